What follows belongs to an exercise in optimizing a design on an open flow for small area; a production flow would make more cautious choices.
At most, simulation tests tie the RTL to the original design; equivalence was not proved.
Runs are listed by start time; runs that overlapped did not see each other's results, and the first one shown may already differ from the original design.
Some runs may be left out. An edit can pass the tests and still lose a function that they never use.
For run 1, only the layout was checked, not whether the RTL still works.
No driver is modelled on the clock port, so clocking that relies on it looks cheaper here than on a real chip.

===== run.sh =====
#!/bin/bash
# synth_recipe.tcl (not shown) runs the flow's synth.tcl, then flattens the netlist and writes it again
# the make line also repeats each setting of config.mk as NAME=value (left out here)
make -C /OpenROAD-flow-scripts/flow DESIGN_CONFIG=/design/flow/config.mk WORK_HOME=/design/flow/orfs CLKGATE_MAP_FILE= SYNTH_SCRIPT=/design/flow/synth_recipe.tcl finish

===== config.mk =====
export PLATFORM = sky130hd
export DESIGN_NAME = sqrt
export DESIGN_NICKNAME = sqrt
export VERILOG_FILES = /design/flow/design.v
export SDC_FILE = /design/flow/constraint.sdc
export NUM_CORES = 4
export LEC_CHECK = 0
export CAP_MARGIN = 20
export CORE_MARGIN = 2
export CORE_UTILIZATION = 50
export CTS_CLUSTER_DIAMETER = 50
export CTS_CLUSTER_SIZE = 10
export SLEW_MARGIN = 20

===== constraint.sdc =====
create_clock -name core_clock -period 15.0 [get_ports {CLK}]
set_input_delay 3.0000 -clock core_clock [delete_from_list [all_inputs] [get_ports {CLK}]]
set_output_delay 3.0000 -clock core_clock [all_outputs]
set_load 0.01 [all_outputs]

===== design.v =====
module sqrt(input RESET, PREVIOUS, NEXT,CLK, input [31:0] N , input [31:0] DELTA , output reg [63:0] m);
    reg done;    
    reg [31:0] sqrt;
    reg [31:0] h;
    reg [31:0] l;
    reg [31:0] n;
    reg [31:0] delta;
    reg [4:0]  iterations;
    reg [63:0] current_sqrt;
    always @(posedge CLK) begin
        if(PREVIOUS && NEXT) begin
            n = N;
            delta = DELTA;    
            iterations = 0;
            done = 0;
            sqrt = n;
        end
        if(~done) begin
        current_sqrt = (h + l)/2;
        if(delta >= 0) begin
            if(current_sqrt * current_sqrt > n) begin
                    h = current_sqrt;
                    n = N; 
                    delta = delta / 2;
            end else begin
                    l = current_sqrt;
                    n = N; 
                    delta = delta / 2;    
            end
        end
        if(iterations == 17) begin
            done = 1;
            iterations = 0;
        end
        if(RESET) begin
            sqrt = 1;
            done = 1;
            delta = 1;
            current_sqrt = 1;
        end
             if(NEXT) begin
             h = sqrt + delta;
             l = sqrt;
             n = n+1;
             delta = delta;
             sqrt = (n+1);
        end
        if(PREVIOUS) begin
            h = sqrt;
            l = sqrt - delta;
            n = n - 1;
            delta = delta;
            sqrt = (n-1);
        end
         m = current_sqrt; 
         iterations = iterations +1; 
       end
    end
endmodule

==> results by group, run 1 <==
Final layout
  – Most common cell after layout, fill and taps aside: inv_1
  – Layout Nets: about 6.9k
  – Ratio of cells with drive above 1 in the final layout: ~5.2%
  – Most frequent cells in the layout: inv_1, fa_1, nand2_1, nor2_1, ha_1
  – Ant diodes: 0
  – Layout area overhead: 6.060%

Clock tree
  – Clock slew at the register clock pins of the worst setup and hold paths: 0.09 ns
  – CTS tree: done
  – Post-CTS Hold Fix Bufs: 0
  – CTS Buf Count: 17
  – Worst skew pair latency: between 0.5 and 0.6 ns
  – CTS Buffer Depth: 2
  – Postcts setup bufs: 0
  – Number of gates resized after cts: 0
  – H-Tree Depth: 4
  – Clock Sinks: 197
  – CTS root buf: clkbuf_16

STA
  – Tmin final: ~14 ns
  – TNS Setup: 0 ns
  – Fin. max-slew vios: 0
  – Clock Skew: ~0.023 ns
  – Max Freq: 0.07072 GHz
  – Worst Tran Pin Value: 1.161 ns
  – RSZ-0062 raised after global routing: false
  – Final setup fails: 0
  – Final period util: between 90% and 100%
  – Final Hold Vio Count: 0
  – Rel. slew slack: between 20% and 30%
  – WHS: between 0.4 and 0.5 ns

Floorplan
  – IO Pins: around 130
  – # rows: 113
  – Initial Utilization: between 50% and 60%
  – Core area: around 95000 um^2
  – Die height: roughly 310 um
  – DIE AREA: between 90000 and 100000 um^2
  – Die W: approximately 310 um

Synthesis
  – Number of flops mapped to enable cells by yosys: 96
  – Largest family of logic cells by synthesized area: adder cells
  – Simple-gate portion of the synthesized area: 15.47%
  – Post-Synthesis Cells: about 5.7k
  – Mapped cell area: slightly below 50000 um^2
  – Sequential share of the synthesized area: approximately a tenth
  – Synth Area in Compound Gates: 12.35%
  – Synth Register Bits: roughly 200
  – Xor and xnor area share after synthesis: about 5.4%
  – Main synth FF type: dfxtp_1
  – Asr flop ratio synth: 0%
  – Avg Cell Area, Syn: approximately 8.5 um^2
  – Adder-cell share of the synthesized area: ~44%
  – Synth cell types: ~110
  – Post-synthesis mux area share: under 10%
  – Synth warn: 1

Global route
  – Vias in the first global route: 39.91k
  – Grt total ovfl: 0
  – Largest net degree at the start of global routing: 84
  – First-pass GRT wire length: ~240000 um
  – Antenna violations before repair: 3
  – GRT Util Overall: roughly a third

Worst setup path
  – Reg2reg setup slack: 0.86 ns
  – Critical path arrival: around 14 ns
  – Slowest stage delay, CP: 0.62 ns
  – Critical Path Start Type: register
  – Slowest cell on the critical path: inv_1
  – WP data required: between 15 and 20 ns
  – Crit. End Element: register
  – Setup Crit Path Kind: register to register
  – Most frequent CP cell: fa_1
  – Crit-path max FO: 32

Drt
  – Routed WL: approximately 150000 um
  – DR WL/cell: about 22 um
  – Detailed-route via count: approximately 39k
  – DRC errors left: 0
  – DRT iter0 DRCs: between 3k and 4k
  – Vias per std cell: 5.709
  – Post-DRT Antenna Nets: 0
  – Pre-Repair DR Iteration Count: 5

Place
  – DP HPWL: ~120000 um
  – Gpl congestion: 0.9373
  – I/O Buffers: 98

Job
  – Number of max-cap violations: 0

Status
  – Status: complete, no violations

Worst hold path
  – Hold Path Class: register to register
==> final cells by class <==
class                      count  area [um^2]
fill                        9164        44180
multi-input combinational   4137        38290
sequential                   197         4905
inverter                    1081         4060
timing repair buffer         188         1669
tap                         1265         1583
clock buffer                  21        481.7
clock inverter                11        125.1
==> cells in the mapped netlist (all sizes together), types with 11 or more instances <==
library cell	instances	area, um^2
inv	1073	4028
fa	807	16160
nand2	571	2146
nor2	502	1887
ha	397	4967
a21oi	342	1715
clkbuf	214	803.3
xnor2	200	1759
o21ai	194	970.9
dfxtp	101	2022
edfxtp	96	2883
xor2	92	820.8
a21o	87	653.1
buf	86	505.5
nand3	83	432.9
nand4	68	483.0
nor3	67	391.6
a211oi	65	510.5
and3	50	312.8
mux2i	46	460.4
or2	45	281.5
nor4	38	292.8
a31oi	32	200.2
nor2b	29	181.4
a21boi	28	210.2
or3	27	173.9
mux2	23	259.0
nand2b	23	143.9
and4	22	195.2
o21bai	22	165.2
and2	21	131.4
o211ai	21	157.7
o21a	19	142.6
o31ai	19	142.6
o22ai	12	87.58
o31a	11	96.34
==> worst max-delay path, delay by kind of cell (launching register included) <==
| kind | cells | cell delay, ns |
|---|---|---|
| xor+xnor | 2 | 0.57 |
| compound gates | 11 | 3.08 |
| simple gates | 12 | 2.84 |
| fa+ha+maj | 11 | 5.26 |
| buf+inv | 6 | 1.59 |
| flops | 1 | 0.40 |
==> flip-flops by register name (all words and copies together) (netlist names) <==
name / cells
done: 1
h: 32
iterations: 5
m: 32
sqrt: 32
l: 32
n: 32
delta: 31
==> path summary, 6_finish.rpt <==
kind	end	from	cells after the start
worst max-delay path	l[6]	h[0]	42
worst min-delay path	sqrt[24]	sqrt[24]	2
worst max register to register	l[6]	h[0]	42
worst min register to register	sqrt[24]	sqrt[24]	2
==> kinds of logic (layout without fill, tap and decap cells) <==
kind of cell    count (synthesis)  count (layout)
buf+inv                      1381            1301
fa+ha+maj                    1204            1204
mux                            72              72
simple gates                 1591            1591
compound gates                945             945
flops                         197             197
other cells                     1              32
xor+xnor                      293             293
==> layer usage <==
metal	GRT usage, %	vias to the layer above	wire length [um]
li1	-	18080	-
met1	43.57	19640	64990
met2	50.52	1427	69540
met3	4.835	244	11120
met4	11.17	2	5967
met5	0	-	13
==> through the flow <==
stage                     std cells  cell area, um^2  setup slack (ns)  util (%)
final                          6900            51110            0.8590     53.63
after global routing           6900            51110            0.1536     53.63
after CTS                      6900            51110            0.8863     53.63
after detailed placement       6868            50500            0.9640     53.00
after global placement         6868            50500            0.9318     53.00
after floorplan                5715            48310             1.015         -
Power of run 1 is not shown: default switching activity piles up to over one toggle a cycle in this logic, so the estimate is an artifact.
==> run 2, diff against run 1 <==
==> design.v (replaced) <==
module sqrt(input RESET, PREVIOUS, NEXT,CLK, input [31:0] N , input [31:0] DELTA , output [63:0] m);
    function automatic [32:0] radd;
        input [31:0] a;
        input [31:0] b;
        input        ci;
        integer i;
        reg k;
        begin
            k = ci;
            for (i = 0; i < 32; i = i + 1) begin
                radd[i] = a[i] ^ b[i] ^ k;
                k = (a[i] & b[i]) | (a[i] & k) | (b[i] & k);
            end
            radd[32] = k;
        end
    endfunction
    reg        done;
    reg [31:0] s;        
    reg [1:0]  ks;       
    reg [31:0] h;
    reg [31:0] l;
    reg [31:0] nn;       
    reg [30:0] dh;       
    reg [4:0]  it;
    reg [31:0] mr;
    assign m = {32'd0, mr};
    wire load   = PREVIOUS & NEXT;
    wire nxt    = NEXT & ~PREVIOUS;
    wire prv    = PREVIOUS & ~NEXT;
    wire active = load | ~done;
    reg  [32:0] sum;
    reg         cy17;
    reg         k;
    integer g;
    always @* begin
        k = 1'b0;
        cy17 = 1'b0;
        for (g = 0; g < 32; g = g + 1) begin
            sum[g] = h[g] ^ l[g] ^ k;
            k = (h[g] & l[g]) | (h[g] & k) | (l[g] & k);
            if (g == 16) cy17 = k;
        end
        sum[32] = k;
    end
    wire [31:0] c   = sum[32:1];
    wire [15:0] x   = c[15:0];
    wire pp1;
    wire pp2;
    wire pp3;
    wire pp4;
    wire pp5;
    wire pp6;
    wire pp7;
    wire pp8;
    wire pp9;
    wire pp10;
    wire pp11;
    wire pp12;
    wire pp13;
    wire pp14;
    wire pp15;
    wire pp16;
    wire pp17;
    wire pp18;
    wire pp19;
    wire pp20;
    wire pp21;
    wire pp22;
    wire pp23;
    wire pp24;
    wire pp25;
    wire pp26;
    wire pp27;
    wire pp28;
    wire pp29;
    wire pp30;
    wire pp31;
    wire pp32;
    wire pp33;
    wire pp34;
    wire pp35;
    wire pp36;
    wire pp37;
    wire pp38;
    wire pp39;
    wire pp40;
    wire pp41;
    wire pp42;
    wire pp43;
    wire pp44;
    wire pp45;
    wire pp46;
    wire pp47;
    wire pp48;
    wire pp49;
    wire pp50;
    wire pp51;
    wire pp52;
    wire pp53;
    wire pp54;
    wire pp55;
    wire pp56;
    wire pp57;
    wire pp58;
    wire pp59;
    wire pp60;
    wire pp61;
    wire pp62;
    wire pp63;
    wire pp64;
    wire pp65;
    wire pp66;
    wire pp67;
    wire pp68;
    wire pp69;
    wire pp70;
    wire pp71;
    wire pp72;
    wire pp73;
    wire pp74;
    wire pp75;
    wire pp76;
    wire pp77;
    wire pp78;
    wire pp79;
    wire pp80;
    wire pp81;
    wire pp82;
    wire pp83;
    wire pp84;
    wire pp85;
    wire pp86;
    wire pp87;
    wire pp88;
    wire pp89;
    wire pp90;
    wire pp91;
    wire pp92;
    wire pp93;
    wire pp94;
    wire pp95;
    wire pp96;
    wire pp97;
    wire pp98;
    wire pp99;
    wire pp100;
    wire pp101;
    wire pp102;
    wire pp103;
    wire pp104;
    wire pp105;
    wire pp106;
    wire pp107;
    wire pp108;
    wire pp109;
    wire pp110;
    wire pp111;
    wire pp112;
    wire pp113;
    wire pp114;
    wire pp115;
    wire pp116;
    wire pp117;
    wire pp118;
    wire pp119;
    wire pp120;
    wire hs121;
    wire hc122;
    wire hs123;
    wire hc124;
    wire hs125;
    wire hc126;
    wire fs127;
    wire fc128;
    wire hs129;
    wire hc130;
    wire fs131;
    wire fc132;
    wire hs133;
    wire hc134;
    wire fs135;
    wire fc136;
    wire fs137;
    wire fc138;
    wire hs139;
    wire hc140;
    wire fs141;
    wire fc142;
    wire fs143;
    wire fc144;
    wire hs145;
    wire hc146;
    wire fs147;
    wire fc148;
    wire fs149;
    wire fc150;
    wire fs151;
    wire fc152;
    wire fs153;
    wire fc154;
    wire fs155;
    wire fc156;
    wire fs157;
    wire fc158;
    wire fs159;
    wire fc160;
    wire fs161;
    wire fc162;
    wire fs163;
    wire fc164;
    wire fs165;
    wire fc166;
    wire fs167;
    wire fc168;
    wire fs169;
    wire fc170;
    wire fs171;
    wire fc172;
    wire fs173;
    wire fc174;
    wire fs175;
    wire fc176;
    wire hs177;
    wire hc178;
    wire hs179;
    wire hc180;
    wire fs181;
    wire fc182;
    wire hs183;
    wire hc184;
    wire fs185;
    wire fc186;
    wire hs187;
    wire hc188;
    wire fs189;
    wire fc190;
    wire fs191;
    wire fc192;
    wire fs193;
    wire fc194;
    wire fs195;
    wire fc196;
    wire fs197;
    wire fc198;
    wire fs199;
    wire fc200;
    wire fs201;
    wire fc202;
    wire fs203;
    wire fc204;
    wire fs205;
    wire fc206;
    wire fs207;
    wire fc208;
    wire fs209;
    wire fc210;
    wire fs211;
    wire fc212;
    wire fs213;
    wire fc214;
    wire fs215;
    wire fc216;
    wire fs217;
    wire fc218;
    wire fs219;
    wire fc220;
    wire fs221;
    wire fc222;
    wire fs223;
    wire fc224;
    wire fs225;
    wire fc226;
    wire fs227;
    wire fc228;
    wire fs229;
    wire fc230;
    wire fs231;
    wire fc232;
    wire fs233;
    wire fc234;
    wire fs235;
    wire fc236;
    wire fs237;
    wire fc238;
    wire fs239;
    wire fc240;
    wire fs241;
    wire fc242;
    wire fs243;
    wire fc244;
    wire fs245;
    wire fc246;
    wire fs247;
    wire fc248;
    wire fs249;
    wire fc250;
    wire fs251;
    wire fc252;
    wire hs253;
    wire hc254;
    wire hs255;
    wire hc256;
    wire fs257;
    wire fc258;
    wire fs259;
    wire fc260;
    wire fs261;
    wire fc262;
    wire fs263;
    wire fc264;
    wire fs265;
    wire fc266;
    wire fs267;
    wire fc268;
    wire fs269;
    wire fc270;
    wire fs271;
    wire fc272;
    wire fs273;
    wire fc274;
    wire fs275;
    wire fc276;
    wire fs277;
    wire fc278;
    wire fs279;
    wire fc280;
    wire fs281;
    wire fc282;
    wire fs283;
    wire fc284;
    wire fs285;
    wire fc286;
    wire fs287;
    wire fc288;
    wire fs289;
    wire fc290;
    wire fs291;
    wire fc292;
    wire fs293;
    wire fc294;
    wire fs295;
    wire fc296;
    wire fs297;
    wire fc298;
    wire fs299;
    wire fc300;
    wire fs301;
    wire fc302;
    wire hs303;
    wire hc304;
    wire hs305;
    wire hc306;
    wire fs307;
    wire fc308;
    wire fs309;
    wire fc310;
    wire fs311;
    wire fc312;
    wire fs313;
    wire fc314;
    wire fs315;
    wire fc316;
    wire fs317;
    wire fc318;
    wire fs319;
    wire fc320;
    wire fs321;
    wire fc322;
    wire fs323;
    wire fc324;
    wire fs325;
    wire fc326;
    wire fs327;
    wire fc328;
    wire fs329;
    wire fc330;
    wire fs331;
    wire fc332;
    wire fs333;
    wire fc334;
    wire fs335;
    wire fc336;
    wire fs337;
    wire fc338;
    wire fs339;
    wire fc340;
    wire fs341;
    wire fc342;
    wire fs343;
    wire fc344;
    wire fs345;
    wire fc346;
    wire fs347;
    wire fc348;
    wire fs349;
    wire fc350;
    wire fs351;
    wire fc352;
    wire fs353;
    wire fc354;
    wire fs355;
    wire fc356;
    wire fs357;
    wire fc358;
    wire fs359;
    wire fc360;
    wire cc361;
    wire cc362;
    wire cc363;
    wire cc364;
    wire cc365;
    wire cc366;
    wire cc367;
    wire cc368;
    wire cc369;
    wire cc370;
    wire cc371;
    wire cc372;
    wire cc373;
    wire cc374;
    wire cc375;
    wire cc376;
    wire cc377;
    wire cc378;
    wire cc379;
    wire cc380;
    wire cc381;
    wire cc382;
    wire cc383;
    wire cc384;
    wire cc385;
    wire cc386;
    wire cc387;
    wire cc388;
    wire cc389;
    wire cc390;
    wire cc391;
    wire cc392;
    assign pp1 = x[0] & x[1];
    assign pp2 = x[0] & x[2];
    assign pp3 = x[0] & x[3];
    assign pp4 = x[0] & x[4];
    assign pp5 = x[0] & x[5];
    assign pp6 = x[0] & x[6];
    assign pp7 = x[0] & x[7];
    assign pp8 = x[0] & x[8];
    assign pp9 = x[0] & x[9];
    assign pp10 = x[0] & x[10];
    assign pp11 = x[0] & x[11];
    assign pp12 = x[0] & x[12];
    assign pp13 = x[0] & x[13];
    assign pp14 = x[0] & x[14];
    assign pp15 = x[0] & x[15];
    assign pp16 = x[1] & x[2];
    assign pp17 = x[1] & x[3];
    assign pp18 = x[1] & x[4];
    assign pp19 = x[1] & x[5];
    assign pp20 = x[1] & x[6];
    assign pp21 = x[1] & x[7];
    assign pp22 = x[1] & x[8];
    assign pp23 = x[1] & x[9];
    assign pp24 = x[1] & x[10];
    assign pp25 = x[1] & x[11];
    assign pp26 = x[1] & x[12];
    assign pp27 = x[1] & x[13];
    assign pp28 = x[1] & x[14];
    assign pp29 = x[1] & x[15];
    assign pp30 = x[2] & x[3];
    assign pp31 = x[2] & x[4];
    assign pp32 = x[2] & x[5];
    assign pp33 = x[2] & x[6];
    assign pp34 = x[2] & x[7];
    assign pp35 = x[2] & x[8];
    assign pp36 = x[2] & x[9];
    assign pp37 = x[2] & x[10];
    assign pp38 = x[2] & x[11];
    assign pp39 = x[2] & x[12];
    assign pp40 = x[2] & x[13];
    assign pp41 = x[2] & x[14];
    assign pp42 = x[2] & x[15];
    assign pp43 = x[3] & x[4];
    assign pp44 = x[3] & x[5];
    assign pp45 = x[3] & x[6];
    assign pp46 = x[3] & x[7];
    assign pp47 = x[3] & x[8];
    assign pp48 = x[3] & x[9];
    assign pp49 = x[3] & x[10];
    assign pp50 = x[3] & x[11];
    assign pp51 = x[3] & x[12];
    assign pp52 = x[3] & x[13];
    assign pp53 = x[3] & x[14];
    assign pp54 = x[3] & x[15];
    assign pp55 = x[4] & x[5];
    assign pp56 = x[4] & x[6];
    assign pp57 = x[4] & x[7];
    assign pp58 = x[4] & x[8];
    assign pp59 = x[4] & x[9];
    assign pp60 = x[4] & x[10];
    assign pp61 = x[4] & x[11];
    assign pp62 = x[4] & x[12];
    assign pp63 = x[4] & x[13];
    assign pp64 = x[4] & x[14];
    assign pp65 = x[4] & x[15];
    assign pp66 = x[5] & x[6];
    assign pp67 = x[5] & x[7];
    assign pp68 = x[5] & x[8];
    assign pp69 = x[5] & x[9];
    assign pp70 = x[5] & x[10];
    assign pp71 = x[5] & x[11];
    assign pp72 = x[5] & x[12];
    assign pp73 = x[5] & x[13];
    assign pp74 = x[5] & x[14];
    assign pp75 = x[5] & x[15];
    assign pp76 = x[6] & x[7];
    assign pp77 = x[6] & x[8];
    assign pp78 = x[6] & x[9];
    assign pp79 = x[6] & x[10];
    assign pp80 = x[6] & x[11];
    assign pp81 = x[6] & x[12];
    assign pp82 = x[6] & x[13];
    assign pp83 = x[6] & x[14];
    assign pp84 = x[6] & x[15];
    assign pp85 = x[7] & x[8];
    assign pp86 = x[7] & x[9];
    assign pp87 = x[7] & x[10];
    assign pp88 = x[7] & x[11];
    assign pp89 = x[7] & x[12];
    assign pp90 = x[7] & x[13];
    assign pp91 = x[7] & x[14];
    assign pp92 = x[7] & x[15];
    assign pp93 = x[8] & x[9];
    assign pp94 = x[8] & x[10];
    assign pp95 = x[8] & x[11];
    assign pp96 = x[8] & x[12];
    assign pp97 = x[8] & x[13];
    assign pp98 = x[8] & x[14];
    assign pp99 = x[8] & x[15];
    assign pp100 = x[9] & x[10];
    assign pp101 = x[9] & x[11];
    assign pp102 = x[9] & x[12];
    assign pp103 = x[9] & x[13];
    assign pp104 = x[9] & x[14];
    assign pp105 = x[9] & x[15];
    assign pp106 = x[10] & x[11];
    assign pp107 = x[10] & x[12];
    assign pp108 = x[10] & x[13];
    assign pp109 = x[10] & x[14];
    assign pp110 = x[10] & x[15];
    assign pp111 = x[11] & x[12];
    assign pp112 = x[11] & x[13];
    assign pp113 = x[11] & x[14];
    assign pp114 = x[11] & x[15];
    assign pp115 = x[12] & x[13];
    assign pp116 = x[12] & x[14];
    assign pp117 = x[12] & x[15];
    assign pp118 = x[13] & x[14];
    assign pp119 = x[13] & x[15];
    assign pp120 = x[14] & x[15];
    assign hs121 = pp15 ^ pp28;
    assign hc122 = pp15 & pp28;
    assign hs123 = pp9 ^ pp22;
    assign hc124 = pp9 & pp22;
    assign hs125 = pp10 ^ pp23;
    assign hc126 = pp10 & pp23;
    assign fs127 = pp11 ^ pp24 ^ pp36;
    assign fc128 = (pp11 & pp24) | (pp11 & pp36) | (pp24 & pp36);
    assign hs129 = pp47 ^ pp57;
    assign hc130 = pp47 & pp57;
    assign fs131 = pp12 ^ pp25 ^ pp37;
    assign fc132 = (pp12 & pp25) | (pp12 & pp37) | (pp25 & pp37);
    assign hs133 = pp48 ^ pp58;
    assign hc134 = pp48 & pp58;
    assign fs135 = pp13 ^ pp26 ^ pp38;
    assign fc136 = (pp13 & pp26) | (pp13 & pp38) | (pp26 & pp38);
    assign fs137 = pp49 ^ pp59 ^ pp68;
    assign fc138 = (pp49 & pp59) | (pp49 & pp68) | (pp59 & pp68);
    assign hs139 = pp76 ^ x[7];
    assign hc140 = pp76 & x[7];
    assign fs141 = pp14 ^ pp27 ^ pp39;
    assign fc142 = (pp14 & pp27) | (pp14 & pp39) | (pp27 & pp39);
    assign fs143 = pp50 ^ pp60 ^ pp69;
    assign fc144 = (pp50 & pp60) | (pp50 & pp69) | (pp60 & pp69);
    assign hs145 = pp77 ^ nn[15];
    assign hc146 = pp77 & nn[15];
    assign fs147 = pp40 ^ pp51 ^ pp61;
    assign fc148 = (pp40 & pp51) | (pp40 & pp61) | (pp51 & pp61);
    assign fs149 = pp70 ^ pp78 ^ pp85;
    assign fc150 = (pp70 & pp78) | (pp70 & pp85) | (pp78 & pp85);
    assign fs151 = x[8] ^ nn[16] ^ hs121;
    assign fc152 = (x[8] & nn[16]) | (x[8] & hs121) | (nn[16] & hs121);
    assign fs153 = pp29 ^ pp41 ^ pp52;
    assign fc154 = (pp29 & pp41) | (pp29 & pp52) | (pp41 & pp52);
    assign fs155 = pp62 ^ pp71 ^ pp79;
    assign fc156 = (pp62 & pp71) | (pp62 & pp79) | (pp71 & pp79);
    assign fs157 = pp86 ^ nn[17] ^ hc122;
    assign fc158 = (pp86 & nn[17]) | (pp86 & hc122) | (nn[17] & hc122);
    assign fs159 = pp42 ^ pp53 ^ pp63;
    assign fc160 = (pp42 & pp53) | (pp42 & pp63) | (pp53 & pp63);
    assign fs161 = pp72 ^ pp80 ^ pp87;
    assign fc162 = (pp72 & pp80) | (pp72 & pp87) | (pp80 & pp87);
    assign fs163 = pp93 ^ x[9] ^ nn[18];
    assign fc164 = (pp93 & x[9]) | (pp93 & nn[18]) | (x[9] & nn[18]);
    assign fs165 = pp54 ^ pp64 ^ pp73;
    assign fc166 = (pp54 & pp64) | (pp54 & pp73) | (pp64 & pp73);
    assign fs167 = pp81 ^ pp88 ^ pp94;
    assign fc168 = (pp81 & pp88) | (pp81 & pp94) | (pp88 & pp94);
    assign fs169 = pp65 ^ pp74 ^ pp82;
    assign fc170 = (pp65 & pp74) | (pp65 & pp82) | (pp74 & pp82);
    assign fs171 = pp89 ^ pp95 ^ pp100;
    assign fc172 = (pp89 & pp95) | (pp89 & pp100) | (pp95 & pp100);
    assign fs173 = pp75 ^ pp83 ^ pp90;
    assign fc174 = (pp75 & pp83) | (pp75 & pp90) | (pp83 & pp90);
    assign fs175 = pp84 ^ pp91 ^ pp97;
    assign fc176 = (pp84 & pp91) | (pp84 & pp97) | (pp91 & pp97);
    assign hs177 = pp5 ^ pp18;
    assign hc178 = pp5 & pp18;
    assign hs179 = pp6 ^ pp19;
    assign hc180 = pp6 & pp19;
    assign fs181 = pp7 ^ pp20 ^ pp32;
    assign fc182 = (pp7 & pp20) | (pp7 & pp32) | (pp20 & pp32);
    assign hs183 = pp43 ^ x[4];
    assign hc184 = pp43 & x[4];
    assign fs185 = pp8 ^ pp21 ^ pp33;
    assign fc186 = (pp8 & pp21) | (pp8 & pp33) | (pp21 & pp33);
    assign hs187 = pp44 ^ nn[9];
    assign hc188 = pp44 & nn[9];
    assign fs189 = pp34 ^ pp45 ^ pp55;
    assign fc190 = (pp34 & pp45) | (pp34 & pp55) | (pp45 & pp55);
    assign fs191 = x[5] ^ nn[10] ^ hs123;
    assign fc192 = (x[5] & nn[10]) | (x[5] & hs123) | (nn[10] & hs123);
    assign fs193 = pp35 ^ pp46 ^ pp56;
    assign fc194 = (pp35 & pp46) | (pp35 & pp56) | (pp46 & pp56);
    assign fs195 = nn[11] ^ hc124 ^ hs125;
    assign fc196 = (nn[11] & hc124) | (nn[11] & hs125) | (hc124 & hs125);
    assign fs197 = pp66 ^ x[6] ^ nn[12];
    assign fc198 = (pp66 & x[6]) | (pp66 & nn[12]) | (x[6] & nn[12]);
    assign fs199 = hc126 ^ fs127 ^ hs129;
    assign fc200 = (hc126 & fs127) | (hc126 & hs129) | (fs127 & hs129);
    assign fs201 = pp67 ^ nn[13] ^ fc128;
    assign fc202 = (pp67 & nn[13]) | (pp67 & fc128) | (nn[13] & fc128);
    assign fs203 = hc130 ^ fs131 ^ hs133;
    assign fc204 = (hc130 & fs131) | (hc130 & hs133) | (fs131 & hs133);
    assign fs205 = nn[14] ^ fc132 ^ hc134;
    assign fc206 = (nn[14] & fc132) | (nn[14] & hc134) | (fc132 & hc134);
    assign fs207 = fs135 ^ fs137 ^ hs139;
    assign fc208 = (fs135 & fs137) | (fs135 & hs139) | (fs137 & hs139);
    assign fs209 = fc136 ^ fc138 ^ hc140;
    assign fc210 = (fc136 & fc138) | (fc136 & hc140) | (fc138 & hc140);
    assign fs211 = fs141 ^ fs143 ^ hs145;
    assign fc212 = (fs141 & fs143) | (fs141 & hs145) | (fs143 & hs145);
    assign fs213 = fc142 ^ fc144 ^ hc146;
    assign fc214 = (fc142 & fc144) | (fc142 & hc146) | (fc144 & hc146);
    assign fs215 = fs147 ^ fs149 ^ fs151;
    assign fc216 = (fs147 & fs149) | (fs147 & fs151) | (fs149 & fs151);
    assign fs217 = fc148 ^ fc150 ^ fc152;
    assign fc218 = (fc148 & fc150) | (fc148 & fc152) | (fc150 & fc152);
    assign fs219 = fs153 ^ fs155 ^ fs157;
    assign fc220 = (fs153 & fs155) | (fs153 & fs157) | (fs155 & fs157);
    assign fs221 = fc154 ^ fc156 ^ fc158;
    assign fc222 = (fc154 & fc156) | (fc154 & fc158) | (fc156 & fc158);
    assign fs223 = fs159 ^ fs161 ^ fs163;
    assign fc224 = (fs159 & fs161) | (fs159 & fs163) | (fs161 & fs163);
    assign fs225 = nn[19] ^ fc160 ^ fc162;
    assign fc226 = (nn[19] & fc160) | (nn[19] & fc162) | (fc160 & fc162);
    assign fs227 = fc164 ^ fs165 ^ fs167;
    assign fc228 = (fc164 & fs165) | (fc164 & fs167) | (fs165 & fs167);
    assign fs229 = x[10] ^ nn[20] ^ fc166;
    assign fc230 = (x[10] & nn[20]) | (x[10] & fc166) | (nn[20] & fc166);
    assign fs231 = fc168 ^ fs169 ^ fs171;
    assign fc232 = (fc168 & fs169) | (fc168 & fs171) | (fs169 & fs171);
    assign fs233 = pp96 ^ pp101 ^ nn[21];
    assign fc234 = (pp96 & pp101) | (pp96 & nn[21]) | (pp101 & nn[21]);
    assign fs235 = fc170 ^ fc172 ^ fs173;
    assign fc236 = (fc170 & fc172) | (fc170 & fs173) | (fc172 & fs173);
    assign fs237 = pp102 ^ pp106 ^ x[11];
    assign fc238 = (pp102 & pp106) | (pp102 & x[11]) | (pp106 & x[11]);
    assign fs239 = nn[22] ^ fc174 ^ fs175;
    assign fc240 = (nn[22] & fc174) | (nn[22] & fs175) | (fc174 & fs175);
    assign fs241 = pp92 ^ pp98 ^ pp103;
    assign fc242 = (pp92 & pp98) | (pp92 & pp103) | (pp98 & pp103);
    assign fs243 = pp107 ^ nn[23] ^ fc176;
    assign fc244 = (pp107 & nn[23]) | (pp107 & fc176) | (nn[23] & fc176);
    assign fs245 = pp99 ^ pp104 ^ pp108;
    assign fc246 = (pp99 & pp104) | (pp99 & pp108) | (pp104 & pp108);
    assign fs247 = pp111 ^ x[12] ^ nn[24];
    assign fc248 = (pp111 & x[12]) | (pp111 & nn[24]) | (x[12] & nn[24]);
    assign fs249 = pp105 ^ pp109 ^ pp112;
    assign fc250 = (pp105 & pp109) | (pp105 & pp112) | (pp109 & pp112);
    assign fs251 = pp110 ^ pp113 ^ pp115;
    assign fc252 = (pp110 & pp113) | (pp110 & pp115) | (pp113 & pp115);
    assign hs253 = pp3 ^ pp16;
    assign hc254 = pp3 & pp16;
    assign hs255 = pp4 ^ pp17;
    assign hc256 = pp4 & pp17;
    assign fs257 = pp30 ^ x[3] ^ nn[6];
    assign fc258 = (pp30 & x[3]) | (pp30 & nn[6]) | (x[3] & nn[6]);
    assign fs259 = pp31 ^ nn[7] ^ hc178;
    assign fc260 = (pp31 & nn[7]) | (pp31 & hc178) | (nn[7] & hc178);
    assign fs261 = nn[8] ^ hc180 ^ fs181;
    assign fc262 = (nn[8] & hc180) | (nn[8] & fs181) | (hc180 & fs181);
    assign fs263 = fc182 ^ hc184 ^ fs185;
    assign fc264 = (fc182 & hc184) | (fc182 & fs185) | (hc184 & fs185);
    assign fs265 = fc186 ^ hc188 ^ fs189;
    assign fc266 = (fc186 & hc188) | (fc186 & fs189) | (hc188 & fs189);
    assign fs267 = fc190 ^ fc192 ^ fs193;
    assign fc268 = (fc190 & fc192) | (fc190 & fs193) | (fc192 & fs193);
    assign fs269 = fc194 ^ fc196 ^ fs197;
    assign fc270 = (fc194 & fc196) | (fc194 & fs197) | (fc196 & fs197);
    assign fs271 = fc198 ^ fc200 ^ fs201;
    assign fc272 = (fc198 & fc200) | (fc198 & fs201) | (fc200 & fs201);
    assign fs273 = fc202 ^ fc204 ^ fs205;
    assign fc274 = (fc202 & fc204) | (fc202 & fs205) | (fc204 & fs205);
    assign fs275 = fc206 ^ fc208 ^ fs209;
    assign fc276 = (fc206 & fc208) | (fc206 & fs209) | (fc208 & fs209);
    assign fs277 = fc210 ^ fc212 ^ fs213;
    assign fc278 = (fc210 & fc212) | (fc210 & fs213) | (fc212 & fs213);
    assign fs279 = fc214 ^ fc216 ^ fs217;
    assign fc280 = (fc214 & fc216) | (fc214 & fs217) | (fc216 & fs217);
    assign fs281 = fc218 ^ fc220 ^ fs221;
    assign fc282 = (fc218 & fc220) | (fc218 & fs221) | (fc220 & fs221);
    assign fs283 = fc222 ^ fc224 ^ fs225;
    assign fc284 = (fc222 & fc224) | (fc222 & fs225) | (fc224 & fs225);
    assign fs285 = fc226 ^ fc228 ^ fs229;
    assign fc286 = (fc226 & fc228) | (fc226 & fs229) | (fc228 & fs229);
    assign fs287 = fc230 ^ fc232 ^ fs233;
    assign fc288 = (fc230 & fc232) | (fc230 & fs233) | (fc232 & fs233);
    assign fs289 = fc234 ^ fc236 ^ fs237;
    assign fc290 = (fc234 & fc236) | (fc234 & fs237) | (fc236 & fs237);
    assign fs291 = fc238 ^ fc240 ^ fs241;
    assign fc292 = (fc238 & fc240) | (fc238 & fs241) | (fc240 & fs241);
    assign fs293 = fc242 ^ fc244 ^ fs245;
    assign fc294 = (fc242 & fc244) | (fc242 & fs245) | (fc244 & fs245);
    assign fs295 = nn[25] ^ fc246 ^ fc248;
    assign fc296 = (nn[25] & fc246) | (nn[25] & fc248) | (fc246 & fc248);
    assign fs297 = x[13] ^ nn[26] ^ fc250;
    assign fc298 = (x[13] & nn[26]) | (x[13] & fc250) | (nn[26] & fc250);
    assign fs299 = pp114 ^ pp116 ^ nn[27];
    assign fc300 = (pp114 & pp116) | (pp114 & nn[27]) | (pp116 & nn[27]);
    assign fs301 = pp117 ^ pp118 ^ x[14];
    assign fc302 = (pp117 & pp118) | (pp117 & x[14]) | (pp118 & x[14]);
    assign hs303 = pp1 ^ x[1];
    assign hc304 = pp1 & x[1];
    assign hs305 = pp2 ^ nn[3];
    assign hc306 = pp2 & nn[3];
    assign fs307 = x[2] ^ nn[4] ^ hs253;
    assign fc308 = (x[2] & nn[4]) | (x[2] & hs253) | (nn[4] & hs253);
    assign fs309 = nn[5] ^ hc254 ^ hs255;
    assign fc310 = (nn[5] & hc254) | (nn[5] & hs255) | (hc254 & hs255);
    assign fs311 = hs177 ^ hc256 ^ fs257;
    assign fc312 = (hs177 & hc256) | (hs177 & fs257) | (hc256 & fs257);
    assign fs313 = hs179 ^ fc258 ^ fs259;
    assign fc314 = (hs179 & fc258) | (hs179 & fs259) | (fc258 & fs259);
    assign fs315 = hs183 ^ fc260 ^ fs261;
    assign fc316 = (hs183 & fc260) | (hs183 & fs261) | (fc260 & fs261);
    assign fs317 = hs187 ^ fc262 ^ fs263;
    assign fc318 = (hs187 & fc262) | (hs187 & fs263) | (fc262 & fs263);
    assign fs319 = fs191 ^ fc264 ^ fs265;
    assign fc320 = (fs191 & fc264) | (fs191 & fs265) | (fc264 & fs265);
    assign fs321 = fs195 ^ fc266 ^ fs267;
    assign fc322 = (fs195 & fc266) | (fs195 & fs267) | (fc266 & fs267);
    assign fs323 = fs199 ^ fc268 ^ fs269;
    assign fc324 = (fs199 & fc268) | (fs199 & fs269) | (fc268 & fs269);
    assign fs325 = fs203 ^ fc270 ^ fs271;
    assign fc326 = (fs203 & fc270) | (fs203 & fs271) | (fc270 & fs271);
    assign fs327 = fs207 ^ fc272 ^ fs273;
    assign fc328 = (fs207 & fc272) | (fs207 & fs273) | (fc272 & fs273);
    assign fs329 = fs211 ^ fc274 ^ fs275;
    assign fc330 = (fs211 & fc274) | (fs211 & fs275) | (fc274 & fs275);
    assign fs331 = fs215 ^ fc276 ^ fs277;
    assign fc332 = (fs215 & fc276) | (fs215 & fs277) | (fc276 & fs277);
    assign fs333 = fs219 ^ fc278 ^ fs279;
    assign fc334 = (fs219 & fc278) | (fs219 & fs279) | (fc278 & fs279);
    assign fs335 = fs223 ^ fc280 ^ fs281;
    assign fc336 = (fs223 & fc280) | (fs223 & fs281) | (fc280 & fs281);
    assign fs337 = fs227 ^ fc282 ^ fs283;
    assign fc338 = (fs227 & fc282) | (fs227 & fs283) | (fc282 & fs283);
    assign fs339 = fs231 ^ fc284 ^ fs285;
    assign fc340 = (fs231 & fc284) | (fs231 & fs285) | (fc284 & fs285);
    assign fs341 = fs235 ^ fc286 ^ fs287;
    assign fc342 = (fs235 & fc286) | (fs235 & fs287) | (fc286 & fs287);
    assign fs343 = fs239 ^ fc288 ^ fs289;
    assign fc344 = (fs239 & fc288) | (fs239 & fs289) | (fc288 & fs289);
    assign fs345 = fs243 ^ fc290 ^ fs291;
    assign fc346 = (fs243 & fc290) | (fs243 & fs291) | (fc290 & fs291);
    assign fs347 = fs247 ^ fc292 ^ fs293;
    assign fc348 = (fs247 & fc292) | (fs247 & fs293) | (fc292 & fs293);
    assign fs349 = fs249 ^ fc294 ^ fs295;
    assign fc350 = (fs249 & fc294) | (fs249 & fs295) | (fc294 & fs295);
    assign fs351 = fs251 ^ fc296 ^ fs297;
    assign fc352 = (fs251 & fc296) | (fs251 & fs297) | (fc296 & fs297);
    assign fs353 = fc252 ^ fc298 ^ fs299;
    assign fc354 = (fc252 & fc298) | (fc252 & fs299) | (fc298 & fs299);
    assign fs355 = nn[28] ^ fc300 ^ fs301;
    assign fc356 = (nn[28] & fc300) | (nn[28] & fs301) | (fc300 & fs301);
    assign fs357 = pp119 ^ nn[29] ^ fc302;
    assign fc358 = (pp119 & nn[29]) | (pp119 & fc302) | (nn[29] & fc302);
    assign fs359 = pp120 ^ x[15] ^ nn[30];
    assign fc360 = (pp120 & x[15]) | (pp120 & nn[30]) | (x[15] & nn[30]);
    assign cc361 = x[0] & nn[0];
    assign cc362 = nn[1] & cc361;
    assign cc363 = (nn[2] & hs303) | (nn[2] & cc362) | (hs303 & cc362);
    assign cc364 = (hc304 & hs305) | (hc304 & cc363) | (hs305 & cc363);
    assign cc365 = (hc306 & fs307) | (hc306 & cc364) | (fs307 & cc364);
    assign cc366 = (fc308 & fs309) | (fc308 & cc365) | (fs309 & cc365);
    assign cc367 = (fc310 & fs311) | (fc310 & cc366) | (fs311 & cc366);
    assign cc368 = (fc312 & fs313) | (fc312 & cc367) | (fs313 & cc367);
    assign cc369 = (fc314 & fs315) | (fc314 & cc368) | (fs315 & cc368);
    assign cc370 = (fc316 & fs317) | (fc316 & cc369) | (fs317 & cc369);
    assign cc371 = (fc318 & fs319) | (fc318 & cc370) | (fs319 & cc370);
    assign cc372 = (fc320 & fs321) | (fc320 & cc371) | (fs321 & cc371);
    assign cc373 = (fc322 & fs323) | (fc322 & cc372) | (fs323 & cc372);
    assign cc374 = (fc324 & fs325) | (fc324 & cc373) | (fs325 & cc373);
    assign cc375 = (fc326 & fs327) | (fc326 & cc374) | (fs327 & cc374);
    assign cc376 = (fc328 & fs329) | (fc328 & cc375) | (fs329 & cc375);
    assign cc377 = (fc330 & fs331) | (fc330 & cc376) | (fs331 & cc376);
    assign cc378 = (fc332 & fs333) | (fc332 & cc377) | (fs333 & cc377);
    assign cc379 = (fc334 & fs335) | (fc334 & cc378) | (fs335 & cc378);
    assign cc380 = (fc336 & fs337) | (fc336 & cc379) | (fs337 & cc379);
    assign cc381 = (fc338 & fs339) | (fc338 & cc380) | (fs339 & cc380);
    assign cc382 = (fc340 & fs341) | (fc340 & cc381) | (fs341 & cc381);
    assign cc383 = (fc342 & fs343) | (fc342 & cc382) | (fs343 & cc382);
    assign cc384 = (fc344 & fs345) | (fc344 & cc383) | (fs345 & cc383);
    assign cc385 = (fc346 & fs347) | (fc346 & cc384) | (fs347 & cc384);
    assign cc386 = (fc348 & fs349) | (fc348 & cc385) | (fs349 & cc385);
    assign cc387 = (fc350 & fs351) | (fc350 & cc386) | (fs351 & cc386);
    assign cc388 = (fc352 & fs353) | (fc352 & cc387) | (fs353 & cc387);
    assign cc389 = (fc354 & fs355) | (fc354 & cc388) | (fs355 & cc388);
    assign cc390 = (fc356 & fs357) | (fc356 & cc389) | (fs357 & cc389);
    assign cc391 = (fc358 & fs359) | (fc358 & cc390) | (fs359 & cc390);
    assign cc392 = (nn[31] & fc360) | (nn[31] & cc391) | (fc360 & cc391);
    wire big = (|h[31:17]) | (|l[31:17]) | cy17;
    wire gt  = big | cc392;
    wire [31:0] dpre  = load ? DELTA : {1'b0, dh};
    wire [31:0] duse  = RESET ? 32'd1 : {1'b0, dpre[31:1]};
    wire [4:0] itpre = load ? 5'd0 : it;
    wire [31:0] xb   = load ? N : s;
    wire        kinc = load | (ks == 2'd0);
    wire        kd2  = ~load & (ks == 2'd1);
    wire        kd1  = ~load & ks[1];
    reg  [31:0] bk;
    reg         p1, z1;
    integer i;
    always @* begin
        bk[0] = xb[0] ^ kd1;
        p1 = 1'b1;
        z1 = 1'b1;
        for (i = 1; i < 32; i = i + 1) begin
            bk[i] = xb[i] ^ ((kinc & p1) | ((kd2 | (kd1 & ~xb[0])) & z1));
            p1 = p1 & xb[i];
            z1 = z1 & ~xb[i];
        end
    end
    wire [31:0] b = (RESET & ~load) ? 32'd1 : bk;
    wire [32:0] asum = radd(b, duse ^ {32{~nxt}}, ~nxt);
    wire [31:0] a    = asum[31:0];
    reg [31:0] nnx;
    reg        q1, q0;
    integer j;
    always @* begin
        q1 = 1'b1;
        q0 = 1'b1;
        for (j = 0; j < 32; j = j + 1) begin
            nnx[j] = ~N[j] ^ ((nxt & q0) | (prv & q1));
            q1 = q1 & ~N[j];
            q0 = q0 & N[j];
        end
    end
    always @(posedge CLK) begin
        nn <= nnx;
        dh <= dpre[31:1];
        it <= itpre + 5'd1;
        if (NEXT | PREVIOUS) begin
            s  <= N;
            ks <= {load, prv};
        end
        if (active) begin
            done <= RESET | (itpre == 5'd17);
            mr   <= RESET ? 32'd1 : c;
            if (nxt) begin
                h <= a;
                l <= b;
            end else if (PREVIOUS) begin
                h <= b;
                l <= a;
            end else if (gt) begin
                h <= c;
            end else begin
                l <= c;
            end
        end
    end
endmodule
==> results by group, run 2 <==
Synthesis
  – Most common library cells after synthesis: nor2_1, fa_1, inv_1
  – Sequential share of the synthesized area: 33.31% (+23 points)
  – Main synth FF type: edfxtp_1
  – Avg Cell Area, Syn: 10.04 um^2 (+18%)
  – Synth area leaders: edfxtp_1, fa_1, dfxtp_1
  – Post-Synthesis Cells: 1577 (-72%)
  – Synth cell types: 79 (-25%)
  – Synth Register Bits: 198 (+0.51%)
  – Top-area cell type share of the netlist area: 24.84% (-8.7 points)
  – Synth warn: 1 (unchanged)
  – Top-count cell post-synth: nor2_1
  – Asr flop ratio synth: 0% (unchanged)
  – Mapped cell area: 15840 um^2 (-67%)
  – Number of flops mapped to enable cells by yosys: 131 (+36%)
  – Leading area contributor after synthesis: edfxtp_1

Drt
  – Pre-Repair DR Iteration Count: 6 (+1)
  – Routed WL: 39250 um (-74%)
  – DR WL/cell: 19.03 um (-13%)
  – Detailed-route via count: 11.30k (-71%)
  – DRC errors left: 0 (unchanged)
  – Vias per std cell: 5.482 (-4.0%)
  – Post-DRT Antenna Nets: 0 (unchanged)
  – DRT iter0 DRCs: 833 (-73%)

Place
  – DP HPWL: 30020 um (-75%)
  – Worst slack at placement: -0.7927 ns (-1.757 ns)
  – Cells after DPL: 2027 (-70%)
  – I/O Buffers: 98 (unchanged)
  – Gpl congestion: 0.8325 (-11%)

STA
  – Worst Tran Pin Value: 0.9900 ns (-0.1713 ns)
  – Clock Skew: 0.01405 ns (-0.009389 ns)
  – Min setup slack post-route: 0.1279 ns (-0.7311 ns)
  – Rel. slew slack: 33.92% (+12 points)
  – Max Freq: 0.06724 GHz (-4.9%)
  – RSZ-0062 raised after global routing: true
  – Final Hold Vio Count: 0 (unchanged)
  – Final period util: 99.15% (+4.9 points)
  – Final setup fails: 0 (unchanged)
  – WHS: 0.4295 ns (-0.02045 ns)
  – Fin. max-slew vios: 0 (unchanged)
  – Tmin final: 14.87 ns (+0.7311 ns)

Floorplan
  – Initial Utilization: 50.45% (-0.12 points)
  – Core area: 31390 um^2 (-67%)
  – Die W: 182.0 um (-42%)
  – Die height: 182.0 um (-42%)
  – IO Pins: 132 (unchanged)
  – DIE AREA: 33110 um^2 (-67%)
  – # rows: 65 (-42%)

Clock tree
  – Clock Sinks: 198 (+0.51%)
  – H-Tree Depth: 4 (unchanged)
  – CTS tree: done
  – Post-CTS Hold Fix Bufs: 0 (unchanged)
  – CTS root buf: clkbuf_16
  – Worst skew pair latency: 0.45 ns (-0.08 ns)
  – Clock slew at the register clock pins of the worst setup and hold paths: 0.08 ns (about the same)
  – CTS Buf Count: 17 (unchanged)
  – CTS Buffer Depth: 2 (unchanged)

Worst setup path
  – Critical path arrival: 15.05 ns (+0.70 ns)
  – Crit path from: PREVIOUS
  – Crit path buffers/inverters: 1 (-5)
  – WP data required: 15.18 ns (-0.02 ns)
  – Crit. End Element: register
  – Slowest cell on the critical path: fa_2
  – Crit-path leading delay family: adder cells
  – Critical Path Start Type: input pin
  – Setup Crit Path Kind: input pin to register
  – RR Startpoint: h[1]
  – Most frequent CP cell: fa_2
  – Crit-path max FO: 4 (-88%)
  – Slowest stage delay, CP: 0.54 ns (-0.08 ns)
  – Reg2reg setup slack: 1.80 ns (+0.94 ns)

Global route
  – GRT Util Overall: 24.64% (-6.9 points)
  – First-pass GRT wire length: 62450 um (-74%)
  – Antenna violations before repair: 1 (-2)
  – Grt total ovfl: 0 (unchanged)
  – Vias in the first global route: 11.05k (-72%)
  – Largest net degree at the start of global routing: 76 (-9.5%)

Final layout
  – Non-filler cells, final: 2062 (-70%)
  – Ant diodes: 0 (unchanged)
  – Layout area overhead: 13.17%
  – Layout Nets: 1896 (-72%)
  – Register Area: 5275 um^2 (+7.6%)
  – Most frequent cells in the layout: nor2_1, inv_1, edfxtp_1, fa_1, clkdlybuf4s50_1
  – Ratio of cells with drive above 1 in the final layout: 13.07% (+7.9 points)
  – FILL cells: 2799 (-69%)
  – Most common cell after layout, fill and taps aside: nor2_1
  – Multi-input gate area: 9612 um^2 (-75%)

Job
  – Number of max-cap violations: 0 (unchanged)

Status
  – Status: complete, no violations

Worst hold path
  – Hold Path Class: register to register
  – Hold Startpoint: it[0]
-- run 2: cell types whose count changed in the layout (fill, tap and decap cells not counted), sizes merged, moves of 59 or more --
cell    delta
nor2     -329
a21o      -83
xor2      -60
ha       -375
a21oi    -267
inv      -937
nand4     -59
nand2    -490
fa       -648
xnor2    -127
nand3     -61
o21ai    -145
a211oi    -59
-- run 2: worst register-to-register path, delay by kind of cell, from the launching register on --
| family | cells | cell delay, ns |
|---|---|---|
| buffers and inverters | 4 | 0.98 |
| AND/OR/NAND/NOR | 3 | 0.45 |
| flip-flops | 1 | 0.32 |
| AO/OA/AOI/OAI | 5 | 2.42 |
| adder cells (fa/ha/maj) | 21 | 8.70 |
-- run 2: what timing repair did --
action	in CTS	in global routing
setup endpoints to repair	5	5
pin swaps	3	5
setup buffers	1	2
gates resized for setup	7	12
-- run 2: metrics by stage --
step                utilization (%)  setup TNS (ns)  area [um^2]
finish                        57.09               0        17920
global route                  57.09         -0.5858        17920
CTS                           56.90               0        17860
detailed placement            54.99          -3.678        17260
global placement              54.99          -3.469        17260
floorplan                         -          -3.307        16080
-- run 2: kinds of logic (layout without fill, tap and decap cells) --
kind of cell / after synthesis / after routing / share of synthesized area [%]
XOR/XNOR: 105 / 105 / 5.807
multiplexers: 86 / 86 / 5.728
AND/OR/NAND/NOR: 496 / 496 / 16.03
buffers and inverters: 276 / 328 / 7.608
flip-flops: 198 / 198 / 33.31
adder cells (fa/ha/maj): 183 / 183 / 21.96
other: 1 / 32 / 0.02368
AO/OA/AOI/OAI: 232 / 232 / 9.529
-- run 2: worst paths after layout --
check / cells past startpoint / to
max reg2reg: 33 / l[16]
max: 41 / l[30]
min: 1 / it[0]
min reg2reg: 1 / it[0]
-- run 2: metal layers --
metal,routed length [um],share of wire [%],vias to the layer above,track usage (%)
met5,0,0,-,0
met4,485,1.2,0,5.839
met3,2114,5.4,28,3.871
met2,16770,43,331,35.71
met1,19880,51,5599,38.64
li1,-,-,5346,-
-- run 2: cell type report --
class                   count  area share (%)
inverters                 143           2.995
flip-flops and latches    198           29.43
clock inverters            10          0.5096
multi-input cells        1134           53.63
well taps                 402           2.806
clock buffers              22           2.827
repair buffers            153           7.798
Power of run 2 is left out for the same reason.
==> run 3, diff against run 2 <==
--- a/design.v
+++ b/design.v
@@ -17,8 +17,9 @@
     reg        done;
     reg [31:0] s;        
     reg [1:0]  ks;       
-    reg [31:0] h;
-    reg [31:0] l;
+    reg [31:0] A;
+    reg [31:0] B;
+    reg        o;
     reg [31:0] nn;       
     reg [30:0] dh;       
     reg [4:0]  it;
@@ -36,8 +37,8 @@
         k = 1'b0;
         cy17 = 1'b0;
         for (g = 0; g < 32; g = g + 1) begin
-            sum[g] = h[g] ^ l[g] ^ k;
-            k = (h[g] & l[g]) | (h[g] & k) | (l[g] & k);
+            sum[g] = A[g] ^ B[g] ^ k;
+            k = (A[g] & B[g]) | (A[g] & k) | (B[g] & k);
             if (g == 16) cy17 = k;
         end
         sum[32] = k;
@@ -828,29 +829,33 @@
     assign cc390 = (fc356 & fs357) | (fc356 & cc389) | (fs357 & cc389);
     assign cc391 = (fc358 & fs359) | (fc358 & cc390) | (fs359 & cc390);
     assign cc392 = (nn[31] & fc360) | (nn[31] & cc391) | (fc360 & cc391);
-    wire big = (|h[31:17]) | (|l[31:17]) | cy17;
+    wire big = (|A[31:17]) | (|B[31:17]) | cy17;
     wire gt  = big | cc392;
     wire [31:0] dpre  = load ? DELTA : {1'b0, dh};
     wire [31:0] duse  = RESET ? 32'd1 : {1'b0, dpre[31:1]};
     wire [4:0] itpre = load ? 5'd0 : it;
-    wire [31:0] xb   = load ? N : s;
-    wire        kinc = load | (ks == 2'd0);
-    wire        kd2  = ~load & (ks == 2'd1);
-    wire        kd1  = ~load & ks[1];
-    reg  [31:0] bk;
-    reg         p1, z1;
+    wire        kinc = (ks == 2'd0);
+    wire        kd2  = (ks == 2'd1);
+    wire        kd1  = ks[1];
+    reg  [31:0] sk;
+    reg  [31:0] n2;
+    reg         p1, z1, p2;
     integer i;
     always @* begin
-        bk[0] = xb[0] ^ kd1;
+        sk[0] = s[0] ^ kd1;
+        n2[0] = N[0];
         p1 = 1'b1;
         z1 = 1'b1;
+        p2 = 1'b1;
         for (i = 1; i < 32; i = i + 1) begin
-            bk[i] = xb[i] ^ ((kinc & p1) | ((kd2 | (kd1 & ~xb[0])) & z1));
-            p1 = p1 & xb[i];
-            z1 = z1 & ~xb[i];
+            sk[i] = s[i] ^ ((kinc & p1) | ((kd2 | (kd1 & ~s[0])) & z1));
+            n2[i] = N[i] ^ p2;
+            p1 = p1 & s[i];
+            z1 = z1 & ~s[i];
+            p2 = p2 & N[i];
         end
     end
-    wire [31:0] b = (RESET & ~load) ? 32'd1 : bk;
+    wire [31:0] b = load ? n2 : RESET ? 32'd1 : sk;
     wire [32:0] asum = radd(b, duse ^ {32{~nxt}}, ~nxt);
     wire [31:0] a    = asum[31:0];
     reg [31:0] nnx;
@@ -876,16 +881,14 @@
         if (active) begin
             done <= RESET | (itpre == 5'd17);
             mr   <= RESET ? 32'd1 : c;
-            if (nxt) begin
-                h <= a;
-                l <= b;
-            end else if (PREVIOUS) begin
-                h <= b;
-                l <= a;
-            end else if (gt) begin
-                h <= c;
+            if (NEXT | PREVIOUS) begin
+                A <= a;
+                B <= b;
+                o <= nxt;
+            end else if (gt == o) begin
+                A <= c;
             end else begin
-                l <= c;
+                B <= c;
             end
         end
     end
--- a/config.mk
+++ b/config.mk
@@ -8,6 +8,8 @@
 export CAP_MARGIN = 20
 export CORE_MARGIN = 2
 export CORE_UTILIZATION = 50
-export CTS_CLUSTER_DIAMETER = 50
-export CTS_CLUSTER_SIZE = 10
+export CTS_BUF_LIST = sky130_fd_sc_hd__clkbuf_8
+export CTS_CLUSTER_DIAMETER = 60
+export CTS_CLUSTER_SIZE = 16
+export SETUP_SLACK_MARGIN = 0.1
 export SLEW_MARGIN = 20
==> results by group, run 3 <==
Drt
  – Pre-Repair DR Iteration Count: 6 (unchanged)
  – DRT iter0 DRCs: 729 (-12%)
  – DRC errors left: 0 (unchanged)
  – Post-DRT Antenna Nets: 0 (unchanged)
  – Routed WL: 37050 um (-5.6%)
  – DR WL/cell: 19.13 um (+0.54%)
  – Detailed-route via count: 10.58k (-6.4%)
  – Vias per std cell: 5.465 (-0.31%)

Synthesis
  – Leading area contributor after synthesis: edfxtp_1
  – Number of flops mapped to enable cells by yosys: 132 (+0.76%)
  – Top-area cell type share of the netlist area: 26.08% (+1.2 points)
  – Top-count cell post-synth: fa_1
  – Synth Register Bits: 199 (+0.51%)
  – Asr flop ratio synth: 0% (unchanged)
  – Mapped cell area: 15200 um^2 (-4.0%)
  – Synth area leaders: edfxtp_1, fa_1, dfxtp_1
  – Avg Cell Area, Syn: 10.51 um^2 (+4.7%)
  – Synth warn: 1 (unchanged)
  – Post-Synthesis Cells: 1446 (-8.3%)
  – Most common library cells after synthesis: fa_1, inv_1, edfxtp_1, nor2_1, nand2_1
  – Main synth FF type: edfxtp_1
  – Sequential share of the synthesized area: 34.90% (+1.6 points)
  – Synth cell types: 70 (-11%)

Worst setup path
  – Critical Path Start Type: input pin
  – Most frequent CP cell: fa_2
  – Crit-path max FO: 4 (unchanged)
  – Setup Crit Path Kind: input pin to register
  – Slowest cell on the critical path: fa_2
  – WP data required: 15.25 ns (+0.07 ns)
  – Critical path arrival: 15.66 ns (+0.61 ns)
  – Crit. End Element: register
  – Slowest stage delay, CP: 0.39 ns (-0.15 ns)

STA
  – Max Freq: 0.06489 GHz (-3.5%)
  – Min setup slack post-route: -0.4111 ns (-0.5390 ns)
  – RSZ-0062 raised after global routing: true
  – Worst Tran Pin Value: 0.9667 ns (-0.02334 ns)
  – Final Hold Vio Count: 0 (unchanged)
  – Final setup fails: 2 (+2)
  – Tmin final: 15.41 ns (+0.5390 ns)
  – Final period util: 102.7% (+3.6 points)
  – Fin. max-slew vios: 0 (unchanged)
  – Rel. slew slack: 35.55% (+1.6 points)
  – Clock Skew: 0.01949 ns (+0.005440 ns)

Clock tree
  – H-Tree Depth: 4 (unchanged)
  – CTS Buffer Depth: 2 (unchanged)
  – Clock Sinks: 199 (+0.51%)
  – Post-CTS Hold Fix Bufs: 0 (unchanged)
  – Clock slew at the register clock pins of the worst setup and hold paths: 0.11 ns (+0.03 ns)
  – Worst skew pair latency: 0.48 ns (+0.03 ns)
  – CTS Buf Count: 17 (unchanged)
  – CTS tree: done
  – CTS root buf: clkbuf_8

Global route
  – Vias in the first global route: 10.64k (-3.7%)
  – Grt total ovfl: 0 (unchanged)
  – First-pass GRT wire length: 59000 um (-5.5%)
  – GRT Util Overall: 24.60% (-0.042 points)
  – Largest net degree at the start of global routing: 70 (-7.9%)
  – Antenna violations before repair: 0 (-1)

Place
  – Worst slack at placement: -1.322 ns (-0.5291 ns)
  – Cells after DPL: 1899 (-6.3%)
  – DP HPWL: 28080 um (-6.5%)
  – Post-Place Cell Area: 16670 um^2 (-3.4%)
  – I/O Buffers: 98 (unchanged)
  – Gpl congestion: 0.8494 (+2.0%)

Final layout
  – Design Area, Final: 17090 um^2 (-4.7%)
  – Most frequent cells in the layout: inv_1, edfxtp_1, nor2_1, fa_1, clkdlybuf4s50_1
  – Most common cell after layout, fill and taps aside: inv_1
  – Ant diodes: 0 (unchanged)
  – Non-filler cells, final: 1936 (-6.1%)
  – Layout area overhead: 12.40%
  – Ratio of cells with drive above 1 in the final layout: 13.58% (+0.51 points)
  – Layout Nets: 1809 (-4.6%)

Floorplan
  – Core area: 29800 um^2 (-5.1%)
  – Die height: 178.4 um (-2.0%)
  – Die W: 178.4 um (-2.0%)
  – # rows: 63 (-3.1%)
  – DIE AREA: 31810 um^2 (-3.9%)
  – Initial Utilization: 51.02% (+0.57 points)
  – IO Pins: 132 (unchanged)

Job
  – Number of max-cap violations: 0 (unchanged)

Worst hold path
  – Hold Path Class: register to register

Status
  – Status: complete, but fails checks
  – SO Faults: negative setup slack
## run 3: what timing repair did
| action | 4_1_cts | 5_1_grt |
|---|---|---|
| resized for setup | 11 | 2 |
| setup endpoints to repair | 3 | 3 |
| pin swaps | 4 | 4 |
| buffers inserted | 3 | 2 |
| cloned | 0 | 0 |
## run 3: per-layer routing
metal / vias to the layer above / routed length, um / share of wire, % / global-route usage [%]
li1: 4932 / - / - / -
met1: 5274 / 17160 / 46 / 35.72
met2: 329 / 16960 / 46 / 38.58
met3: 45 / 2182 / 5.9 / 3.751
met4: 0 / 748 / 2.0 / 6.572
met5: - / 0 / 0 / 0
## run 3: metrics by stage
stage	TNS, ns	hold WS, ns	util, %
floorplan	-0.7655	0.3860	-
global placement	-2.980	0.3970	55.95
detailed placement	-3.125	0.4159	55.95
CTS	-0.7030	0.4418	57.27
global route	-1.124	0.4714	57.34
finish	-0.4207	0.4398	57.34
## run 3: cells by family after synthesis
logic type	synth area share, %
flops	34.90
other cells	0.02467
xor+xnor	5.984
compound gates	7.416
fa+ha+maj	25.10
buf+inv	7.120
simple gates	15.00
mux	4.453
## run 3: critical path: cells and delay by family
kind	cells	cell delay [ns]
AO/OA/AOI/OAI	3	0.59
adder cells (fa/ha/maj)	31	11.23
buffers and inverters	1	0.10
XOR/XNOR	1	0.19
AND/OR/NAND/NOR	5	0.55
## run 3: cell type report
class / instances / area, um^2
Multi-Input combinational cell: 1028 / 9049
Clock inverter: 14 / 121.4
Fill cell: 2610 / 12710
Sequential cell: 199 / 5305
Timing Repair Buffer: 147 / 1350
Inverter: 140 / 525.5
Clock buffer: 18 / 247.7
Tap cell: 390 / 488.0
## run 3: path summary, 6_finish.rpt
path / start / to / slack [ns] / cells past startpoint
setup / recovery: PREVIOUS / A[31] / -0.41 / 41
hold / removal: it[0] / it[0] / 0.44 / 1
setup reg to reg: ks[1] / A[31] / 1.86 / 39
hold reg to reg: it[0] / it[0] / 0.44 / 1
Power of run 3 is left out for the same reason.
==> run 4, diff against run 3 <==
==> flow/run.sh (new file) <==
#!/bin/bash
# Standard ORFS layout with two changes: ports are buffered with the smallest
# buffer, and clock tree synthesis inserts no dummy loads.
set -euo pipefail
bash standard.sh \
  BUFFER_PORTS_ARGS="-buffer_cell sky130_fd_sc_hd__buf_1" \
  CTS_ARGS="-sink_clustering_enable -repair_clock_nets -sink_clustering_size 16 -sink_clustering_max_diameter 60 -buf_list {sky130_fd_sc_hd__clkbuf_8} -dont_use_dummy_load" \
  finish > flow_make.log 2>&1
==> standard.sh (new file) <==
#!/bin/bash
# synth_recipe.tcl (not shown) runs the flow's synth.tcl, then flattens the netlist and writes it again
# the make line also repeats each setting of config.mk as NAME=value (left out here)
make -C /OpenROAD-flow-scripts/flow DESIGN_CONFIG=/design/flow/config.mk WORK_HOME=/design/flow/orfs CLKGATE_MAP_FILE= SYNTH_SCRIPT=/design/flow/synth_recipe.tcl "${@:-finish}"
removed: run.sh
==> results by group, run 4 <==
Status
  – Status: complete, but fails checks
  – SO Faults: negative setup slack

Worst setup path
  – Most frequent CP cell: fa_2
  – Slowest stage delay, CP: 0.40 ns (about the same)
  – Critical path arrival: 15.72 ns (+0.06 ns)
  – Crit. End Element: register
  – Setup Crit Path Kind: input pin to register
  – Crit-path max FO: 5 (+1)
  – WP data required: 15.22 ns (-0.03 ns)
  – Slowest cell on the critical path: fa_2
  – Critical Path Start Type: input pin

STA
  – Fin. max-slew vios: 0 (unchanged)
  – Tmin final: 15.50 ns (+0.08432 ns)
  – Max Freq: 0.06454 GHz (-0.54%)
  – Clock Skew: 0.03720 ns (+0.01770 ns)
  – Final period util: 103.3% (+0.56 points)
  – RSZ-0062 raised after global routing: true
  – Final setup fails: 2 (unchanged)
  – Min setup slack post-route: -0.4954 ns (-0.08432 ns)
  – Final Hold Vio Count: 0 (unchanged)
  – Worst Tran Pin Value: 0.9946 ns (+0.02794 ns)
  – Rel. slew slack: 33.46% (-2.1 points)
  – TNS Setup: -0.5773 ns (-0.1566 ns)

Synthesis
  – Asr flop ratio synth: 0% (unchanged)
  – Most common library cells after synthesis: fa_1, inv_1, edfxtp_1, nor2_1, nand2_1
  – Main synth FF type: edfxtp_1
  – Top-area cell type share of the netlist area: 26.08% (unchanged)
  – Synth warn: 1 (unchanged)
  – Mapped cell area: 15200 um^2 (unchanged)
  – Synth Register Bits: 199 (unchanged)
  – Post-Synthesis Cells: 1446 (unchanged)
  – Leading area contributor after synthesis: edfxtp_1
  – Top-count cell post-synth: fa_1
  – Sequential share of the synthesized area: 34.90% (unchanged)
  – Synth area leaders: edfxtp_1, fa_1, dfxtp_1
  – Number of flops mapped to enable cells by yosys: 132 (unchanged)
  – Synth cell types: 70 (unchanged)
  – Avg Cell Area, Syn: 10.51 um^2 (unchanged)

Worst hold path
  – Hold Path Class: register to register

Job
  – Number of max-cap violations: 0 (unchanged)

Final layout
  – Core Util, Final: 54.90% (-2.4 points)
  – Most common cell after layout, fill and taps aside: inv_1
  – Most frequent cells in the layout: inv_1, edfxtp_1, nor2_1, fa_1, buf_1
  – Ratio of cells with drive above 1 in the final layout: 12.74% (-0.85 points)
  – FILL cells: 2683 (+2.8%)
  – Layout area overhead: 7.614%
  – Layout Nets: 1809 (unchanged)
  – Ant diodes: 0 (unchanged)

Global route
  – Largest net degree at the start of global routing: 71 (+1.4%)
  – Antenna violations before repair: 0 (unchanged)
  – First-pass GRT wire length: 58100 um (-1.5%)
  – GRT Util Overall: 24.29% (-0.30 points)
  – Grt total ovfl: 0 (unchanged)
  – Vias in the first global route: 10.60k (-0.39%)

Drt
  – Pre-Repair DR Iteration Count: 7 (+1)
  – Vias per std cell: 5.501 (+0.67%)
  – DRC errors left: 0 (unchanged)
  – Detailed-route via count: 10.57k (-0.11%)
  – Routed WL: 36800 um (-0.67%)
  – DRT iter0 DRCs: 852 (+17%)
  – DR WL/cell: 19.15 um (+0.10%)
  – Post-DRT Antenna Nets: 0 (unchanged)
  – WL met2: 16780 um (-1.0%)
  – DR WL met3: 1914 um (-12%)
  – Highest routed layer: met4
  – Met1 wire length: 17280 um (+0.71%)

Floorplan
  – # rows: 63 (unchanged)
  – Die W: 178.4 um (unchanged)
  – Initial Utilization: 51.02% (unchanged)
  – DIE AREA: 31810 um^2 (unchanged)
  – Core area: 29800 um^2 (unchanged)
  – IO Pins: 132 (unchanged)
  – Die height: 178.4 um (unchanged)

Clock tree
  – CTS root buf: clkbuf_8
  – CTS Buf Count: 17 (unchanged)
  – CTS Buffer Depth: 2 (unchanged)
  – Clock slew at the register clock pins of the worst setup and hold paths: 0.10 ns (about the same)
  – Clock Sinks: 199 (unchanged)
  – H-Tree Depth: 4 (unchanged)
  – Post-CTS Hold Fix Bufs: 0 (unchanged)
  – CTS tree: done
  – Worst skew pair latency: 0.49 ns (about the same)

Place
  – Gpl congestion: 0.8522 (+0.33%)
  – I/O Buffers: 98 (unchanged)
  – DP HPWL: 27840 um (-0.85%)
run 4: changes by cell type in the layout (fill, tap and decap cells not counted), moves of 2 or more:
cell / before / now
inv_6: 5 / 0
clkdlybuf4s50_1: 95 / 0
clkinv_2: 3 / 0
inv_4: 2 / 0
buf_1: 0 / 95
run 4: layout make-up:
| class | instances | area, um^2 | share of cell area (%) |
|---|---|---|---|
| Clock buffer | 17 | 234.0 | 1.430 |
| Multi-Input combinational cell | 1028 | 9046 | 55.30 |
| Tap cell | 390 | 488.0 | 2.983 |
| Inverter | 140 | 525.5 | 3.212 |
| Timing Repair Buffer | 147 | 759.5 | 4.643 |
| Sequential cell | 199 | 5305 | 32.43 |
run 4: routing by layer:
metal	GRT usage [%]	vias to the layer above
li1	-	4915
met1	35.15	5260
met2	37.73	344
met3	3.815	49
met4	7.486	0
met5	0	-
run 4: path summary, 6_finish.rpt:
| kind | startpoint | end | slack, ns | cells after the start |
|---|---|---|---|---|
| max | PREVIOUS | A[31] | -0.50 | 41 |
| min | it[0] | it[0] | 0.43 | 1 |
| max reg2reg | ks[1] | A[31] | 1.82 | 39 |
| min reg2reg | it[0] | it[0] | 0.43 | 1 |
run 4: cells by family (layout without fill, tap and decap cells):
group           Yosys count  in the layout  synth area share [%]
compound gates          171            171                 7.416
fa+ha+maj               210            210                 25.10
xor+xnor                103            103                 5.984
flops                   199            199                 34.90
buf+inv                 250            304                 7.120
simple gates            451            451                 15.00
mux                      61             61                 4.453
other cells               1             32               0.02467
run 4: per-stage QoR:
step           instances  hold WS (ns)  setup slack [ns]  cell area [um^2]
2_1_floorplan       1477        0.3860           -0.5730             15440
3_3_place_gp        1900        0.3989           -0.9410             16070
3_5_place_dp        1900        0.4046           -0.9714             16070
4_1_cts             1919        0.4296           -0.4499             16340
5_1_grt             1921        0.4570           -0.7205             16360
6_report            1921        0.4277           -0.4954             16360
run 4: what timing repair did:
item	CTS	global route
gates resized for setup	6	2
pin swaps	0	0
buffers inserted	2	2
cloned	0	0
endpoints found under the setup margin	2	3
run 4: critical path: cells and delay by family:
| family | cells | cell delay, ns |
|---|---|---|
| buffers and inverters | 1 | 0.10 |
| AO/OA/AOI/OAI | 3 | 0.58 |
| AND/OR/NAND/NOR | 5 | 0.58 |
| adder cells (fa/ha/maj) | 31 | 11.24 |
| XOR/XNOR | 1 | 0.18 |
Power of run 4 is left out for the same reason.
==> run 5, diff against run 4 <==
==> design.v (replaced) <==
module sqrt(input RESET, PREVIOUS, NEXT,CLK, input [31:0] N , input [31:0] DELTA , output [63:0] m);
    reg        done;
    reg [31:0] s;        
    reg [1:0]  ks;       
    reg [31:0] A;
    reg [31:0] B;
    reg        o;
    reg [31:0] nq;       
    reg        pcn;      
    reg        nz;       
    reg [30:0] dh;       
    reg [4:0]  it;
    reg [31:0] mr;
    assign m = {32'd0, mr};
    wire load   = PREVIOUS & NEXT;
    wire nxt    = NEXT & ~PREVIOUS;
    wire prv    = PREVIOUS & ~NEXT;
    wire active = load | ~done;
    wire [32:0] sum;
    wire [32:0] sk_c;
    assign sk_c[0] = 1'b0;
    genvar g;
    generate
        for (g = 0; g < 32; g = g + 1) begin : add_hl
            sqrt_fa u_fa (.a(A[g]), .b(B[g]), .c(sk_c[g]), .s(sum[g]), .co(sk_c[g+1]));
        end
    endgenerate
    assign sum[32] = sk_c[32];
    wire cy17 = sk_c[17];
    wire [31:0] c   = sum[32:1];
    wire [15:0] x   = c[15:0];
    wire [15:0] xn  = ~x;
    wire pp1;
    wire pp2;
    wire pp3;
    wire pp4;
    wire pp5;
    wire pp6;
    wire pp7;
    wire pp8;
    wire pp9;
    wire pp10;
    wire pp11;
    wire pp12;
    wire pp13;
    wire pp14;
    wire pp15;
    wire pp16;
    wire pp17;
    wire pp18;
    wire pp19;
    wire pp20;
    wire pp21;
    wire pp22;
    wire pp23;
    wire pp24;
    wire pp25;
    wire pp26;
    wire pp27;
    wire pp28;
    wire pp29;
    wire pp30;
    wire pp31;
    wire pp32;
    wire pp33;
    wire pp34;
    wire pp35;
    wire pp36;
    wire pp37;
    wire pp38;
    wire pp39;
    wire pp40;
    wire pp41;
    wire pp42;
    wire pp43;
    wire pp44;
    wire pp45;
    wire pp46;
    wire pp47;
    wire pp48;
    wire pp49;
    wire pp50;
    wire pp51;
    wire pp52;
    wire pp53;
    wire pp54;
    wire pp55;
    wire pp56;
    wire pp57;
    wire pp58;
    wire pp59;
    wire pp60;
    wire pp61;
    wire pp62;
    wire pp63;
    wire pp64;
    wire pp65;
    wire pp66;
    wire pp67;
    wire pp68;
    wire pp69;
    wire pp70;
    wire pp71;
    wire pp72;
    wire pp73;
    wire pp74;
    wire pp75;
    wire pp76;
    wire pp77;
    wire pp78;
    wire pp79;
    wire pp80;
    wire pp81;
    wire pp82;
    wire pp83;
    wire pp84;
    wire pp85;
    wire pp86;
    wire pp87;
    wire pp88;
    wire pp89;
    wire pp90;
    wire pp91;
    wire pp92;
    wire pp93;
    wire pp94;
    wire pp95;
    wire pp96;
    wire pp97;
    wire pp98;
    wire pp99;
    wire pp100;
    wire pp101;
    wire pp102;
    wire pp103;
    wire pp104;
    wire pp105;
    wire pp106;
    wire pp107;
    wire pp108;
    wire pp109;
    wire pp110;
    wire pp111;
    wire pp112;
    wire pp113;
    wire pp114;
    wire pp115;
    wire pp116;
    wire pp117;
    wire pp118;
    wire pp119;
    wire pp120;
    wire hs121;
    wire hc122;
    wire hs123;
    wire hc124;
    wire hs125;
    wire hc126;
    wire fs127;
    wire fc128;
    wire hs129;
    wire hc130;
    wire fs131;
    wire fc132;
    wire hs133;
    wire hc134;
    wire fs135;
    wire fc136;
    wire fs137;
    wire fc138;
    wire hs139;
    wire hc140;
    wire fs141;
    wire fc142;
    wire fs143;
    wire fc144;
    wire hs145;
    wire hc146;
    wire fs147;
    wire fc148;
    wire fs149;
    wire fc150;
    wire fs151;
    wire fc152;
    wire fs153;
    wire fc154;
    wire fs155;
    wire fc156;
    wire fs157;
    wire fc158;
    wire fs159;
    wire fc160;
    wire fs161;
    wire fc162;
    wire fs163;
    wire fc164;
    wire fs165;
    wire fc166;
    wire fs167;
    wire fc168;
    wire fs169;
    wire fc170;
    wire fs171;
    wire fc172;
    wire fs173;
    wire fc174;
    wire fs175;
    wire fc176;
    wire hs177;
    wire hc178;
    wire hs179;
    wire hc180;
    wire fs181;
    wire fc182;
    wire hs183;
    wire hc184;
    wire fs185;
    wire fc186;
    wire hs187;
    wire hc188;
    wire fs189;
    wire fc190;
    wire fs191;
    wire fc192;
    wire fs193;
    wire fc194;
    wire fs195;
    wire fc196;
    wire fs197;
    wire fc198;
    wire fs199;
    wire fc200;
    wire fs201;
    wire fc202;
    wire fs203;
    wire fc204;
    wire fs205;
    wire fc206;
    wire fs207;
    wire fc208;
    wire fs209;
    wire fc210;
    wire fs211;
    wire fc212;
    wire fs213;
    wire fc214;
    wire fs215;
    wire fc216;
    wire fs217;
    wire fc218;
    wire fs219;
    wire fc220;
    wire fs221;
    wire fc222;
    wire fs223;
    wire fc224;
    wire fs225;
    wire fc226;
    wire fs227;
    wire fc228;
    wire fs229;
    wire fc230;
    wire fs231;
    wire fc232;
    wire fs233;
    wire fc234;
    wire fs235;
    wire fc236;
    wire fs237;
    wire fc238;
    wire fs239;
    wire fc240;
    wire fs241;
    wire fc242;
    wire fs243;
    wire fc244;
    wire fs245;
    wire fc246;
    wire fs247;
    wire fc248;
    wire fs249;
    wire fc250;
    wire fs251;
    wire fc252;
    wire hs253;
    wire hc254;
    wire hs255;
    wire hc256;
    wire fs257;
    wire fc258;
    wire fs259;
    wire fc260;
    wire fs261;
    wire fc262;
    wire fs263;
    wire fc264;
    wire fs265;
    wire fc266;
    wire fs267;
    wire fc268;
    wire fs269;
    wire fc270;
    wire fs271;
    wire fc272;
    wire fs273;
    wire fc274;
    wire fs275;
    wire fc276;
    wire fs277;
    wire fc278;
    wire fs279;
    wire fc280;
    wire fs281;
    wire fc282;
    wire fs283;
    wire fc284;
    wire fs285;
    wire fc286;
    wire fs287;
    wire fc288;
    wire fs289;
    wire fc290;
    wire fs291;
    wire fc292;
    wire fs293;
    wire fc294;
    wire fs295;
    wire fc296;
    wire fs297;
    wire fc298;
    wire fs299;
    wire fc300;
    wire fs301;
    wire fc302;
    wire hs303;
    wire hc304;
    wire hs305;
    wire hc306;
    wire hs307;
    wire hc308;
    wire fs309;
    wire fc310;
    wire fs311;
    wire fc312;
    wire fs313;
    wire fc314;
    wire fs315;
    wire fc316;
    wire fs317;
    wire fc318;
    wire fs319;
    wire fc320;
    wire fs321;
    wire fc322;
    wire fs323;
    wire fc324;
    wire fs325;
    wire fc326;
    wire fs327;
    wire fc328;
    wire fs329;
    wire fc330;
    wire fs331;
    wire fc332;
    wire fs333;
    wire fc334;
    wire fs335;
    wire fc336;
    wire fs337;
    wire fc338;
    wire fs339;
    wire fc340;
    wire fs341;
    wire fc342;
    wire fs343;
    wire fc344;
    wire fs345;
    wire fc346;
    wire fs347;
    wire fc348;
    wire fs349;
    wire fc350;
    wire fs351;
    wire fc352;
    wire fs353;
    wire fc354;
    wire fs355;
    wire fc356;
    wire fs357;
    wire fc358;
    wire fs359;
    wire fc360;
    wire fs361;
    wire fc362;
    wire cc363;
    wire cc364;
    wire cc365;
    wire cc366;
    wire cc367;
    wire cc368;
    wire cc369;
    wire cc370;
    wire cc371;
    wire cc372;
    wire cc373;
    wire cc374;
    wire cc375;
    wire cc376;
    wire cc377;
    wire cc378;
    wire cc379;
    wire cc380;
    wire cc381;
    wire cc382;
    wire cc383;
    wire cc384;
    wire cc385;
    wire cc386;
    wire cc387;
    wire cc388;
    wire cc389;
    wire cc390;
    wire cc391;
    wire cc392;
    wire cc393;
    wire cc394;
    assign pp1 = ~(x[0] & x[1]);
    assign pp2 = ~(x[0] & x[2]);
    assign pp3 = ~(x[0] & x[3]);
    assign pp4 = ~(x[0] & x[4]);
    assign pp5 = ~(x[0] & x[5]);
    assign pp6 = ~(x[0] & x[6]);
    assign pp7 = ~(x[0] & x[7]);
    assign pp8 = ~(x[0] & x[8]);
    assign pp9 = ~(x[0] & x[9]);
    assign pp10 = ~(x[0] & x[10]);
    assign pp11 = ~(x[0] & x[11]);
    assign pp12 = ~(x[0] & x[12]);
    assign pp13 = ~(x[0] & x[13]);
    assign pp14 = ~(x[0] & x[14]);
    assign pp15 = ~(x[0] & x[15]);
    assign pp16 = ~(x[1] & x[2]);
    assign pp17 = ~(x[1] & x[3]);
    assign pp18 = ~(x[1] & x[4]);
    assign pp19 = ~(x[1] & x[5]);
    assign pp20 = ~(x[1] & x[6]);
    assign pp21 = ~(x[1] & x[7]);
    assign pp22 = ~(x[1] & x[8]);
    assign pp23 = ~(x[1] & x[9]);
    assign pp24 = ~(x[1] & x[10]);
    assign pp25 = ~(x[1] & x[11]);
    assign pp26 = ~(x[1] & x[12]);
    assign pp27 = ~(x[1] & x[13]);
    assign pp28 = ~(x[1] & x[14]);
    assign pp29 = ~(x[1] & x[15]);
    assign pp30 = ~(x[2] & x[3]);
    assign pp31 = ~(x[2] & x[4]);
    assign pp32 = ~(x[2] & x[5]);
    assign pp33 = ~(x[2] & x[6]);
    assign pp34 = ~(x[2] & x[7]);
    assign pp35 = ~(x[2] & x[8]);
    assign pp36 = ~(x[2] & x[9]);
    assign pp37 = ~(x[2] & x[10]);
    assign pp38 = ~(x[2] & x[11]);
    assign pp39 = ~(x[2] & x[12]);
    assign pp40 = ~(x[2] & x[13]);
    assign pp41 = ~(x[2] & x[14]);
    assign pp42 = ~(x[2] & x[15]);
    assign pp43 = ~(x[3] & x[4]);
    assign pp44 = ~(x[3] & x[5]);
    assign pp45 = ~(x[3] & x[6]);
    assign pp46 = ~(x[3] & x[7]);
    assign pp47 = ~(x[3] & x[8]);
    assign pp48 = ~(x[3] & x[9]);
    assign pp49 = ~(x[3] & x[10]);
    assign pp50 = ~(x[3] & x[11]);
    assign pp51 = ~(x[3] & x[12]);
    assign pp52 = ~(x[3] & x[13]);
    assign pp53 = ~(x[3] & x[14]);
    assign pp54 = ~(x[3] & x[15]);
    assign pp55 = ~(x[4] & x[5]);
    assign pp56 = ~(x[4] & x[6]);
    assign pp57 = ~(x[4] & x[7]);
    assign pp58 = ~(x[4] & x[8]);
    assign pp59 = ~(x[4] & x[9]);
    assign pp60 = ~(x[4] & x[10]);
    assign pp61 = ~(x[4] & x[11]);
    assign pp62 = ~(x[4] & x[12]);
    assign pp63 = ~(x[4] & x[13]);
    assign pp64 = ~(x[4] & x[14]);
    assign pp65 = ~(x[4] & x[15]);
    assign pp66 = ~(x[5] & x[6]);
    assign pp67 = ~(x[5] & x[7]);
    assign pp68 = ~(x[5] & x[8]);
    assign pp69 = ~(x[5] & x[9]);
    assign pp70 = ~(x[5] & x[10]);
    assign pp71 = ~(x[5] & x[11]);
    assign pp72 = ~(x[5] & x[12]);
    assign pp73 = ~(x[5] & x[13]);
    assign pp74 = ~(x[5] & x[14]);
    assign pp75 = ~(x[5] & x[15]);
    assign pp76 = ~(x[6] & x[7]);
    assign pp77 = ~(x[6] & x[8]);
    assign pp78 = ~(x[6] & x[9]);
    assign pp79 = ~(x[6] & x[10]);
    assign pp80 = ~(x[6] & x[11]);
    assign pp81 = ~(x[6] & x[12]);
    assign pp82 = ~(x[6] & x[13]);
    assign pp83 = ~(x[6] & x[14]);
    assign pp84 = ~(x[6] & x[15]);
    assign pp85 = ~(x[7] & x[8]);
    assign pp86 = ~(x[7] & x[9]);
    assign pp87 = ~(x[7] & x[10]);
    assign pp88 = ~(x[7] & x[11]);
    assign pp89 = ~(x[7] & x[12]);
    assign pp90 = ~(x[7] & x[13]);
    assign pp91 = ~(x[7] & x[14]);
    assign pp92 = ~(x[7] & x[15]);
    assign pp93 = ~(x[8] & x[9]);
    assign pp94 = ~(x[8] & x[10]);
    assign pp95 = ~(x[8] & x[11]);
    assign pp96 = ~(x[8] & x[12]);
    assign pp97 = ~(x[8] & x[13]);
    assign pp98 = ~(x[8] & x[14]);
    assign pp99 = ~(x[8] & x[15]);
    assign pp100 = ~(x[9] & x[10]);
    assign pp101 = ~(x[9] & x[11]);
    assign pp102 = ~(x[9] & x[12]);
    assign pp103 = ~(x[9] & x[13]);
    assign pp104 = ~(x[9] & x[14]);
    assign pp105 = ~(x[9] & x[15]);
    assign pp106 = ~(x[10] & x[11]);
    assign pp107 = ~(x[10] & x[12]);
    assign pp108 = ~(x[10] & x[13]);
    assign pp109 = ~(x[10] & x[14]);
    assign pp110 = ~(x[10] & x[15]);
    assign pp111 = ~(x[11] & x[12]);
    assign pp112 = ~(x[11] & x[13]);
    assign pp113 = ~(x[11] & x[14]);
    assign pp114 = ~(x[11] & x[15]);
    assign pp115 = ~(x[12] & x[13]);
    assign pp116 = ~(x[12] & x[14]);
    assign pp117 = ~(x[12] & x[15]);
    assign pp118 = ~(x[13] & x[14]);
    assign pp119 = ~(x[13] & x[15]);
    assign pp120 = ~(x[14] & x[15]);
    assign hs121 = ~(pp15 ^ pp28);
    assign hc122 = pp15 | pp28;
    assign hs123 = ~(pp9 ^ pp22);
    assign hc124 = pp9 | pp22;
    assign hs125 = ~(pp10 ^ pp23);
    assign hc126 = pp10 | pp23;
    sqrt_fa u_fs127 (.a(pp11), .b(pp24), .c(pp36), .s(fs127), .co(fc128));
    assign hs129 = ~(pp47 ^ pp57);
    assign hc130 = pp47 | pp57;
    sqrt_fa u_fs131 (.a(pp12), .b(pp25), .c(pp37), .s(fs131), .co(fc132));
    assign hs133 = ~(pp48 ^ pp58);
    assign hc134 = pp48 | pp58;
    sqrt_fa u_fs135 (.a(pp13), .b(pp26), .c(pp38), .s(fs135), .co(fc136));
    sqrt_fa u_fs137 (.a(pp49), .b(pp59), .c(pp68), .s(fs137), .co(fc138));
    assign hs139 = ~(pp76 ^ xn[7]);
    assign hc140 = pp76 | xn[7];
    sqrt_fa u_fs141 (.a(pp14), .b(pp27), .c(pp39), .s(fs141), .co(fc142));
    sqrt_fa u_fs143 (.a(pp50), .b(pp60), .c(pp69), .s(fs143), .co(fc144));
    assign hs145 = ~(pp77 ^ nq[15]);
    assign hc146 = pp77 | nq[15];
    sqrt_fa u_fs147 (.a(pp40), .b(pp51), .c(pp61), .s(fs147), .co(fc148));
    sqrt_fa u_fs149 (.a(pp70), .b(pp78), .c(pp85), .s(fs149), .co(fc150));
    sqrt_fa u_fs151 (.a(xn[8]), .b(nq[16]), .c(hs121), .s(fs151), .co(fc152));
    sqrt_fa u_fs153 (.a(pp29), .b(pp41), .c(pp52), .s(fs153), .co(fc154));
    sqrt_fa u_fs155 (.a(pp62), .b(pp71), .c(pp79), .s(fs155), .co(fc156));
    sqrt_fa u_fs157 (.a(pp86), .b(nq[17]), .c(hc122), .s(fs157), .co(fc158));
    sqrt_fa u_fs159 (.a(pp42), .b(pp53), .c(pp63), .s(fs159), .co(fc160));
    sqrt_fa u_fs161 (.a(pp72), .b(pp80), .c(pp87), .s(fs161), .co(fc162));
    sqrt_fa u_fs163 (.a(pp93), .b(xn[9]), .c(nq[18]), .s(fs163), .co(fc164));
    sqrt_fa u_fs165 (.a(pp54), .b(pp64), .c(pp73), .s(fs165), .co(fc166));
    sqrt_fa u_fs167 (.a(pp81), .b(pp88), .c(pp94), .s(fs167), .co(fc168));
    sqrt_fa u_fs169 (.a(pp65), .b(pp74), .c(pp82), .s(fs169), .co(fc170));
    sqrt_fa u_fs171 (.a(pp89), .b(pp95), .c(pp100), .s(fs171), .co(fc172));
    sqrt_fa u_fs173 (.a(pp75), .b(pp83), .c(pp90), .s(fs173), .co(fc174));
    sqrt_fa u_fs175 (.a(pp84), .b(pp91), .c(pp97), .s(fs175), .co(fc176));
    assign hs177 = ~(pp5 ^ pp18);
    assign hc178 = pp5 | pp18;
    assign hs179 = ~(pp6 ^ pp19);
    assign hc180 = pp6 | pp19;
    sqrt_fa u_fs181 (.a(pp7), .b(pp20), .c(pp32), .s(fs181), .co(fc182));
    assign hs183 = ~(pp43 ^ xn[4]);
    assign hc184 = pp43 | xn[4];
    sqrt_fa u_fs185 (.a(pp8), .b(pp21), .c(pp33), .s(fs185), .co(fc186));
    assign hs187 = ~(pp44 ^ nq[9]);
    assign hc188 = pp44 | nq[9];
    sqrt_fa u_fs189 (.a(pp34), .b(pp45), .c(pp55), .s(fs189), .co(fc190));
    sqrt_fa u_fs191 (.a(xn[5]), .b(nq[10]), .c(hs123), .s(fs191), .co(fc192));
    sqrt_fa u_fs193 (.a(pp35), .b(pp46), .c(pp56), .s(fs193), .co(fc194));
    sqrt_fa u_fs195 (.a(nq[11]), .b(hc124), .c(hs125), .s(fs195), .co(fc196));
    sqrt_fa u_fs197 (.a(pp66), .b(xn[6]), .c(nq[12]), .s(fs197), .co(fc198));
    sqrt_fa u_fs199 (.a(hc126), .b(fs127), .c(hs129), .s(fs199), .co(fc200));
    sqrt_fa u_fs201 (.a(pp67), .b(nq[13]), .c(fc128), .s(fs201), .co(fc202));
    sqrt_fa u_fs203 (.a(hc130), .b(fs131), .c(hs133), .s(fs203), .co(fc204));
    sqrt_fa u_fs205 (.a(nq[14]), .b(fc132), .c(hc134), .s(fs205), .co(fc206));
    sqrt_fa u_fs207 (.a(fs135), .b(fs137), .c(hs139), .s(fs207), .co(fc208));
    sqrt_fa u_fs209 (.a(fc136), .b(fc138), .c(hc140), .s(fs209), .co(fc210));
    sqrt_fa u_fs211 (.a(fs141), .b(fs143), .c(hs145), .s(fs211), .co(fc212));
    sqrt_fa u_fs213 (.a(fc142), .b(fc144), .c(hc146), .s(fs213), .co(fc214));
    sqrt_fa u_fs215 (.a(fs147), .b(fs149), .c(fs151), .s(fs215), .co(fc216));
    sqrt_fa u_fs217 (.a(fc148), .b(fc150), .c(fc152), .s(fs217), .co(fc218));
    sqrt_fa u_fs219 (.a(fs153), .b(fs155), .c(fs157), .s(fs219), .co(fc220));
    sqrt_fa u_fs221 (.a(fc154), .b(fc156), .c(fc158), .s(fs221), .co(fc222));
    sqrt_fa u_fs223 (.a(fs159), .b(fs161), .c(fs163), .s(fs223), .co(fc224));
    sqrt_fa u_fs225 (.a(nq[19]), .b(fc160), .c(fc162), .s(fs225), .co(fc226));
    sqrt_fa u_fs227 (.a(fc164), .b(fs165), .c(fs167), .s(fs227), .co(fc228));
    sqrt_fa u_fs229 (.a(xn[10]), .b(nq[20]), .c(fc166), .s(fs229), .co(fc230));
    sqrt_fa u_fs231 (.a(fc168), .b(fs169), .c(fs171), .s(fs231), .co(fc232));
    sqrt_fa u_fs233 (.a(pp96), .b(pp101), .c(nq[21]), .s(fs233), .co(fc234));
    sqrt_fa u_fs235 (.a(fc170), .b(fc172), .c(fs173), .s(fs235), .co(fc236));
    sqrt_fa u_fs237 (.a(pp102), .b(pp106), .c(xn[11]), .s(fs237), .co(fc238));
    sqrt_fa u_fs239 (.a(nq[22]), .b(fc174), .c(fs175), .s(fs239), .co(fc240));
    sqrt_fa u_fs241 (.a(pp92), .b(pp98), .c(pp103), .s(fs241), .co(fc242));
    sqrt_fa u_fs243 (.a(pp107), .b(nq[23]), .c(fc176), .s(fs243), .co(fc244));
    sqrt_fa u_fs245 (.a(pp99), .b(pp104), .c(pp108), .s(fs245), .co(fc246));
    sqrt_fa u_fs247 (.a(pp111), .b(xn[12]), .c(nq[24]), .s(fs247), .co(fc248));
    sqrt_fa u_fs249 (.a(pp105), .b(pp109), .c(pp112), .s(fs249), .co(fc250));
    sqrt_fa u_fs251 (.a(pp110), .b(pp113), .c(pp115), .s(fs251), .co(fc252));
    assign hs253 = ~(pp3 ^ pp16);
    assign hc254 = pp3 | pp16;
    assign hs255 = ~(pp4 ^ pp17);
    assign hc256 = pp4 | pp17;
    sqrt_fa u_fs257 (.a(pp30), .b(xn[3]), .c(nq[6]), .s(fs257), .co(fc258));
    sqrt_fa u_fs259 (.a(pp31), .b(nq[7]), .c(hc178), .s(fs259), .co(fc260));
    sqrt_fa u_fs261 (.a(nq[8]), .b(hc180), .c(fs181), .s(fs261), .co(fc262));
    sqrt_fa u_fs263 (.a(fc182), .b(hc184), .c(fs185), .s(fs263), .co(fc264));
    sqrt_fa u_fs265 (.a(fc186), .b(hc188), .c(fs189), .s(fs265), .co(fc266));
    sqrt_fa u_fs267 (.a(fc190), .b(fc192), .c(fs193), .s(fs267), .co(fc268));
    sqrt_fa u_fs269 (.a(fc194), .b(fc196), .c(fs197), .s(fs269), .co(fc270));
    sqrt_fa u_fs271 (.a(fc198), .b(fc200), .c(fs201), .s(fs271), .co(fc272));
    sqrt_fa u_fs273 (.a(fc202), .b(fc204), .c(fs205), .s(fs273), .co(fc274));
    sqrt_fa u_fs275 (.a(fc206), .b(fc208), .c(fs209), .s(fs275), .co(fc276));
    sqrt_fa u_fs277 (.a(fc210), .b(fc212), .c(fs213), .s(fs277), .co(fc278));
    sqrt_fa u_fs279 (.a(fc214), .b(fc216), .c(fs217), .s(fs279), .co(fc280));
    sqrt_fa u_fs281 (.a(fc218), .b(fc220), .c(fs221), .s(fs281), .co(fc282));
    sqrt_fa u_fs283 (.a(fc222), .b(fc224), .c(fs225), .s(fs283), .co(fc284));
    sqrt_fa u_fs285 (.a(fc226), .b(fc228), .c(fs229), .s(fs285), .co(fc286));
    sqrt_fa u_fs287 (.a(fc230), .b(fc232), .c(fs233), .s(fs287), .co(fc288));
    sqrt_fa u_fs289 (.a(fc234), .b(fc236), .c(fs237), .s(fs289), .co(fc290));
    sqrt_fa u_fs291 (.a(fc238), .b(fc240), .c(fs241), .s(fs291), .co(fc292));
    sqrt_fa u_fs293 (.a(fc242), .b(fc244), .c(fs245), .s(fs293), .co(fc294));
    sqrt_fa u_fs295 (.a(nq[25]), .b(fc246), .c(fc248), .s(fs295), .co(fc296));
    sqrt_fa u_fs297 (.a(xn[13]), .b(nq[26]), .c(fc250), .s(fs297), .co(fc298));
    sqrt_fa u_fs299 (.a(pp114), .b(pp116), .c(nq[27]), .s(fs299), .co(fc300));
    sqrt_fa u_fs301 (.a(pp117), .b(pp118), .c(xn[14]), .s(fs301), .co(fc302));
    assign hs303 = ~(xn[0] ^ nq[0]);
    assign hc304 = xn[0] | nq[0];
    assign hs305 = ~(pp1 ^ xn[1]);
    assign hc306 = pp1 | xn[1];
    assign hs307 = ~(pp2 ^ nq[3]);
    assign hc308 = pp2 | nq[3];
    sqrt_fa u_fs309 (.a(xn[2]), .b(nq[4]), .c(hs253), .s(fs309), .co(fc310));
    sqrt_fa u_fs311 (.a(nq[5]), .b(hc254), .c(hs255), .s(fs311), .co(fc312));
    sqrt_fa u_fs313 (.a(hs177), .b(hc256), .c(fs257), .s(fs313), .co(fc314));
    sqrt_fa u_fs315 (.a(hs179), .b(fc258), .c(fs259), .s(fs315), .co(fc316));
    sqrt_fa u_fs317 (.a(hs183), .b(fc260), .c(fs261), .s(fs317), .co(fc318));
    sqrt_fa u_fs319 (.a(hs187), .b(fc262), .c(fs263), .s(fs319), .co(fc320));
    sqrt_fa u_fs321 (.a(fs191), .b(fc264), .c(fs265), .s(fs321), .co(fc322));
    sqrt_fa u_fs323 (.a(fs195), .b(fc266), .c(fs267), .s(fs323), .co(fc324));
    sqrt_fa u_fs325 (.a(fs199), .b(fc268), .c(fs269), .s(fs325), .co(fc326));
    sqrt_fa u_fs327 (.a(fs203), .b(fc270), .c(fs271), .s(fs327), .co(fc328));
    sqrt_fa u_fs329 (.a(fs207), .b(fc272), .c(fs273), .s(fs329), .co(fc330));
    sqrt_fa u_fs331 (.a(fs211), .b(fc274), .c(fs275), .s(fs331), .co(fc332));
    sqrt_fa u_fs333 (.a(fs215), .b(fc276), .c(fs277), .s(fs333), .co(fc334));
    sqrt_fa u_fs335 (.a(fs219), .b(fc278), .c(fs279), .s(fs335), .co(fc336));
    sqrt_fa u_fs337 (.a(fs223), .b(fc280), .c(fs281), .s(fs337), .co(fc338));
    sqrt_fa u_fs339 (.a(fs227), .b(fc282), .c(fs283), .s(fs339), .co(fc340));
    sqrt_fa u_fs341 (.a(fs231), .b(fc284), .c(fs285), .s(fs341), .co(fc342));
    sqrt_fa u_fs343 (.a(fs235), .b(fc286), .c(fs287), .s(fs343), .co(fc344));
    sqrt_fa u_fs345 (.a(fs239), .b(fc288), .c(fs289), .s(fs345), .co(fc346));
    sqrt_fa u_fs347 (.a(fs243), .b(fc290), .c(fs291), .s(fs347), .co(fc348));
    sqrt_fa u_fs349 (.a(fs247), .b(fc292), .c(fs293), .s(fs349), .co(fc350));
    sqrt_fa u_fs351 (.a(fs249), .b(fc294), .c(fs295), .s(fs351), .co(fc352));
    sqrt_fa u_fs353 (.a(fs251), .b(fc296), .c(fs297), .s(fs353), .co(fc354));
    sqrt_fa u_fs355 (.a(fc252), .b(fc298), .c(fs299), .s(fs355), .co(fc356));
    sqrt_fa u_fs357 (.a(nq[28]), .b(fc300), .c(fs301), .s(fs357), .co(fc358));
    sqrt_fa u_fs359 (.a(pp119), .b(nq[29]), .c(fc302), .s(fs359), .co(fc360));
    sqrt_fa u_fs361 (.a(pp120), .b(xn[15]), .c(nq[30]), .s(fs361), .co(fc362));
    assign cc363 = pcn | hs303;
    assign cc364 = (nq[1] & hc304) | (nq[1] & cc363) | (hc304 & cc363);
    assign cc365 = (nq[2] & hs305) | (nq[2] & cc364) | (hs305 & cc364);
    assign cc366 = (hc306 & hs307) | (hc306 & cc365) | (hs307 & cc365);
    assign cc367 = (hc308 & fs309) | (hc308 & cc366) | (fs309 & cc366);
    assign cc368 = (fc310 & fs311) | (fc310 & cc367) | (fs311 & cc367);
    assign cc369 = (fc312 & fs313) | (fc312 & cc368) | (fs313 & cc368);
    assign cc370 = (fc314 & fs315) | (fc314 & cc369) | (fs315 & cc369);
    assign cc371 = (fc316 & fs317) | (fc316 & cc370) | (fs317 & cc370);
    assign cc372 = (fc318 & fs319) | (fc318 & cc371) | (fs319 & cc371);
    assign cc373 = (fc320 & fs321) | (fc320 & cc372) | (fs321 & cc372);
    assign cc374 = (fc322 & fs323) | (fc322 & cc373) | (fs323 & cc373);
    assign cc375 = (fc324 & fs325) | (fc324 & cc374) | (fs325 & cc374);
    assign cc376 = (fc326 & fs327) | (fc326 & cc375) | (fs327 & cc375);
    assign cc377 = (fc328 & fs329) | (fc328 & cc376) | (fs329 & cc376);
    assign cc378 = (fc330 & fs331) | (fc330 & cc377) | (fs331 & cc377);
    assign cc379 = (fc332 & fs333) | (fc332 & cc378) | (fs333 & cc378);
    assign cc380 = (fc334 & fs335) | (fc334 & cc379) | (fs335 & cc379);
    assign cc381 = (fc336 & fs337) | (fc336 & cc380) | (fs337 & cc380);
    assign cc382 = (fc338 & fs339) | (fc338 & cc381) | (fs339 & cc381);
    assign cc383 = (fc340 & fs341) | (fc340 & cc382) | (fs341 & cc382);
    assign cc384 = (fc342 & fs343) | (fc342 & cc383) | (fs343 & cc383);
    assign cc385 = (fc344 & fs345) | (fc344 & cc384) | (fs345 & cc384);
    assign cc386 = (fc346 & fs347) | (fc346 & cc385) | (fs347 & cc385);
    assign cc387 = (fc348 & fs349) | (fc348 & cc386) | (fs349 & cc386);
    assign cc388 = (fc350 & fs351) | (fc350 & cc387) | (fs351 & cc387);
    assign cc389 = (fc352 & fs353) | (fc352 & cc388) | (fs353 & cc388);
    assign cc390 = (fc354 & fs355) | (fc354 & cc389) | (fs355 & cc389);
    assign cc391 = (fc356 & fs357) | (fc356 & cc390) | (fs357 & cc390);
    assign cc392 = (fc358 & fs359) | (fc358 & cc391) | (fs359 & cc391);
    assign cc393 = (fc360 & fs361) | (fc360 & cc392) | (fs361 & cc392);
    assign cc394 = (nq[31] & fc362) | (nq[31] & cc393) | (fc362 & cc393);
    wire big = (|A[31:17]) | (|B[31:17]) | cy17;
    wire gt  = big | ((~(cc394)) & ~nz);
    wire [31:0] dpre  = load ? DELTA : {1'b0, dh};
    wire [31:0] duse  = RESET ? 32'd1 : {1'b0, dpre[31:1]};
    wire [4:0] itpre = load ? 5'd0 : it;
    wire        kinc = (ks == 2'd0);
    wire        kd2  = (ks == 2'd1);
    wire        kd1  = ks[1];
    reg  [31:0] sk;
    reg  [31:0] n2;
    reg         p1, z1, p2;
    integer i;
    always @* begin
        sk[0] = s[0] ^ kd1;
        n2[0] = N[0];
        p1 = 1'b1;
        z1 = 1'b1;
        p2 = 1'b1;
        for (i = 1; i < 32; i = i + 1) begin
            sk[i] = s[i] ^ ((kinc & p1) | ((kd2 | (kd1 & ~s[0])) & z1));
            n2[i] = N[i] ^ p2;
            p1 = p1 & s[i];
            z1 = z1 & ~s[i];
            p2 = p2 & N[i];
        end
    end
    wire [31:0] b = load ? n2 : RESET ? 32'd1 : sk;
    localparam K = 22;
    wire [31:0] a;
    wire [32:0] a_c;
    wire [31:0] dx = duse ^ {32{~nxt}};
    wire [31:K] t;
    wire [32:K] t_c;
    wire [32:K] t_p;
    assign a_c[0] = ~nxt;
    generate
        for (g = 0; g < K; g = g + 1) begin : add_a
            sqrt_fa u_fa (.a(b[g]), .b(dx[g]), .c(a_c[g]), .s(a[g]), .co(a_c[g+1]));
        end
        sqrt_ha u_ha (.a(b[K]), .b(dx[K]), .s(t[K]), .co(t_c[K+1]));
        for (g = K + 1; g < 32; g = g + 1) begin : add_t
            sqrt_fa u_fa (.a(b[g]), .b(dx[g]), .c(t_c[g]), .s(t[g]), .co(t_c[g+1]));
        end
        assign t_p[K] = a_c[K];
        for (g = K; g < 32; g = g + 1) begin : inc_t
            assign a[g]     = t[g] ^ t_p[g];
            assign t_p[g+1] = t_p[g] & t[g];
        end
    endgenerate
    reg [31:0] nnx;
    reg        q0;
    integer j;
    always @* begin
        q0 = nxt;
        for (j = 0; j < 32; j = j + 1) begin
            nnx[j] = N[j] ^ q0;
            q0 = q0 & N[j];
        end
    end
    always @(posedge CLK) begin
        nq <= nnx;
        pcn <= ~prv;
        nz <= prv & ~|N;
        dh <= dpre[31:1];
        it <= itpre + 5'd1;
        if (NEXT | PREVIOUS) begin
            s  <= N;
            ks <= {load, prv};
        end
        if (active) begin
            done <= RESET | (itpre == 5'd17);
            mr   <= RESET ? 32'd1 : c;
            if (NEXT | PREVIOUS) begin
                A <= a;
                B <= b;
                o <= nxt;
            end else if (gt == o) begin
                A <= c;
            end else begin
                B <= c;
            end
        end
    end
endmodule
module sqrt_fa(input a, b, c, output s, co);
    assign s  = a ^ b ^ c;
    assign co = (a & b) | (a & c) | (b & c);
endmodule
module sqrt_ha(input a, b, output s, co);
    assign s  = a ^ b;
    assign co = a & b;
endmodule
==> run.sh (new file) <==
#!/bin/bash
# synth_recipe.tcl (not shown) runs the flow's synth.tcl, then flattens the netlist and writes it again
# the make line also repeats each setting of config.mk as NAME=value (left out here)
make -C /OpenROAD-flow-scripts/flow DESIGN_CONFIG=/design/flow/config.mk WORK_HOME=/design/flow/orfs CLKGATE_MAP_FILE= SYNTH_SCRIPT=/design/flow/synth_recipe.tcl finish
--- a/config.mk
+++ b/config.mk
@@ -13,3 +13,5 @@
 export CTS_CLUSTER_SIZE = 16
 export SETUP_SLACK_MARGIN = 0.1
 export SLEW_MARGIN = 20
+export SYNTH_HIERARCHICAL = 1
+export SYNTH_MINIMUM_KEEP_SIZE = 0
removed: flow/run.sh
removed: standard.sh
==> results by group, run 5 <==
Status
  – Status: complete, no violations

Final layout
  – Most frequent cells in the layout: nand2_1, fa_1, edfxtp_1, clkdlybuf4s50_1, ha_1
  – Design Area, Final: 16460 um^2 (+0.63%)
  – Most common cell after layout, fill and taps aside: nand2_1
  – Ant diodes: 0 (unchanged)
  – Register Area: 5345 um^2 (+0.75%)
  – Multi-input gate area: 8742 um^2 (-3.4%)
  – FILL cells: 2488 (-7.3%)
  – Ratio of cells with drive above 1 in the final layout: 9.154% (-3.6 points)
  – Layout area overhead: 12.12%
  – Layout Nets: 1744 (-3.6%)

Synthesis
  – Synth area leaders: edfxtp_1, fa_1, dfxtp_1
  – Top-count cell post-synth: nand2_1
  – Main synth FF type: edfxtp_1
  – Sequential share of the synthesized area: 36.41% (+1.5 points)
  – Post-Synthesis Cells: 1341 (-7.3%)
  – Asr flop ratio synth: 0% (unchanged)
  – Leading area contributor after synthesis: edfxtp_1
  – Most common library cells after synthesis: nand2_1, fa_1, edfxtp_1
  – Synth Register Bits: 201 (+1.0%)
  – Number of flops mapped to enable cells by yosys: 132 (unchanged)
  – Synth warn: 7 (+6)
  – Top-area cell type share of the netlist area: 27.00% (+0.92 points)
  – Avg Cell Area, Syn: 10.95 um^2 (+4.1%)
  – Mapped cell area: 14680 um^2 (-3.4%)
  – Synth cell types: 78 (+11%)

Worst setup path
  – Crit. End Element: register
  – Critical path arrival: 14.73 ns (-0.99 ns)
  – Slowest cell on the critical path: clkdlybuf4s50_1
  – Crit path buffers/inverters: 1 (unchanged)
  – Most frequent CP cell: fa_1
  – Crit-path leading delay family: adder cells
  – Setup Crit Path Kind: input pin to register
  – WP data required: 15.34 ns (+0.12 ns)
  – Critical Path Start Type: input pin
  – Slowest stage delay, CP: 0.50 ns (+0.10 ns)
  – Crit-path max FO: 5 (unchanged)

Floorplan
  – Die W: 175.4 um (-1.7%)
  – Initial Utilization: 51.01% (about the same)
  – IO Pins: 132 (unchanged)
  – Core area: 28780 um^2 (-3.4%)
  – Die height: 175.4 um (-1.7%)
  – DIE AREA: 30750 um^2 (-3.3%)
  – # rows: 62 (-1.6%)

Clock tree
  – Postcts setup bufs: 0 (-2)
  – Clock Sinks: 201 (+1.0%)
  – CTS root buf: clkbuf_8
  – Clock slew at the register clock pins of the worst setup and hold paths: 0.10 ns (about the same)
  – Worst skew pair latency: 0.59 ns (+0.10 ns)
  – H-Tree Depth: 1 (-3)
  – Number of gates resized after cts: 0 (-6)
  – Post-CTS Hold Fix Bufs: 0 (unchanged)
  – CTS Buffer Depth: 3 (+1)
  – CTS tree: done
  – CTS Buf Count: 25 (+8)

Place
  – Post-Place Cell Area: 15960 um^2 (-0.71%)
  – DP HPWL: 27510 um (-1.2%)
  – Gpl congestion: 0.9204 (+8.0%)
  – I/O Buffers: 98 (unchanged)

STA
  – Final setup fails: 0 (-2)
  – Final period util: 95.96% (-7.3 points)
  – Clock Skew: 0.03806 ns (+0.0008669 ns)
  – RSZ-0062 raised after global routing: false
  – Worst Tran Pin Value: 1.083 ns (+0.08844 ns)
  – Rel. slew slack: 26.78% (-6.7 points)
  – Max Freq: 0.06947 GHz (+7.6%)
  – Fin. max-slew vios: 0 (unchanged)
  – Final Hold Vio Count: 0 (unchanged)
  – Tmin final: 14.39 ns (-1.101 ns)

Drt
  – DRC errors left: 0 (unchanged)
  – Vias per std cell: 5.474 (-0.50%)
  – Post-DRT Antenna Nets: 0 (unchanged)
  – DRT iter0 DRCs: 705 (-17%)
  – Pre-Repair DR Iteration Count: 6 (-1)
  – Detailed-route via count: 9995 (-5.4%)
  – Routed WL: 36210 um (-1.6%)
  – DR WL/cell: 19.83 um (+3.5%)

Global route
  – Largest net degree at the start of global routing: 58 (-18%)
  – GRT Util Overall: 24.36% (+0.070 points)
  – Grt total ovfl: 0 (unchanged)
  – First-pass GRT wire length: 57330 um (-1.3%)
  – Vias in the first global route: 10.21k (-3.7%)
  – Antenna violations before repair: 1 (+1)

Worst hold path
  – Hold Path Class: register to register

Job
  – Number of max-cap violations: 0 (unchanged)
run 5: cell types whose count changed after synthesis, sizes merged, moves of 12 or more:
cell / previous run / this run
nand2: 89 / 329
nor2: 132 / 42
inv: 139 / 53
nand2b: 52 / 3
xor2: 61 / 16
ha: 49 / 85
mux2: 53 / 29
or2: 29 / 5
a21oi: 27 / 12
and2: 9 / 22
nor2b: 35 / 22
nand3: 24 / 12
o21ai: 53 / 41
run 5: stage by stage:
stage               std cells  setup slack (ns)  hold slack, ns  setup TNS [ns]  utilization [%]
floorplan                1373            0.4781          0.3778               0                -
global placement         1780           0.03634          0.3901               0            55.45
detailed placement       1780          -0.03566          0.3941        -0.03566            55.45
CTS                      1826            0.6006          0.4197               0            57.19
global route             1826            0.2240          0.4444               0            57.19
finish                   1826            0.6053          0.4175               0            57.19
run 5: cell type report:
cell class | instances | share of cell area (%)
flip-flops and latches | 201 | 32.47
multi-input cells | 1015 | 53.11
clock inverters | 21 | 0.9653
repair buffers | 126 | 7.206
clock buffers | 25 | 2.090
inverters | 54 | 1.239
well taps | 384 | 2.919
run 5: metal layers:
layer	share of wire (%)	GRT usage (%)	wire length, um
met1	42	33.06	15150
met2	49	40.26	17650
met3	6.7	4.329	2410
met4	2.7	7.187	988
met5	0.030	0	11
run 5: worst paths after layout:
path                              end  cells past startpoint  slack [ns]     start
worst min register to register  it[0]                      1        0.42     it[0]
worst max-delay path            A[31]                     36        0.61  PREVIOUS
worst min-delay path            it[0]                      1        0.42     it[0]
worst max register to register  B[30]                     33        1.09      A[0]
run 5: per-module statistics from Yosys (local to each module, per instance):
module   copies in the design  cells
sqrt                        1   1172
sqrt_fa                   168      1
sqrt_ha                     1      1
run 5: cells by family (layout without fill, tap and decap cells):
| logic type | after synthesis | count (layout) | synth area share (%) |
|---|---|---|---|
| compound gates | 125 | 125 | 6.093 |
| xor+xnor | 66 | 66 | 3.937 |
| fa+ha+maj | 259 | 259 | 30.56 |
| buf+inv | 157 | 226 | 4.977 |
| flops | 201 | 201 | 36.41 |
| mux | 30 | 30 | 2.318 |
| other cells | 1 | 33 | 0.02554 |
| simple gates | 502 | 502 | 15.68 |
run 5: worst reg2reg max path: cells and delay by family, from the launching register on:
family	cells	cell delay, ns
adders and majority gates	32	12.99
DFF	1	0.41
muxes	1	0.28
Power of run 5 is left out for the same reason.
==> run 6, diff against run 5 <==
==> flow/run.sh (new file) <==
#!/bin/bash
# Standard ORFS layout with two changes: ports are buffered with the smallest
# buffer, and clock tree synthesis inserts no dummy loads.
set -euo pipefail
bash standard.sh \
  BUFFER_PORTS_ARGS="-buffer_cell sky130_fd_sc_hd__buf_1" \
  CTS_ARGS="-sink_clustering_enable -repair_clock_nets -sink_clustering_size 16 -sink_clustering_max_diameter 60 -buf_list {sky130_fd_sc_hd__clkbuf_8} -dont_use_dummy_load" \
  finish > flow_make.log 2>&1
==> standard.sh (new file) <==
#!/bin/bash
# synth_recipe.tcl (not shown) runs the flow's synth.tcl, then flattens the netlist and writes it again
# the make line also repeats each setting of config.mk as NAME=value (left out here)
make -C /OpenROAD-flow-scripts/flow DESIGN_CONFIG=/design/flow/config.mk WORK_HOME=/design/flow/orfs CLKGATE_MAP_FILE= SYNTH_SCRIPT=/design/flow/synth_recipe.tcl "${@:-finish}"
removed: run.sh
==> results by group, run 6 <==
Status
  – Status: complete, no violations

Synthesis
  – Sequential share of the synthesized area: 36.41% (unchanged)
  – Leading area contributor after synthesis: edfxtp_1
  – Most common library cells after synthesis: nand2_1, fa_1, edfxtp_1
  – Post-Synthesis Cells: 1341 (unchanged)
  – Synth cell types: 78 (unchanged)
  – Synth Register Bits: 201 (unchanged)
  – Synth area leaders: edfxtp_1, fa_1, dfxtp_1
  – Main synth FF type: edfxtp_1
  – Top-area cell type share of the netlist area: 27.00% (unchanged)
  – Avg Cell Area, Syn: 10.95 um^2 (unchanged)
  – Mapped cell area: 14680 um^2 (unchanged)
  – Top-count cell post-synth: nand2_1
  – Synth warn: 7 (unchanged)
  – Number of flops mapped to enable cells by yosys: 132 (unchanged)
  – Asr flop ratio synth: 0% (unchanged)

Clock tree
  – Number of gates resized after cts: 0 (unchanged)
  – H-Tree Depth: 1 (unchanged)
  – Clock Sinks: 201 (unchanged)
  – Worst skew pair latency: 0.58 ns (about the same)
  – CTS Buffer Depth: 3 (unchanged)
  – Postcts setup bufs: 0 (unchanged)
  – CTS Buf Count: 26 (+4.0%)
  – CTS tree: done
  – Clock slew at the register clock pins of the worst setup and hold paths: 0.10 ns (about the same)
  – CTS root buf: clkbuf_8
  – Post-CTS Hold Fix Bufs: 0 (unchanged)

STA
  – Final Hold Vio Count: 0 (unchanged)
  – Clock Skew: 0.04228 ns (+0.004212 ns)
  – TNS Setup: 0 ns (unchanged)
  – Fin. max-slew vios: 0 (unchanged)
  – Final setup fails: 0 (unchanged)
  – Rel. slew slack: 36.52% (+9.7 points)
  – RSZ-0062 raised after global routing: false
  – Max Freq: 0.07110 GHz (+2.4%)
  – Final period util: 93.76% (-2.2 points)
  – Tmin final: 14.06 ns (-0.3307 ns)
  – Worst Tran Pin Value: 0.9511 ns (-0.1320 ns)

Worst setup path
  – Crit-path max FO: 4 (-1)
  – WP depth: 36 (unchanged)
  – Crit. End Element: register
  – Most frequent CP cell: fa_1
  – RR Endpoint: B[30]
  – WP data required: 15.33 ns (about the same)
  – Setup Crit Path Kind: input pin to register
  – Critical path arrival: 14.39 ns (-0.34 ns)
  – Slowest cell on the critical path: fa_1
  – Crit-path leading delay family: adder cells
  – Critical Path Start Type: input pin
  – Crit path buffers/inverters: 1 (unchanged)
  – Slowest stage delay, CP: 0.44 ns (-0.06 ns)
  – RR Startpoint: A[0]
  – FF-to-FF path depth: 33 (unchanged)
  – Reg2reg setup slack: 1.14 ns (+0.05 ns)

Final layout
  – Most frequent cells in the layout: nand2_1, fa_1, edfxtp_1, buf_1, ha_1
  – FILL cells: 2559 (+2.9%)
  – Layout area overhead: 6.800%
  – Ant diodes: 0 (unchanged)
  – Most common cell after layout, fill and taps aside: nand2_1
  – Ratio of cells with drive above 1 in the final layout: 7.963% (-1.2 points)
  – Layout Nets: 1742 (-0.11%)

Worst hold path
  – Hold Startpoint: it[0]
  – WHS Path Cells: 1 (unchanged)
  – WHS Endpoint: it[0]
  – Hold Path Class: register to register

Drt
  – DR WL/cell: 20.29 um (+2.3%)
  – Detailed-route via count: 9949 (-0.46%)
  – Routed WL: 36580 um (+1.0%)
  – DRC errors left: 0 (unchanged)
  – DRT iter0 DRCs: 633 (-10%)
  – Post-DRT Antenna Nets: 0 (unchanged)
  – Vias per std cell: 5.518 (+0.81%)
  – Pre-Repair DR Iteration Count: 5 (-1)

Place
  – DP HPWL: 27770 um (+0.93%)
  – Gpl congestion: 0.9128 (-0.83%)
  – I/O Buffers: 98 (unchanged)

Global route
  – Largest net degree at the start of global routing: 79 (+36%)
  – Grt total ovfl: 0 (unchanged)
  – Antenna violations before repair: 0 (-1)
  – First-pass GRT wire length: 58280 um (+1.6%)
  – Vias in the first global route: 10.37k (+1.6%)
  – GRT Util Overall: 24.84% (+0.48 points)

Floorplan
  – # rows: 62 (unchanged)
  – DIE AREA: 30750 um^2 (unchanged)
  – Die height: 175.4 um (unchanged)
  – IO Pins: 132 (unchanged)
  – Initial Utilization: 51.01% (unchanged)
  – Die W: 175.4 um (unchanged)
  – Core area: 28780 um^2 (unchanged)

Job
  – Number of max-cap violations: 0 (unchanged)
-- run 6: changes by cell type in the layout (fill, tap and decap cells not counted), moves of 2 or more --
cell / delta
clkdlybuf4s50_1: -97
clkinv_4: -2
buf_1: +97
inv_6: -6
inv_1: -3
inv_8: -3
clkinv_2: -2
clkinvlp_4: -4
buf_4: -3
-- run 6: final cells by class --
type | count | area, um^2 | area share [%]
Multi-Input combinational cell | 1015 | 8736 | 55.71
Sequential cell | 201 | 5345 | 34.09
Timing Repair Buffer | 123 | 556.8 | 3.551
Tap cell | 384 | 480.5 | 3.064
Clock buffer | 26 | 357.8 | 2.282
Inverter | 54 | 203.9 | 1.301
-- run 6: logic make-up after synthesis --
group | share of synthesized area [%]
adder cells (fa/ha/maj) | 30.56
XOR/XNOR | 3.937
AND/OR/NAND/NOR | 15.68
other | 0.02554
AO/OA/AOI/OAI | 6.093
multiplexers | 2.318
flip-flops | 36.41
buffers and inverters | 4.977
-- run 6: per-module statistics from Yosys, one instance, submodules excluded --
module / area [um^2] / times used
sqrt: 11310 / 1
sqrt_fa: 20.02 / 168
sqrt_ha: 12.51 / 1
-- run 6: layer usage --
| layer | global-route usage [%] | part of all wire, % |
|---|---|---|
| met1 | 34.16 | 42 |
| met2 | 40.93 | 49 |
| met3 | 2.900 | 5.7 |
| met4 | 8.924 | 3.7 |
| met5 | 0 | 0 |
-- run 6: worst max-delay path by stage --
stage,slack (ns),from,endpoint
2_1_floorplan,0.48,NEXT,A[31]
6_report,0.94,PREVIOUS,A[31]
3_5_place_dp,0.32,RESET,A[31]
3_3_place_gp,0.36,PREVIOUS,A[31]
5_1_grt,0.49,PREVIOUS,A[31]
4_1_cts,0.90,RESET,A[31]
-- run 6: worst reg2reg max path, delay by kind of cell (launching register included) --
| family | cells | cell delay [ns] |
|---|---|---|
| adders and majority gates | 32 | 12.91 |
| DFF | 1 | 0.41 |
| muxes | 1 | 0.28 |
-- run 6: per-stage QoR --
step	instance area [um^2]	setup slack (ns)	utilization [%]	instances	hold slack (ns)
floorplan	14800	0.4781	-	1373	0.3778
global placement	15320	0.3616	53.24	1777	0.3895
detailed placement	15320	0.3235	53.24	1777	0.3946
CTS	15680	0.9039	54.48	1803	0.4176
global route	15680	0.4913	54.48	1803	0.4469
finish	15680	0.9359	54.48	1803	0.4153
Power of run 6 is left out for the same reason.
==> run 7, diff against run 6 <==
--- a/design.v
+++ b/design.v
@@ -1,12 +1,12 @@
 module sqrt(input RESET, PREVIOUS, NEXT,CLK, input [31:0] N , input [31:0] DELTA , output [63:0] m);
     reg        done;
-    reg [31:0] s;        
-    reg [1:0]  ks;       
+    reg [31:0] s;
     reg [31:0] A;
     reg [31:0] B;
     reg        o;
     reg [31:0] nq;       
-    reg        pcn;      
+    reg        pcn;
+    reg        p2n;
     reg        nz;       
     reg [30:0] dh;       
     reg [4:0]  it;
@@ -336,10 +336,10 @@
     wire hc304;
     wire hs305;
     wire hc306;
-    wire hs307;
-    wire hc308;
-    wire fs309;
-    wire fc310;
+    wire fs307;
+    wire fc308;
+    wire hs309;
+    wire hc310;
     wire fs311;
     wire fc312;
     wire fs313;
@@ -392,8 +392,8 @@
     wire fc360;
     wire fs361;
     wire fc362;
-    wire cc363;
-    wire cc364;
+    wire fs363;
+    wire fc364;
     wire cc365;
     wire cc366;
     wire cc367;
@@ -424,6 +424,8 @@
     wire cc392;
     wire cc393;
     wire cc394;
+    wire cc395;
+    wire cc396;
     assign pp1 = ~(x[0] & x[1]);
     assign pp2 = ~(x[0] & x[2]);
     assign pp3 = ~(x[0] & x[3]);
@@ -650,96 +652,89 @@
     sqrt_fa u_fs301 (.a(pp117), .b(pp118), .c(xn[14]), .s(fs301), .co(fc302));
     assign hs303 = ~(xn[0] ^ nq[0]);
     assign hc304 = xn[0] | nq[0];
-    assign hs305 = ~(pp1 ^ xn[1]);
-    assign hc306 = pp1 | xn[1];
-    assign hs307 = ~(pp2 ^ nq[3]);
-    assign hc308 = pp2 | nq[3];
-    sqrt_fa u_fs309 (.a(xn[2]), .b(nq[4]), .c(hs253), .s(fs309), .co(fc310));
-    sqrt_fa u_fs311 (.a(nq[5]), .b(hc254), .c(hs255), .s(fs311), .co(fc312));
-    sqrt_fa u_fs313 (.a(hs177), .b(hc256), .c(fs257), .s(fs313), .co(fc314));
-    sqrt_fa u_fs315 (.a(hs179), .b(fc258), .c(fs259), .s(fs315), .co(fc316));
-    sqrt_fa u_fs317 (.a(hs183), .b(fc260), .c(fs261), .s(fs317), .co(fc318));
-    sqrt_fa u_fs319 (.a(hs187), .b(fc262), .c(fs263), .s(fs319), .co(fc320));
-    sqrt_fa u_fs321 (.a(fs191), .b(fc264), .c(fs265), .s(fs321), .co(fc322));
-    sqrt_fa u_fs323 (.a(fs195), .b(fc266), .c(fs267), .s(fs323), .co(fc324));
-    sqrt_fa u_fs325 (.a(fs199), .b(fc268), .c(fs269), .s(fs325), .co(fc326));
-    sqrt_fa u_fs327 (.a(fs203), .b(fc270), .c(fs271), .s(fs327), .co(fc328));
-    sqrt_fa u_fs329 (.a(fs207), .b(fc272), .c(fs273), .s(fs329), .co(fc330));
-    sqrt_fa u_fs331 (.a(fs211), .b(fc274), .c(fs275), .s(fs331), .co(fc332));
-    sqrt_fa u_fs333 (.a(fs215), .b(fc276), .c(fs277), .s(fs333), .co(fc334));
-    sqrt_fa u_fs335 (.a(fs219), .b(fc278), .c(fs279), .s(fs335), .co(fc336));
-    sqrt_fa u_fs337 (.a(fs223), .b(fc280), .c(fs281), .s(fs337), .co(fc338));
-    sqrt_fa u_fs339 (.a(fs227), .b(fc282), .c(fs283), .s(fs339), .co(fc340));
-    sqrt_fa u_fs341 (.a(fs231), .b(fc284), .c(fs285), .s(fs341), .co(fc342));
-    sqrt_fa u_fs343 (.a(fs235), .b(fc286), .c(fs287), .s(fs343), .co(fc344));
-    sqrt_fa u_fs345 (.a(fs239), .b(fc288), .c(fs289), .s(fs345), .co(fc346));
-    sqrt_fa u_fs347 (.a(fs243), .b(fc290), .c(fs291), .s(fs347), .co(fc348));
-    sqrt_fa u_fs349 (.a(fs247), .b(fc292), .c(fs293), .s(fs349), .co(fc350));
-    sqrt_fa u_fs351 (.a(fs249), .b(fc294), .c(fs295), .s(fs351), .co(fc352));
-    sqrt_fa u_fs353 (.a(fs251), .b(fc296), .c(fs297), .s(fs353), .co(fc354));
-    sqrt_fa u_fs355 (.a(fc252), .b(fc298), .c(fs299), .s(fs355), .co(fc356));
-    sqrt_fa u_fs357 (.a(nq[28]), .b(fc300), .c(fs301), .s(fs357), .co(fc358));
-    sqrt_fa u_fs359 (.a(pp119), .b(nq[29]), .c(fc302), .s(fs359), .co(fc360));
-    sqrt_fa u_fs361 (.a(pp120), .b(xn[15]), .c(nq[30]), .s(fs361), .co(fc362));
-    assign cc363 = pcn | hs303;
-    assign cc364 = (nq[1] & hc304) | (nq[1] & cc363) | (hc304 & cc363);
-    assign cc365 = (nq[2] & hs305) | (nq[2] & cc364) | (hs305 & cc364);
-    assign cc366 = (hc306 & hs307) | (hc306 & cc365) | (hs307 & cc365);
-    assign cc367 = (hc308 & fs309) | (hc308 & cc366) | (fs309 & cc366);
-    assign cc368 = (fc310 & fs311) | (fc310 & cc367) | (fs311 & cc367);
-    assign cc369 = (fc312 & fs313) | (fc312 & cc368) | (fs313 & cc368);
-    assign cc370 = (fc314 & fs315) | (fc314 & cc369) | (fs315 & cc369);
-    assign cc371 = (fc316 & fs317) | (fc316 & cc370) | (fs317 & cc370);
-    assign cc372 = (fc318 & fs319) | (fc318 & cc371) | (fs319 & cc371);
-    assign cc373 = (fc320 & fs321) | (fc320 & cc372) | (fs321 & cc372);
-    assign cc374 = (fc322 & fs323) | (fc322 & cc373) | (fs323 & cc373);
-    assign cc375 = (fc324 & fs325) | (fc324 & cc374) | (fs325 & cc374);
-    assign cc376 = (fc326 & fs327) | (fc326 & cc375) | (fs327 & cc375);
-    assign cc377 = (fc328 & fs329) | (fc328 & cc376) | (fs329 & cc376);
-    assign cc378 = (fc330 & fs331) | (fc330 & cc377) | (fs331 & cc377);
-    assign cc379 = (fc332 & fs333) | (fc332 & cc378) | (fs333 & cc378);
-    assign cc380 = (fc334 & fs335) | (fc334 & cc379) | (fs335 & cc379);
-    assign cc381 = (fc336 & fs337) | (fc336 & cc380) | (fs337 & cc380);
-    assign cc382 = (fc338 & fs339) | (fc338 & cc381) | (fs339 & cc381);
-    assign cc383 = (fc340 & fs341) | (fc340 & cc382) | (fs341 & cc382);
-    assign cc384 = (fc342 & fs343) | (fc342 & cc383) | (fs343 & cc383);
-    assign cc385 = (fc344 & fs345) | (fc344 & cc384) | (fs345 & cc384);
-    assign cc386 = (fc346 & fs347) | (fc346 & cc385) | (fs347 & cc385);
-    assign cc387 = (fc348 & fs349) | (fc348 & cc386) | (fs349 & cc386);
-    assign cc388 = (fc350 & fs351) | (fc350 & cc387) | (fs351 & cc387);
-    assign cc389 = (fc352 & fs353) | (fc352 & cc388) | (fs353 & cc388);
-    assign cc390 = (fc354 & fs355) | (fc354 & cc389) | (fs355 & cc389);
-    assign cc391 = (fc356 & fs357) | (fc356 & cc390) | (fs357 & cc390);
-    assign cc392 = (fc358 & fs359) | (fc358 & cc391) | (fs359 & cc391);
-    assign cc393 = (fc360 & fs361) | (fc360 & cc392) | (fs361 & cc392);
-    assign cc394 = (nq[31] & fc362) | (nq[31] & cc393) | (fc362 & cc393);
+    assign hs305 = ~(nq[1] ^ p2n);
+    assign hc306 = nq[1] | p2n;
+    sqrt_fa u_fs307 (.a(pp1), .b(xn[1]), .c(nq[2]), .s(fs307), .co(fc308));
+    assign hs309 = ~(pp2 ^ nq[3]);
+    assign hc310 = pp2 | nq[3];
+    sqrt_fa u_fs311 (.a(xn[2]), .b(nq[4]), .c(hs253), .s(fs311), .co(fc312));
+    sqrt_fa u_fs313 (.a(nq[5]), .b(hc254), .c(hs255), .s(fs313), .co(fc314));
+    sqrt_fa u_fs315 (.a(hs177), .b(hc256), .c(fs257), .s(fs315), .co(fc316));
+    sqrt_fa u_fs317 (.a(hs179), .b(fc258), .c(fs259), .s(fs317), .co(fc318));
+    sqrt_fa u_fs319 (.a(hs183), .b(fc260), .c(fs261), .s(fs319), .co(fc320));
+    sqrt_fa u_fs321 (.a(hs187), .b(fc262), .c(fs263), .s(fs321), .co(fc322));
+    sqrt_fa u_fs323 (.a(fs191), .b(fc264), .c(fs265), .s(fs323), .co(fc324));
+    sqrt_fa u_fs325 (.a(fs195), .b(fc266), .c(fs267), .s(fs325), .co(fc326));
+    sqrt_fa u_fs327 (.a(fs199), .b(fc268), .c(fs269), .s(fs327), .co(fc328));
+    sqrt_fa u_fs329 (.a(fs203), .b(fc270), .c(fs271), .s(fs329), .co(fc330));
+    sqrt_fa u_fs331 (.a(fs207), .b(fc272), .c(fs273), .s(fs331), .co(fc332));
+    sqrt_fa u_fs333 (.a(fs211), .b(fc274), .c(fs275), .s(fs333), .co(fc334));
+    sqrt_fa u_fs335 (.a(fs215), .b(fc276), .c(fs277), .s(fs335), .co(fc336));
+    sqrt_fa u_fs337 (.a(fs219), .b(fc278), .c(fs279), .s(fs337), .co(fc338));
+    sqrt_fa u_fs339 (.a(fs223), .b(fc280), .c(fs281), .s(fs339), .co(fc340));
+    sqrt_fa u_fs341 (.a(fs227), .b(fc282), .c(fs283), .s(fs341), .co(fc342));
+    sqrt_fa u_fs343 (.a(fs231), .b(fc284), .c(fs285), .s(fs343), .co(fc344));
+    sqrt_fa u_fs345 (.a(fs235), .b(fc286), .c(fs287), .s(fs345), .co(fc346));
+    sqrt_fa u_fs347 (.a(fs239), .b(fc288), .c(fs289), .s(fs347), .co(fc348));
+    sqrt_fa u_fs349 (.a(fs243), .b(fc290), .c(fs291), .s(fs349), .co(fc350));
+    sqrt_fa u_fs351 (.a(fs247), .b(fc292), .c(fs293), .s(fs351), .co(fc352));
+    sqrt_fa u_fs353 (.a(fs249), .b(fc294), .c(fs295), .s(fs353), .co(fc354));
+    sqrt_fa u_fs355 (.a(fs251), .b(fc296), .c(fs297), .s(fs355), .co(fc356));
+    sqrt_fa u_fs357 (.a(fc252), .b(fc298), .c(fs299), .s(fs357), .co(fc358));
+    sqrt_fa u_fs359 (.a(nq[28]), .b(fc300), .c(fs301), .s(fs359), .co(fc360));
+    sqrt_fa u_fs361 (.a(pp119), .b(nq[29]), .c(fc302), .s(fs361), .co(fc362));
+    sqrt_fa u_fs363 (.a(pp120), .b(xn[15]), .c(nq[30]), .s(fs363), .co(fc364));
+    assign cc365 = pcn | hs303;
+    assign cc366 = (hc304 & hs305) | (hc304 & cc365) | (hs305 & cc365);
+    assign cc367 = (hc306 & fs307) | (hc306 & cc366) | (fs307 & cc366);
+    assign cc368 = (fc308 & hs309) | (fc308 & cc367) | (hs309 & cc367);
+    assign cc369 = (hc310 & fs311) | (hc310 & cc368) | (fs311 & cc368);
+    assign cc370 = (fc312 & fs313) | (fc312 & cc369) | (fs313 & cc369);
+    assign cc371 = (fc314 & fs315) | (fc314 & cc370) | (fs315 & cc370);
+    assign cc372 = (fc316 & fs317) | (fc316 & cc371) | (fs317 & cc371);
+    assign cc373 = (fc318 & fs319) | (fc318 & cc372) | (fs319 & cc372);
+    assign cc374 = (fc320 & fs321) | (fc320 & cc373) | (fs321 & cc373);
+    assign cc375 = (fc322 & fs323) | (fc322 & cc374) | (fs323 & cc374);
+    assign cc376 = (fc324 & fs325) | (fc324 & cc375) | (fs325 & cc375);
+    assign cc377 = (fc326 & fs327) | (fc326 & cc376) | (fs327 & cc376);
+    assign cc378 = (fc328 & fs329) | (fc328 & cc377) | (fs329 & cc377);
+    assign cc379 = (fc330 & fs331) | (fc330 & cc378) | (fs331 & cc378);
+    assign cc380 = (fc332 & fs333) | (fc332 & cc379) | (fs333 & cc379);
+    assign cc381 = (fc334 & fs335) | (fc334 & cc380) | (fs335 & cc380);
+    assign cc382 = (fc336 & fs337) | (fc336 & cc381) | (fs337 & cc381);
+    assign cc383 = (fc338 & fs339) | (fc338 & cc382) | (fs339 & cc382);
+    assign cc384 = (fc340 & fs341) | (fc340 & cc383) | (fs341 & cc383);
+    assign cc385 = (fc342 & fs343) | (fc342 & cc384) | (fs343 & cc384);
+    assign cc386 = (fc344 & fs345) | (fc344 & cc385) | (fs345 & cc385);
+    assign cc387 = (fc346 & fs347) | (fc346 & cc386) | (fs347 & cc386);
+    assign cc388 = (fc348 & fs349) | (fc348 & cc387) | (fs349 & cc387);
+    assign cc389 = (fc350 & fs351) | (fc350 & cc388) | (fs351 & cc388);
+    assign cc390 = (fc352 & fs353) | (fc352 & cc389) | (fs353 & cc389);
+    assign cc391 = (fc354 & fs355) | (fc354 & cc390) | (fs355 & cc390);
+    assign cc392 = (fc356 & fs357) | (fc356 & cc391) | (fs357 & cc391);
+    assign cc393 = (fc358 & fs359) | (fc358 & cc392) | (fs359 & cc392);
+    assign cc394 = (fc360 & fs361) | (fc360 & cc393) | (fs361 & cc393);
+    assign cc395 = (fc362 & fs363) | (fc362 & cc394) | (fs363 & cc394);
+    assign cc396 = (nq[31] & fc364) | (nq[31] & cc395) | (fc364 & cc395);
     wire big = (|A[31:17]) | (|B[31:17]) | cy17;
-    wire gt  = big | ((~(cc394)) & ~nz);
+    wire gt  = big | ((~(cc396)) & ~nz);
     wire [31:0] dpre  = load ? DELTA : {1'b0, dh};
     wire [31:0] duse  = RESET ? 32'd1 : {1'b0, dpre[31:1]};
     wire [4:0] itpre = load ? 5'd0 : it;
-    wire        kinc = (ks == 2'd0);
-    wire        kd2  = (ks == 2'd1);
-    wire        kd1  = ks[1];
-    reg  [31:0] sk;
-    reg  [31:0] n2;
-    reg         p1, z1, p2;
+    reg  [31:0] sw;
+    reg         p1, z1;
     integer i;
     always @* begin
-        sk[0] = s[0] ^ kd1;
-        n2[0] = N[0];
+        sw[0] = N[0] ^ load;
         p1 = 1'b1;
         z1 = 1'b1;
-        p2 = 1'b1;
         for (i = 1; i < 32; i = i + 1) begin
-            sk[i] = s[i] ^ ((kinc & p1) | ((kd2 | (kd1 & ~s[0])) & z1));
-            n2[i] = N[i] ^ p2;
-            p1 = p1 & s[i];
-            z1 = z1 & ~s[i];
-            p2 = p2 & N[i];
+            sw[i] = N[i] ^ ((nxt & p1) | ((prv | (load & ~N[0])) & z1));
+            p1 = p1 & N[i];
+            z1 = z1 & ~N[i];
         end
     end
-    wire [31:0] b = load ? n2 : RESET ? 32'd1 : sk;
+    wire [31:0] b = load ? u : RESET ? 32'd1 : s;
     localparam K = 22;
     wire [31:0] a;
     wire [32:0] a_c;
@@ -762,25 +757,26 @@
             assign t_p[g+1] = t_p[g] & t[g];
         end
     endgenerate
-    reg [31:0] nnx;
+    reg [31:0] u;
     reg        q0;
     integer j;
     always @* begin
-        q0 = nxt;
-        for (j = 0; j < 32; j = j + 1) begin
-            nnx[j] = N[j] ^ q0;
+        u[0] = N[0] ^ nxt;
+        q0 = (nxt & N[0]) | load;
+        for (j = 1; j < 32; j = j + 1) begin
+            u[j] = N[j] ^ q0;
             q0 = q0 & N[j];
         end
     end
     always @(posedge CLK) begin
-        nq <= nnx;
+        nq <= u;
         pcn <= ~prv;
-        nz <= prv & ~|N;
+        p2n <= ~load;
+        nz <= (prv & ~|N) | (load & q0);
         dh <= dpre[31:1];
         it <= itpre + 5'd1;
         if (NEXT | PREVIOUS) begin
-            s  <= N;
-            ks <= {load, prv};
+            s  <= sw;
         end
         if (active) begin
             done <= RESET | (itpre == 5'd17);
==> flow/run.sh (replaced) <==
#!/bin/bash
# Standard ORFS layout with three changes: ports are buffered with the smallest
# buffer, clock tree synthesis inserts no dummy loads, and after clock tree
# synthesis the clock buffers whose flip-flop clock pins see a slow slew are
# upsized (flow/post_cts.tcl).
set -euo pipefail
here=$(pwd)
bash standard.sh \
  BUFFER_PORTS_ARGS="-buffer_cell sky130_fd_sc_hd__buf_1" \
  CTS_ARGS="-sink_clustering_enable -repair_clock_nets -sink_clustering_size 16 -sink_clustering_max_diameter 60 -buf_list {sky130_fd_sc_hd__clkbuf_8} -dont_use_dummy_load" \
  POST_CTS_TCL="$here/flow/post_cts.tcl" \
  finish > flow_make.log 2>&1
==> flow/post_cts.tcl (new file) <==
# Upsize the clock buffers that drive flip-flop clock pins with a slow slew.
estimate_parasitics -placement
foreach pass {1 2 3} {
  set todo {}
  foreach p [get_pins -hierarchical */CLK] {
    if {[get_property $p slew_max] > 0.100} {
      set net [get_nets -of_objects $p]
      foreach d [get_pins -of_objects $net -filter "direction == output"] {
        lappend todo [get_full_name [get_cells -of_objects $d]]
      }
    }
  }
  set n 0
  foreach i [lsort -unique $todo] {
    set ref [get_property [get_cells $i] ref_name]
    set to ""
    if {$ref eq "sky130_fd_sc_hd__clkbuf_4"} { set to sky130_fd_sc_hd__clkbuf_8 }
    if {$ref eq "sky130_fd_sc_hd__clkbuf_8"} { set to sky130_fd_sc_hd__clkbuf_16 }
    if {$to ne ""} { replace_cell [get_cells $i] $to; incr n }
  }
  puts "post_cts pass $pass: upsized $n clock buffers"
  if {$n == 0} { break }
  estimate_parasitics -placement
}
detailed_placement
==> results by group, run 7 <==
Status
  – Status: complete, no violations

STA
  – WHS: 0.4160 ns (+0.0007770 ns)
  – Final Hold Vio Count: 0 (unchanged)
  – RSZ-0062 raised after global routing: false
  – Tmin final: 14.41 ns (+0.3450 ns)
  – Rel. slew slack: 21.66% (-15 points)
  – Worst Tran Pin Value: 1.160 ns (+0.2093 ns)
  – Final period util: 96.06% (+2.3 points)
  – Min setup slack post-route: 0.5910 ns (-0.3450 ns)
  – Fin. max-slew vios: 0 (unchanged)
  – Clock Skew: 0.03605 ns (-0.006228 ns)
  – Max Freq: 0.06940 GHz (-2.4%)
  – Final setup fails: 0 (unchanged)
  – TNS Setup: 0 ns (unchanged)

Place
  – I/O Buffers: 98 (unchanged)
  – Gpl congestion: 0.8437 (-7.6%)
  – Worst slack at placement: 0.2116 ns (-0.1119 ns)
  – Post-Place Cell Area: 14800 um^2 (-3.4%)
  – DP HPWL: 27040 um (-2.6%)

Worst setup path
  – WP depth: 38 (+5.6%)
  – Setup Crit Path Kind: input pin to register
  – Slowest stage delay, CP: 0.45 ns (about the same)
  – Reg2reg setup slack: 0.93 ns (-0.21 ns)
  – Crit path from: NEXT
  – Crit. End Element: register
  – WP data required: 15.20 ns (-0.13 ns)
  – Worst Setup EP: A[31]
  – FF-to-FF path depth: 33 (unchanged)
  – Crit-path max FO: 2 (-2)
  – RR Startpoint: A[0]
  – Critical Path Start Type: input pin
  – Most frequent CP cell: fa_1
  – Slowest cell on the critical path: fa_1
  – Critical path arrival: 14.61 ns (+0.22 ns)
  – Crit path buffers/inverters: 1 (unchanged)
  – Crit-path leading delay family: adder cells
  – RR Endpoint: mr[30]

Floorplan
  – Initial Utilization: 50.89% (-0.12 points)
  – Core area: 27860 um^2 (-3.2%)
  – IO Pins: 132 (unchanged)
  – # rows: 61 (-1.6%)
  – Die W: 172.4 um (-1.7%)
  – DIE AREA: 29720 um^2 (-3.4%)
  – Die height: 172.4 um (-1.7%)

Drt
  – Vias per std cell: 5.414 (-1.9%)
  – Routed WL: 35900 um (-1.9%)
  – DR WL/cell: 19.68 um (-3.0%)
  – Detailed-route via count: 9875 (-0.74%)
  – Post-DRT Antenna Nets: 0 (unchanged)
  – DRC errors left: 0 (unchanged)
  – Pre-Repair DR Iteration Count: 7 (+2)
  – DRT iter0 DRCs: 792 (+25%)

Synthesis
  – Simple-gate portion of the synthesized area: 18.67% (+3.0 points)
  – Largest family of logic cells by synthesized area: adder cells
  – Avg Cell Area, Syn: 10.25 um^2 (-6.4%)
  – Main synth FF type: edfxtp_1
  – Synth Area in Compound Gates: 5.304% (-0.79 points)
  – Post-Synthesis Cells: 1383 (+3.1%)
  – Number of flops mapped to enable cells by yosys: 130 (-1.5%)
  – Synth Register Bits: 200 (-0.50%)
  – Xor and xnor area share after synthesis: 3.954% (+0.016 points)
  – Adder-cell share of the synthesized area: 29.35% (-1.2 points)
  – Asr flop ratio synth: 0% (unchanged)
  – Mapped cell area: 14180 um^2 (-3.4%)
  – Most common library cells after synthesis: nand2_1, fa_1, edfxtp_1
  – Post-synthesis mux area share: 0.1412% (-2.2 points)
  – Synth cell types: 59 (-24%)
  – Top-count cell post-synth: nand2_1
  – Synth warn: 7 (unchanged)
  – Leading area contributor after synthesis: edfxtp_1
  – Top-area cell type share of the netlist area: 27.54% (+0.54 points)
  – Sequential share of the synthesized area: 37.42% (+1.0 points)
  – Synth area leaders: edfxtp_1, fa_1, nand2_1

Final layout
  – Ratio of cells with drive above 1 in the final layout: 3.942% (-4.0 points)
  – Ant diodes: 0 (unchanged)
  – FILL cells: 2571 (+0.47%)
  – Layout Nets: 1744 (+0.11%)
  – Most common cell after layout, fill and taps aside: nand2_1
  – Design Area, Final: 15090 um^2 (-3.8%)
  – Layout area overhead: 6.407%
  – Most frequent cells in the layout: nand2_1, fa_1, edfxtp_1, buf_1, nor2_1

Worst hold path
  – Hold Path Class: register to register

Global route
  – Largest net degree at the start of global routing: 112 (+42%)
  – Antenna violations before repair: 1 (+1)
  – Grt total ovfl: 0 (unchanged)
  – First-pass GRT wire length: 55810 um (-4.2%)
  – Vias in the first global route: 9741 (-6.1%)
  – GRT Util Overall: 25.40% (+0.56 points)

Clock tree
  – Clock slew at the register clock pins of the worst setup and hold paths: 0.09 ns (about the same)
  – Worst skew pair latency: 0.49 ns (-0.09 ns)
  – CTS tree: done
  – Clock Sinks: 200 (-0.50%)

Job
  – Number of max-cap violations: 0 (unchanged)
==> run 7: worst reg2reg max path, delay by kind of cell (launching register included) <==
family        cells  cell delay [ns]
fa+ha+maj        32            13.22
flops             1             0.40
simple gates      1             0.20
==> run 7: cell families after synthesis <==
| group | after synthesis |
|---|---|
| fa+ha+maj | 232 |
| compound gates | 117 |
| simple gates | 606 |
| flops | 200 |
| other cells | 1 |
| buf+inv | 161 |
| xor+xnor | 64 |
| mux | 2 |
==> run 7: routing by layer <==
metal / vias up / global-route usage, % / part of all wire (%)
li1: 4641 / - / -
met1: 4845 / 38.65 / 47
met2: 361 / 38.21 / 44
met3: 26 / 4.738 / 7.2
met4: 2 / 5.005 / 1.2
met5: - / 0 / 0.031
==> run 7: metrics by stage <==
stage | utilization (%) | instances
2_1_floorplan | - | 1415
3_3_place_gp | 53.14 | 1807
3_5_place_dp | 53.14 | 1807
5_1_grt | 54.15 | 1824
6_report | 54.15 | 1824
==> run 7: how the worst min path moves through the flow <==
stage	start	end	slack (ns)	depth (start not counted)
6_report	it[0]	it[0]	0.42	1
5_1_grt	it[0]	it[0]	0.44	1
2_1_floorplan	it[0]	it[0]	0.38	1
3_5_place_dp	it[0]	it[0]	0.40	1
3_3_place_gp	it[0]	it[0]	0.39	1
==> run 7: final cells by class <==
| type | count | area, um^2 | share of cell area, % |
|---|---|---|---|
| inverter | 57 | 216.5 | 1.435 |
| clock buffer | 17 | 279.0 | 1.850 |
| timing repair buffer | 118 | 523.0 | 3.467 |
| multi-input combinational | 1054 | 8289 | 54.95 |
| sequential | 200 | 5305 | 35.17 |
| tap | 378 | 473.0 | 3.135 |
==> run 7: per-module statistics from Yosys, one instance, submodules excluded <==
module / cell area, um^2 / flops+latches / cells inside / times used
sqrt: 10780 / 200 / 1213 / 1
sqrt_ha: 12.51 / 0 / 1 / 1
sqrt_fa: 20.02 / 0 / 1 / 169
Power of run 7 is left out for the same reason.
==> run 8, diff against run 7 <==
==> config.mk (replaced) <==
export PLATFORM = sky130hd
export DESIGN_NAME = sqrt
export DESIGN_NICKNAME = sqrt
export VERILOG_FILES = /design/flow/design.v
export SDC_FILE = /design/flow/constraint.sdc
export NUM_CORES = 4
export LEC_CHECK = 0
export CAP_MARGIN = 5
export CORE_MARGIN = 2
export CORE_UTILIZATION = 60
export CTS_BUF_LIST = sky130_fd_sc_hd__clkbuf_8
export CTS_CLUSTER_DIAMETER = 60
export CTS_CLUSTER_SIZE = 16
export SETUP_SLACK_MARGIN = 0.1
export SLEW_MARGIN = 5
export SYNTH_HIERARCHICAL = 1
export SYNTH_MINIMUM_KEEP_SIZE = 0
==> results by group, run 8 <==
Worst setup path
  – Crit path from: NEXT
  – Critical Path Start Type: input pin
  – Worst Setup EP: A[31]
  – FF-to-FF path depth: 34 (+3.0%)
  – Crit. End Element: register
  – Setup Crit Path Kind: input pin to register
  – RR Endpoint: B[30]
  – Slowest cell on the critical path: fa_1
  – WP data required: 15.19 ns (about the same)
  – RR Startpoint: A[0]
  – Most frequent CP cell: fa_1
  – Crit-path max FO: 2 (unchanged)
  – Slowest stage delay, CP: 0.45 ns (about the same)
  – Reg2reg setup slack: 0.97 ns (+0.04 ns)
  – Critical path arrival: 14.63 ns (+0.02 ns)

Clock tree
  – Clock slew at the register clock pins of the worst setup and hold paths: 0.09 ns (about the same)
  – CTS tree: done
  – Worst skew pair latency: 0.49 ns (about the same)
  – Clock Sinks: 200 (unchanged)

Drt
  – Pre-Repair DR Iteration Count: 7 (unchanged)
  – DRT iter0 DRCs: 832 (+5.1%)
  – DR WL/cell: 19.83 um (+0.73%)
  – DRC errors left: 0 (unchanged)
  – Post-DRT Antenna Nets: 0 (unchanged)
  – Vias per std cell: 5.647 (+4.3%)
  – Routed WL: 34990 um (-2.5%)
  – Detailed-route via count: 9967 (+0.93%)

STA
  – TNS Setup: 0 ns (unchanged)
  – Tmin final: 14.44 ns (+0.03321 ns)
  – Worst Tran Pin Value: 1.180 ns (+0.02009 ns)
  – Rel. slew slack: 21.18% (-0.48 points)
  – Final Hold Vio Count: 0 (unchanged)
  – RSZ-0062 raised after global routing: false
  – Final period util: 96.28% (+0.22 points)
  – Clock Skew: 0.03425 ns (-0.001794 ns)
  – Max Freq: 0.06924 GHz (-0.23%)
  – Fin. max-slew vios: 0 (unchanged)
  – Final setup fails: 0 (unchanged)

Global route
  – Vias in the first global route: 9850 (+1.1%)
  – GRT Util Overall: 29.60% (+4.2 points)
  – First-pass GRT wire length: 54730 um (-1.9%)
  – Largest net degree at the start of global routing: 84 (-25%)
  – Antenna violations before repair: 3 (+2)
  – Grt total ovfl: 0 (unchanged)

Synthesis
  – Top-count cell post-synth: nand2_1
  – Synth cell types: 59 (unchanged)
  – Number of flops mapped to enable cells by yosys: 130 (unchanged)
  – Synth Register Bits: 200 (unchanged)
  – Synth warn: 7 (unchanged)
  – Synth area leaders: edfxtp_1, fa_1, nand2_1
  – Main synth FF type: edfxtp_1
  – Top-area cell type share of the netlist area: 27.54% (unchanged)
  – Leading area contributor after synthesis: edfxtp_1
  – Mapped cell area: 14180 um^2 (unchanged)
  – Sequential share of the synthesized area: 37.42% (unchanged)
  – Asr flop ratio synth: 0% (unchanged)
  – Most common library cells after synthesis: nand2_1, fa_1, edfxtp_1
  – Post-Synthesis Cells: 1383 (unchanged)
  – Avg Cell Area, Syn: 10.25 um^2 (unchanged)

Job
  – Number of max-cap violations: 0 (unchanged)

Floorplan
  – Initial Utilization: 60.76% (+9.9 points)
  – DIE AREA: 24870 um^2 (-16%)
  – IO Pins: 132 (unchanged)
  – Core area: 23330 um^2 (-16%)
  – # rows: 56 (-8.2%)
  – Die height: 157.7 um (-8.5%)
  – Die W: 157.7 um (-8.5%)

Final layout
  – Design Area, Final: 15030 um^2 (-0.34%)
  – FILL cells: 1968 (-23%)
  – Most common cell after layout, fill and taps aside: nand2_1
  – Layout area overhead: 6.045%
  – Register Area: 5305 um^2 (unchanged)
  – Layout Nets: 1742 (-0.11%)
  – Multi-input gate area: 8289 um^2 (unchanged)
  – Most frequent cells in the layout: nand2_1, fa_1, edfxtp_1, buf_1, nor2_1
  – Non-filler cells, final: 1765 (-3.2%)
  – Ratio of cells with drive above 1 in the final layout: 3.809% (-0.13 points)

Place
  – Cells after DPL: 1746 (-3.4%)
  – Post-Place Cell Area: 14740 um^2 (-0.43%)
  – I/O Buffers: 98 (unchanged)
  – DP HPWL: 26510 um (-2.0%)
  – Gpl congestion: 0.8956 (+6.2%)

Worst hold path
  – Hold Path Class: register to register
  – Hold Startpoint: it[0]

Status
  – Status: complete, no violations
-- run 8: worst min path at each step --
stage	cells after the start	end	slack (ns)
final	1	it[0]	0.42
after global placement	1	it[0]	0.39
after floorplan	1	it[0]	0.38
after detailed placement	1	it[0]	0.40
after global routing	1	it[0]	0.44
-- run 8: Yosys stat by module (local to each module, per instance) --
module	cells inside	flip-flops and latches	cell area (um^2)	times used
sqrt_ha	1	0	12.51	1
sqrt	1213	200	10780	1
sqrt_fa	1	0	20.02	169
-- run 8: per-stage QoR --
stage,hold slack (ns),util (%),setup slack [ns]
after floorplan,0.3778,-,0.7297
after global placement,0.3894,63.17,0.1893
after detailed placement,0.3998,63.17,0.1875
after global routing,0.4432,64.41,0.1490
final,0.4197,64.44,0.5578
-- run 8: kinds of logic after synthesis --
family | Yosys count | synth area share (%)
adder cells (fa/ha/maj) | 232 | 29.35
AND/OR/NAND/NOR | 606 | 18.67
multiplexers | 2 | 0.1412
other | 1 | 0.02645
AO/OA/AOI/OAI | 117 | 5.304
flip-flops | 200 | 37.42
XOR/XNOR | 64 | 3.954
buffers and inverters | 161 | 5.136
-- run 8: area by class of cell --
cell class                 count  area share (%)
sequential                   200           35.29
tap                          319           2.655
inverter                      57           1.440
multi-input combinational   1054           55.13
antenna                        2         0.03329
clock buffer                  17           1.931
timing repair buffer         116           3.520
-- run 8: critical path, delay by kind of cell --
kind,cells,cell delay (ns)
adders and majority gates,32,10.98
and+or+nand+nor,3,0.35
xor gates and xnor gates,1,0.15
buffers and inverters,1,0.08
AOI/OAI and AO/OA,1,0.08
-- run 8: routing by layer --
metal / share of wire, % / track usage, %
met3: 9.3 / 6.871
met4: 1.2 / 6.017
met1: 45 / 44.53
met2: 44 / 44.29
met5: 0.037 / 0
Power of run 8 is left out for the same reason.
==> run 9, diff against run 8 <==
--- a/design.v
+++ b/design.v
@@ -751,9 +751,9 @@
         for (g = K + 1; g < 32; g = g + 1) begin : add_t
             sqrt_fa u_fa (.a(b[g]), .b(dx[g]), .c(t_c[g]), .s(t[g]), .co(t_c[g+1]));
         end
-        assign t_p[K] = a_c[K];
+        assign t_p[K] = 1'b1;
         for (g = K; g < 32; g = g + 1) begin : inc_t
-            assign a[g]     = t[g] ^ t_p[g];
+            assign a[g]     = t[g] ^ (a_c[K] & t_p[g]);
             assign t_p[g+1] = t_p[g] & t[g];
         end
     endgenerate
==> config.mk (replaced) <==
export PLATFORM = sky130hd
export DESIGN_NAME = sqrt
export DESIGN_NICKNAME = sqrt
export VERILOG_FILES = /design/flow/design.v
export SDC_FILE = /design/flow/constraint.sdc
export NUM_CORES = 4
export LEC_CHECK = 0
export CAP_MARGIN = 20
export CORE_MARGIN = 2
export CORE_UTILIZATION = 50
export CTS_BUF_LIST = sky130_fd_sc_hd__clkbuf_8
export CTS_CLUSTER_DIAMETER = 60
export CTS_CLUSTER_SIZE = 16
export SETUP_SLACK_MARGIN = 0.1
export SLEW_MARGIN = 20
export SYNTH_HIERARCHICAL = 1
export SYNTH_MINIMUM_KEEP_SIZE = 0
==> results by group, run 9 <==
Synthesis
  – Number of flops mapped to enable cells by yosys: 130 (unchanged)
  – Most common library cells after synthesis: nand2_1, fa_1, edfxtp_1
  – Main synth FF type: edfxtp_1
  – Post-Synthesis Cells: 1370 (-0.94%)
  – Synth area leaders: edfxtp_1, fa_1, dfxtp_1
  – Avg Cell Area, Syn: 10.32 um^2 (+0.68%)
  – Sequential share of the synthesized area: 37.52% (+0.099 points)
  – Synth warn: 7 (unchanged)
  – Top-count cell post-synth: nand2_1
  – Top-area cell type share of the netlist area: 27.61% (+0.073 points)
  – Mapped cell area: 14140 um^2 (-0.26%)
  – Leading area contributor after synthesis: edfxtp_1
  – Synth Register Bits: 200 (unchanged)
  – Asr flop ratio synth: 0% (unchanged)
  – Synth cell types: 64 (+8.5%)

STA
  – Fin. max-slew vios: 0 (unchanged)
  – TNS Setup: 0 ns (unchanged)
  – Rel. slew slack: 30.28% (+9.1 points)
  – Max Freq: 0.07096 GHz (+2.5%)
  – Worst Tran Pin Value: 1.042 ns (-0.1384 ns)
  – Final period util: 93.95% (-2.3 points)
  – RSZ-0062 raised after global routing: false
  – Tmin final: 14.09 ns (-0.3491 ns)
  – Final setup fails: 0 (unchanged)
  – Final Hold Vio Count: 0 (unchanged)
  – Clock Skew: 0.03732 ns (+0.003072 ns)

Floorplan
  – IO Pins: 132 (unchanged)
  – # rows: 61 (+8.9%)
  – Die W: 172.2 um (+9.2%)
  – DIE AREA: 29640 um^2 (+19%)
  – Initial Utilization: 50.90% (-9.9 points)
  – Core area: 27780 um^2 (+19%)
  – Die height: 172.2 um (+9.2%)

Global route
  – Largest net degree at the start of global routing: 100 (+19%)
  – First-pass GRT wire length: 54550 um (-0.33%)
  – Vias in the first global route: 9537 (-3.2%)
  – Grt total ovfl: 0 (unchanged)
  – Antenna violations before repair: 1 (-2)
  – GRT Util Overall: 25.05% (-4.5 points)

Final layout
  – FILL cells: 2611 (+33%)
  – Most frequent cells in the layout: nand2_1, fa_1, edfxtp_1, buf_1, nor2_1
  – Ant diodes: 0 (-2)
  – Layout Nets: 1723 (-1.1%)
  – Most common cell after layout, fill and taps aside: nand2_1
  – Layout area overhead: 6.354%
  – Ratio of cells with drive above 1 in the final layout: 3.978% (+0.17 points)

Drt
  – Detailed-route via count: 9693 (-2.7%)
  – Routed WL: 35400 um (+1.2%)
  – DRT iter0 DRCs: 824 (-0.96%)
  – DRC errors left: 0 (unchanged)
  – Vias per std cell: 5.352 (-5.2%)
  – DR WL/cell: 19.55 um (-1.4%)
  – Post-DRT Antenna Nets: 0 (unchanged)
  – Pre-Repair DR Iteration Count: 5 (-2)

Worst setup path
  – RR Startpoint: A[0]
  – Most frequent CP cell: fa_1
  – Crit path from: NEXT
  – FF-to-FF path depth: 34 (unchanged)
  – Setup Crit Path Kind: input pin to register
  – Critical Path Start Type: input pin
  – Slowest cell on the critical path: nor2b_1
  – Crit-path max FO: 7 (+5)
  – Crit. End Element: register
  – WP data required: 15.23 ns (+0.04 ns)
  – Slowest stage delay, CP: 0.46 ns (about the same)
  – Critical path arrival: 14.33 ns (-0.30 ns)

Clock tree
  – Clock Sinks: 200 (unchanged)
  – Clock slew at the register clock pins of the worst setup and hold paths: 0.10 ns (about the same)
  – CTS tree: done
  – Worst skew pair latency: 0.48 ns (about the same)

Status
  – Status: complete, no violations

Worst hold path
  – Hold Path Class: register to register
  – Hold Startpoint: it[0]
  – WHS Path Cells: 1 (unchanged)

Place
  – Gpl congestion: 0.8433 (-5.8%)
  – I/O Buffers: 98 (unchanged)
  – DP HPWL: 26930 um (+1.6%)

Job
  – Number of max-cap violations: 0 (unchanged)
[run 9: path summary, 6_finish.rpt]
path	slack, ns	endpoint
max	0.91	A[30]
min	0.42	it[0]
max reg2reg	1.00	B[30]
min reg2reg	0.42	it[0]
[run 9: cells by family after synthesis]
group | count (synthesis) | synth area share [%]
compound gates | 122 | 5.469
xor+xnor | 70 | 4.336
fa+ha+maj | 224 | 28.72
buf+inv | 157 | 5.017
flops | 200 | 37.52
mux | 2 | 0.2301
other cells | 1 | 0.02652
simple gates | 594 | 18.68
[run 9: cell type report]
type,count,area [um^2],area share [%]
inverters,55,209.0,1.389
clock buffers,17,279.0,1.855
well taps,378,473.0,3.145
flip-flops and latches,200,5305,35.28
multi-input cells,1045,8255,54.90
repair buffers,116,516.7,3.436
[run 9: worst max-delay path: cells and delay by family]
| kind | cells | cell delay (ns) |
|---|---|---|
| AO/OA/AOI/OAI | 2 | 0.37 |
| adder cells (fa/ha/maj) | 23 | 9.34 |
| buffers and inverters | 1 | 0.22 |
| AND/OR/NAND/NOR | 7 | 1.39 |
[run 9: metrics by stage]
stage | worst slack, ns | instances | hold slack [ns] | util (%) | instance area, um^2
detailed placement | 0.5443 | 1794 | 0.3964 | 53.13 | 14760
global route | 0.5771 | 1811 | 0.4358 | 54.13 | 15040
global placement | 0.5867 | 1794 | 0.3917 | 53.13 | 14760
finish | 0.9069 | 1811 | 0.4180 | 54.13 | 15040
floorplan | 1.436 | 1402 | 0.3778 | - | 14260
[run 9: modules after synthesis (local to each module, per instance)]
module | cell area, um^2 | flops+latches | times used | cells
sqrt_fa | 20.02 | 0 | 169 | 1
sqrt | 10740 | 200 | 1 | 1200
sqrt_ha | 12.51 | 0 | 1 | 1
[run 9: metal layers]
layer,track usage (%),wire length [um],vias to the layer above
met5,0,0,-
met4,5.590,521,0
met3,3.571,2305,26
met2,38.05,15790,336
met1,38.33,16780,4723
li1,-,-,4608
Power of run 9 is left out for the same reason.
==> run 10, diff against run 9 <==
--- a/config.mk
+++ b/config.mk
@@ -11,6 +11,7 @@
 export CTS_BUF_LIST = sky130_fd_sc_hd__clkbuf_8
 export CTS_CLUSTER_DIAMETER = 60
 export CTS_CLUSTER_SIZE = 16
+export GPL_TIMING_DRIVEN = 0
 export SETUP_SLACK_MARGIN = 0.1
 export SLEW_MARGIN = 20
 export SYNTH_HIERARCHICAL = 1
==> results by group, run 10 <==
Status
  – Status: complete, no violations

Final layout
  – Most frequent cells in the layout: nand2_1, fa_1, edfxtp_1, buf_1, nor2_1
  – Most common cell after layout, fill and taps aside: nand2_1
  – Layout Nets: 1811 (+5.1%)
  – Ratio of cells with drive above 1 in the final layout: 5.062% (+1.1 points)
  – Layout area overhead: 9.282%
  – Ant diodes: 0 (unchanged)

Worst setup path
  – WP data required: 15.25 ns (+0.02 ns)
  – Most frequent CP cell: fa_1
  – Slowest stage delay, CP: 0.60 ns (+0.14 ns)
  – Setup Crit Path Kind: input pin to register
  – Critical path arrival: 14.80 ns (+0.47 ns)
  – Crit. End Element: register
  – Slowest cell on the critical path: clkbuf_1
  – Crit-path max FO: 10 (+3)
  – Critical Path Start Type: input pin

STA
  – Rel. slew slack: 25.46% (-4.8 points)
  – RSZ-0062 raised after global routing: false
  – Final setup fails: 0 (unchanged)
  – Final period util: 97.00% (+3.0 points)
  – Final Hold Vio Count: 0 (unchanged)
  – WHS: 0.4130 ns (-0.004978 ns)
  – Tmin final: 14.55 ns (+0.4567 ns)
  – Worst Tran Pin Value: 1.113 ns (+0.07110 ns)
  – Fin. max-slew vios: 0 (unchanged)
  – Clock Skew: 0.03874 ns (+0.001412 ns)
  – Max Freq: 0.06873 GHz (-3.1%)

Global route
  – Vias in the first global route: 10.07k (+5.6%)
  – Grt total ovfl: 0 (unchanged)
  – GRT Util Overall: 26.95% (+1.9 points)
  – Antenna violations before repair: 0 (-1)
  – First-pass GRT wire length: 58500 um (+7.2%)
  – Largest net degree at the start of global routing: 42 (-58%)

Synthesis
  – Sequential share of the synthesized area: 37.52% (unchanged)
  – Most common library cells after synthesis: nand2_1, fa_1, edfxtp_1
  – Top-count cell post-synth: nand2_1
  – Mapped cell area: 14140 um^2 (unchanged)
  – Top-area cell type share of the netlist area: 27.61% (unchanged)
  – Number of flops mapped to enable cells by yosys: 130 (unchanged)
  – Main synth FF type: edfxtp_1
  – Synth cell types: 64 (unchanged)
  – Post-Synthesis Cells: 1370 (unchanged)
  – Leading area contributor after synthesis: edfxtp_1
  – Synth Register Bits: 200 (unchanged)
  – Synth warn: 7 (unchanged)
  – Avg Cell Area, Syn: 10.32 um^2 (unchanged)
  – Asr flop ratio synth: 0% (unchanged)
  – Synth area leaders: edfxtp_1, fa_1, dfxtp_1

Floorplan
  – DIE AREA: 29640 um^2 (unchanged)
  – IO Pins: 132 (unchanged)
  – Core area: 27780 um^2 (unchanged)
  – Initial Utilization: 50.90% (unchanged)
  – Die height: 172.2 um (unchanged)
  – # rows: 61 (unchanged)
  – Die W: 172.2 um (unchanged)

Drt
  – Post-DRT Antenna Nets: 0 (unchanged)
  – Routed WL: 38060 um (+7.5%)
  – DR WL/cell: 20.04 um (+2.5%)
  – DRT iter0 DRCs: 782 (-5.1%)
  – Vias per std cell: 5.390 (+0.70%)
  – Detailed-route via count: 10.24k (+5.6%)
  – Pre-Repair DR Iteration Count: 5 (unchanged)
  – DRC errors left: 0 (unchanged)

Place
  – Gpl congestion: 0.8760 (+3.9%)
  – I/O Buffers: 97 (-1.0%)
  – DP HPWL: 30340 um (+13%)

Job
  – Number of max-cap violations: 0 (unchanged)

Worst hold path
  – Hold Path Class: register to register

Clock tree
  – Clock Sinks: 200 (unchanged)
  – CTS tree: done
  – Worst skew pair latency: 0.49 ns (about the same)
  – Clock slew at the register clock pins of the worst setup and hold paths: 0.10 ns (about the same)
==> run 10: cell types whose count changed in the layout (fill, tap and decap cells not counted), sizes merged <==
cell,previous run,this run
buf,115,139
clkbuf,18,82
==> run 10: per-layer routing <==
metal	share of wire (%)	GRT usage, %
met1	45	38.62
met2	45	42.05
met3	7.2	5.219
met4	2.3	7.709
met5	0	0
==> run 10: per-stage QoR <==
stage / utilization (%) / instance area, um^2 / worst slack [ns] / TNS [ns] / cells
final: 55.62 / 15450 / 0.4502 / 0 / 1899
after global routing: 55.62 / 15450 / 0.1656 / 0 / 1899
after detailed placement: 54.65 / 15180 / -0.03745 / -0.05174 / 1882
after global placement: 54.34 / 15100 / -1.736 / -55.61 / 1877
after floorplan: - / 14260 / 1.436 / 0 / 1402
==> run 10: cell type report <==
cell class                 instances  area, um^2
fill                            2618       12330
multi-input combinational       1045        8253
sequential                       200        5305
buffer                           102       509.2
tap                              378       473.0
timing repair buffer             102       437.9
clock buffer                      17       267.8
inverter                          55       206.4
==> run 10: cells by family after synthesis <==
logic type	after synthesis	synth area share (%)
other	1	0.02652
muxes	2	0.2301
DFF	200	37.52
xor gates and xnor gates	70	4.336
adders and majority gates	224	28.72
AOI/OAI and AO/OA	122	5.469
buffers and inverters	157	5.017
and+or+nand+nor	594	18.68
==> run 10: final timing paths <==
check | startpoint | to | slack (ns) | cells past startpoint
max | RESET | A[30] | 0.45 | 32
min | it[0] | it[0] | 0.41 | 1
max reg2reg | A[0] | B[30] | 0.84 | 34
min reg2reg | it[0] | it[0] | 0.41 | 1
==> run 10: Yosys stat by module, one instance, submodules excluded <==
| module | times used | cells | cell area, um^2 |
|---|---|---|---|
| sqrt | 1 | 1200 | 10740 |
| sqrt_ha | 1 | 1 | 12.51 |
| sqrt_fa | 169 | 1 | 20.02 |
==> run 10: worst max-delay path: cells and delay by family <==
family / cells / cell delay, ns
fa+ha+maj: 22 / 9.03
buf+inv: 3 / 1.31
simple gates: 4 / 0.75
compound gates: 3 / 0.69
Power of run 10 is left out for the same reason.
==> run 11, diff against run 10 <==
--- a/config.mk
+++ b/config.mk
@@ -7,10 +7,11 @@
 export LEC_CHECK = 0
 export CAP_MARGIN = 20
 export CORE_MARGIN = 2
-export CORE_UTILIZATION = 50
+export CORE_UTILIZATION = 65
 export CTS_BUF_LIST = sky130_fd_sc_hd__clkbuf_8
 export CTS_CLUSTER_DIAMETER = 60
 export CTS_CLUSTER_SIZE = 16
+export GPL_ROUTABILITY_DRIVEN = 0
 export GPL_TIMING_DRIVEN = 0
 export SETUP_SLACK_MARGIN = 0.1
 export SLEW_MARGIN = 20
==> results by group, run 11 <==
Synthesis
  – Leading area contributor after synthesis: edfxtp_1
  – Top-count cell post-synth: nand2_1
  – Post-Synthesis Cells: 1370 (unchanged)
  – Mapped cell area: 14140 um^2 (unchanged)
  – Top-area cell type share of the netlist area: 27.61% (unchanged)
  – Sequential share of the synthesized area: 37.52% (unchanged)
  – Avg Cell Area, Syn: 10.32 um^2 (unchanged)
  – Synth cell types: 64 (unchanged)
  – Number of flops mapped to enable cells by yosys: 130 (unchanged)
  – Main synth FF type: edfxtp_1
  – Synth warn: 7 (unchanged)
  – Asr flop ratio synth: 0% (unchanged)
  – Synth area leaders: edfxtp_1, fa_1, dfxtp_1
  – Most common library cells after synthesis: nand2_1, fa_1, edfxtp_1
  – Synth Register Bits: 200 (unchanged)

Worst hold path
  – Hold Path Class: register to register
  – WHS Path Cells: 1 (unchanged)
  – Hold Startpoint: it[0]

Worst setup path
  – Setup Crit Path Kind: input pin to register
  – Crit path from: NEXT
  – Crit. End Element: register
  – RR Startpoint: A[0]
  – Slowest cell on the critical path: fa_1
  – FF-to-FF path depth: 34 (unchanged)
  – Critical path arrival: 14.78 ns (-0.02 ns)
  – Slowest stage delay, CP: 0.54 ns (-0.06 ns)
  – Crit-path max FO: 11 (+1)
  – Most frequent CP cell: fa_1
  – Critical Path Start Type: input pin
  – WP data required: 15.22 ns (-0.03 ns)
  – Reg2reg setup slack: 0.82 ns (-0.02 ns)

Job
  – Number of max-cap violations: 0 (unchanged)

STA
  – Tmin final: 14.55 ns (+0.004535 ns)
  – Rel. slew slack: 42.62% (+17 points)
  – Max Freq: 0.06871 GHz (about the same)
  – Final Hold Vio Count: 0 (unchanged)
  – Worst Tran Pin Value: 0.8607 ns (-0.2525 ns)
  – Final setup fails: 0 (unchanged)
  – Fin. max-slew vios: 0 (unchanged)
  – RSZ-0062 raised after global routing: false
  – Clock Skew: 0.03725 ns (-0.001483 ns)
  – TNS Setup: 0 ns (unchanged)
  – Final period util: 97.03% (about the same)

Floorplan
  – Core area: 21150 um^2 (-24%)
  – Initial Utilization: 66.84% (+16 points)
  – Die W: 151.5 um (-12%)
  – # rows: 53 (-13%)
  – DIE AREA: 22950 um^2 (-23%)
  – Die height: 151.5 um (-12%)
  – IO Pins: 132 (unchanged)

Global route
  – Gr busiest metal: met2
  – M3 GR Usage: 8.144% (+2.9 points)
  – Vias in the first global route: 10.23k (+1.5%)
  – GR Util met1: 48.22% (+9.6 points)
  – Met2 Use GR: 51.40% (+9.4 points)
  – First-pass GRT wire length: 56090 um (-4.1%)
  – GRT Util Overall: 33.43% (+6.5 points)
  – Grt total ovfl: 0 (unchanged)
  – Antenna violations before repair: 0 (unchanged)
  – Largest net degree at the start of global routing: 27 (-36%)

Drt
  – Detailed-route via count: 10.49k (+2.5%)
  – DR WL/cell: 20.36 um (+1.6%)
  – Post-DRT Antenna Nets: 0 (unchanged)
  – Pre-Repair DR Iteration Count: 5 (unchanged)
  – DRT iter0 DRCs: 947 (+21%)
  – Routed WL: 36620 um (-3.8%)
  – DRC errors left: 0 (unchanged)
  – Vias per std cell: 5.833 (+8.2%)

Final layout
  – Most common cell after layout, fill and taps aside: nand2_1
  – Layout Nets: 1813 (+0.11%)
  – Most frequent cells in the layout: nand2_1, fa_1, edfxtp_1, buf_1, nor2_1
  – Ratio of cells with drive above 1 in the final layout: 5.121% (+0.059 points)
  – Layout area overhead: 8.663%

Clock tree
  – Worst skew pair latency: 0.49 ns (about the same)
  – Clock Sinks: 200 (unchanged)
  – Clock slew at the register clock pins of the worst setup and hold paths: 0.10 ns (about the same)
  – CTS tree: done

Place
  – I/O Buffers: 97 (unchanged)
  – DP HPWL: 29610 um (-2.4%)

Status
  – Status: complete, no violations
==> run 11: changes by cell type in the layout (fill, tap and decap cells not counted), sizes merged <==
cell	before	now
diode	0	1
buf	139	141
==> run 11: cell type report <==
cell class              instances  area, um^2
diodes                          1       2.502
well taps                     275       344.1
clock buffers                  17       267.8
inverters                      55       206.4
flip-flops and latches        200        5305
multi-input cells            1045        8253
repair buffers                104       480.5
fillers                      1589        5789
plain buffers                 102       505.5
==> run 11: critical path: cells and delay by family <==
family	cells	cell delay, ns
adders and majority gates	22	9.11
and+or+nand+nor	5	1.30
buffers and inverters	4	1.02
xor gates and xnor gates	1	0.23
AOI/OAI and AO/OA	1	0.10
==> run 11: modules after synthesis, one instance, submodules excluded <==
module	flip-flops and latches	cells inside	copies in the design
sqrt_fa	0	1	169
sqrt	200	1200	1
sqrt_ha	0	1	1
==> run 11: kinds of logic after synthesis <==
logic type	count (synthesis)	share of synthesized area, %
AND/OR/NAND/NOR	594	18.68
buffers and inverters	157	5.017
AO/OA/AOI/OAI	122	5.469
other	1	0.02652
adder cells (fa/ha/maj)	224	28.72
XOR/XNOR	70	4.336
multiplexers	2	0.2301
flip-flops	200	37.52
==> run 11: worst paths after layout <==
path,to
min,it[0]
min reg2reg,it[0]
max,A[31]
max reg2reg,B[31]
==> run 11: stage by stage <==
| step | std cells | area (um^2) | setup WS [ns] | utilization, % | hold slack [ns] |
|---|---|---|---|---|---|
| 3_3_place_gp | 1774 | 14970 | -1.303 | 70.76 | 0.3919 |
| 5_1_grt | 1798 | 15360 | 0.1402 | 72.62 | 0.4267 |
| 6_report | 1799 | 15360 | 0.4457 | 72.63 | 0.4115 |
| 2_1_floorplan | 1402 | 14260 | 1.436 | - | 0.3778 |
| 3_5_place_dp | 1781 | 15090 | 0.02142 | 71.35 | 0.3925 |
==> run 11: layer usage <==
| metal | share of wire (%) | wire [um] | vias up |
|---|---|---|---|
| met4 | 2.3 | 855 | 0 |
| li1 | - | - | 4789 |
| met1 | 43 | 15630 | 5085 |
| met2 | 44 | 16270 | 560 |
| met5 | 0 | 0 | - |
| met3 | 11 | 3873 | 60 |
Power of run 11 is left out for the same reason.
==> run 12, diff against run 11 <==
==> flow/run.sh (replaced) <==
#!/bin/bash
# Standard ORFS layout with four changes: ports are buffered with the smallest
# buffer, clock tree synthesis inserts no dummy loads, and after clock tree
# synthesis the clock buffers whose flip-flop clock pins see a slow slew are
# upsized (flow/post_cts.tcl); the output ports tied low share one tie cell
# (flow/post_floorplan.tcl).
set -euo pipefail
here=$(pwd)
bash standard.sh \
  BUFFER_PORTS_ARGS="-buffer_cell sky130_fd_sc_hd__buf_1" \
  CTS_ARGS="-sink_clustering_enable -repair_clock_nets -sink_clustering_size 16 -sink_clustering_max_diameter 60 -buf_list {sky130_fd_sc_hd__clkbuf_8} -dont_use_dummy_load" \
  POST_CTS_TCL="$here/flow/post_cts.tcl" \
  POST_FLOORPLAN_TCL="$here/flow/post_floorplan.tcl" \
  finish > flow_make.log 2>&1
==> flow/post_floorplan.tcl (new file) <==
# The constant outputs: drive all output ports tied low from one tie cell
# instead of one tie cell per port.
set block [ord::get_db_block]
set keep_net ""
set moved 0
foreach inst [$block getInsts] {
  if {[[$inst getMaster] getName] ne "sky130_fd_sc_hd__conb_1"} { continue }
  set lo [$inst findITerm LO]
  set hi [$inst findITerm HI]
  if {$hi ne "NULL" && [$hi getNet] ne "NULL"} { continue }
  set net [$lo getNet]
  if {$net eq "NULL"} { continue }
  set bterms [$net getBTerms]
  if {[llength $bterms] != 1 || [llength [$net getITerms]] != 1} { continue }
  if {$keep_net eq ""} { set keep_net $net; continue }
  set bt [lindex $bterms 0]
  $bt disconnect
  $bt connect $keep_net
  odb::dbInst_destroy $inst
  odb::dbNet_destroy $net
  incr moved
}
puts "post_floorplan: moved $moved tied-low output ports onto one tie cell"
--- a/config.mk
+++ b/config.mk
@@ -7,12 +7,10 @@
 export LEC_CHECK = 0
 export CAP_MARGIN = 20
 export CORE_MARGIN = 2
-export CORE_UTILIZATION = 65
+export CORE_UTILIZATION = 50
 export CTS_BUF_LIST = sky130_fd_sc_hd__clkbuf_8
 export CTS_CLUSTER_DIAMETER = 60
 export CTS_CLUSTER_SIZE = 16
-export GPL_ROUTABILITY_DRIVEN = 0
-export GPL_TIMING_DRIVEN = 0
 export SETUP_SLACK_MARGIN = 0.1
 export SLEW_MARGIN = 20
 export SYNTH_HIERARCHICAL = 1
==> results by group, run 12 <==
Drt
  – Post-DRT Antenna Nets: 0 (unchanged)
  – Pre-Repair DR Iteration Count: 5 (unchanged)
  – Routed WL: 35400 um (-3.3%)
  – DRT iter0 DRCs: 824 (-13%)
  – Vias per std cell: 5.352 (-8.2%)
  – DRC errors left: 0 (unchanged)
  – DR WL/cell: 19.55 um (-4.0%)
  – Detailed-route via count: 9693 (-7.6%)

Synthesis
  – Mapped cell area: 14140 um^2 (unchanged)
  – Avg Cell Area, Syn: 10.32 um^2 (unchanged)
  – Asr flop ratio synth: 0% (unchanged)
  – Number of flops mapped to enable cells by yosys: 130 (unchanged)
  – Synth Register Bits: 200 (unchanged)
  – Main synth FF type: edfxtp_1
  – Leading area contributor after synthesis: edfxtp_1
  – Top-area cell type share of the netlist area: 27.61% (unchanged)
  – Synth warn: 7 (unchanged)
  – Synth area leaders: edfxtp_1, fa_1, dfxtp_1
  – Post-Synthesis Cells: 1370 (unchanged)
  – Most common library cells after synthesis: nand2_1, fa_1, edfxtp_1
  – Sequential share of the synthesized area: 37.52% (unchanged)
  – Top-count cell post-synth: nand2_1
  – Synth cell types: 64 (unchanged)

Clock tree
  – Clock slew at the register clock pins of the worst setup and hold paths: 0.10 ns (about the same)
  – Worst skew pair latency: 0.48 ns (about the same)
  – CTS tree: done
  – Clock Sinks: 200 (unchanged)

Worst hold path
  – WHS Path Cells: 1 (unchanged)
  – Hold Startpoint: it[0]
  – Hold Path Class: register to register
  – WHS Endpoint: it[0]

Worst setup path
  – Slowest stage delay, CP: 0.46 ns (-0.08 ns)
  – RR Endpoint: B[30]
  – FF-to-FF path depth: 34 (unchanged)
  – Critical Path Start Type: input pin
  – RR Startpoint: A[0]
  – Crit-path max FO: 7 (-4)
  – Slowest cell on the critical path: nor2b_1
  – Most frequent CP cell: fa_1
  – Setup Crit Path Kind: input pin to register
  – WP data required: 15.23 ns (about the same)
  – Crit. End Element: register
  – Reg2reg setup slack: 1.00 ns (+0.18 ns)
  – Critical path arrival: 14.33 ns (-0.45 ns)

Global route
  – Antenna violations before repair: 1 (+1)
  – Grt total ovfl: 0 (unchanged)
  – Vias in the first global route: 9537 (-6.7%)
  – GRT Util Overall: 25.05% (-8.4 points)
  – Largest net degree at the start of global routing: 100 (+270%)
  – First-pass GRT wire length: 54550 um (-2.7%)

Floorplan
  – Die W: 172.2 um (+14%)
  – DIE AREA: 29640 um^2 (+29%)
  – Die height: 172.2 um (+14%)
  – # rows: 61 (+15%)
  – Core area: 27780 um^2 (+31%)
  – IO Pins: 132 (unchanged)
  – Initial Utilization: 50.90% (-16 points)

Job
  – Number of max-cap violations: 0 (unchanged)

Final layout
  – Ratio of cells with drive above 1 in the final layout: 3.978% (-1.1 points)
  – Non-filler cells, final: 1811 (+0.67%)
  – Core Util, Final: 54.13% (-19 points)
  – Most frequent cells in the layout: nand2_1, fa_1, edfxtp_1, buf_1, nor2_1
  – Layout Nets: 1723 (-5.0%)
  – Ant diodes: 0 (-1)
  – Most common cell after layout, fill and taps aside: nand2_1
  – Layout area overhead: 6.354%
  – FILL cells: 2611 (+64%)

STA
  – Final setup fails: 0 (unchanged)
  – Max Freq: 0.07096 GHz (+3.3%)
  – Rel. slew slack: 30.28% (-12 points)
  – Clock Skew: 0.03732 ns (+0.00007080 ns)
  – Fin. max-slew vios: 0 (unchanged)
  – Tmin final: 14.09 ns (-0.4612 ns)
  – RSZ-0062 raised after global routing: false
  – Worst Tran Pin Value: 1.042 ns (+0.1814 ns)
  – Final Hold Vio Count: 0 (unchanged)
  – TNS Setup: 0 ns (unchanged)
  – Final period util: 93.95% (-3.1 points)

Place
  – Gpl congestion: around 0.84
  – DP HPWL: 26930 um (-9.1%)
  – I/O Buffers: 98 (+1.0%)
  – Cells after DPL: 1794 (+0.73%)

Status
  – Status: complete, no violations
## run 12: cell type report
class	instances	area, um^2	area share [%]
multi-input cells	1045	8255	54.90
flip-flops and latches	200	5305	35.28
repair buffers	116	516.7	3.436
well taps	378	473.0	3.145
clock buffers	17	279.0	1.855
inverters	55	209.0	1.389
## run 12: how the worst max path moves through the flow
stage | from | to | slack [ns] | cells past startpoint
finish | NEXT | A[30] | 0.91 | 33
global route | NEXT | A[31] | 0.58 | 33
detailed placement | NEXT | A[30] | 0.54 | 33
global placement | NEXT | A[30] | 0.59 | 33
floorplan | PREVIOUS | A[31] | 1.44 | 35
## run 12: cells by family (layout without fill, tap and decap cells)
family	after synthesis	after routing	synth area share (%)
buf+inv	157	188	5.017
simple gates	594	594	18.68
flops	200	200	37.52
fa+ha+maj	224	224	28.72
compound gates	122	122	5.469
mux	2	2	0.2301
other cells	1	33	0.02652
xor+xnor	70	70	4.336
## run 12: routing by layer
metal / global-route usage (%) / vias up / routed length [um]
met5: 0 / - / 0
met4: 5.590 / 0 / 521
met3: 3.571 / 26 / 2305
met2: 38.05 / 336 / 15790
met1: 38.33 / 4723 / 16780
li1: - / 4608 / -
## run 12: worst max-delay path, delay by kind of cell
| family | cells | cell delay (ns) |
|---|---|---|
| adder cells (fa/ha/maj) | 23 | 9.34 |
| AND/OR/NAND/NOR | 7 | 1.39 |
| AO/OA/AOI/OAI | 2 | 0.37 |
| buffers and inverters | 1 | 0.22 |
## run 12: metrics by stage
step | setup slack, ns | cell area, um^2 | hold slack, ns
final | 0.9069 | 15040 | 0.4180
after global routing | 0.5771 | 15040 | 0.4358
after global placement | 0.5867 | 14760 | 0.3917
after detailed placement | 0.5443 | 14760 | 0.3964
after floorplan | 1.436 | 14260 | 0.3778
## run 12: Yosys stat by module (local to each module, per instance)
module   cell area, um^2  times used
sqrt               10740           1
sqrt_fa            20.02         169
sqrt_ha            12.51           1
Power of run 12 is left out for the same reason.
==> run 13, diff against run 12 <==
==> flow/post_floorplan.tcl (replaced) <==
# The constant outputs: drive all output ports tied low from one tie cell
# instead of one tie cell per port. Here each such port is driven by a
# buffer fed by its own tie cell; feed all those buffers from the first tie
# cell (global placement later removes the buffers).
set block [ord::get_db_block]
set keep_net ""
set moved 0
foreach inst [$block getInsts] {
  if {[[$inst getMaster] getName] ne "sky130_fd_sc_hd__conb_1"} { continue }
  set hi [$inst findITerm HI]
  if {$hi ne "NULL" && [$hi getNet] ne "NULL"} { continue }
  set lo [$inst findITerm LO]
  set net [$lo getNet]
  if {$net eq "NULL"} { continue }
  if {[llength [$net getBTerms]] != 0} { continue }
  set its [$net getITerms]
  if {[llength $its] != 2} { continue }
  set load ""
  foreach it $its { if {[$it getInst] ne $inst} { set load $it } }
  if {$load eq ""} { continue }
  set buf [$load getInst]
  if {![string match "sky130_fd_sc_hd__buf_*" [[$buf getMaster] getName]]} { continue }
  set out [$buf findITerm X]
  if {$out eq "NULL" || [$out getNet] eq "NULL"} { continue }
  set onet [$out getNet]
  if {[llength [$onet getBTerms]] != 1 || [llength [$onet getITerms]] != 1} { continue }
  if {$keep_net eq ""} { set keep_net $net; continue }
  $load disconnect
  $load connect $keep_net
  odb::dbInst_destroy $inst
  odb::dbNet_destroy $net
  incr moved
}
puts "post_floorplan: moved $moved tied-low output ports onto one tie cell"
==> results by group, run 13 <==
Status
  – Status: complete, no violations

Worst hold path
  – Hold Path Class: register to register

Floorplan
  – # rows: 61 (unchanged)
  – Die height: 172.2 um (unchanged)
  – DIE AREA: 29640 um^2 (unchanged)
  – Initial Utilization: 50.90% (unchanged)
  – Core area: 27780 um^2 (unchanged)
  – Die W: 172.2 um (unchanged)
  – IO Pins: 132 (unchanged)

Final layout
  – FILL cells: 2545 (-2.5%)
  – Most common cell after layout, fill and taps aside: nand2_1
  – Register Area: 5305 um^2 (unchanged)
  – Layout area overhead: 5.787%
  – Core Util, Final: 53.84% (-0.29 points)
  – Layout Nets: 1695 (-1.6%)
  – Non-filler cells, final: 1784 (-1.5%)
  – Multi-input gate area: 8139 um^2 (-1.4%)
  – Most frequent cells in the layout: nand2_1, fa_1, edfxtp_1, buf_1, nor2_1
  – Ratio of cells with drive above 1 in the final layout: 4.270% (+0.29 points)

Worst setup path
  – Slowest stage delay, CP: 0.45 ns (about the same)
  – Slowest cell on the critical path: fa_1
  – Crit. End Element: register
  – Critical path arrival: 14.31 ns (-0.02 ns)
  – Setup Crit Path Kind: input pin to register
  – WP data required: 15.25 ns (+0.02 ns)
  – Critical Path Start Type: input pin
  – Crit-path max FO: 7 (unchanged)
  – Most frequent CP cell: fa_1

Synthesis
  – Main synth FF type: edfxtp_1
  – Top-area cell type share of the netlist area: 27.61% (unchanged)
  – Sequential share of the synthesized area: 37.52% (unchanged)
  – Top-count cell post-synth: nand2_1
  – Avg Cell Area, Syn: 10.32 um^2 (unchanged)
  – Synth Register Bits: 200 (unchanged)
  – Leading area contributor after synthesis: edfxtp_1
  – Synth warn: 7 (unchanged)
  – Synth cell types: 64 (unchanged)
  – Most common library cells after synthesis: nand2_1, fa_1, edfxtp_1
  – Synth area leaders: edfxtp_1, fa_1, dfxtp_1
  – Asr flop ratio synth: 0% (unchanged)
  – Post-Synthesis Cells: 1370 (unchanged)
  – Number of flops mapped to enable cells by yosys: 130 (unchanged)
  – Mapped cell area: 14140 um^2 (unchanged)

Job
  – Number of max-cap violations: 0 (unchanged)

Drt
  – Pre-Repair DR Iteration Count: 5 (unchanged)
  – DR WL/cell: 19.59 um (+0.21%)
  – Detailed-route via count: 9704 (+0.11%)
  – DRC errors left: 0 (unchanged)
  – Routed WL: 34950 um (-1.3%)
  – DRT iter0 DRCs: 783 (-5.0%)
  – Vias per std cell: 5.439 (+1.6%)
  – Post-DRT Antenna Nets: 0 (unchanged)

STA
  – Fin. max-slew vios: 0 (unchanged)
  – WHS: 0.4183 ns (+0.0003400 ns)
  – Rel. slew slack: 31.37% (+1.1 points)
  – Final period util: 93.70% (-0.25 points)
  – Clock Skew: 0.02996 ns (-0.007363 ns)
  – Final setup fails: 0 (unchanged)
  – Worst Tran Pin Value: 1.026 ns (-0.01631 ns)
  – Tmin final: 14.06 ns (-0.03803 ns)
  – TNS Setup: 0 ns (unchanged)
  – Max Freq: 0.07115 GHz (+0.27%)
  – Final Hold Vio Count: 0 (unchanged)
  – RSZ-0062 raised after global routing: false

Global route
  – Grt total ovfl: 0 (unchanged)
  – First-pass GRT wire length: 54660 um (+0.20%)
  – GRT Util Overall: 24.85% (-0.20 points)
  – Largest net degree at the start of global routing: 82 (-18%)
  – Vias in the first global route: 9613 (+0.80%)
  – Antenna violations before repair: 3 (+2)

Clock tree
  – Clock slew at the register clock pins of the worst setup and hold paths: 0.09 ns (about the same)
  – Worst skew pair latency: 0.49 ns (about the same)
  – CTS tree: done
  – Clock Sinks: 200 (unchanged)

Place
  – Gpl congestion: 0.9171 (+8.8%)
  – I/O Buffers: 98 (unchanged)
  – DP HPWL: 26710 um (-0.80%)
  – Cells after DPL: 1766 (-1.6%)
==> run 13: changes by cell type in the layout (fill, tap and decap cells not counted), sizes merged <==
| cell | change |
|---|---|
| buf | +3 |
| conb | -31 |
| diode | +1 |
==> run 13: through the flow <==
stage	cell area [um^2]	setup WS, ns
6_report	14960	0.9449
5_1_grt	14960	0.6217
3_5_place_dp	14670	0.5133
3_3_place_gp	14670	0.5965
2_1_floorplan	14260	1.436
==> run 13: critical path, delay by kind of cell <==
family          cells  cell delay (ns)
simple gates        7             1.36
fa+ha+maj          23             9.31
buf+inv             1             0.23
compound gates      2             0.39
==> run 13: worst paths after layout <==
| check | to | startpoint | cells after the start | slack [ns] |
|---|---|---|---|---|
| setup / recovery | A[30] | NEXT | 33 | 0.94 |
| setup reg to reg | B[30] | A[0] | 34 | 1.09 |
| hold reg to reg | it[0] | it[0] | 1 | 0.42 |
| hold / removal | it[0] | it[0] | 1 | 0.42 |
==> run 13: per-layer routing <==
metal	vias to the layer above	GRT usage (%)	part of all wire (%)
met4	2	5.846	1.4
met1	4760	36.95	47
met2	338	38.34	44
met5	-	0	0.046
li1	4573	-	-
met3	31	4.166	7.3
==> run 13: cells by family (layout without fill, tap and decap cells) <==
kind of cell	after synthesis	count (layout)	share of synthesized area (%)
AO/OA/AOI/OAI	122	122	5.469
XOR/XNOR	70	70	4.336
adder cells (fa/ha/maj)	224	224	28.72
buffers and inverters	157	191	5.017
flip-flops	200	200	37.52
multiplexers	2	2	0.2301
other	1	3	0.02652
AND/OR/NAND/NOR	594	594	18.68
==> run 13: layout make-up <==
| class | count | area share (%) |
|---|---|---|
| Antenna cell | 1 | 0.01673 |
| Multi-Input combinational cell | 1014 | 54.41 |
| Tap cell | 378 | 3.162 |
| Clock buffer | 17 | 1.941 |
| Sequential cell | 200 | 35.47 |
| Inverter | 55 | 1.397 |
| Timing Repair Buffer | 119 | 3.605 |
==> run 13: Yosys stat by module, one instance, submodules excluded <==
module | cell area [um^2] | flip-flops and latches | cells inside
sqrt_ha | 12.51 | 0 | 1
sqrt | 10740 | 200 | 1200
sqrt_fa | 20.02 | 0 | 1
Power of run 13 is left out for the same reason.
==> run 14, diff against run 13 <==
--- a/design.v
+++ b/design.v
@@ -17,11 +17,11 @@
     wire prv    = PREVIOUS & ~NEXT;
     wire active = load | ~done;
     wire [32:0] sum;
-    wire [32:0] sk_c;
-    assign sk_c[0] = 1'b0;
+    wire [32:1] sk_c;
     genvar g;
     generate
-        for (g = 0; g < 32; g = g + 1) begin : add_hl
+        sqrt_ha u_ha0 (.a(A[0]), .b(B[0]), .s(sum[0]), .co(sk_c[1]));
+        for (g = 1; g < 32; g = g + 1) begin : add_hl
             sqrt_fa u_fa (.a(A[g]), .b(B[g]), .c(sk_c[g]), .s(sum[g]), .co(sk_c[g+1]));
         end
     endgenerate
==> flow/run.sh (replaced) <==
#!/bin/bash
# Standard ORFS layout with three changes: ports are buffered with the smallest
# buffer, clock tree synthesis inserts no dummy loads, and after clock tree
# synthesis the clock buffers whose flip-flop clock pins see a slow slew are
# upsized (flow/post_cts.tcl).
set -euo pipefail
here=$(pwd)
bash standard.sh \
  BUFFER_PORTS_ARGS="-buffer_cell sky130_fd_sc_hd__buf_1" \
  CTS_ARGS="-sink_clustering_enable -repair_clock_nets -sink_clustering_size 16 -sink_clustering_max_diameter 60 -buf_list {sky130_fd_sc_hd__clkbuf_8} -dont_use_dummy_load" \
  POST_CTS_TCL="$here/flow/post_cts.tcl" \
  finish > flow_make.log 2>&1
removed: flow/post_floorplan.tcl
==> results by group, run 14 <==
Status
  – Status: complete, no violations

Synthesis
  – Mapped cell area: 14130 um^2 (about the same)
  – Asr flop ratio synth: 0% (unchanged)
  – Most common library cells after synthesis: nand2_1, fa_1, edfxtp_1
  – Top-count cell post-synth: nand2_1
  – Number of flops mapped to enable cells by yosys: 130 (unchanged)
  – Top-area cell type share of the netlist area: 27.62% (about the same)
  – Synth cell types: 64 (unchanged)
  – Synth warn: 7 (unchanged)
  – Sequential share of the synthesized area: 37.54% (about the same)
  – Synth area leaders: edfxtp_1, fa_1, dfxtp_1
  – Main synth FF type: edfxtp_1
  – Avg Cell Area, Syn: 10.32 um^2 (about the same)
  – Post-Synthesis Cells: 1370 (unchanged)
  – Synth Register Bits: 200 (unchanged)
  – Leading area contributor after synthesis: edfxtp_1

Place
  – Post-Place Cell Area: 14720 um^2 (+0.36%)
  – Gpl congestion: 0.8734 (-4.8%)
  – Worst slack at placement: 0.4814 ns (-0.03198 ns)
  – I/O Buffers: 98 (unchanged)
  – DP HPWL: 26740 um (+0.11%)

Worst hold path
  – Hold Startpoint: it[0]
  – Hold Path Class: register to register
  – WHS Endpoint: it[0]
  – WHS Path Cells: 1 (unchanged)

Drt
  – Detailed-route via count: 9830 (+1.3%)
  – Vias per std cell: 5.443 (about the same)
  – DRC errors left: 0 (unchanged)
  – Post-DRT Antenna Nets: 0 (unchanged)
  – Pre-Repair DR Iteration Count: 5 (unchanged)
  – DR WL/cell: 19.70 um (+0.59%)
  – Routed WL: 35580 um (+1.8%)
  – DRT iter0 DRCs: 801 (+2.3%)

Floorplan
  – Initial Utilization: 50.87% (about the same)
  – # rows: 61 (unchanged)
  – Die W: 172.1 um (about the same)
  – Die height: 172.1 um (about the same)
  – IO Pins: 132 (unchanged)
  – Core area: 27780 um^2 (unchanged)
  – DIE AREA: 29630 um^2 (about the same)

Clock tree
  – Clock slew at the register clock pins of the worst setup and hold paths: 0.10 ns (about the same)
  – Clock Sinks: 200 (unchanged)
  – Worst skew pair latency: 0.50 ns (about the same)
  – CTS tree: done

Global route
  – Gr busiest metal: met2
  – Vias in the first global route: 9726 (+1.2%)
  – Antenna violations before repair: 0 (-3)
  – GR Util met1: 38.37% (+1.4 points)
  – GRT Util Overall: 25.41% (+0.56 points)
  – Largest net degree at the start of global routing: 105 (+28%)
  – First-pass GRT wire length: 55350 um (+1.3%)
  – Grt total ovfl: 0 (unchanged)
  – M3 GR Usage: 4.532% (+0.37 points)
  – Met2 Use GR: 38.68% (+0.33 points)

STA
  – Max Freq: 0.07082 GHz (-0.46%)
  – Worst Tran Pin Value: 1.077 ns (+0.05100 ns)
  – Final Hold Vio Count: 0 (unchanged)
  – RSZ-0062 raised after global routing: false
  – Clock Skew: 0.03074 ns (+0.0007775 ns)
  – Rel. slew slack: 28.21% (-3.2 points)
  – TNS Setup: 0 ns (unchanged)
  – Tmin final: 14.12 ns (+0.06479 ns)
  – Min setup slack post-route: 0.8802 ns (-0.06479 ns)
  – Final period util: 94.13% (+0.43 points)
  – Fin. max-slew vios: 0 (unchanged)
  – Final setup fails: 0 (unchanged)

Worst setup path
  – Slowest cell on the critical path: nor2b_1
  – Critical Path Start Type: input pin
  – RR Startpoint: A[0]
  – Most frequent CP cell: fa_1
  – Crit-path max FO: 7 (unchanged)
  – WP data required: 15.25 ns (about the same)
  – FF-to-FF path depth: 34 (unchanged)
  – Crit. End Element: register
  – Critical path arrival: 14.37 ns (+0.06 ns)
  – Crit-path leading delay family: adder cells
  – Crit path buffers/inverters: 1 (unchanged)
  – Reg2reg setup slack: 1.17 ns (+0.08 ns)
  – Crit path from: NEXT
  – RR Endpoint: B[30]
  – Slowest stage delay, CP: 0.47 ns (+0.02 ns)
  – Setup Crit Path Kind: input pin to register

Final layout
  – Most frequent cells in the layout: nand2_1, fa_1, edfxtp_1, buf_1, nor2_1
  – Design Area, Final: 14990 um^2 (+0.18%)
  – Layout Nets: 1718 (+1.4%)
  – Ratio of cells with drive above 1 in the final layout: 3.711% (-0.56 points)
  – Ant diodes: 0 (-1)
  – FILL cells: 2621 (+3.0%)
  – Most common cell after layout, fill and taps aside: nand2_1
  – Layout area overhead: 6.038%
  – Core Util, Final: 53.94% (+0.099 points)

Job
  – Number of max-cap violations: 0 (unchanged)
==> run 14: cell types whose count changed after synthesis <==
cell / change
fa_1: -1
ha_1: +1
==> run 14: worst max path at each step <==
stage               slack (ns)  depth (start not counted)    end
detailed placement        0.48                         33  A[30]
global placement          0.53                         33  A[30]
floorplan                 1.44                         35  A[31]
finish                    0.88                         33  A[30]
global route              0.54                         33  A[29]
==> run 14: layer usage <==
layer,part of all wire [%],wire (um)
met1,46,16510
met2,45,15840
met3,7.8,2768
met4,1.3,463
met5,0,0
==> run 14: per-module statistics from Yosys (local to each module, per instance) <==
module	flip-flops and latches	area (um^2)	times used
sqrt_fa	0	20.02	168
sqrt	200	10740	1
sqrt_ha	0	12.51	2
==> run 14: worst reg2reg max path, delay by kind of cell, from the launching register on <==
| kind | cells | cell delay (ns) |
|---|---|---|
| adders and majority gates | 32 | 12.86 |
| AOI/OAI and AO/OA | 1 | 0.06 |
| and+or+nand+nor | 1 | 0.20 |
| DFF | 1 | 0.38 |
==> run 14: area by class of cell <==
cell class,instances,area [um^2],share of cell area [%]
Clock buffer,17,267.8,1.787
Timing Repair Buffer,112,486.7,3.248
Sequential cell,200,5305,35.40
Inverter,55,209.0,1.394
Multi-Input combinational cell,1044,8244,55.01
Tap cell,378,473.0,3.156
==> run 14: kinds of logic after synthesis <==
logic type               after synthesis  share of synthesized area [%]
AO/OA/AOI/OAI                        122                          5.472
adder cells (fa/ha/maj)              224                          28.69
other                                  1                        0.02653
buffers and inverters                157                          5.020
AND/OR/NAND/NOR                      594                          18.69
flip-flops                           200                          37.54
multiplexers                           2                         0.2302
XOR/XNOR                              70                          4.338
==> run 14: through the flow <==
stage          hold slack (ns)  cells
2_1_floorplan           0.3778   1401
3_3_place_gp            0.3893   1789
3_5_place_dp            0.3929   1789
5_1_grt                 0.4362   1806
6_report                0.4144   1806
Power of run 14 is left out for the same reason.
==> run 15, diff against run 14 <==
==> flow/run.sh (replaced) <==
#!/bin/bash
# Standard ORFS layout with four changes: ports are buffered with the smallest
# buffer, clock tree synthesis inserts no dummy loads, and after clock tree
# synthesis the clock buffers whose flip-flop clock pins see a slow slew are
# upsized (flow/post_cts.tcl); the output ports tied low share one tie cell
# (flow/post_floorplan.tcl).
set -euo pipefail
here=$(pwd)
bash standard.sh \
  BUFFER_PORTS_ARGS="-buffer_cell sky130_fd_sc_hd__buf_1" \
  CTS_ARGS="-sink_clustering_enable -repair_clock_nets -sink_clustering_size 16 -sink_clustering_max_diameter 60 -buf_list {sky130_fd_sc_hd__clkbuf_8} -dont_use_dummy_load" \
  POST_CTS_TCL="$here/flow/post_cts.tcl" \
  POST_FLOORPLAN_TCL="$here/flow/post_floorplan.tcl" \
  finish > flow_make.log 2>&1
==> flow/post_floorplan.tcl (new file) <==
# The constant outputs: drive all output ports tied low from one tie cell
# instead of one tie cell per port. Here each such port is driven by a
# buffer fed by its own tie cell; feed all those buffers from the first tie
# cell (global placement later removes the buffers).
set block [ord::get_db_block]
set keep_net ""
set moved 0
foreach inst [$block getInsts] {
  if {[[$inst getMaster] getName] ne "sky130_fd_sc_hd__conb_1"} { continue }
  set hi [$inst findITerm HI]
  if {$hi ne "NULL" && [$hi getNet] ne "NULL"} { continue }
  set lo [$inst findITerm LO]
  set net [$lo getNet]
  if {$net eq "NULL"} { continue }
  if {[llength [$net getBTerms]] != 0} { continue }
  set its [$net getITerms]
  if {[llength $its] != 2} { continue }
  set load ""
  foreach it $its { if {[$it getInst] ne $inst} { set load $it } }
  if {$load eq ""} { continue }
  set buf [$load getInst]
  if {![string match "sky130_fd_sc_hd__buf_*" [[$buf getMaster] getName]]} { continue }
  set out [$buf findITerm X]
  if {$out eq "NULL" || [$out getNet] eq "NULL"} { continue }
  set onet [$out getNet]
  if {[llength [$onet getBTerms]] != 1 || [llength [$onet getITerms]] != 1} { continue }
  if {$keep_net eq ""} { set keep_net $net; continue }
  $load disconnect
  $load connect $keep_net
  odb::dbInst_destroy $inst
  odb::dbNet_destroy $net
  incr moved
}
puts "post_floorplan: moved $moved tied-low output ports onto one tie cell"
==> results by group, run 15 <==
Worst setup path
  – Slowest cell on the critical path: fa_1
  – Crit path buffers/inverters: 1 (unchanged)
  – Crit. End Element: register
  – Critical Path Start Type: input pin
  – Reg2reg setup slack: 1.19 ns (+0.02 ns)
  – Crit-path max FO: 7 (unchanged)
  – Crit-path leading delay family: adder cells
  – RR Startpoint: A[0]
  – FF-to-FF path depth: 34 (unchanged)
  – RR Endpoint: B[30]
  – Critical path arrival: 14.47 ns (+0.10 ns)
  – Slowest stage delay, CP: 0.46 ns (about the same)
  – WP data required: 15.24 ns (about the same)
  – Setup Crit Path Kind: input pin to register
  – Most frequent CP cell: fa_1

Synthesis
  – Post-synthesis mux area share: 0.2302% (unchanged)
  – Top-area cell type share of the netlist area: 27.62% (unchanged)
  – Post-Synthesis Cells: 1370 (unchanged)
  – Xor and xnor area share after synthesis: 4.338% (unchanged)
  – Leading area contributor after synthesis: edfxtp_1
  – Top-count cell post-synth: nand2_1
  – Largest family of logic cells by synthesized area: adder cells
  – Synth warn: 7 (unchanged)
  – Asr flop ratio synth: 0% (unchanged)
  – Synth Area in Compound Gates: 5.471% (unchanged)
  – Adder-cell share of the synthesized area: 28.69% (unchanged)
  – Synth Register Bits: 200 (unchanged)
  – Avg Cell Area, Syn: 10.32 um^2 (unchanged)
  – Mapped cell area: 14130 um^2 (unchanged)
  – Synth cell types: 64 (unchanged)
  – Simple-gate portion of the synthesized area: 18.69% (unchanged)
  – Most common library cells after synthesis: nand2_1, fa_1, edfxtp_1
  – Number of flops mapped to enable cells by yosys: 130 (unchanged)
  – Synth area leaders: edfxtp_1, fa_1, dfxtp_1
  – Main synth FF type: edfxtp_1
  – Sequential share of the synthesized area: 37.54% (unchanged)

Floorplan
  – IO Pins: 132 (unchanged)
  – DIE AREA: 29630 um^2 (unchanged)
  – # rows: 61 (unchanged)
  – Die W: 172.1 um (unchanged)
  – Die height: 172.1 um (unchanged)
  – Initial Utilization: 50.87% (unchanged)
  – Core area: 27780 um^2 (unchanged)

STA
  – Worst Tran Pin Value: 1.016 ns (-0.06075 ns)
  – Rel. slew slack: 32.03% (+3.8 points)
  – Fin. max-slew vios: 0 (unchanged)
  – Final period util: 94.83% (+0.69 points)
  – Final Hold Vio Count: 0 (unchanged)
  – Tmin final: 14.22 ns (+0.1039 ns)
  – RSZ-0062 raised after global routing: false
  – Clock Skew: 0.03140 ns (+0.0006573 ns)
  – Max Freq: 0.07030 GHz (-0.73%)
  – Final setup fails: 0 (unchanged)
  – TNS Setup: 0 ns (unchanged)

Place
  – DP HPWL: 27010 um (+1.0%)
  – Cells after DPL: 1763 (-1.5%)
  – I/O Buffers: 98 (unchanged)
  – Gpl congestion: 0.8610 (-1.4%)
  – Post-Place Cell Area: 14640 um^2 (-0.54%)

Worst hold path
  – Hold Path Class: register to register
  – WHS Endpoint: it[0]
  – WHS Path Cells: 1 (unchanged)
  – Hold Startpoint: it[0]

Final layout
  – Most common cell after layout, fill and taps aside: nand2_1
  – Design Area, Final: 14930 um^2 (-0.38%)
  – Core Util, Final: 53.74% (-0.20 points)
  – Ratio of cells with drive above 1 in the final layout: 4.137% (+0.43 points)
  – Layout area overhead: 5.640%
  – Ant diodes: 0 (unchanged)
  – Layout Nets: 1692 (-1.5%)
  – Most frequent cells in the layout: nand2_1, fa_1, edfxtp_1, buf_1, nor2_1
  – Non-filler cells, final: 1780 (-1.4%)
  – FILL cells: 2547 (-2.8%)

Global route
  – Vias in the first global route: 9667 (-0.61%)
  – First-pass GRT wire length: 54730 um (-1.1%)
  – Grt total ovfl: 0 (unchanged)
  – Largest net degree at the start of global routing: 82 (-22%)
  – Antenna violations before repair: 1 (+1)
  – GRT Util Overall: 25.06% (-0.35 points)

Drt
  – Pre-Repair DR Iteration Count: 5 (unchanged)
  – Post-DRT Antenna Nets: 0 (unchanged)
  – DRT iter0 DRCs: 813 (+1.5%)
  – Detailed-route via count: 9841 (+0.11%)
  – DRC errors left: 0 (unchanged)
  – DR WL/cell: 19.84 um (+0.72%)
  – Vias per std cell: 5.529 (+1.6%)
  – Routed WL: 35320 um (-0.73%)

Job
  – Number of max-cap violations: 0 (unchanged)

Clock tree
  – Worst skew pair latency: 0.49 ns (about the same)
  – Clock Sinks: 200 (unchanged)
  – Clock slew at the register clock pins of the worst setup and hold paths: 0.09 ns (about the same)
  – CTS tree: done

Status
  – Status: complete, no violations
run 15: changes by cell type in the layout (fill, tap and decap cells not counted), sizes merged:
cell	before	now
conb	32	1
buf	111	116
run 15: worst register-to-register path, delay by kind of cell, from the launching register on:
| kind | cells | cell delay [ns] |
|---|---|---|
| flops | 1 | 0.37 |
| compound gates | 1 | 0.06 |
| simple gates | 1 | 0.20 |
| fa+ha+maj | 32 | 12.87 |
run 15: cell families after synthesis:
group,after synthesis
AND/OR/NAND/NOR,594
adder cells (fa/ha/maj),224
flip-flops,200
buffers and inverters,157
AO/OA/AOI/OAI,122
XOR/XNOR,70
multiplexers,2
other,1
run 15: through the flow:
step | hold WS (ns) | worst slack (ns)
final | 0.4172 | 0.7762
after global routing | 0.4506 | 0.4348
after detailed placement | 0.3940 | 0.3936
after global placement | 0.3904 | 0.4703
after floorplan | 0.3778 | 1.436
run 15: how the worst max path moves through the flow:
stage / startpoint / to / slack, ns / cells after the start
2_1_floorplan: PREVIOUS / A[31] / 1.44 / 35
3_3_place_gp: NEXT / A[30] / 0.47 / 33
3_5_place_dp: NEXT / A[30] / 0.39 / 33
5_1_grt: NEXT / A[30] / 0.43 / 33
6_report: NEXT / A[30] / 0.78 / 33
run 15: area by class of cell:
cell class                 count  area [um^2]  area share, %
clock buffer                  17        290.3          1.944
inverter                      55        209.0          1.400
multi-input combinational   1013         8128          54.44
sequential                   200         5305          35.53
tap                          378        473.0          3.168
timing repair buffer         117        524.3          3.512
run 15: layer usage:
metal | part of all wire [%] | vias to the layer above | global-route usage [%]
li1 | - | 4570 | -
met1 | 47 | 4820 | 37.91
met2 | 44 | 410 | 38.47
met3 | 7.4 | 39 | 3.799
met4 | 1.5 | 2 | 5.444
met5 | 0.045 | - | 0
run 15: per-module statistics from Yosys, one instance, submodules excluded:
module	area [um^2]	cells	copies in the design	flip-flops and latches
sqrt	10740	1200	1	200
sqrt_fa	20.02	1	168	0
sqrt_ha	12.51	1	2	0
Power of run 15 is left out for the same reason.
==> run 16, diff against run 15 <==
--- a/design.v
+++ b/design.v
@@ -9,7 +9,7 @@
     reg        p2n;
     reg        nz;       
     reg [30:0] dh;       
-    reg [4:0]  it;
+    reg [4:0]  it;       
     reg [31:0] mr;
     assign m = {32'd0, mr};
     wire load   = PREVIOUS & NEXT;
@@ -20,7 +20,8 @@
     wire [32:1] sk_c;
     genvar g;
     generate
-        sqrt_ha u_ha0 (.a(A[0]), .b(B[0]), .s(sum[0]), .co(sk_c[1]));
+        assign sum[0]  = 1'b0;    
+        assign sk_c[1] = A[0] & B[0];
         for (g = 1; g < 32; g = g + 1) begin : add_hl
             sqrt_fa u_fa (.a(A[g]), .b(B[g]), .c(sk_c[g]), .s(sum[g]), .co(sk_c[g+1]));
         end
@@ -720,7 +721,7 @@
     wire gt  = big | ((~(cc396)) & ~nz);
     wire [31:0] dpre  = load ? DELTA : {1'b0, dh};
     wire [31:0] duse  = RESET ? 32'd1 : {1'b0, dpre[31:1]};
-    wire [4:0] itpre = load ? 5'd0 : it;
+    wire [4:0] itpre = load ? 5'd1 : it;
     reg  [31:0] sw;
     reg         p1, z1;
     integer i;
@@ -774,12 +775,12 @@
         p2n <= ~load;
         nz <= (prv & ~|N) | (load & q0);
         dh <= dpre[31:1];
-        it <= itpre + 5'd1;
+        it <= {itpre[3:0], itpre[4] ^ itpre[2]};
         if (NEXT | PREVIOUS) begin
             s  <= sw;
         end
         if (active) begin
-            done <= RESET | (itpre == 5'd17);
+            done <= RESET | (itpre == 5'b10001);    
             mr   <= RESET ? 32'd1 : c;
             if (NEXT | PREVIOUS) begin
                 A <= a;
==> results by group, run 16 <==
Place
  – Gpl congestion: 0.8620 (+0.12%)
  – I/O Buffers: 98 (unchanged)
  – DP HPWL: 26760 um (-0.92%)

STA
  – Worst Tran Pin Value: 0.9959 ns (-0.02013 ns)
  – Rel. slew slack: 32.56% (+0.53 points)
  – RSZ-0062 raised after global routing: false
  – Final period util: 93.34% (-1.5 points)
  – TNS Setup: 0 ns (unchanged)
  – Clock Skew: 0.02542 ns (-0.005978 ns)
  – Final Hold Vio Count: 0 (unchanged)
  – Final setup fails: 0 (unchanged)
  – Tmin final: 14.00 ns (-0.2227 ns)
  – Fin. max-slew vios: 0 (unchanged)
  – Max Freq: 0.07142 GHz (+1.6%)

Job
  – Number of max-cap violations: 0 (unchanged)

Synthesis
  – Main synth FF type: edfxtp_1
  – Asr flop ratio synth: 0% (unchanged)
  – Mapped cell area: 14080 um^2 (-0.40%)
  – Leading area contributor after synthesis: edfxtp_1
  – Number of flops mapped to enable cells by yosys: 130 (unchanged)
  – Post-Synthesis Cells: 1358 (-0.88%)
  – Top-count cell post-synth: nand2_1
  – Top-area cell type share of the netlist area: 27.73% (+0.11 points)
  – Synth Register Bits: 200 (unchanged)
  – Synth warn: 7 (unchanged)
  – Most common library cells after synthesis: nand2_1, fa_1, edfxtp_1
  – Avg Cell Area, Syn: 10.37 um^2 (+0.48%)
  – Synth area leaders: edfxtp_1, fa_1, dfxtp_1
  – Sequential share of the synthesized area: 37.69% (+0.15 points)
  – Synth cell types: 66 (+3.1%)

Floorplan
  – DIE AREA: 29510 um^2 (-0.39%)
  – # rows: 61 (unchanged)
  – IO Pins: 132 (unchanged)
  – Die height: 171.8 um (-0.19%)
  – Core area: 27780 um^2 (unchanged)
  – Die W: 171.8 um (-0.19%)
  – Initial Utilization: 50.67% (-0.20 points)

Worst setup path
  – Critical path arrival: 14.25 ns (-0.22 ns)
  – Crit. End Element: register
  – WP data required: 15.25 ns (about the same)
  – Slowest cell on the critical path: fa_1
  – Setup Crit Path Kind: input pin to register
  – Slowest stage delay, CP: 0.45 ns (about the same)
  – Most frequent CP cell: fa_1
  – Crit-path leading delay family: adder cells
  – Crit-path max FO: 7 (unchanged)
  – Critical Path Start Type: input pin
  – Reg2reg setup slack: 1.41 ns (+0.22 ns)
  – Crit path buffers/inverters: 1 (unchanged)

Drt
  – DRT iter0 DRCs: 840 (+3.3%)
  – Post-DRT Antenna Nets: 0 (unchanged)
  – Detailed-route via count: 9684 (-1.6%)
  – DRC errors left: 0 (unchanged)
  – Pre-Repair DR Iteration Count: 5 (unchanged)
  – Routed WL: 35190 um (-0.38%)
  – Vias per std cell: 5.465 (-1.2%)
  – DR WL/cell: 19.86 um (about the same)

Clock tree
  – Clock slew at the register clock pins of the worst setup and hold paths: 0.09 ns (about the same)
  – Clock Sinks: 200 (unchanged)
  – CTS tree: done
  – Worst skew pair latency: 0.49 ns (about the same)

Final layout
  – Core Util, Final: 53.49% (-0.24 points)
  – Most common cell after layout, fill and taps aside: nand2_1
  – Layout area overhead: 5.583% (about the same)
  – Ratio of cells with drive above 1 in the final layout: 4.098% (-0.039 points)
  – Layout Nets: 1678 (-0.83%)
  – Most frequent cells in the layout: nand2_1, fa_1, edfxtp_1, buf_1, nor2_1

Global route
  – Grt total ovfl: 0 (unchanged)
  – Antenna violations before repair: 3 (+2)
  – Vias in the first global route: 9646 (-0.22%)
  – GRT Util Overall: 25.01% (-0.048 points)
  – First-pass GRT wire length: 54560 um (-0.31%)
  – Largest net degree at the start of global routing: 114 (+39%)

Status
  – Status: complete, no violations

Worst hold path
  – Hold Path Class: register to register
[run 16: cell types whose count changed after synthesis, sizes merged, moves of 3 or more]
| cell | before | now |
|---|---|---|
| clkbuf | 65 | 51 |
| buf | 37 | 46 |
| and2 | 14 | 18 |
| ha | 52 | 49 |
| inv | 52 | 49 |
| nor2b | 23 | 20 |
| nor4b | 3 | 0 |
| xor2 | 20 | 17 |
[run 16: area by class of cell]
cell class	instances	area (um^2)
Fill cell	2621	12920
Multi-Input combinational cell	1008	8102
Sequential cell	200	5305
Timing Repair Buffer	113	505.5
Tap cell	378	473.0
Clock buffer	17	267.8
Inverter	53	201.4
Antenna cell	3	7.507
[run 16: logic make-up after synthesis]
logic type / after synthesis / share of synthesized area [%]
other cells: 1 / 0.02664
xor+xnor: 68 / 4.231
buf+inv: 150 / 4.933
fa+ha+maj: 221 / 28.53
simple gates: 594 / 18.81
flops: 200 / 37.69
compound gates: 122 / 5.636
mux: 2 / 0.1422
[run 16: tightest hold or removal path, cell delays in order (launching register included)]
cell	delay, ns
dfxtp_1	0.30
nand2_1	0.05
nand2_1	0.06
[run 16: per-layer routing]
| layer | part of all wire, % | GRT usage, % |
|---|---|---|
| met1 | 46 | 36.45 |
| met2 | 45 | 37.98 |
| met3 | 7.3 | 6.190 |
| met4 | 1.3 | 5.590 |
| met5 | 0.077 | 0 |
[run 16: per-stage QoR]
stage                     worst slack, ns  cell area [um^2]  instances  hold WS [ns]
final                              0.9990             14860       1772        0.4549
after floorplan                     1.108             14190       1389        0.4107
after detailed placement           0.5889             14560       1751        0.4312
after global placement             0.6509             14560       1751        0.4165
after global routing               0.6459             14860       1770        0.4603
[run 16: final timing paths]
kind / from / endpoint / cells past startpoint
worst max-delay path: NEXT / A[30] / 33
worst min-delay path: dh[4] / dh[3] / 2
worst max register to register: A[0] / B[30] / 34
worst min register to register: dh[4] / dh[3] / 2
[run 16: Yosys stat by module (local to each module, per instance)]
module	cells inside	times used	flip-flops and latches	cell area (um^2)
sqrt	1189	1	200	10700
sqrt_fa	1	168	0	20.02
sqrt_ha	1	1	0	12.51
Power of run 16 is left out for the same reason.
==> run 17, diff against run 16 <==
==> run.sh (new file) <==
#!/bin/bash
# synth_recipe.tcl (not shown) runs the flow's synth.tcl, then flattens the netlist and writes it again
# the make line also repeats each setting of config.mk as NAME=value (left out here)
make -C /OpenROAD-flow-scripts/flow DESIGN_CONFIG=/design/flow/config.mk WORK_HOME=/design/flow/orfs CLKGATE_MAP_FILE= SYNTH_SCRIPT=/design/flow/synth_recipe.tcl finish
--- a/config.mk
+++ b/config.mk
@@ -8,9 +8,8 @@
 export CAP_MARGIN = 20
 export CORE_MARGIN = 2
 export CORE_UTILIZATION = 50
-export CTS_BUF_LIST = sky130_fd_sc_hd__clkbuf_8
-export CTS_CLUSTER_DIAMETER = 60
-export CTS_CLUSTER_SIZE = 16
+export CTS_CLUSTER_DIAMETER = 50
+export CTS_CLUSTER_SIZE = 10
 export SETUP_SLACK_MARGIN = 0.1
 export SLEW_MARGIN = 20
 export SYNTH_HIERARCHICAL = 1
removed: flow/run.sh
removed: flow/post_cts.tcl
removed: flow/post_floorplan.tcl
removed: standard.sh
==> results by group, run 17 <==
Status
  – Status: complete, no violations

Job
  – Number of max-cap violations: 0 (unchanged)

Worst setup path
  – Crit-path max FO: 7 (unchanged)
  – Reg2reg setup slack: 1.33 ns (-0.08 ns)
  – RR Endpoint: B[30]
  – Crit. End Element: register
  – Most frequent CP cell: fa_1
  – FF-to-FF path depth: 34 (unchanged)
  – Slowest cell on the critical path: clkdlybuf4s50_1
  – RR Startpoint: A[0]
  – Critical Path Start Type: input pin
  – Critical path arrival: 14.35 ns (+0.10 ns)
  – Slowest stage delay, CP: 0.59 ns (+0.14 ns)
  – WP data required: 15.22 ns (-0.03 ns)
  – Setup Crit Path Kind: input pin to register

Clock tree
  – H-Tree Depth: 4
  – CTS root buf: clkbuf_16
  – Post-CTS Hold Fix Bufs: 0
  – Clock Sinks: 200 (unchanged)
  – CTS Buf Count: 17
  – Number of gates resized after cts: 0
  – Postcts setup bufs: 0
  – CTS tree: done
  – Worst skew pair latency: 0.45 ns (-0.04 ns)
  – Clock slew at the register clock pins of the worst setup and hold paths: 0.09 ns (about the same)
  – CTS Buffer Depth: 2

Global route
  – Largest net degree at the start of global routing: 76 (-33%)
  – GRT Util Overall: 25.76% (+0.75 points)
  – Vias in the first global route: 9834 (+1.9%)
  – First-pass GRT wire length: 56360 um (+3.3%)
  – Grt total ovfl: 0 (unchanged)
  – Antenna violations before repair: 0 (-3)

Synthesis
  – Synth Register Bits: 200 (unchanged)
  – Post-Synthesis Cells: 1358 (unchanged)
  – Synth area leaders: edfxtp_1, fa_1, dfxtp_1
  – Top-count cell post-synth: nand2_1
  – Top-area cell type share of the netlist area: 27.73% (unchanged)
  – Synth warn: 7 (unchanged)
  – Avg Cell Area, Syn: 10.37 um^2 (unchanged)
  – Leading area contributor after synthesis: edfxtp_1
  – Sequential share of the synthesized area: 37.69% (unchanged)
  – Mapped cell area: 14080 um^2 (unchanged)
  – Main synth FF type: edfxtp_1
  – Number of flops mapped to enable cells by yosys: 130 (unchanged)
  – Most common library cells after synthesis: nand2_1, fa_1, edfxtp_1
  – Asr flop ratio synth: 0% (unchanged)
  – Synth cell types: 66 (unchanged)

Worst hold path
  – Hold Path Class: register to register
  – Hold Startpoint: dh[10]
  – WHS Endpoint: dh[9]
  – WHS Path Cells: 2 (unchanged)

STA
  – Final Hold Vio Count: 0 (unchanged)
  – RSZ-0062 raised after global routing: false
  – Rel. slew slack: 36.09% (+3.5 points)
  – TNS Setup: 0 ns (unchanged)
  – Min setup slack post-route: 0.8710 ns (-0.1279 ns)
  – Final period util: 94.19% (+0.85 points)
  – Worst Tran Pin Value: 0.9576 ns (-0.03832 ns)
  – Final setup fails: 0 (unchanged)
  – Fin. max-slew vios: 0 (unchanged)
  – Clock Skew: 0.02393 ns (-0.001491 ns)
  – Max Freq: 0.07078 GHz (-0.91%)
  – Tmin final: 14.13 ns (+0.1279 ns)

Floorplan
  – # rows: 61 (unchanged)
  – Die height: 171.8 um (unchanged)
  – Initial Utilization: 50.67% (unchanged)
  – IO Pins: 132 (unchanged)
  – DIE AREA: 29510 um^2 (unchanged)
  – Die W: 171.8 um (unchanged)
  – Core area: 27780 um^2 (unchanged)

Drt
  – DR WL/cell: 19.77 um (-0.47%)
  – DRT iter0 DRCs: 781 (-7.0%)
  – DRC errors left: 0 (unchanged)
  – Pre-Repair DR Iteration Count: 5 (unchanged)
  – Vias per std cell: 5.434 (-0.57%)
  – Post-DRT Antenna Nets: 0 (unchanged)
  – Routed WL: 35900 um (+2.0%)
  – Detailed-route via count: 9868 (+1.9%)

Final layout
  – Layout Nets: 1710 (+1.9%)
  – Register Area: 5305 um^2 (unchanged)
  – Most common cell after layout, fill and taps aside: nand2_1
  – Ratio of cells with drive above 1 in the final layout: 5.076% (+0.98 points)
  – FILL cells: 2476 (-5.5%)
  – Layout area overhead: 13.03%
  – Multi-input gate area: 8223 um^2 (+1.5%)
  – Ant diodes: 0 (-3)
  – Design Area, Final: 15910 um^2 (+7.1%)
  – Core Util, Final: 57.27% (+3.8 points)
  – Most frequent cells in the layout: nand2_1, fa_1, edfxtp_1, clkdlybuf4s50_1, nor2_1

Place
  – Post-Place Cell Area: 15290 um^2 (+5.1%)
  – I/O Buffers: 98 (unchanged)
  – Gpl congestion: 0.8591 (-0.34%)
  – Worst slack at placement: 0.4831 ns (-0.1057 ns)
  – DP HPWL: 27480 um (+2.7%)
-- run 17: cell counts after synthesis --
No cell type changed its count.
-- run 17: per-module statistics from Yosys (local to each module, per instance) --
module / cells / flops+latches
sqrt: 1189 / 200
sqrt_fa: 1 / 0
sqrt_ha: 1 / 0
-- run 17: final cells by class --
cell class	count	share of cell area [%]
Timing Repair Buffer	114	6.889
Tap cell	378	2.973
Inverter	53	1.266
Clock inverter	15	1.172
Sequential cell	200	33.34
Clock buffer	17	2.674
Multi-Input combinational cell	1039	51.68
-- run 17: kinds of logic (layout without fill, tap and decap cells) --
| logic type | after synthesis | after routing | share of synthesized area, % |
|---|---|---|---|
| AND/OR/NAND/NOR | 594 | 594 | 18.81 |
| adder cells (fa/ha/maj) | 221 | 221 | 28.53 |
| flip-flops | 200 | 200 | 37.69 |
| buffers and inverters | 150 | 199 | 4.933 |
| AO/OA/AOI/OAI | 122 | 122 | 5.636 |
| XOR/XNOR | 68 | 68 | 4.231 |
| multiplexers | 2 | 2 | 0.1422 |
| other | 1 | 32 | 0.02664 |
-- run 17: through the flow --
step           cells  hold slack (ns)
2_1_floorplan   1389           0.4107
3_5_place_dp    1784           0.4324
5_1_grt         1816           0.4612
6_report        1816           0.4452
4_1_cts         1816           0.4520
3_3_place_gp    1784           0.4253
-- run 17: how the worst max path moves through the flow --
stage | startpoint | end | slack [ns] | depth (start not counted)
2_1_floorplan | A[0] | B[0] | 1.11 | 31
3_3_place_gp | NEXT | A[30] | 0.50 | 33
3_5_place_dp | NEXT | A[30] | 0.48 | 33
4_1_cts | NEXT | A[31] | 0.94 | 33
5_1_grt | NEXT | A[30] | 0.38 | 33
6_report | NEXT | A[30] | 0.87 | 33
-- run 17: per-layer routing --
layer	up-vias	wire length, um	track usage [%]
met5	-	0	0
met4	0	804	7.526
met3	45	2282	4.073
met2	352	16000	39.41
met1	4867	16810	38.11
li1	4604	-	-
-- run 17: worst max-delay path: cells and delay by family --
family                   cells  cell delay, ns
AO/OA/AOI/OAI                2            0.38
adder cells (fa/ha/maj)     23            9.24
buffers and inverters        1            0.59
AND/OR/NAND/NOR              7            1.12
Power of run 17 is left out for the same reason.
==> run 18, diff against run 17 <==
==> flow/run.sh (new file) <==
#!/bin/bash
# Standard ORFS layout with these changes:
#  - synthesis is the standard synthesis (synth_recipe.tcl), except that its
#    final ABC mapping uses flow/abc_area.script (area-oriented, no buffering);
#  - ports are buffered with the smallest buffer;
#  - clock tree synthesis inserts no dummy loads, and afterwards the clock
#    buffers whose flip-flop clock pins see a slow slew are upsized
#    (flow/post_cts.tcl);
#  - the output ports tied low share one tie cell (flow/post_floorplan.tcl).
set -euo pipefail
here=$(pwd)
cat > "$here/synth_abc.tcl" <<EOT
proc abc {args} {
  set i [lsearch -exact \$args -script]
  if {\$i >= 0} { lset args [expr {\$i + 1}] $here/flow/abc_area.script }
  yosys abc {*}\$args
}
source $here/synth_recipe.tcl
EOT
bash standard.sh \
  SYNTH_SCRIPT="$here/synth_abc.tcl" \
  BUFFER_PORTS_ARGS="-buffer_cell sky130_fd_sc_hd__buf_1" \
  CTS_ARGS="-sink_clustering_enable -repair_clock_nets -sink_clustering_size 16 -sink_clustering_max_diameter 60 -buf_list {sky130_fd_sc_hd__clkbuf_8} -dont_use_dummy_load" \
  POST_CTS_TCL="$here/flow/post_cts.tcl" \
  POST_FLOORPLAN_TCL="$here/flow/post_floorplan.tcl" \
  finish > flow_make.log 2>&1
==> flow/abc_area.script (new file) <==
&get -n
&st
&dch
&nf
&st
&syn2
&if -g -K 6
&synch2
&nf
&st
&syn2
&if -g -K 6
&synch2
&nf
&st
&dch -f
&nf -a
&put
topo
stime -c
==> flow/post_cts.tcl (new file) <==
# Upsize the clock buffers that drive flip-flop clock pins with a slow slew.
estimate_parasitics -placement
foreach pass {1 2 3} {
  set todo {}
  foreach p [get_pins -hierarchical */CLK] {
    if {[get_property $p slew_max] > 0.100} {
      set net [get_nets -of_objects $p]
      foreach d [get_pins -of_objects $net -filter "direction == output"] {
        lappend todo [get_full_name [get_cells -of_objects $d]]
      }
    }
  }
  set n 0
  foreach i [lsort -unique $todo] {
    set ref [get_property [get_cells $i] ref_name]
    set to ""
    if {$ref eq "sky130_fd_sc_hd__clkbuf_4"} { set to sky130_fd_sc_hd__clkbuf_8 }
    if {$ref eq "sky130_fd_sc_hd__clkbuf_8"} { set to sky130_fd_sc_hd__clkbuf_16 }
    if {$to ne ""} { replace_cell [get_cells $i] $to; incr n }
  }
  puts "post_cts pass $pass: upsized $n clock buffers"
  if {$n == 0} { break }
  estimate_parasitics -placement
}
detailed_placement
==> flow/post_floorplan.tcl (new file) <==
# The constant outputs: drive all output ports tied low from one tie cell
# instead of one tie cell per port. Here each such port is driven by a
# buffer fed by its own tie cell; feed all those buffers from the first tie
# cell (global placement later removes the buffers).
set block [ord::get_db_block]
set keep_net ""
set moved 0
foreach inst [$block getInsts] {
  if {[[$inst getMaster] getName] ne "sky130_fd_sc_hd__conb_1"} { continue }
  set hi [$inst findITerm HI]
  if {$hi ne "NULL" && [$hi getNet] ne "NULL"} { continue }
  set lo [$inst findITerm LO]
  set net [$lo getNet]
  if {$net eq "NULL"} { continue }
  if {[llength [$net getBTerms]] != 0} { continue }
  set its [$net getITerms]
  if {[llength $its] != 2} { continue }
  set load ""
  foreach it $its { if {[$it getInst] ne $inst} { set load $it } }
  if {$load eq ""} { continue }
  set buf [$load getInst]
  if {![string match "sky130_fd_sc_hd__buf_*" [[$buf getMaster] getName]]} { continue }
  set out [$buf findITerm X]
  if {$out eq "NULL" || [$out getNet] eq "NULL"} { continue }
  set onet [$out getNet]
  if {[llength [$onet getBTerms]] != 1 || [llength [$onet getITerms]] != 1} { continue }
  if {$keep_net eq ""} { set keep_net $net; continue }
  $load disconnect
  $load connect $keep_net
  odb::dbInst_destroy $inst
  odb::dbNet_destroy $net
  incr moved
}
puts "post_floorplan: moved $moved tied-low output ports onto one tie cell"
==> standard.sh (new file) <==
#!/bin/bash
# synth_recipe.tcl (not shown) runs the flow's synth.tcl, then flattens the netlist and writes it again
# the make line also repeats each setting of config.mk as NAME=value (left out here)
make -C /OpenROAD-flow-scripts/flow DESIGN_CONFIG=/design/flow/config.mk WORK_HOME=/design/flow/orfs CLKGATE_MAP_FILE= SYNTH_SCRIPT=/design/flow/synth_recipe.tcl "${@:-finish}"
--- a/config.mk
+++ b/config.mk
@@ -8,8 +8,9 @@
 export CAP_MARGIN = 20
 export CORE_MARGIN = 2
 export CORE_UTILIZATION = 50
-export CTS_CLUSTER_DIAMETER = 50
-export CTS_CLUSTER_SIZE = 10
+export CTS_BUF_LIST = sky130_fd_sc_hd__clkbuf_8
+export CTS_CLUSTER_DIAMETER = 60
+export CTS_CLUSTER_SIZE = 16
 export SETUP_SLACK_MARGIN = 0.1
 export SLEW_MARGIN = 20
 export SYNTH_HIERARCHICAL = 1
removed: run.sh
==> results by group, run 18 <==
Final layout
  – Register Area: 5305 um^2 (unchanged)
  – FILL cells: 2395 (-3.3%)
  – Layout Nets: 1644 (-3.9%)
  – Most common cell after layout, fill and taps aside: nor2_1
  – Multi-input gate area: 7883 um^2 (-4.1%)
  – Most frequent cells in the layout: nor2_1, fa_1, nand2_1, edfxtp_1, buf_1
  – Core Util, Final: 54.48% (-2.8 points)
  – Ratio of cells with drive above 1 in the final layout: 3.242% (-1.8 points)
  – Layout area overhead: 7.360%

Synthesis
  – Top-count cell post-synth: nor2_1
  – Xor and xnor area share after synthesis: 4.379% (+0.15 points)
  – Most common library cells after synthesis: nor2_1, fa_1, nand2_1
  – Simple-gate portion of the synthesized area: 16.39% (-2.4 points)
  – Main synth FF type: edfxtp_1
  – Asr flop ratio synth: 0% (unchanged)
  – Avg Cell Area, Syn: 10.83 um^2 (+4.5%)
  – Post-synthesis mux area share: 0.07360% (-0.069 points)
  – Synth area leaders: edfxtp_1, fa_1, dfxtp_1
  – Synth warn: 7 (unchanged)
  – Mapped cell area: 13600 um^2 (-3.4%)
  – Number of flops mapped to enable cells by yosys: 130 (unchanged)
  – Top-area cell type share of the netlist area: 28.70% (+0.97 points)
  – Synth Register Bits: 200 (unchanged)
  – Post-Synthesis Cells: 1256 (-7.5%)
  – Largest family of logic cells by synthesized area: adder cells
  – Synth cell types: 47 (-29%)
  – Sequential share of the synthesized area: 39.01% (+1.3 points)
  – Synth Area in Compound Gates: 7.654% (+2.0 points)
  – Leading area contributor after synthesis: edfxtp_1
  – Adder-cell share of the synthesized area: 29.24% (+0.70 points)

Worst setup path
  – RR Endpoint: B[30]
  – Crit-path leading delay family: adder cells
  – Critical Path Start Type: input pin
  – Slowest stage delay, CP: 0.45 ns (-0.14 ns)
  – Crit path buffers/inverters: 2 (+1)
  – Crit. End Element: register
  – FF-to-FF path depth: 34 (unchanged)
  – Slowest cell on the critical path: fa_1
  – Most frequent CP cell: fa_1
  – Setup Crit Path Kind: input pin to register
  – RR Startpoint: B[0]
  – WP data required: 15.20 ns (-0.02 ns)
  – Crit-path max FO: 7 (unchanged)
  – Crit path from: PREVIOUS
  – Reg2reg setup slack: 1.29 ns (-0.04 ns)
  – Critical path arrival: 14.05 ns (-0.30 ns)

Global route
  – Antenna violations before repair: 0 (unchanged)
  – First-pass GRT wire length: 53500 um (-5.1%)
  – Vias in the first global route: 9655 (-1.8%)
  – Largest net degree at the start of global routing: 75 (-1.3%)
  – Grt total ovfl: 0 (unchanged)
  – GRT Util Overall: 24.73% (-1.0 points)

STA
  – Tmin final: 13.85 ns (-0.2824 ns)
  – Final Hold Vio Count: 0 (unchanged)
  – Fin. max-slew vios: 0 (unchanged)
  – TNS Setup: 0 ns (unchanged)
  – Final period util: 92.31% (-1.9 points)
  – RSZ-0062 raised after global routing: false
  – Max Freq: 0.07222 GHz (+2.0%)
  – Rel. slew slack: 35.03% (-1.1 points)
  – Final setup fails: 0 (unchanged)
  – WHS: 0.4435 ns (-0.001674 ns)
  – Worst Tran Pin Value: 0.9711 ns (+0.01352 ns)
  – Clock Skew: 0.02384 ns (-0.00009020 ns)

Worst hold path
  – Hold Startpoint: it[0]
  – WHS Endpoint: it[1]
  – Hold Path Class: register to register
  – WHS Path Cells: 1 (-1)

Floorplan
  – # rows: 60 (-1.6%)
  – DIE AREA: 28540 um^2 (-3.3%)
  – IO Pins: 132 (unchanged)
  – Initial Utilization: 50.75% (+0.080 points)
  – Die height: 168.9 um (-1.7%)
  – Core area: 26800 um^2 (-3.5%)
  – Die W: 168.9 um (-1.7%)

Drt
  – Pre-Repair DR Iteration Count: 5 (unchanged)
  – DRT iter0 DRCs: 649 (-17%)
  – Routed WL: 33540 um (-6.6%)
  – Detailed-route via count: 9354 (-5.2%)
  – DR WL/cell: 19.73 um (-0.20%)
  – Post-DRT Antenna Nets: 0 (unchanged)
  – DRC errors left: 0 (unchanged)
  – Vias per std cell: 5.502 (+1.3%)

Status
  – Status: complete, no violations

Place
  – I/O Buffers: 98 (unchanged)
  – Gpl congestion: 0.8531 (-0.70%)
  – DP HPWL: 24810 um (-9.7%)

Clock tree
  – Worst skew pair latency: 0.49 ns (+0.04 ns)
  – Clock Sinks: 200 (unchanged)
  – CTS tree: done
  – Clock slew at the register clock pins of the worst setup and hold paths: 0.09 ns (about the same)

Job
  – Number of max-cap violations: 0 (unchanged)
## run 18: area by class of cell
type | instances | area share, %
well taps | 341 | 2.922
flip-flops and latches | 200 | 36.33
inverters | 53 | 1.362
diodes | 2 | 0.03428
repair buffers | 116 | 3.453
clock buffers | 17 | 1.911
multi-input cells | 971 | 53.98
## run 18: per-stage QoR
stage / instances / setup slack (ns) / area, um^2
after floorplan: 1287 / 0.2847 / 13720
after global placement: 1681 / 0.7570 / 14320
after detailed placement: 1681 / 0.6991 / 14320
after global routing: 1698 / 0.6926 / 14600
final: 1700 / 1.153 / 14600
## run 18: how the worst max path moves through the flow
stage,to,slack [ns],cells past startpoint
after floorplan,A[31],0.28,33
after global placement,A[31],0.76,35
after detailed placement,A[31],0.70,35
after global routing,A[31],0.69,35
final,A[31],1.15,35
## run 18: cell families after synthesis
group / Yosys count
buffers and inverters: 85
xor gates and xnor gates: 68
AOI/OAI and AO/OA: 149
muxes: 1
and+or+nand+nor: 535
adders and majority gates: 217
DFF: 200
other: 1
## run 18: routing by layer
metal | wire, um | up-vias | global-route usage, %
li1 | - | 4380 | -
met1 | 15320 | 4673 | 35.13
met2 | 15910 | 268 | 40.09
met3 | 1841 | 33 | 3.975
met4 | 471 | 0 | 6.109
met5 | 0 | - | 0
## run 18: modules after synthesis, one instance, submodules excluded
module	flops+latches	cells
sqrt	200	1087
sqrt_fa	0	1
sqrt_ha	0	1
Power of run 18 is left out for the same reason.
==> run 19, diff against run 18 <==
==> flow/abc_area.script (replaced) <==
&get -n
&st
&syn2
&dch -f
&nf -a -R 1000
&st
&syn2
&dch -f
&nf -a -R 1000
&put
topo
stime -c
==> results by group, run 19 <==
Worst setup path
  – Slowest stage delay, CP: 0.45 ns (about the same)
  – Setup Crit Path Kind: input pin to register
  – RR Endpoint: B[30]
  – Crit-path max FO: 6 (-1)
  – Critical Path Start Type: input pin
  – WP data required: 15.20 ns (about the same)
  – Crit. End Element: register
  – Critical path arrival: 14.09 ns (+0.04 ns)
  – Slowest cell on the critical path: fa_1
  – FF-to-FF path depth: 34 (unchanged)
  – Most frequent CP cell: fa_1
  – RR Startpoint: A[0]
  – Reg2reg setup slack: 1.43 ns (+0.14 ns)

Floorplan
  – # rows: 60 (unchanged)
  – Core area: 26800 um^2 (unchanged)
  – DIE AREA: 28420 um^2 (-0.41%)
  – Die W: 168.6 um (-0.20%)
  – Initial Utilization: 50.53% (-0.21 points)
  – IO Pins: 132 (unchanged)
  – Die height: 168.6 um (-0.20%)

STA
  – Final Hold Vio Count: 0 (unchanged)
  – Fin. max-slew vios: 0 (unchanged)
  – Max Freq: 0.07202 GHz (-0.27%)
  – Final setup fails: 0 (unchanged)
  – Final period util: 92.57% (+0.25 points)
  – TNS Setup: 0 ns (unchanged)
  – Tmin final: 13.88 ns (+0.03816 ns)
  – RSZ-0062 raised after global routing: false
  – Rel. slew slack: 30.11% (-4.9 points)
  – Clock Skew: 0.02498 ns (+0.001141 ns)
  – Worst Tran Pin Value: 1.045 ns (+0.07362 ns)

Place
  – DP HPWL: 23700 um (-4.5%)
  – I/O Buffers: 98 (unchanged)
  – Gpl congestion: 0.8528 (about the same)

Synthesis
  – Number of flops mapped to enable cells by yosys: 130 (unchanged)
  – Top-count cell post-synth: nor2_1
  – Main synth FF type: edfxtp_1
  – Leading area contributor after synthesis: edfxtp_1
  – Most common library cells after synthesis: nor2_1, fa_1, nand2_1
  – Synth warn: 7 (unchanged)
  – Post-Synthesis Cells: 1243 (-1.0%)
  – Synth cell types: 45 (-4.3%)
  – Avg Cell Area, Syn: 10.90 um^2 (+0.62%)
  – Synth area leaders: edfxtp_1, fa_1, dfxtp_1
  – Sequential share of the synthesized area: 39.17% (+0.17 points)
  – Top-area cell type share of the netlist area: 28.82% (+0.12 points)
  – Synth Register Bits: 200 (unchanged)
  – Mapped cell area: 13540 um^2 (-0.42%)
  – Asr flop ratio synth: 0% (unchanged)

Global route
  – First-pass GRT wire length: 52450 um (-2.0%)
  – Grt total ovfl: 0 (unchanged)
  – Antenna violations before repair: 3 (+3)
  – GRT Util Overall: 24.14% (-0.59 points)
  – Vias in the first global route: 9455 (-2.1%)
  – Largest net degree at the start of global routing: 75 (unchanged)

Drt
  – Pre-Repair DR Iteration Count: 5 (unchanged)
  – Vias per std cell: 5.521 (+0.33%)
  – Post-DRT Antenna Nets: 0 (unchanged)
  – Detailed-route via count: 9297 (-0.61%)
  – DRT iter0 DRCs: 725 (+12%)
  – DR WL/cell: 19.32 um (-2.1%)
  – Routed WL: 32540 um (-3.0%)
  – DRC errors left: 0 (unchanged)

Final layout
  – Most frequent cells in the layout: nor2_1, fa_1, nand2_1, edfxtp_1, buf_1
  – Most common cell after layout, fill and taps aside: nor2_1
  – Multi-input gate area: 7818 um^2 (-0.83%)
  – Core Util, Final: 54.18% (-0.30 points)
  – Layout area overhead: 7.224%
  – FILL cells: 2432 (+1.5%)
  – Register Area: 5305 um^2 (unchanged)
  – Layout Nets: 1628 (-0.97%)
  – Ratio of cells with drive above 1 in the final layout: 3.057% (-0.19 points)

Job
  – Number of max-cap violations: 0 (unchanged)

Clock tree
  – Clock slew at the register clock pins of the worst setup and hold paths: 0.09 ns (about the same)
  – CTS tree: done
  – Clock Sinks: 200 (unchanged)
  – Worst skew pair latency: 0.49 ns (about the same)

Worst hold path
  – Hold Path Class: register to register
  – WHS Endpoint: it[1]
  – Hold Startpoint: it[0]
  – WHS Path Cells: 1 (unchanged)

Status
  – Status: complete, no violations
run 19: changes by cell type after synthesis, sizes merged, moves of 4 or more:
cell    delta
nand2      -5
o21ai      +5
a21oi      +6
nor2       -7
nand3      -7
a211oi     -4
run 19: per-layer routing:
layer  global-route usage, %  routed length (um)
met1                   34.68               14930
met2                   39.58               15440
met3                   3.437                1739
met4                   5.022                 415
met5                       0                  13
run 19: final cells by class:
| class | instances | area share (%) |
|---|---|---|
| tap | 341 | 2.938 |
| sequential | 200 | 36.53 |
| inverter | 55 | 1.422 |
| multi-input combinational | 956 | 53.83 |
| clock buffer | 17 | 1.921 |
| antenna | 2 | 0.03446 |
| timing repair buffer | 113 | 3.317 |
run 19: critical path: cells and delay by family:
kind	cells	cell delay (ns)
buffers and inverters	2	0.39
AOI/OAI and AO/OA	1	0.08
and+or+nand+nor	8	1.15
adders and majority gates	23	9.31
xor gates and xnor gates	1	0.16
run 19: through the flow:
stage                     cells  cell area, um^2  hold slack [ns]  setup slack, ns
after detailed placement   1665            14240           0.4299           0.6681
final                      1684            14520           0.4618            1.115
after global routing       1682            14520           0.4831           0.5922
after floorplan            1274            13660           0.4107           0.1506
after global placement     1665            14240           0.4396           0.7510
run 19: per-module statistics from Yosys, one instance, submodules excluded:
module	copies in the design	cells
sqrt	1	1074
sqrt_fa	168	1
sqrt_ha	1	1
run 19: how the worst max path moves through the flow:
stage / start / to / slack [ns] / cells after the start
3_3_place_gp: PREVIOUS / A[31] / 0.75 / 35
3_5_place_dp: PREVIOUS / A[31] / 0.67 / 35
5_1_grt: PREVIOUS / A[31] / 0.59 / 35
6_report: PREVIOUS / A[31] / 1.12 / 35
2_1_floorplan: PREVIOUS / A[31] / 0.15 / 33
run 19: cell families (layout without fill, tap and decap cells):
family | Yosys count | in the layout | synth area share [%]
xor gates and xnor gates | 67 | 67 | 4.333
adders and majority gates | 218 | 218 | 29.43
buffers and inverters | 87 | 185 | 3.298
DFF | 200 | 200 | 39.17
and+or+nand+nor | 520 | 520 | 16.18
other | 1 | 3 | 0.02769
muxes | 2 | 2 | 0.1478
AOI/OAI and AO/OA | 148 | 148 | 7.409
Power of run 19 is left out for the same reason.
==> run 20, diff against run 19 <==
--- a/config.mk
+++ b/config.mk
@@ -7,7 +7,7 @@
 export LEC_CHECK = 0
 export CAP_MARGIN = 20
 export CORE_MARGIN = 2
-export CORE_UTILIZATION = 50
+export CORE_UTILIZATION = 70
 export CTS_BUF_LIST = sky130_fd_sc_hd__clkbuf_8
 export CTS_CLUSTER_DIAMETER = 60
 export CTS_CLUSTER_SIZE = 16
==> results by group, run 20 <==
Clock tree
  – Clock slew at the register clock pins of the worst setup and hold paths: 0.08 ns (about the same)
  – CTS tree: done
  – Clock Sinks: 200 (unchanged)
  – Worst skew pair latency: 0.49 ns (about the same)

STA
  – RSZ-0062 raised after global routing: false
  – Final period util: 92.40% (-0.16 points)
  – TNS Setup: 0 ns (unchanged)
  – Worst Tran Pin Value: 1.047 ns (+0.001844 ns)
  – Final Hold Vio Count: 0 (unchanged)
  – Max Freq: 0.07215 GHz (+0.17%)
  – Clock Skew: 0.03313 ns (+0.008154 ns)
  – Tmin final: 13.86 ns (-0.02408 ns)
  – Rel. slew slack: 30.23% (+0.12 points)
  – Fin. max-slew vios: 0 (unchanged)
  – Final setup fails: 0 (unchanged)

Global route
  – Grt total ovfl: 0 (unchanged)
  – GRT Util Overall: 33.15% (+9.0 points)
  – Antenna violations before repair: 2 (-1)
  – Vias in the first global route: 9803 (+3.7%)
  – Largest net degree at the start of global routing: 58 (-23%)
  – First-pass GRT wire length: 50810 um (-3.1%)

Synthesis
  – Mapped cell area: 13540 um^2 (unchanged)
  – Most common library cells after synthesis: nor2_1, fa_1, nand2_1
  – Leading area contributor after synthesis: edfxtp_1
  – Sequential share of the synthesized area: 39.17% (unchanged)
  – Synth warn: 7 (unchanged)
  – Post-Synthesis Cells: 1243 (unchanged)
  – Asr flop ratio synth: 0% (unchanged)
  – Synth cell types: 45 (unchanged)
  – Top-count cell post-synth: nor2_1
  – Avg Cell Area, Syn: 10.90 um^2 (unchanged)
  – Main synth FF type: edfxtp_1
  – Top-area cell type share of the netlist area: 28.82% (unchanged)
  – Synth area leaders: edfxtp_1, fa_1, dfxtp_1
  – Synth Register Bits: 200 (unchanged)
  – Number of flops mapped to enable cells by yosys: 130 (unchanged)

Worst setup path
  – Slowest stage delay, CP: 0.44 ns (about the same)
  – Slowest cell on the critical path: fa_1
  – Crit-path leading delay family: adder cells
  – Setup Crit Path Kind: input pin to register
  – Crit-path max FO: 6 (unchanged)
  – Critical Path Start Type: input pin
  – Crit. End Element: register
  – Most frequent CP cell: fa_1
  – Crit path buffers/inverters: 2 (unchanged)
  – WP data required: 15.21 ns (about the same)
  – Critical path arrival: 14.08 ns (about the same)

Drt
  – Vias per std cell: 5.951 (+7.8%)
  – DRT iter0 DRCs: 681 (-6.1%)
  – Detailed-route via count: 9522 (+2.4%)
  – Routed WL: 31640 um (-2.8%)
  – Post-DRT Antenna Nets: 0 (unchanged)
  – DRC errors left: 0 (unchanged)
  – Pre-Repair DR Iteration Count: 7 (+2)
  – DR WL/cell: 19.77 um (+2.3%)

Floorplan
  – # rows: 50 (-17%)
  – Die height: 143.1 um (-15%)
  – Die W: 143.1 um (-15%)
  – DIE AREA: 20480 um^2 (-28%)
  – Core area: 18830 um^2 (-30%)
  – Initial Utilization: 71.92% (+21 points)
  – IO Pins: 132 (unchanged)

Final layout
  – Multi-input gate area: 7818 um^2 (unchanged)
  – Register Area: 5305 um^2 (unchanged)
  – Layout Nets: 1626 (-0.12%)
  – Most common cell after layout, fill and taps aside: nor2_1
  – Ratio of cells with drive above 1 in the final layout: 2.913% (-0.14 points)
  – Layout area overhead: 6.412%
  – FILL cells: 1322 (-46%)
  – Most frequent cells in the layout: nor2_1, fa_1, nand2_1, edfxtp_1, buf_1

Place
  – Gpl congestion: 0.9107 (+6.8%)
  – DP HPWL: 23390 um (-1.3%)
  – I/O Buffers: 98 (unchanged)

Job
  – Number of max-cap violations: 0 (unchanged)

Status
  – Status: complete, no violations

Worst hold path
  – Hold Path Class: register to register
==> run 20: per-stage QoR <==
| step | std cells | cell area, um^2 | util (%) | setup slack, ns | hold WS (ns) |
|---|---|---|---|---|---|
| after floorplan | 1274 | 13660 | - | 0.1506 | 0.4107 |
| after global placement | 1581 | 14110 | 74.95 | 0.8287 | 0.4384 |
| after detailed placement | 1582 | 14140 | 75.10 | 0.7202 | 0.4468 |
| after global routing | 1599 | 14410 | 76.52 | 0.6879 | 0.4779 |
| final | 1600 | 14410 | 76.53 | 1.139 | 0.4697 |
==> run 20: path summary, 6_finish.rpt <==
kind	startpoint	to	slack (ns)	cells after the start
setup / recovery	PREVIOUS	A[31]	1.14	35
hold / removal	it[1]	it[2]	0.47	1
setup reg to reg	A[0]	B[30]	1.30	34
hold reg to reg	it[1]	it[2]	0.47	1
==> run 20: cell families after synthesis <==
| group | after synthesis | synth area share (%) |
|---|---|---|
| simple gates | 520 | 16.18 |
| fa+ha+maj | 218 | 29.43 |
| flops | 200 | 39.17 |
| compound gates | 148 | 7.409 |
| buf+inv | 87 | 3.298 |
| xor+xnor | 67 | 4.333 |
| mux | 2 | 0.1478 |
| other cells | 1 | 0.02769 |
==> run 20: layout make-up <==
| type | count | area share (%) |
|---|---|---|
| clock buffers | 17 | 1.858 |
| inverters | 55 | 1.433 |
| repair buffers | 111 | 3.377 |
| diodes | 1 | 0.01736 |
| multi-input cells | 956 | 54.25 |
| flip-flops and latches | 200 | 36.81 |
| well taps | 260 | 2.257 |
==> run 20: metal layers <==
layer / track usage (%) / wire length [um] / up-vias
li1: - / - / 4327
met1: 45.18 / 12750 / 4691
met2: 54.85 / 15450 / 425
met3: 4.997 / 2467 / 77
met4: 11.88 / 955 / 2
met5: 0 / 13 / -
==> run 20: per-module statistics from Yosys (local to each module, per instance) <==
module   cell area, um^2  flops+latches  copies in the design  cells
sqrt_ha            12.51              0                     1      1
sqrt               10170            200                     1   1074
sqrt_fa            20.02              0                   168      1
Power of run 20 is left out for the same reason.

what the ideal ports hide:
How much do the figures lean on ideal ports? The routed layouts below were timed once more, with nothing changed but the port constraints. Step 1 sets driving cells, clkbuf_16 on the clock port and buf_2 on the other inputs (assumed; they add their load-dependent delay and slew). Step 2 adds t to the input delays and takes it off the output delays; t is the mean of the earliest and latest rising clock arrival at the registers after step 1. Input paths then give back, and output paths get back, about the clock's delay inside the block. a / b / c = no drivers / after step 1 / after step 2; a / b = the first two.
run | t, ns | setup WS [ns] | worst data-port slew with drivers (ns)
run 1 | 0.581 | 0.859 / 0.859 / 0.859 | 0.06
run 2 | 0.500 | 0.128 / 0.140 / -0.360 | 0.06
run 3 | 0.520 | -0.411 / -0.403 / -0.923 | 0.05
run 4 | 0.520 | -0.495 / -0.490 / -1.010 | 0.05
run 5 | 0.611 | 0.605 / 0.624 / 0.013 | 0.04
run 6 | 0.603 | 0.936 / 0.954 / 0.351 | 0.04
run 7 | 0.518 | 0.591 / 0.609 / 0.091 | 0.08
run 8 | 0.512 | 0.558 / 0.576 / 0.064 | 0.08
run 9 | 0.514 | 0.907 / 0.934 / 0.420 | 0.06
run 10 | 0.518 | 0.450 / 0.468 / -0.049 | 0.05
run 11 | 0.517 | 0.446 / 0.471 / -0.046 | 0.05
run 12 | 0.514 | 0.907 / 0.934 / 0.420 | 0.06
run 13 | 0.517 | 0.945 / 0.966 / 0.449 | 0.08
run 14 | 0.528 | 0.880 / 0.901 / 0.374 | 0.06
run 15 | 0.514 | 0.776 / 0.793 / 0.279 | 0.08
run 16 | 0.524 | 0.999 / 1.023 / 0.499 | 0.09
run 17 | 0.490 | 0.871 / 0.897 / 0.407 | 0.05
run 18 | 0.523 | 1.153 / 1.179 / 0.656 | 0.07
run 19 | 0.517 | 1.115 / 1.136 / 0.619 | 0.17
run 20 | 0.512 | 1.139 / 1.157 / 0.645 | 0.08
Met with ideal ports but missed after step 2: setup timing in run 2, run 10 and run 11. The setup slack of run 5, which loses most, moves by +0.019 ns with the drivers and by -0.592 ns with both steps.
